This is an optimization exercise on Yosys and OpenROAD, whose aim is small area and a short achievable clock period, not a production implementation.
RTL that was checked went through simulation tests only; none was proved equivalent to the original.
The runs stand in the order in which they began. Some may have run side by side, so a run need not build on the results above it, and the first need not be the original design.
Some runs may be left out. An edit can pass the tests and still lose a function that they never use.
Only the layout flow was run in runs 2 to 5, 10, 12, 15, 17, 19 and 20; the RTL was not checked for function there.
Power figures rest on the tool's default switching activity, not on a simulated workload.

==> design.v <==
`timescale 1ns / 1ps
module matrix_convol#(parameter m=9,f=3)(clk,rst,a,b,stride,out,done);
input clk,rst;
input [7:0]a,b;
input [3:0]stride;
output reg [15:0]out;
output reg done;
reg [1:0]state,next_state;
reg [7:0]x[m*m-1:0];
reg [7:0]h[f*f-1:0];
reg [15:0]sum;
reg [m:0]index;
reg [f:0]row,col;
reg [m:0]count_row,count_col;
always@(posedge clk)
begin
if(rst)
    state<=0;
else
    state<=next_state;
end
always@(posedge clk)
begin
case(state)
    0:  begin
        index<=0;
        row<=0;
        col<=0;
        count_row<=0;
        count_col<=0;
        done<=0;
        out<=0;
        end
    1:  begin
        x[index]<=a;
        if(index<f*f)
            h[index]<=b;
        if(index<m*m)
            index<=index+1;
        else
            index<=0;
        end
    2:  begin
        done=0;
        if(row==0 && col==0)
            begin
            sum = x[m*(count_row+row)+count_col]*h[f*row+col];
            end
        else
            begin
            sum = sum + x[m*(count_row+row)+count_col+col]*h[f*row+col];
            end
        if(row==f-1 && col==f-1)
            begin
            out = sum;
            done = 1;
            end
        end
    3:  begin
        if(col<f-1)
            begin
            col<=col+1;
            end
        else
            begin
            col<=0;
            if(row<f-1)
                begin
                row<=row+1;
                end
            else
                begin
                row<=0;
                if(count_col+f<m)
                    begin
                    count_col<=count_col+stride;
                    end
                else
                    begin
                    count_col<=0;
                    if(count_row+f<m)
                        begin
                        count_row<=count_row+stride;
                        end
                    else
                        begin
                        count_row<=0;
                        end
                    end
                end
            end
        end
endcase
end
always@(*)
begin
case(state)
    0:  begin
        next_state=1;
        end
    1:  begin
        if(index==m*m)
            begin
            next_state=2;
            end
        else
            begin
            next_state=1;
            end
        end
    2:  begin
        next_state=3;
        end
    3:  begin
        next_state=2;
        if((count_col+f>m || count_row+f>m)||(count_col+f==m && count_row+f==m && col>=f-1 && row>=f-1))
            begin
            next_state=0;
            end
        end
endcase
end
endmodule
==> run.sh <==
#!/bin/bash
# synth_recipe.tcl (not shown) runs the flow's synth.tcl, then flattens the netlist and writes it again
# the make line also repeats each setting of config.mk as NAME=value (left out here)
make -C /OpenROAD-flow-scripts/flow DESIGN_CONFIG=/design/flow/config.mk WORK_HOME=/design/flow/orfs CLKGATE_MAP_FILE= SYNTH_SCRIPT=/design/flow/synth_recipe.tcl finish
==> config.mk <==
export PLATFORM = sky130hd
export DESIGN_NAME = matrix_convol
export DESIGN_NICKNAME = matrix_convol
export VERILOG_FILES = /design/flow/design.v
export SDC_FILE = /design/flow/constraint.sdc
export NUM_CORES = 4
export LEC_CHECK = 0
export CAP_MARGIN = 20
export CORE_MARGIN = 2
export CORE_UTILIZATION = 40
export SLEW_MARGIN = 20
==> constraint.sdc <==
create_clock -name core_clock -period 11.0 [get_ports {clk}]
set_input_delay 2.2000 -clock core_clock [delete_from_list [all_inputs] [get_ports {clk}]]
set_output_delay 2.2000 -clock core_clock [all_outputs]
set_load 0.01 [all_outputs]
==> impl_metrics.env, run 1 <==
export IMPL_status="finished clean"
export IMPL_finalSetupViolCount=0
export IMPL_skew_pair_late_insertion_delay_ns=0.66
export IMPL_yosys_top_cells_count="791 x sky130_fd_sc_hd__edfxtp_1, 394 x sky130_fd_sc_hd__mux4_2, 194 x sky130_fd_sc_hd__inv_1"
export IMPL_floorplan_initialDensity=0.403
export IMPL_highest_clock_rate_ghz=0.0969
export IMPL_grt_usage=0.215
export IMPL_yosys_area_top_type_share=0.560
export IMPL_cp_num_buf_inv=4
export IMPL_cts_path_max_buffers=3
export IMPL_cts_tree="yes"
export IMPL_max_slew_margin=0.206
export IMPL_via_per_inst=6.07
export IMPL_finalHoldViolations=0
export IMPL_final_max_slew_viol_count=0
export IMPL_cp_arrival_ns=10.70
export IMPL_design_core_area_um2=105000
export IMPL_crit_path_top_delay_cell="sky130_fd_sc_hd__nor2_2"
export IMPL_ctsResizeCount=0
export IMPL_timing_critical_path_max_delay_family="adder cells"
export IMPL_drive_above_1_share=0.240
export IMPL_number_of_global_route_vias_before_repair=24800
export IMPL_synth_ff_latch_count=793
export IMPL_synth_lib_cells_used_distinct=68
export IMPL_totalWireLength_um=116000
export IMPL_critical_path_most_common_cell="sky130_fd_sc_hd__ha_1"
export IMPL_grt_pass1_wl_um=170000
export IMPL_cts_htree_levels=3
export IMPL_min_path_type="reg -> reg"
export IMPL_final_setup_skew_ns=0.0309
export IMPL_port_buffers=38
export IMPL_io_pin_count=39
export IMPL_synthTopCellsByArea="sky130_fd_sc_hd__edfxtp_1 56%, sky130_fd_sc_hd__mux4_2 21%, sky130_fd_sc_hd__fa_1 4.5%, sky130_fd_sc_hd__ha_1 3.5%, sky130_fd_sc_hd__inv_1 1.7%"
export IMPL_die_width_um=330
export IMPL_nFillCells=8903
export IMPL_drc_errors=0
export IMPL_synthFlopType="sky130_fd_sc_hd__edfxtp_1"
export IMPL_layout_nets=2825
export IMPL_tritoncts_num_sinks=793
export IMPL_worst_slew_pin_slew_ns=1.19
export IMPL_multi_input_combinational_cell_area_um2=17400
export IMPL_placed_cell_area_um2=44500
export IMPL_grt_max_degree=100
export IMPL_cts_reportedPaths_clkPinSlew_ns=0.06
export IMPL_slack_of_the_worst_reg_to_reg_path_ns=0.68
export IMPL_netlist_area_um2=42400
export IMPL_avgSynthCellArea_um2=16.8
export IMPL_grt_ovfl_total=0
export IMPL_worstSetupEndpointType="register"
export IMPL_critical_path_max_fanout=17
export IMPL_dp_hpwl_um=78600
export IMPL_period_needed_ns=10.32
export IMPL_post_cts_setup_buffers=0
export IMPL_finalCritPeriodShare=0.938
export IMPL_numCtsBuffers=85
export IMPL_setup_tns_ns=0
export IMPL_die_area_um2=109000
export IMPL_syn_to_final_growth_pct=11.5
export IMPL_post_synth_top_count_cell="sky130_fd_sc_hd__edfxtp_1"
export IMPL_number_of_drc_violations_after_detailed_routing_iteration_0=2668
export IMPL_row_count=119
export IMPL_netlist_top_cell_by_area="sky130_fd_sc_hd__edfxtp_1"
export IMPL_globalplace_congestion=0.932
export IMPL_number_of_antenna_violations_at_the_first_check_in_global_routing=0
export IMPL_layout_cell_area_non_filler_um2=47300
export IMPL_post_synth_arst_share=0
export IMPL_via_count=24500
export IMPL_yosysWarnings=1
export IMPL_antenna_violating_nets_post_route=0
export IMPL_timing_worst_setup_path_type="reg -> reg"
export IMPL_timing_critical_path_required_ns=11.39
export IMPL_seq_area_frac_synth=0.561
export IMPL_crit_path_start_kind="register"
export IMPL_rsz0062_at_grt="false"
export IMPL_root_buffer="sky130_fd_sc_hd__clkbuf_16"
export IMPL_firstDrtPassIters=7
export IMPL_max_cap_violations=0
export IMPL_ctsHoldBuffers=0
export IMPL_syn_inst=2519
export IMPL_die_height_um=330
export IMPL_critical_path_max_stage_delay_ns=0.78
export IMPL_drt_wirelength_per_cell_um=28.6
export IMPL_synth_enable_flop_cells=791
export IMPL_final_seq_area_um2=23800
kinds of logic (layout without fill, tap and decap cells):
kind of cell               after synthesis  after routing  share of synthesized area
DFF                                    793            793                      0.561
muxes                                  468            468                      0.229
and+or+nand+nor                        461            461                     0.0521
buffers and inverters                  322            441                     0.0326
adders and majority gates              215            215                     0.0804
AOI/OAI and AO/OA                      209            209                     0.0339
xor gates and xnor gates                50             50                     0.0112
other                                    1             16                  0.0000884
cell type report:
| class | count | share of cell area |
|---|---|---|
| Sequential cell | 793 | 0.503 |
| Multi-Input combinational cell | 1417 | 0.368 |
| Clock buffer | 100 | 0.0480 |
| Tap cell | 1391 | 0.0368 |
| Timing Repair Buffer | 95 | 0.0180 |
| Inverter | 196 | 0.0156 |
| Clock inverter | 50 | 0.0104 |
| Antenna cell | 2 | 0.000106 |
through the flow:
step | std cells | hold WS (ns) | worst slack (ns) | utilization
floorplan | 2532 | 0.487 | 1.53 | -
finish | 4044 | 0.541 | 0.684 | 0.449
global route | 4042 | 0.569 | 0.103 | 0.449
CTS | 4042 | 0.542 | 0.676 | 0.449
detailed placement | 3892 | 0.530 | 0.737 | 0.423
global placement | 3891 | 0.505 | 1.00 | 0.423
tightest hold or removal path, delay by kind of cell (launching register included):
kind | cells | cell delay [ns]
compound gates | 1 | 0.06
flops | 1 | 0.34
simple gates | 1 | 0.09
state kept, by name (all words and copies together), names as in the netlist:
signal / cells
h: 72
count_row: 10
sum: 16
count_col: 10
col: 4
done: 1
x: 648
row: 4
state: 2
index: 10
out: 16
per-layer routing:
layer | GRT usage | wire (um) | up-vias
met2 | 0.349 | 56000 | 1225
met3 | 0.0377 | 8700 | 208
li1 | - | - | 10200
met4 | 0.0729 | 3790 | 0
met5 | 0 | 0 | -
met1 | 0.294 | 47100 | 12900
worst paths after layout:
| check | depth (start not counted) | start | endpoint |
|---|---|---|---|
| worst max-delay path | 31 | row[2] | out[14] |
| worst min-delay path | 2 | state[0] | state[0] |
| worst max register to register | 31 | row[2] | out[14] |
| worst min register to register | 2 | state[0] | state[0] |
placed cells by master, fill, tap and decap left out, types with 25 or more instances in the layout:
cell,n
sky130_fd_sc_hd__fa_1,94
sky130_fd_sc_hd__a21oi_1,47
sky130_fd_sc_hd__mux2i_1,57
sky130_fd_sc_hd__nor3_1,58
sky130_fd_sc_hd__buf_4,50
sky130_fd_sc_hd__clkbuf_16,89
sky130_fd_sc_hd__o21ai_0,46
sky130_fd_sc_hd__xnor2_1,25
sky130_fd_sc_hd__mux4_2,394
sky130_fd_sc_hd__edfxtp_1,791
sky130_fd_sc_hd__nand2_1,86
sky130_fd_sc_hd__inv_1,194
sky130_fd_sc_hd__clkdlybuf4s50_1,30
sky130_fd_sc_hd__nor2_1,133
sky130_fd_sc_hd__ha_1,116
sky130_fd_sc_hd__nand3_1,63
Power of run 1 is not shown: default switching activity piles up to over one toggle a cycle in this logic, so the estimate is an artifact.
==> run 2, diff against run 1 <==
==> design.v (replaced) <==
`timescale 1ns / 1ps
module matrix_convol #(parameter m=9, f=3) (clk, rst, a, b, stride, out, done);
input clk, rst;
input [7:0] a, b;
input [3:0] stride;
output reg [15:0] out;
output reg done;
localparam [1:0] S_IDLE = 2'd0, S_LOAD = 2'd1, S_MAC = 2'd2, S_STEP = 2'd3;
reg [1:0] state;
reg [3:0] lr;       
reg [3:0] lc;       
reg [2:0] cc, cr;   
reg       ov;       
reg [647:0] xq;     
reg [71:0]  hq;     
reg [8:0]  rs;      
reg [1:0]  r, c;    
reg [8:0]  hs;      
reg [7:0]  xr, hr;  
reg [15:0] ps, pc;  
reg [15:0] acc;
wire ld_st   = (state == S_LOAD);
wire mac_st  = (state == S_MAC);
wire step_st = (state == S_STEP);
wire last_e  = (lc == 4'd8);
integer R, j;
always @(posedge clk) begin
    for (R = 0; R < 9; R = R + 1) begin
        for (j = 1; j < 9; j = j + 1)
            xq[(9*R+j)*8 +: 8] <= xq[(9*R+j-1)*8 +: 8];
        if (ld_st && lr == R)
            xq[(9*R)*8 +: 8] <= a;
        else
            xq[(9*R)*8 +: 8] <= xq[(9*R+8)*8 +: 8];
    end
    for (j = 1; j < 9; j = j + 1)
        hq[j*8 +: 8] <= hq[(j-1)*8 +: 8];
    if (ld_st && lr == 4'd0)
        hq[7:0] <= b;
    else
        hq[7:0] <= hq[71:64];
end
reg [7:0] xt, ht;
always @(*) begin
    xt = 8'd0;
    ht = 8'd0;
    for (R = 0; R < 9; R = R + 1) begin
        xt = xt | ({8{rs[R]}} & xq[(9*R + (3*R)%9)*8 +: 8]);
        ht = ht | ({8{hs[R]}} & hq[R*8 +: 8]);
    end
end
reg [8:0] hs_n, rs_n;
reg [1:0] r_n, c_n;
always @(*) begin
    hs_n = 9'd0;
    case ({cr, cc})
        6'd0: hs_n = 9'b000000001;
        6'd1: hs_n = 9'b000000010;
        6'd2: hs_n = 9'b000000100;
        6'd3: hs_n = 9'b000001000;
        6'd4: hs_n = 9'b000010000;
        6'd5: hs_n = 9'b000100000;
        6'd6: hs_n = 9'b001000000;
        6'd7: hs_n = 9'b010000000;
        6'd8: hs_n = 9'b000001000;
        6'd9: hs_n = 9'b000010000;
        6'd10: hs_n = 9'b000100000;
        6'd11: hs_n = 9'b001000000;
        6'd12: hs_n = 9'b010000000;
        6'd13: hs_n = 9'b100000000;
        6'd14: hs_n = 9'b000000001;
        6'd15: hs_n = 9'b000000010;
        6'd16: hs_n = 9'b001000000;
        6'd17: hs_n = 9'b010000000;
        6'd18: hs_n = 9'b100000000;
        6'd19: hs_n = 9'b000000001;
        6'd20: hs_n = 9'b000000010;
        6'd21: hs_n = 9'b000000100;
        6'd22: hs_n = 9'b000001000;
        6'd23: hs_n = 9'b000010000;
        6'd24: hs_n = 9'b000000001;
        6'd25: hs_n = 9'b000000010;
        6'd26: hs_n = 9'b000000100;
        6'd27: hs_n = 9'b000001000;
        6'd28: hs_n = 9'b000010000;
        6'd29: hs_n = 9'b000100000;
        6'd30: hs_n = 9'b001000000;
        6'd31: hs_n = 9'b010000000;
        6'd32: hs_n = 9'b000001000;
        6'd33: hs_n = 9'b000010000;
        6'd34: hs_n = 9'b000100000;
        6'd35: hs_n = 9'b001000000;
        6'd36: hs_n = 9'b010000000;
        6'd37: hs_n = 9'b100000000;
        6'd38: hs_n = 9'b000000001;
        6'd39: hs_n = 9'b000000010;
        6'd40: hs_n = 9'b001000000;
        6'd41: hs_n = 9'b010000000;
        6'd42: hs_n = 9'b100000000;
        6'd43: hs_n = 9'b000000001;
        6'd44: hs_n = 9'b000000010;
        6'd45: hs_n = 9'b000000100;
        6'd46: hs_n = 9'b000001000;
        6'd47: hs_n = 9'b000010000;
        6'd48: hs_n = 9'b000000001;
        6'd49: hs_n = 9'b000000010;
        6'd50: hs_n = 9'b000000100;
        6'd51: hs_n = 9'b000001000;
        6'd52: hs_n = 9'b000010000;
        6'd53: hs_n = 9'b000100000;
        6'd54: hs_n = 9'b001000000;
        6'd55: hs_n = 9'b010000000;
        6'd56: hs_n = 9'b000001000;
        6'd57: hs_n = 9'b000010000;
        6'd58: hs_n = 9'b000100000;
        6'd59: hs_n = 9'b001000000;
        6'd60: hs_n = 9'b010000000;
        6'd61: hs_n = 9'b100000000;
        6'd62: hs_n = 9'b000000001;
        6'd63: hs_n = 9'b000000010;
        default: hs_n = 9'd0;
    endcase
    rs_n = 9'd0; r_n = 2'd0; c_n = 2'd0;
    case ({cr, cc})
        6'd0: begin rs_n = 9'b000000001; r_n = 2'd0; c_n = 2'd1; end
        6'd1: begin rs_n = 9'b000000001; r_n = 2'd0; c_n = 2'd0; end
        6'd2: begin rs_n = 9'b000000100; r_n = 2'd2; c_n = 2'd2; end
        6'd3: begin rs_n = 9'b000000100; r_n = 2'd2; c_n = 2'd1; end
        6'd4: begin rs_n = 9'b000000100; r_n = 2'd2; c_n = 2'd0; end
        6'd5: begin rs_n = 9'b000000010; r_n = 2'd1; c_n = 2'd2; end
        6'd6: begin rs_n = 9'b000000010; r_n = 2'd1; c_n = 2'd1; end
        6'd7: begin rs_n = 9'b000000010; r_n = 2'd1; c_n = 2'd0; end
        6'd8: begin rs_n = 9'b000001000; r_n = 2'd2; c_n = 2'd1; end
        6'd9: begin rs_n = 9'b000001000; r_n = 2'd2; c_n = 2'd0; end
        6'd10: begin rs_n = 9'b000000100; r_n = 2'd1; c_n = 2'd2; end
        6'd11: begin rs_n = 9'b000000100; r_n = 2'd1; c_n = 2'd1; end
        6'd12: begin rs_n = 9'b000000100; r_n = 2'd1; c_n = 2'd0; end
        6'd13: begin rs_n = 9'b000000010; r_n = 2'd0; c_n = 2'd2; end
        6'd14: begin rs_n = 9'b000000010; r_n = 2'd0; c_n = 2'd1; end
        6'd15: begin rs_n = 9'b000000010; r_n = 2'd0; c_n = 2'd0; end
        6'd16: begin rs_n = 9'b000001000; r_n = 2'd1; c_n = 2'd1; end
        6'd17: begin rs_n = 9'b000001000; r_n = 2'd1; c_n = 2'd0; end
        6'd18: begin rs_n = 9'b000000100; r_n = 2'd0; c_n = 2'd2; end
        6'd19: begin rs_n = 9'b000000100; r_n = 2'd0; c_n = 2'd1; end
        6'd20: begin rs_n = 9'b000000100; r_n = 2'd0; c_n = 2'd0; end
        6'd21: begin rs_n = 9'b000010000; r_n = 2'd2; c_n = 2'd2; end
        6'd22: begin rs_n = 9'b000010000; r_n = 2'd2; c_n = 2'd1; end
        6'd23: begin rs_n = 9'b000010000; r_n = 2'd2; c_n = 2'd0; end
        6'd24: begin rs_n = 9'b000001000; r_n = 2'd0; c_n = 2'd1; end
        6'd25: begin rs_n = 9'b000001000; r_n = 2'd0; c_n = 2'd0; end
        6'd26: begin rs_n = 9'b000100000; r_n = 2'd2; c_n = 2'd2; end
        6'd27: begin rs_n = 9'b000100000; r_n = 2'd2; c_n = 2'd1; end
        6'd28: begin rs_n = 9'b000100000; r_n = 2'd2; c_n = 2'd0; end
        6'd29: begin rs_n = 9'b000010000; r_n = 2'd1; c_n = 2'd2; end
        6'd30: begin rs_n = 9'b000010000; r_n = 2'd1; c_n = 2'd1; end
        6'd31: begin rs_n = 9'b000010000; r_n = 2'd1; c_n = 2'd0; end
        6'd32: begin rs_n = 9'b001000000; r_n = 2'd2; c_n = 2'd1; end
        6'd33: begin rs_n = 9'b001000000; r_n = 2'd2; c_n = 2'd0; end
        6'd34: begin rs_n = 9'b000100000; r_n = 2'd1; c_n = 2'd2; end
        6'd35: begin rs_n = 9'b000100000; r_n = 2'd1; c_n = 2'd1; end
        6'd36: begin rs_n = 9'b000100000; r_n = 2'd1; c_n = 2'd0; end
        6'd37: begin rs_n = 9'b000010000; r_n = 2'd0; c_n = 2'd2; end
        6'd38: begin rs_n = 9'b000010000; r_n = 2'd0; c_n = 2'd1; end
        6'd39: begin rs_n = 9'b000010000; r_n = 2'd0; c_n = 2'd0; end
        6'd40: begin rs_n = 9'b001000000; r_n = 2'd1; c_n = 2'd1; end
        6'd41: begin rs_n = 9'b001000000; r_n = 2'd1; c_n = 2'd0; end
        6'd42: begin rs_n = 9'b000100000; r_n = 2'd0; c_n = 2'd2; end
        6'd43: begin rs_n = 9'b000100000; r_n = 2'd0; c_n = 2'd1; end
        6'd44: begin rs_n = 9'b000100000; r_n = 2'd0; c_n = 2'd0; end
        6'd45: begin rs_n = 9'b010000000; r_n = 2'd2; c_n = 2'd2; end
        6'd46: begin rs_n = 9'b010000000; r_n = 2'd2; c_n = 2'd1; end
        6'd47: begin rs_n = 9'b010000000; r_n = 2'd2; c_n = 2'd0; end
        6'd48: begin rs_n = 9'b001000000; r_n = 2'd0; c_n = 2'd1; end
        6'd49: begin rs_n = 9'b001000000; r_n = 2'd0; c_n = 2'd0; end
        6'd50: begin rs_n = 9'b100000000; r_n = 2'd2; c_n = 2'd2; end
        6'd51: begin rs_n = 9'b100000000; r_n = 2'd2; c_n = 2'd1; end
        6'd52: begin rs_n = 9'b100000000; r_n = 2'd2; c_n = 2'd0; end
        6'd53: begin rs_n = 9'b010000000; r_n = 2'd1; c_n = 2'd2; end
        6'd54: begin rs_n = 9'b010000000; r_n = 2'd1; c_n = 2'd1; end
        6'd55: begin rs_n = 9'b010000000; r_n = 2'd1; c_n = 2'd0; end
        6'd58: begin rs_n = 9'b100000000; r_n = 2'd1; c_n = 2'd2; end
        6'd59: begin rs_n = 9'b100000000; r_n = 2'd1; c_n = 2'd1; end
        6'd60: begin rs_n = 9'b100000000; r_n = 2'd1; c_n = 2'd0; end
        6'd61: begin rs_n = 9'b010000000; r_n = 2'd0; c_n = 2'd2; end
        6'd62: begin rs_n = 9'b010000000; r_n = 2'd0; c_n = 2'd1; end
        6'd63: begin rs_n = 9'b010000000; r_n = 2'd0; c_n = 2'd0; end
        default: begin rs_n = 9'd0; r_n = 2'd0; c_n = 2'd0; end
    endcase
end
wire first = mac_st && lc == 4'd0;            
wire clr   = mac_st && lc == 4'd1;            
wire stop  = step_st && lc == 4'd4;           
always @(posedge clk) begin
    hs <= hs_n;
    if (first) begin
        rs <= rs_n; r <= r_n; c <= c_n;
    end else if (stop) begin
        rs <= 9'd0;
    end else if (c == 2'd2) begin
        c <= 2'd0;
        if (r == 2'd2) begin r <= 2'd0; rs <= rs >> 2; end
        else begin r <= r + 2'd1; rs <= rs << 1; end
    end else
        c <= c + 2'd1;
end
wire m_pp0_0 = xr[0] & hr[0];
wire m_pp0_1 = xr[1] & hr[0];
wire m_pp0_2 = xr[2] & hr[0];
wire m_pp0_3 = xr[3] & hr[0];
wire m_pp0_4 = xr[4] & hr[0];
wire m_pp0_5 = xr[5] & hr[0];
wire m_pp0_6 = xr[6] & hr[0];
wire m_pp0_7 = xr[7] & hr[0];
wire m_pp1_0 = xr[0] & hr[1];
wire m_pp1_1 = xr[1] & hr[1];
wire m_pp1_2 = xr[2] & hr[1];
wire m_pp1_3 = xr[3] & hr[1];
wire m_pp1_4 = xr[4] & hr[1];
wire m_pp1_5 = xr[5] & hr[1];
wire m_pp1_6 = xr[6] & hr[1];
wire m_pp1_7 = xr[7] & hr[1];
wire m_pp2_0 = xr[0] & hr[2];
wire m_pp2_1 = xr[1] & hr[2];
wire m_pp2_2 = xr[2] & hr[2];
wire m_pp2_3 = xr[3] & hr[2];
wire m_pp2_4 = xr[4] & hr[2];
wire m_pp2_5 = xr[5] & hr[2];
wire m_pp2_6 = xr[6] & hr[2];
wire m_pp2_7 = xr[7] & hr[2];
wire m_pp3_0 = xr[0] & hr[3];
wire m_pp3_1 = xr[1] & hr[3];
wire m_pp3_2 = xr[2] & hr[3];
wire m_pp3_3 = xr[3] & hr[3];
wire m_pp3_4 = xr[4] & hr[3];
wire m_pp3_5 = xr[5] & hr[3];
wire m_pp3_6 = xr[6] & hr[3];
wire m_pp3_7 = xr[7] & hr[3];
wire m_pp4_0 = xr[0] & hr[4];
wire m_pp4_1 = xr[1] & hr[4];
wire m_pp4_2 = xr[2] & hr[4];
wire m_pp4_3 = xr[3] & hr[4];
wire m_pp4_4 = xr[4] & hr[4];
wire m_pp4_5 = xr[5] & hr[4];
wire m_pp4_6 = xr[6] & hr[4];
wire m_pp4_7 = xr[7] & hr[4];
wire m_pp5_0 = xr[0] & hr[5];
wire m_pp5_1 = xr[1] & hr[5];
wire m_pp5_2 = xr[2] & hr[5];
wire m_pp5_3 = xr[3] & hr[5];
wire m_pp5_4 = xr[4] & hr[5];
wire m_pp5_5 = xr[5] & hr[5];
wire m_pp5_6 = xr[6] & hr[5];
wire m_pp5_7 = xr[7] & hr[5];
wire m_pp6_0 = xr[0] & hr[6];
wire m_pp6_1 = xr[1] & hr[6];
wire m_pp6_2 = xr[2] & hr[6];
wire m_pp6_3 = xr[3] & hr[6];
wire m_pp6_4 = xr[4] & hr[6];
wire m_pp6_5 = xr[5] & hr[6];
wire m_pp6_6 = xr[6] & hr[6];
wire m_pp6_7 = xr[7] & hr[6];
wire m_pp7_0 = xr[0] & hr[7];
wire m_pp7_1 = xr[1] & hr[7];
wire m_pp7_2 = xr[2] & hr[7];
wire m_pp7_3 = xr[3] & hr[7];
wire m_pp7_4 = xr[4] & hr[7];
wire m_pp7_5 = xr[5] & hr[7];
wire m_pp7_6 = xr[6] & hr[7];
wire m_pp7_7 = xr[7] & hr[7];
wire m_s1 = m_pp0_6 ^ m_pp1_5;
wire m_c2 = m_pp0_6 & m_pp1_5;
wire m_s3 = m_pp0_7 ^ m_pp1_6 ^ m_pp2_5;
wire m_c4 = (m_pp0_7 & m_pp1_6) | (m_pp0_7 & m_pp2_5) | (m_pp1_6 & m_pp2_5);
wire m_s5 = m_pp3_4 ^ m_pp4_3;
wire m_c6 = m_pp3_4 & m_pp4_3;
wire m_s7 = m_pp1_7 ^ m_pp2_6 ^ m_pp3_5;
wire m_c8 = (m_pp1_7 & m_pp2_6) | (m_pp1_7 & m_pp3_5) | (m_pp2_6 & m_pp3_5);
wire m_s9 = m_pp4_4 ^ m_pp5_3;
wire m_c10 = m_pp4_4 & m_pp5_3;
wire m_s11 = m_pp2_7 ^ m_pp3_6 ^ m_pp4_5;
wire m_c12 = (m_pp2_7 & m_pp3_6) | (m_pp2_7 & m_pp4_5) | (m_pp3_6 & m_pp4_5);
wire m_s13 = m_pp0_4 ^ m_pp1_3;
wire m_c14 = m_pp0_4 & m_pp1_3;
wire m_s15 = m_pp0_5 ^ m_pp1_4 ^ m_pp2_3;
wire m_c16 = (m_pp0_5 & m_pp1_4) | (m_pp0_5 & m_pp2_3) | (m_pp1_4 & m_pp2_3);
wire m_s17 = m_pp3_2 ^ m_pp4_1;
wire m_c18 = m_pp3_2 & m_pp4_1;
wire m_s19 = m_s1 ^ m_pp2_4 ^ m_pp3_3;
wire m_c20 = (m_s1 & m_pp2_4) | (m_s1 & m_pp3_3) | (m_pp2_4 & m_pp3_3);
wire m_s21 = m_pp4_2 ^ m_pp5_1 ^ m_pp6_0;
wire m_c22 = (m_pp4_2 & m_pp5_1) | (m_pp4_2 & m_pp6_0) | (m_pp5_1 & m_pp6_0);
wire m_s23 = m_s3 ^ m_s5 ^ m_pp5_2;
wire m_c24 = (m_s3 & m_s5) | (m_s3 & m_pp5_2) | (m_s5 & m_pp5_2);
wire m_s25 = m_pp6_1 ^ m_pp7_0 ^ m_c2;
wire m_c26 = (m_pp6_1 & m_pp7_0) | (m_pp6_1 & m_c2) | (m_pp7_0 & m_c2);
wire m_s27 = m_s7 ^ m_s9 ^ m_pp6_2;
wire m_c28 = (m_s7 & m_s9) | (m_s7 & m_pp6_2) | (m_s9 & m_pp6_2);
wire m_s29 = m_pp7_1 ^ m_c4 ^ m_c6;
wire m_c30 = (m_pp7_1 & m_c4) | (m_pp7_1 & m_c6) | (m_c4 & m_c6);
wire m_s31 = m_s11 ^ m_pp5_4 ^ m_pp6_3;
wire m_c32 = (m_s11 & m_pp5_4) | (m_s11 & m_pp6_3) | (m_pp5_4 & m_pp6_3);
wire m_s33 = m_pp7_2 ^ m_c8 ^ m_c10;
wire m_c34 = (m_pp7_2 & m_c8) | (m_pp7_2 & m_c10) | (m_c8 & m_c10);
wire m_s35 = m_pp3_7 ^ m_pp4_6 ^ m_pp5_5;
wire m_c36 = (m_pp3_7 & m_pp4_6) | (m_pp3_7 & m_pp5_5) | (m_pp4_6 & m_pp5_5);
wire m_s37 = m_pp6_4 ^ m_pp7_3 ^ m_c12;
wire m_c38 = (m_pp6_4 & m_pp7_3) | (m_pp6_4 & m_c12) | (m_pp7_3 & m_c12);
wire m_s39 = m_pp4_7 ^ m_pp5_6 ^ m_pp6_5;
wire m_c40 = (m_pp4_7 & m_pp5_6) | (m_pp4_7 & m_pp6_5) | (m_pp5_6 & m_pp6_5);
wire m_s41 = m_pp0_3 ^ m_pp1_2;
wire m_c42 = m_pp0_3 & m_pp1_2;
wire m_s43 = m_s13 ^ m_pp2_2 ^ m_pp3_1;
wire m_c44 = (m_s13 & m_pp2_2) | (m_s13 & m_pp3_1) | (m_pp2_2 & m_pp3_1);
wire m_s45 = m_s15 ^ m_s17 ^ m_pp5_0;
wire m_c46 = (m_s15 & m_s17) | (m_s15 & m_pp5_0) | (m_s17 & m_pp5_0);
wire m_s47 = m_s19 ^ m_s21 ^ m_c16;
wire m_c48 = (m_s19 & m_s21) | (m_s19 & m_c16) | (m_s21 & m_c16);
wire m_s49 = m_s23 ^ m_s25 ^ m_c20;
wire m_c50 = (m_s23 & m_s25) | (m_s23 & m_c20) | (m_s25 & m_c20);
wire m_s51 = m_s27 ^ m_s29 ^ m_c24;
wire m_c52 = (m_s27 & m_s29) | (m_s27 & m_c24) | (m_s29 & m_c24);
wire m_s53 = m_s31 ^ m_s33 ^ m_c28;
wire m_c54 = (m_s31 & m_s33) | (m_s31 & m_c28) | (m_s33 & m_c28);
wire m_s55 = m_s35 ^ m_s37 ^ m_c32;
wire m_c56 = (m_s35 & m_s37) | (m_s35 & m_c32) | (m_s37 & m_c32);
wire m_s57 = m_s39 ^ m_pp7_4 ^ m_c36;
wire m_c58 = (m_s39 & m_pp7_4) | (m_s39 & m_c36) | (m_pp7_4 & m_c36);
wire m_s59 = m_pp5_7 ^ m_pp6_6 ^ m_pp7_5;
wire m_c60 = (m_pp5_7 & m_pp6_6) | (m_pp5_7 & m_pp7_5) | (m_pp6_6 & m_pp7_5);
wire m_s61 = m_pp0_2 ^ m_pp1_1;
wire m_c62 = m_pp0_2 & m_pp1_1;
wire m_s63 = m_s41 ^ m_pp2_1 ^ m_pp3_0;
wire m_c64 = (m_s41 & m_pp2_1) | (m_s41 & m_pp3_0) | (m_pp2_1 & m_pp3_0);
wire m_s65 = m_s43 ^ m_pp4_0 ^ m_c42;
wire m_c66 = (m_s43 & m_pp4_0) | (m_s43 & m_c42) | (m_pp4_0 & m_c42);
wire m_s67 = m_s45 ^ m_c14 ^ m_c44;
wire m_c68 = (m_s45 & m_c14) | (m_s45 & m_c44) | (m_c14 & m_c44);
wire m_s69 = m_s47 ^ m_c18 ^ m_c46;
wire m_c70 = (m_s47 & m_c18) | (m_s47 & m_c46) | (m_c18 & m_c46);
wire m_s71 = m_s49 ^ m_c22 ^ m_c48;
wire m_c72 = (m_s49 & m_c22) | (m_s49 & m_c48) | (m_c22 & m_c48);
wire m_s73 = m_s51 ^ m_c26 ^ m_c50;
wire m_c74 = (m_s51 & m_c26) | (m_s51 & m_c50) | (m_c26 & m_c50);
wire m_s75 = m_s53 ^ m_c30 ^ m_c52;
wire m_c76 = (m_s53 & m_c30) | (m_s53 & m_c52) | (m_c30 & m_c52);
wire m_s77 = m_s55 ^ m_c34 ^ m_c54;
wire m_c78 = (m_s55 & m_c34) | (m_s55 & m_c54) | (m_c34 & m_c54);
wire m_s79 = m_s57 ^ m_c38 ^ m_c56;
wire m_c80 = (m_s57 & m_c38) | (m_s57 & m_c56) | (m_c38 & m_c56);
wire m_s81 = m_s59 ^ m_c40 ^ m_c58;
wire m_c82 = (m_s59 & m_c40) | (m_s59 & m_c58) | (m_c40 & m_c58);
wire m_s83 = m_pp6_7 ^ m_pp7_6 ^ m_c60;
wire m_c84 = (m_pp6_7 & m_pp7_6) | (m_pp6_7 & m_c60) | (m_pp7_6 & m_c60);
always @(posedge clk) begin
    xr  <= xt;
    hr  <= ht;
    ps  <= {1'b0, m_pp7_7, m_s83, m_s81, m_s79, m_s77, m_s75, m_s73, m_s71, m_s69, m_s67, m_s65, m_s63, m_s61, m_pp0_1, m_pp0_0};
    pc  <= {1'b0, m_c84, m_c82, m_c80, m_c78, m_c76, m_c74, m_c72, m_c70, m_c68, m_c66, m_c64, m_c62, m_pp2_0, m_pp1_0, 1'b0};
    acc <= clr ? 16'd0 : acc + ps + pc;
end
always @(posedge clk) begin
    if (rst)
        state <= S_IDLE;
    else case (state)
        S_IDLE: state <= S_LOAD;
        S_LOAD: state <= (lr == 4'd9) ? S_MAC : S_LOAD;
        S_MAC:  state <= S_STEP;
        default: state <= (ov || (cc == 3'd6 && cr == 3'd6 && last_e)) ? S_IDLE : S_MAC;
    endcase
end
wire [4:0] ccs = cc + stride;
wire [4:0] crs = cr + stride;
always @(posedge clk) begin
    case (state)
        S_IDLE: begin
            lr <= 4'd0; lc <= 4'd0;
            cc <= 3'd0; cr <= 3'd0; ov <= 1'b0;
            done <= 1'b0; out <= 16'd0;
        end
        S_LOAD: begin
            if (lr == 4'd9) lc <= 4'd0;
            else if (last_e) begin lc <= 4'd0; lr <= lr + 4'd1; end
            else lc <= lc + 4'd1;
        end
        S_MAC: begin
            done <= last_e;
            if (last_e) out <= acc;
        end
        default: begin
            lc <= last_e ? 4'd0 : lc + 4'd1;
            if (last_e) begin
                if (cc != 3'd6) begin
                    cc <= ccs[2:0];
                    ov <= ccs > 5'd6;
                end else begin
                    cc <= 3'd0;
                    if (cr != 3'd6) begin
                        cr <= crs[2:0];
                        ov <= crs > 5'd6;
                    end else
                        cr <= 3'd0;
                end
            end
        end
    endcase
end
endmodule
--- a/config.mk
+++ b/config.mk
@@ -10,2 +10,3 @@
 export CORE_UTILIZATION = 40
+export CTS_BUF_LIST = sky130_fd_sc_hd__clkbuf_8 sky130_fd_sc_hd__clkbuf_4
 export SLEW_MARGIN = 20
==> run 2 against run 1 <==
Compared with the run above:
- still clean
- first-iteration DRC count shrank 80%
- clock-buffer cell count up 85
- worst hold slack worse by 0.23 ns
- register-to-register slack improved by 7.3 ns
- global-route usage is 7.7 points lower
- via count is 54% lower
- clock skew is 0.0025 ns higher
- sequential share of layout area is 14 points higher
- die area is 45% lower
- cell count is 38% lower
- synthesized area shrank 46%
- fmax rose to 2.7 times the previous value
- critical path type is now reg -> out
==> impl_metrics.env, run 2 <==
export IMPL_status="finished clean"
export IMPL_avgSynthCellArea_um2=14.8
export IMPL_hold_end="xq[91]"
export IMPL_number_of_instances_in_the_placed_design=2316
export IMPL_floorplan_initialDensity=0.402
export IMPL_hold_path_depth=0
export IMPL_synth_ff_latch_count=837
export IMPL_via_count=11300
export IMPL_worst_slew_pin_slew_ns=1.03
export IMPL_power_per_cell_area_nw_per_um2=284
export IMPL_max_flop_register="xq"
export IMPL_yosys_top_cells_count="792 x sky130_fd_sc_hd__dfxtp_1, 72 x sky130_fd_sc_hd__mux2_2, 64 x sky130_fd_sc_hd__and2_1"
export IMPL_io_pin_count=39
export IMPL_largest_reg_flops=648
export IMPL_slack_of_the_worst_reg_to_reg_path_ns=8.00
export IMPL_clockPowerShare=0.331
export IMPL_root_buffer="sky130_fd_sc_hd__clkbuf_8"
export IMPL_skew_pair_late_insertion_delay_ns=0.71
export IMPL_cell_internal_pwr_uw=5580
export IMPL_tritoncts_num_sinks=837
export IMPL_largestRegisters="xq (648), hq (72)"
export IMPL_setup_tns_ns=0
export IMPL_post_synth_top_count_cell="sky130_fd_sc_hd__dfxtp_1"
export IMPL_p_sw_frac=0.268
export IMPL_antenna_violating_nets_post_route=0
export IMPL_timing_critical_path_max_delay_family="buffers and inverters"
export IMPL_final_setup_skew_ns=0.0335
export IMPL_globalplace_congestion=0.808
export IMPL_most_common_layout_cells="792 x sky130_fd_sc_hd__dfxtp_1, 144 x sky130_fd_sc_hd__clkbuf_8, 72 x sky130_fd_sc_hd__mux2_2"
export IMPL_synth_enable_flop_cells=45
export IMPL_highest_clock_rate_ghz=0.266
export IMPL_worstSetupEndpointType="output port"
export IMPL_numCtsBuffers=119
export IMPL_crit_path_top_delay_cell="sky130_fd_sc_hd__clkdlybuf4s50_1"
export IMPL_die_area_um2=59600
export IMPL_ctsHoldBuffers=0
export IMPL_rr_endpoint="ps[7]"
export IMPL_yosys_area_top_type_share=0.687
export IMPL_combinationalPowerShare=0.145
export IMPL_rsz0062_at_grt="false"
export IMPL_post_layout_nonfiller_instances=2525
export IMPL_synthTopCellsByArea="sky130_fd_sc_hd__dfxtp_1 69%, sky130_fd_sc_hd__edfxtp_1 5.9%, sky130_fd_sc_hd__fa_1 4.5%, sky130_fd_sc_hd__mux2_2 3.5%, sky130_fd_sc_hd__ha_1 2.4%"
export IMPL_min_path_type="reg -> reg"
export IMPL_port_buffers=38
export IMPL_cts_htree_levels=3
export IMPL_syn_inst=1555
export IMPL_drt_wirelength_per_cell_um=15.9
export IMPL_timing_worst_setup_path_type="reg -> out"
export IMPL_timing_critical_path_required_ns=8.80
export IMPL_final_common_cell="sky130_fd_sc_hd__dfxtp_1"
export IMPL_number_of_global_route_vias_before_repair=11800
export IMPL_reg2reg_from="xr[7]"
export IMPL_crit_path_start_kind="register"
export IMPL_post_synth_arst_share=0
export IMPL_netlist_top_cell_by_area="sky130_fd_sc_hd__dfxtp_1"
export IMPL_grt_ovfl_total=0
export IMPL_finalHoldViolations=0
export IMPL_synth_lib_cells_used_distinct=64
export IMPL_critical_path_max_stage_delay_ns=0.55
export IMPL_max_cap_violations=0
export IMPL_ir_worst_vdd_v=0.000119
export IMPL_period_needed_ns=3.76
export IMPL_cp_num_buf_inv=1
export IMPL_finalSetupViolCount=0
export IMPL_layout_nets=1791
export IMPL_via_per_inst=4.47
export IMPL_drc_errors=0
export IMPL_cts_path_max_buffers=3
export IMPL_power_uw=7620
export IMPL_synthFlopType="sky130_fd_sc_hd__dfxtp_1"
export IMPL_yosysWarnings=1
export IMPL_grt_max_degree=35
export IMPL_number_of_antenna_violations_at_the_first_check_in_global_routing=3
export IMPL_max_slew_margin=0.311
export IMPL_number_of_drc_violations_after_detailed_routing_iteration_0=524
export IMPL_p_leak_uw=0.0111
export IMPL_totalWireLength_um=40200
export IMPL_row_count=88
export IMPL_grt_pass1_wl_um=64300
export IMPL_cts_reportedPaths_clkPinSlew_ns=0.06
export IMPL_cts_tree="yes"
export IMPL_critical_path_max_fanout=1
export IMPL_netlist_area_um2=23100
export IMPL_grt_usage=0.138
export IMPL_syn_to_final_growth_pct=16.2
export IMPL_seq_area_frac_synth=0.746
export IMPL_cp_arrival_ns=1.56
export IMPL_firstDrtPassIters=5
export IMPL_seq_power_share=0.525
export IMPL_num_antenna_cells=0
export IMPL_power_net_switching_uw=2040
export IMPL_ctsResizeCount=0
export IMPL_dp_hpwl_um=25200
export IMPL_timing_reg2reg_worst_path_depth=8
export IMPL_timing_critical_path_cells="clkdlybuf4s50_1"
export IMPL_post_cts_setup_buffers=0
export IMPL_die_width_um=244
export IMPL_final_max_slew_viol_count=0
export IMPL_die_height_um=244
export IMPL_finalCritPeriodShare=0.342
export IMPL_holdCritStartpoint="xq[83]"
export IMPL_drive_above_1_share=0.173
export IMPL_design_core_area_um2=57400
[run 2: logic make-up after synthesis]
group | count (synthesis) | share of synthesized area
flops | 837 | 0.746
simple gates | 240 | 0.0566
compound gates | 169 | 0.0553
mux | 102 | 0.0503
buf+inv | 96 | 0.0171
fa+ha+maj | 96 | 0.0690
xor+xnor | 15 | 0.00570
[run 2: power by group through the flow]
stage          logic (uW)  clock network [uW]  registers (uW)
3_3_place_gp         1070                   0            4060
6_report             1100                2520            4000
2_1_floorplan         927                   0            3840
4_1_cts              1110                2600            4010
3_5_place_dp         1110                   0            4070
5_1_grt              1280                2740            4060
[run 2: metal layers]
layer	share of wire	wire [um]	vias to the layer above	GRT usage
met1	0.47	18900	5488	0.178
met2	0.47	18800	210	0.224
met5	0	0	-	0
li1	-	-	5513	-
met4	0.022	874	0	0.0522
met3	0.042	1680	65	0.0344
[run 2: worst max-delay path by stage]
stage / from / cells past startpoint / endpoint / slack [ns]
6_report: done / 1 / done / 7.24
5_1_grt: done / 1 / done / 7.15
4_1_cts: done / 1 / done / 7.16
3_5_place_dp: stride[0] / 7 / ov / 6.66
3_3_place_gp: stride[0] / 7 / ov / 6.72
2_1_floorplan: stride[0] / 6 / ov / 7.27
[run 2: area by class of cell]
type,count,area (um2)
sequential,837,17200
fill,4966,30600
clock inverter,23,283
inverter,52,195
multi-input combinational,622,5470
tap,765,957
clock buffer,185,2290
timing repair buffer,41,410
[run 2: metrics by stage]
step	utilization	hold slack, ns	setup slack, ns	cell area (um2)
final	0.467	0.311	7.24	26800
after CTS	0.467	0.306	7.16	26800
after global routing	0.467	0.315	7.15	26800
after global placement	0.422	0.310	6.72	24200
after floorplan	-	0.310	7.27	23100
after detailed placement	0.422	0.312	6.66	24200
==> run 3, diff against run 2 <==
--- a/config.mk
+++ b/config.mk
@@ -10,3 +10,2 @@
 export CORE_UTILIZATION = 40
-export CTS_BUF_LIST = sky130_fd_sc_hd__clkbuf_8 sky130_fd_sc_hd__clkbuf_4
 export SLEW_MARGIN = 20
==> run 3 against run 2 <==
Compared with the run above:
- still clean
- clock power is 12% higher
- register-to-register slack hardly changed
- die area stayed put
- sequential cell count stayed put
- final area is 0.73% higher
- power is 3.9% higher
- critical path depth is 6 higher
- clock skew is 0.016 ns lower
- non-clock buffer count stayed put
- global-route usage is 0.060 points lower
- sequential power hardly changed
- critical path type is now in -> reg
==> impl_metrics.env, run 3 <==
export IMPL_cts_htree_levels=3
export IMPL_synth_top_family_by_area="adder cells"
export IMPL_root_buffer="sky130_fd_sc_hd__clkbuf_16"
export IMPL_number_of_drc_violations_after_detailed_routing_iteration_0=590
export IMPL_floorplan_initialDensity=0.402
export IMPL_ctsHoldBuffers=0
export IMPL_timing_critical_path_cells="clkdlybuf4s50_1 -> ha_1 -> fa_1 -> xnor2_1 -> nor2_1 -> o41a_1 -> o21a_1"
export IMPL_dp_hpwl_um=25200
export IMPL_min_path_type="reg -> reg"
export IMPL_highest_clock_rate_ghz=0.269
export IMPL_grt_usage=0.137
export IMPL_power_per_cell_area_nw_per_um2=293
export IMPL_number_of_global_route_vias_before_repair=11600
export IMPL_die_height_um=244
export IMPL_synth_ff_latch_count=837
export IMPL_cts_reportedPaths_clkPinSlew_ns=0.06
export IMPL_drt_wirelength_per_cell_um=16.2
export IMPL_largest_reg_flops=648
export IMPL_num_antenna_cells=0
export IMPL_critical_path_max_stage_delay_ns=0.45
export IMPL_final_seq_area_um2=17200
export IMPL_yosysWarnings=1
export IMPL_cts_path_max_buffers=3
export IMPL_cp_arrival_ns=4.08
export IMPL_finalSetupViolCount=0
export IMPL_syn_to_final_growth_pct=17.1
export IMPL_nFillCells=4905
export IMPL_crit_path_start_kind="input port"
export IMPL_synth_lib_cells_used_distinct=64
export IMPL_timing_worst_setup_path_type="in -> reg"
export IMPL_cp_num_buf_inv=1
export IMPL_adder_and_majority_gate_portion_of_the_synthesized_area=0.0690
export IMPL_seq_power_share=0.505
export IMPL_finalHoldViolations=0
export IMPL_crit_path_top_delay_cell="sky130_fd_sc_hd__clkdlybuf4s50_1"
export IMPL_netlist_area_um2=23100
export IMPL_met2_wl_um=18600
export IMPL_status="finished clean"
export IMPL_most_common_layout_cells="792 x sky130_fd_sc_hd__dfxtp_1, 82 x sky130_fd_sc_hd__clkbuf_16, 72 x sky130_fd_sc_hd__mux2_2"
export IMPL_post_layout_nonfiller_instances=2462
export IMPL_ir_worst_vdd_v=0.000147
export IMPL_period_needed_ns=3.72
export IMPL_met3RoutedLength_um=1640
export IMPL_critical_path_max_fanout=2
export IMPL_rsz0062_at_grt="false"
export IMPL_post_synth_mux_area_share=0.0503
export IMPL_yosys_area_top_type_share=0.687
export IMPL_antenna_violating_nets_post_route=0
export IMPL_p_leak_uw=0.0111
export IMPL_finalCritPeriodShare=0.338
export IMPL_max_cap_violations=0
export IMPL_final_setup_skew_ns=0.0179
export IMPL_worstSetupEndpointType="register"
export IMPL_totalWireLength_um=39800
export IMPL_synthFlopType="sky130_fd_sc_hd__dfxtp_1"
export IMPL_yosys_top_cells_count="792 x sky130_fd_sc_hd__dfxtp_1, 72 x sky130_fd_sc_hd__mux2_2, 64 x sky130_fd_sc_hd__and2_1"
export IMPL_numCtsBuffers=80
export IMPL_synth_compound_gate_area_share=0.0553
export IMPL_grt_pass1_wl_um=63700
export IMPL_max_slew_margin=0.312
export IMPL_number_of_instances_in_the_placed_design=2316
export IMPL_design_core_area_um2=57400
export IMPL_drive_above_1_share=0.134
export IMPL_layout_nets=1752
export IMPL_synth_simple_area_share=0.0566
export IMPL_wirelength_met1_um=18800
export IMPL_worst_slew_pin_slew_ns=1.03
export IMPL_dr_max_layer_used="met4"
export IMPL_post_synth_top_count_cell="sky130_fd_sc_hd__dfxtp_1"
export IMPL_syn_inst=1555
export IMPL_netlist_top_cell_by_area="sky130_fd_sc_hd__dfxtp_1"
export IMPL_grt_max_degree=35
export IMPL_timing_critical_path_max_delay_family="adder cells"
export IMPL_post_synth_arst_share=0
export IMPL_grt_ovfl_total=0
export IMPL_avgSynthCellArea_um2=14.8
export IMPL_port_buffers=38
export IMPL_timing_critical_path_required_ns=11.36
export IMPL_die_width_um=244
export IMPL_via_count=11100
export IMPL_cell_internal_pwr_uw=5850
export IMPL_die_area_um2=59600
export IMPL_clockPowerShare=0.356
export IMPL_power_net_switching_uw=2080
export IMPL_final_max_slew_viol_count=0
export IMPL_seq_area_frac_synth=0.746
export IMPL_drc_errors=0
export IMPL_number_of_antenna_violations_at_the_first_check_in_global_routing=2
export IMPL_post_cts_setup_buffers=0
export IMPL_skew_pair_late_insertion_delay_ns=0.61
export IMPL_io_pin_count=39
export IMPL_ctsResizeCount=0
export IMPL_firstDrtPassIters=7
export IMPL_p_sw_frac=0.262
export IMPL_row_count=88
export IMPL_combinationalPowerShare=0.139
export IMPL_largestRegisters="xq (648), hq (72)"
export IMPL_via_per_inst=4.52
export IMPL_synthTopCellsByArea="sky130_fd_sc_hd__dfxtp_1 69%, sky130_fd_sc_hd__edfxtp_1 5.9%, sky130_fd_sc_hd__fa_1 4.5%, sky130_fd_sc_hd__mux2_2 3.5%, sky130_fd_sc_hd__ha_1 2.4%"
export IMPL_final_common_cell="sky130_fd_sc_hd__dfxtp_1"
export IMPL_multi_input_combinational_cell_area_um2=5470
export IMPL_setup_tns_ns=0
export IMPL_synth_enable_flop_cells=45
export IMPL_max_flop_register="xq"
export IMPL_globalplace_congestion=0.808
export IMPL_cts_tree="yes"
export IMPL_tritoncts_num_sinks=837
export IMPL_xor_xnor_share_of_the_synthesized_area=0.00570
==> run 3: kinds of logic after synthesis <==
family                   after synthesis
buffers and inverters                 96
XOR/XNOR                              15
multiplexers                         102
AO/OA/AOI/OAI                        169
flip-flops                           837
AND/OR/NAND/NOR                      240
adder cells (fa/ha/maj)               96
==> run 3: area by class of cell <==
class	instances	area share
Sequential cell	837	0.637
Clock inverter	38	0.0193
Clock buffer	107	0.0832
Timing Repair Buffer	41	0.0152
Multi-Input combinational cell	622	0.202
Tap cell	765	0.0354
Inverter	52	0.00723
==> run 3: final timing paths <==
| kind | slack, ns | endpoint | startpoint | cells after the start |
|---|---|---|---|---|
| hold / removal | 0.32 | xq[279] | xq[271] | 0 |
| setup reg to reg | 8.00 | ps[7] | xr[7] | 8 |
| hold reg to reg | 0.32 | xq[279] | xq[271] | 0 |
| setup / recovery | 7.28 | ov | stride[0] | 7 |
==> run 3: through the flow <==
step                instance area [um2]   util  power (uW)  hold slack, ns  setup WS (ns)
finish                            27000  0.471        7920           0.316           7.28
global route                      27000  0.471        8360           0.325           7.23
CTS                               27000  0.470        8020           0.312           7.25
detailed placement                24200  0.422        5170           0.312           6.66
global placement                  24200  0.422        5130           0.310           6.72
floorplan                         23100      -        4770           0.310           7.27
==> run 3: per-layer routing <==
layer  track usage  up-vias
li1              -     5427
met1         0.181     5441
met2         0.225      196
met3        0.0272       63
met4        0.0502        0
met5             0        -
==> run 3: power by group through the flow <==
stage               clock, uW  combinational, uW  sequential [uW]
finish                   2820               1100             4000
global route             3020               1280             4060
CTS                      2890               1110             4010
detailed placement          0               1110             4070
floorplan                   0                927             3840
global placement            0               1070             4060
==> run 4, diff against run 3 <==
--- a/design.v
+++ b/design.v
@@ -13,2 +13,4 @@
 reg       ov;       
+reg [3:0] strd;     
+reg       upd;      
 reg [647:0] xq;     
@@ -124,64 +126,63 @@
     case ({cr, cc})
-        6'd0: begin rs_n = 9'b000000001; r_n = 2'd0; c_n = 2'd1; end
-        6'd1: begin rs_n = 9'b000000001; r_n = 2'd0; c_n = 2'd0; end
-        6'd2: begin rs_n = 9'b000000100; r_n = 2'd2; c_n = 2'd2; end
-        6'd3: begin rs_n = 9'b000000100; r_n = 2'd2; c_n = 2'd1; end
-        6'd4: begin rs_n = 9'b000000100; r_n = 2'd2; c_n = 2'd0; end
-        6'd5: begin rs_n = 9'b000000010; r_n = 2'd1; c_n = 2'd2; end
-        6'd6: begin rs_n = 9'b000000010; r_n = 2'd1; c_n = 2'd1; end
-        6'd7: begin rs_n = 9'b000000010; r_n = 2'd1; c_n = 2'd0; end
-        6'd8: begin rs_n = 9'b000001000; r_n = 2'd2; c_n = 2'd1; end
-        6'd9: begin rs_n = 9'b000001000; r_n = 2'd2; c_n = 2'd0; end
-        6'd10: begin rs_n = 9'b000000100; r_n = 2'd1; c_n = 2'd2; end
-        6'd11: begin rs_n = 9'b000000100; r_n = 2'd1; c_n = 2'd1; end
-        6'd12: begin rs_n = 9'b000000100; r_n = 2'd1; c_n = 2'd0; end
-        6'd13: begin rs_n = 9'b000000010; r_n = 2'd0; c_n = 2'd2; end
-        6'd14: begin rs_n = 9'b000000010; r_n = 2'd0; c_n = 2'd1; end
-        6'd15: begin rs_n = 9'b000000010; r_n = 2'd0; c_n = 2'd0; end
-        6'd16: begin rs_n = 9'b000001000; r_n = 2'd1; c_n = 2'd1; end
-        6'd17: begin rs_n = 9'b000001000; r_n = 2'd1; c_n = 2'd0; end
-        6'd18: begin rs_n = 9'b000000100; r_n = 2'd0; c_n = 2'd2; end
-        6'd19: begin rs_n = 9'b000000100; r_n = 2'd0; c_n = 2'd1; end
-        6'd20: begin rs_n = 9'b000000100; r_n = 2'd0; c_n = 2'd0; end
-        6'd21: begin rs_n = 9'b000010000; r_n = 2'd2; c_n = 2'd2; end
-        6'd22: begin rs_n = 9'b000010000; r_n = 2'd2; c_n = 2'd1; end
-        6'd23: begin rs_n = 9'b000010000; r_n = 2'd2; c_n = 2'd0; end
-        6'd24: begin rs_n = 9'b000001000; r_n = 2'd0; c_n = 2'd1; end
-        6'd25: begin rs_n = 9'b000001000; r_n = 2'd0; c_n = 2'd0; end
-        6'd26: begin rs_n = 9'b000100000; r_n = 2'd2; c_n = 2'd2; end
-        6'd27: begin rs_n = 9'b000100000; r_n = 2'd2; c_n = 2'd1; end
-        6'd28: begin rs_n = 9'b000100000; r_n = 2'd2; c_n = 2'd0; end
-        6'd29: begin rs_n = 9'b000010000; r_n = 2'd1; c_n = 2'd2; end
-        6'd30: begin rs_n = 9'b000010000; r_n = 2'd1; c_n = 2'd1; end
-        6'd31: begin rs_n = 9'b000010000; r_n = 2'd1; c_n = 2'd0; end
-        6'd32: begin rs_n = 9'b001000000; r_n = 2'd2; c_n = 2'd1; end
-        6'd33: begin rs_n = 9'b001000000; r_n = 2'd2; c_n = 2'd0; end
-        6'd34: begin rs_n = 9'b000100000; r_n = 2'd1; c_n = 2'd2; end
-        6'd35: begin rs_n = 9'b000100000; r_n = 2'd1; c_n = 2'd1; end
-        6'd36: begin rs_n = 9'b000100000; r_n = 2'd1; c_n = 2'd0; end
-        6'd37: begin rs_n = 9'b000010000; r_n = 2'd0; c_n = 2'd2; end
-        6'd38: begin rs_n = 9'b000010000; r_n = 2'd0; c_n = 2'd1; end
-        6'd39: begin rs_n = 9'b000010000; r_n = 2'd0; c_n = 2'd0; end
-        6'd40: begin rs_n = 9'b001000000; r_n = 2'd1; c_n = 2'd1; end
-        6'd41: begin rs_n = 9'b001000000; r_n = 2'd1; c_n = 2'd0; end
-        6'd42: begin rs_n = 9'b000100000; r_n = 2'd0; c_n = 2'd2; end
-        6'd43: begin rs_n = 9'b000100000; r_n = 2'd0; c_n = 2'd1; end
-        6'd44: begin rs_n = 9'b000100000; r_n = 2'd0; c_n = 2'd0; end
-        6'd45: begin rs_n = 9'b010000000; r_n = 2'd2; c_n = 2'd2; end
-        6'd46: begin rs_n = 9'b010000000; r_n = 2'd2; c_n = 2'd1; end
-        6'd47: begin rs_n = 9'b010000000; r_n = 2'd2; c_n = 2'd0; end
-        6'd48: begin rs_n = 9'b001000000; r_n = 2'd0; c_n = 2'd1; end
-        6'd49: begin rs_n = 9'b001000000; r_n = 2'd0; c_n = 2'd0; end
-        6'd50: begin rs_n = 9'b100000000; r_n = 2'd2; c_n = 2'd2; end
-        6'd51: begin rs_n = 9'b100000000; r_n = 2'd2; c_n = 2'd1; end
-        6'd52: begin rs_n = 9'b100000000; r_n = 2'd2; c_n = 2'd0; end
-        6'd53: begin rs_n = 9'b010000000; r_n = 2'd1; c_n = 2'd2; end
-        6'd54: begin rs_n = 9'b010000000; r_n = 2'd1; c_n = 2'd1; end
-        6'd55: begin rs_n = 9'b010000000; r_n = 2'd1; c_n = 2'd0; end
-        6'd58: begin rs_n = 9'b100000000; r_n = 2'd1; c_n = 2'd2; end
-        6'd59: begin rs_n = 9'b100000000; r_n = 2'd1; c_n = 2'd1; end
-        6'd60: begin rs_n = 9'b100000000; r_n = 2'd1; c_n = 2'd0; end
-        6'd61: begin rs_n = 9'b010000000; r_n = 2'd0; c_n = 2'd2; end
-        6'd62: begin rs_n = 9'b010000000; r_n = 2'd0; c_n = 2'd1; end
-        6'd63: begin rs_n = 9'b010000000; r_n = 2'd0; c_n = 2'd0; end
+        6'd0: begin rs_n = 9'b000000001; r_n = 2'd0; c_n = 2'd2; end
+        6'd1: begin rs_n = 9'b000000001; r_n = 2'd0; c_n = 2'd1; end
+        6'd2: begin rs_n = 9'b000000001; r_n = 2'd0; c_n = 2'd0; end
+        6'd3: begin rs_n = 9'b000000100; r_n = 2'd2; c_n = 2'd2; end
+        6'd4: begin rs_n = 9'b000000100; r_n = 2'd2; c_n = 2'd1; end
+        6'd5: begin rs_n = 9'b000000100; r_n = 2'd2; c_n = 2'd0; end
+        6'd6: begin rs_n = 9'b000000010; r_n = 2'd1; c_n = 2'd2; end
+        6'd7: begin rs_n = 9'b000000010; r_n = 2'd1; c_n = 2'd1; end
+        6'd8: begin rs_n = 9'b000001000; r_n = 2'd2; c_n = 2'd2; end
+        6'd9: begin rs_n = 9'b000001000; r_n = 2'd2; c_n = 2'd1; end
+        6'd10: begin rs_n = 9'b000001000; r_n = 2'd2; c_n = 2'd0; end
+        6'd11: begin rs_n = 9'b000000100; r_n = 2'd1; c_n = 2'd2; end
+        6'd12: begin rs_n = 9'b000000100; r_n = 2'd1; c_n = 2'd1; end
+        6'd13: begin rs_n = 9'b000000100; r_n = 2'd1; c_n = 2'd0; end
+        6'd14: begin rs_n = 9'b000000010; r_n = 2'd0; c_n = 2'd2; end
+        6'd15: begin rs_n = 9'b000000010; r_n = 2'd0; c_n = 2'd1; end
+        6'd16: begin rs_n = 9'b000001000; r_n = 2'd1; c_n = 2'd2; end
+        6'd17: begin rs_n = 9'b000001000; r_n = 2'd1; c_n = 2'd1; end
+        6'd18: begin rs_n = 9'b000001000; r_n = 2'd1; c_n = 2'd0; end
+        6'd19: begin rs_n = 9'b000000100; r_n = 2'd0; c_n = 2'd2; end
+        6'd20: begin rs_n = 9'b000000100; r_n = 2'd0; c_n = 2'd1; end
+        6'd21: begin rs_n = 9'b000000100; r_n = 2'd0; c_n = 2'd0; end
+        6'd22: begin rs_n = 9'b000010000; r_n = 2'd2; c_n = 2'd2; end
+        6'd23: begin rs_n = 9'b000010000; r_n = 2'd2; c_n = 2'd1; end
+        6'd24: begin rs_n = 9'b000001000; r_n = 2'd0; c_n = 2'd2; end
+        6'd25: begin rs_n = 9'b000001000; r_n = 2'd0; c_n = 2'd1; end
+        6'd26: begin rs_n = 9'b000001000; r_n = 2'd0; c_n = 2'd0; end
+        6'd27: begin rs_n = 9'b000100000; r_n = 2'd2; c_n = 2'd2; end
+        6'd28: begin rs_n = 9'b000100000; r_n = 2'd2; c_n = 2'd1; end
+        6'd29: begin rs_n = 9'b000100000; r_n = 2'd2; c_n = 2'd0; end
+        6'd30: begin rs_n = 9'b000010000; r_n = 2'd1; c_n = 2'd2; end
+        6'd31: begin rs_n = 9'b000010000; r_n = 2'd1; c_n = 2'd1; end
+        6'd32: begin rs_n = 9'b001000000; r_n = 2'd2; c_n = 2'd2; end
+        6'd33: begin rs_n = 9'b001000000; r_n = 2'd2; c_n = 2'd1; end
+        6'd34: begin rs_n = 9'b001000000; r_n = 2'd2; c_n = 2'd0; end
+        6'd35: begin rs_n = 9'b000100000; r_n = 2'd1; c_n = 2'd2; end
+        6'd36: begin rs_n = 9'b000100000; r_n = 2'd1; c_n = 2'd1; end
+        6'd37: begin rs_n = 9'b000100000; r_n = 2'd1; c_n = 2'd0; end
+        6'd38: begin rs_n = 9'b000010000; r_n = 2'd0; c_n = 2'd2; end
+        6'd39: begin rs_n = 9'b000010000; r_n = 2'd0; c_n = 2'd1; end
+        6'd40: begin rs_n = 9'b001000000; r_n = 2'd1; c_n = 2'd2; end
+        6'd41: begin rs_n = 9'b001000000; r_n = 2'd1; c_n = 2'd1; end
+        6'd42: begin rs_n = 9'b001000000; r_n = 2'd1; c_n = 2'd0; end
+        6'd43: begin rs_n = 9'b000100000; r_n = 2'd0; c_n = 2'd2; end
+        6'd44: begin rs_n = 9'b000100000; r_n = 2'd0; c_n = 2'd1; end
+        6'd45: begin rs_n = 9'b000100000; r_n = 2'd0; c_n = 2'd0; end
+        6'd46: begin rs_n = 9'b010000000; r_n = 2'd2; c_n = 2'd2; end
+        6'd47: begin rs_n = 9'b010000000; r_n = 2'd2; c_n = 2'd1; end
+        6'd48: begin rs_n = 9'b001000000; r_n = 2'd0; c_n = 2'd2; end
+        6'd49: begin rs_n = 9'b001000000; r_n = 2'd0; c_n = 2'd1; end
+        6'd50: begin rs_n = 9'b001000000; r_n = 2'd0; c_n = 2'd0; end
+        6'd51: begin rs_n = 9'b100000000; r_n = 2'd2; c_n = 2'd2; end
+        6'd52: begin rs_n = 9'b100000000; r_n = 2'd2; c_n = 2'd1; end
+        6'd53: begin rs_n = 9'b100000000; r_n = 2'd2; c_n = 2'd0; end
+        6'd54: begin rs_n = 9'b010000000; r_n = 2'd1; c_n = 2'd2; end
+        6'd55: begin rs_n = 9'b010000000; r_n = 2'd1; c_n = 2'd1; end
+        6'd59: begin rs_n = 9'b100000000; r_n = 2'd1; c_n = 2'd2; end
+        6'd60: begin rs_n = 9'b100000000; r_n = 2'd1; c_n = 2'd1; end
+        6'd61: begin rs_n = 9'b100000000; r_n = 2'd1; c_n = 2'd0; end
+        6'd62: begin rs_n = 9'b010000000; r_n = 2'd0; c_n = 2'd2; end
+        6'd63: begin rs_n = 9'b010000000; r_n = 2'd0; c_n = 2'd1; end
         default: begin rs_n = 9'd0; r_n = 2'd0; c_n = 2'd0; end
@@ -189,5 +190,5 @@
 end
-wire first = mac_st && lc == 4'd0;            
-wire clr   = mac_st && lc == 4'd1;            
-wire stop  = step_st && lc == 4'd4;           
+wire first = step_st && lc == 4'd0;           
+wire clr   = step_st && lc == 4'd1;           
+wire stop  = mac_st && lc == 4'd5;            
 always @(posedge clk) begin
@@ -370,4 +371,8 @@
 end
-wire [4:0] ccs = cc + stride;
-wire [4:0] crs = cr + stride;
+wire [4:0] ccs = cc + strd;
+wire [4:0] crs = cr + strd;
+always @(posedge clk) begin
+    strd <= stride;
+    upd  <= step_st && last_e;
+end
 always @(posedge clk) begin
@@ -387,6 +392,3 @@
             if (last_e) out <= acc;
-        end
-        default: begin
-            lc <= last_e ? 4'd0 : lc + 4'd1;
-            if (last_e) begin
+            if (upd) begin
                 if (cc != 3'd6) begin
@@ -404,2 +406,5 @@
         end
+        default: begin
+            lc <= last_e ? 4'd0 : lc + 4'd1;
+        end
     endcase
--- a/config.mk
+++ b/config.mk
@@ -10,2 +10,5 @@
 export CORE_UTILIZATION = 40
+export CTS_BUF_LIST = sky130_fd_sc_hd__clkbuf_8
+export CTS_CLUSTER_DIAMETER = 50
+export CTS_CLUSTER_SIZE = 16
 export SLEW_MARGIN = 20
==> run 4 against run 3 <==
Compared with the run above:
- first-iteration DRC count down 13%
- register-to-register slack about the same
- power down 13%
- sequential power down 2%
- clock power down 39%
- setup slack better by 0.0011 ns
- via count down 1.6%
- clock-buffer cell count down 31
- critical path type is now reg -> out
- largest cell class unchanged
- highest routed layer unchanged
==> impl_metrics.env, run 4 <==
export IMPL_status="finished clean"
export IMPL_grt_ovfl_total=0
export IMPL_grt_max_degree=38
export IMPL_post_synth_top_count_cell="sky130_fd_sc_hd__dfxtp_1"
export IMPL_most_common_layout_cells="797 x sky130_fd_sc_hd__dfxtp_1, 82 x sky130_fd_sc_hd__mux2_2, 76 x sky130_fd_sc_hd__clkbuf_8"
export IMPL_seq_area_frac_synth=0.751
export IMPL_die_width_um=244
export IMPL_critical_path_max_fanout=1
export IMPL_die_area_um2=59500
export IMPL_launching_element_of_the_worst_setup_path="out[14]"
export IMPL_die_height_um=244
export IMPL_via_per_inst=4.53
export IMPL_finalSetupViolCount=0
export IMPL_grt_usage=0.135
export IMPL_max_flop_register="xq"
export IMPL_timing_worst_setup_path_type="reg -> out"
export IMPL_ctsResizeCount=0
export IMPL_place_ws_ns=7.69
export IMPL_setup_tns_ns=0
export IMPL_cts_tree="yes"
export IMPL_skew_pair_late_insertion_delay_ns=0.68
export IMPL_synthTopCellsByArea="sky130_fd_sc_hd__dfxtp_1 69%, sky130_fd_sc_hd__edfxtp_1 5.9%, sky130_fd_sc_hd__fa_1 4.5%, sky130_fd_sc_hd__mux2_2 4.0%, sky130_fd_sc_hd__ha_1 2.1%"
export IMPL_rsz0062_at_grt="false"
export IMPL_highest_clock_rate_ghz=0.269
export IMPL_period_needed_ns=3.72
export IMPL_port_buffers=38
export IMPL_netlist_area_um2=23000
export IMPL_crit_path_start_kind="register"
export IMPL_number_of_drc_violations_after_detailed_routing_iteration_0=515
export IMPL_timing_final_ws_setup_ns=7.28
export IMPL_largest_reg_flops=648
export IMPL_max_cap_violations=0
export IMPL_final_setup_skew_ns=0.0300
export IMPL_reg2reg_from="xr[7]"
export IMPL_cts_htree_levels=3
export IMPL_p_leak_uw=0.0104
export IMPL_netlist_top_cell_by_area="sky130_fd_sc_hd__dfxtp_1"
export IMPL_row_count=87
export IMPL_design_core_area_um2=56700
export IMPL_final_max_slew_viol_count=0
export IMPL_ctsHoldBuffers=0
export IMPL_layout_nets=1742
export IMPL_finalCritPeriodShare=0.338
export IMPL_worst_slew_pin_slew_ns=1.07
export IMPL_cts_path_max_buffers=3
export IMPL_synthFlopType="sky130_fd_sc_hd__dfxtp_1"
export IMPL_numCtsBuffers=72
export IMPL_timing_critical_path_cells="clkdlybuf4s50_1"
export IMPL_worstSetupEndpointType="output port"
export IMPL_grt_pass1_wl_um=61800
export IMPL_holdCritStartpoint="xq[172]"
export IMPL_antenna_violating_nets_post_route=0
export IMPL_via_count=11000
export IMPL_io_pin_count=39
export IMPL_dp_hpwl_um=25200
export IMPL_tritoncts_num_sinks=842
export IMPL_final_common_cell="sky130_fd_sc_hd__dfxtp_1"
export IMPL_avgSynthCellArea_um2=14.8
export IMPL_totalWireLength_um=39500
export IMPL_critical_path_max_stage_delay_ns=0.52
export IMPL_yosys_top_cells_count="797 x sky130_fd_sc_hd__dfxtp_1, 82 x sky130_fd_sc_hd__mux2_2, 63 x sky130_fd_sc_hd__and2_1"
export IMPL_timing_critical_path_max_delay_family="buffers and inverters"
export IMPL_drive_above_1_share=0.126
export IMPL_timing_critical_path_required_ns=8.80
export IMPL_max_slew_margin=0.289
export IMPL_yosys_area_top_type_share=0.693
export IMPL_min_path_type="reg -> reg"
export IMPL_number_of_antenna_violations_at_the_first_check_in_global_routing=1
export IMPL_post_synth_arst_share=0
export IMPL_drc_errors=0
export IMPL_globalplace_congestion=0.787
export IMPL_syn_to_final_growth_pct=11.0
export IMPL_root_buffer="sky130_fd_sc_hd__clkbuf_8"
export IMPL_power_per_cell_area_nw_per_um2=271
export IMPL_cp_num_buf_inv=1
export IMPL_largestRegisters="xq (648), hq (72)"
export IMPL_syn_inst=1559
export IMPL_firstDrtPassIters=5
export IMPL_finalHoldViolations=0
export IMPL_synth_lib_cells_used_distinct=70
export IMPL_crit_path_top_delay_cell="sky130_fd_sc_hd__clkdlybuf4s50_1"
export IMPL_synth_enable_flop_cells=45
export IMPL_floorplan_initialDensity=0.406
export IMPL_post_cts_setup_buffers=0
export IMPL_cts_reportedPaths_clkPinSlew_ns=0.10
export IMPL_cp_arrival_ns=1.52
export IMPL_number_of_global_route_vias_before_repair=11200
export IMPL_yosysWarnings=1
export IMPL_finalCoreUtilization=0.451
export IMPL_drt_wirelength_per_cell_um=16.3
export IMPL_ir_worst_vdd_v=0.000110
export IMPL_synth_ff_latch_count=842
[run 4: power by group]
group / switching, uW / leakage, uW / internal (uW)
Combinational: 694 / 0.00267 / 579
Sequential: 314 / 0.00703 / 3620
Clock: 1000 / 0.000703 / 718
[run 4: cell type report]
class                   count  area (um2)
flip-flops and latches    842       17300
diodes                      1        2.50
clock buffers              76        1050
well taps                 756         946
repair buffers             41         403
inverters                  52         195
fillers                  4966       31100
clock inverters            30         315
multi-input cells         620        5350
[run 4: cell families (layout without fill, tap and decap cells)]
kind of cell,after synthesis,after routing,synth area share
flip-flops,842,842,0.751
AND/OR/NAND/NOR,251,251,0.0591
AO/OA/AOI/OAI,163,163,0.0524
multiplexers,99,99,0.0481
buffers and inverters,97,199,0.0168
adder cells (fa/ha/maj),91,91,0.0664
XOR/XNOR,16,16,0.00608
other,0,1,0
[run 4: final timing paths]
check | slack [ns] | end | cells after the start
worst max-delay path | 7.28 | out[14] | 1
worst min-delay path | 0.31 | xq[180] | 0
worst max register to register | 8.01 | ps[7] | 8
worst min register to register | 0.31 | xq[180] | 0
[run 4: through the flow]
step / cells / area, um2 / hold WS [ns] / power (uW)
after floorplan: 1559 / 23000 / 0.310 / 4870
after global placement: 2311 / 24200 / 0.310 / 5250
after detailed placement: 2311 / 24200 / 0.312 / 5300
after CTS: 2417 / 25600 / 0.310 / 7020
after global routing: 2417 / 25600 / 0.316 / 7390
final: 2418 / 25600 / 0.313 / 6930
[run 4: routing by layer]
layer  wire length, um  part of all wire  track usage  vias up
met1             18000              0.45        0.169     5309
met4              1550             0.039       0.0717        0
met2             18500              0.47        0.222      202
li1                  -                 -            -     5368
met5                 0                 0            0        -
met3              1520             0.038       0.0259       73
==> run 5, diff against run 4 <==
--- a/config.mk
+++ b/config.mk
@@ -11,4 +11,4 @@
 export CTS_BUF_LIST = sky130_fd_sc_hd__clkbuf_8
-export CTS_CLUSTER_DIAMETER = 50
-export CTS_CLUSTER_SIZE = 16
+export CTS_CLUSTER_DIAMETER = 60
+export CTS_CLUSTER_SIZE = 20
 export SLEW_MARGIN = 20
==> run 5 against run 4 <==
Compared with the run above:
- sequential power about the same
- fmax shrank 0.18%
- combinational power hardly changed
- clock power decreased by 14%
- sequential share of layout area rose by 0.90 points
==> impl_metrics.env, run 5 <==
export IMPL_status="finished clean"
export IMPL_ctsHoldBuffers=0
export IMPL_via_count=10800
export IMPL_grt_pass1_wl_um=61500
export IMPL_ir_worst_vdd_v=0.000143
export IMPL_crit_path_start_kind="register"
export IMPL_largestRegisters="xq (648), hq (72)"
export IMPL_cp_arrival_ns=1.53
export IMPL_p_leak_uw=0.0102
export IMPL_finalHoldViolations=0
export IMPL_placed_cell_area_um2=24200
export IMPL_number_of_drc_violations_after_detailed_routing_iteration_0=524
export IMPL_timing_critical_path_max_delay_family="buffers and inverters"
export IMPL_number_of_instances_in_the_placed_design=2311
export IMPL_place_ws_ns=7.69
export IMPL_avgSynthCellArea_um2=14.8
export IMPL_synth_enable_flop_cells=45
export IMPL_grt_ovfl_total=0
export IMPL_port_buffers=38
export IMPL_post_synth_arst_share=0
export IMPL_power_per_cell_area_nw_per_um2=265
export IMPL_yosys_top_cells_count="797 x sky130_fd_sc_hd__dfxtp_1, 82 x sky130_fd_sc_hd__mux2_2, 63 x sky130_fd_sc_hd__and2_1"
export IMPL_worstSetupEndpointType="output port"
export IMPL_drive_above_1_share=0.110
export IMPL_number_of_antenna_violations_at_the_first_check_in_global_routing=2
export IMPL_rsz0062_at_grt="false"
export IMPL_critical_path_max_stage_delay_ns=0.52
export IMPL_post_cts_setup_buffers=0
export IMPL_timing_critical_path_required_ns=8.80
export IMPL_layout_cell_area_non_filler_um2=25200
export IMPL_final_setup_skew_ns=0.0336
export IMPL_grt_usage=0.134
export IMPL_die_area_um2=59500
export IMPL_max_slew_margin=0.291
export IMPL_die_height_um=244
export IMPL_yosysWarnings=1
export IMPL_max_cap_violations=0
export IMPL_cts_path_max_buffers=3
export IMPL_most_common_layout_cells="797 x sky130_fd_sc_hd__dfxtp_1, 82 x sky130_fd_sc_hd__mux2_2, 63 x sky130_fd_sc_hd__and2_1"
export IMPL_root_buffer="sky130_fd_sc_hd__clkbuf_8"
export IMPL_syn_to_final_growth_pct=9.51
export IMPL_setup_tns_ns=0
export IMPL_synth_ff_latch_count=842
export IMPL_synthTopCellsByArea="sky130_fd_sc_hd__dfxtp_1 69%, sky130_fd_sc_hd__edfxtp_1 5.9%, sky130_fd_sc_hd__fa_1 4.5%, sky130_fd_sc_hd__mux2_2 4.0%, sky130_fd_sc_hd__ha_1 2.1%"
export IMPL_synth_lib_cells_used_distinct=70
export IMPL_io_pin_count=39
export IMPL_number_of_global_route_vias_before_repair=11000
export IMPL_floorplan_initialDensity=0.406
export IMPL_num_antenna_cells=0
export IMPL_tritoncts_num_sinks=842
export IMPL_timing_final_ws_setup_ns=7.27
export IMPL_timing_worst_setup_path_type="reg -> out"
export IMPL_final_max_slew_viol_count=0
export IMPL_ctsResizeCount=0
export IMPL_max_flop_register="xq"
export IMPL_post_synth_top_count_cell="sky130_fd_sc_hd__dfxtp_1"
export IMPL_firstDrtPassIters=5
export IMPL_wirelength_met1_um=17900
export IMPL_antenna_violating_nets_post_route=0
export IMPL_finalHoldWorstSlack_ns=0.330
export IMPL_finalSetupViolCount=0
export IMPL_min_path_type="reg -> reg"
export IMPL_drt_wirelength_per_cell_um=16.4
export IMPL_final_seq_area_um2=17300
export IMPL_skew_pair_late_insertion_delay_ns=0.69
export IMPL_seq_area_frac_synth=0.751
export IMPL_totalWireLength_um=39200
export IMPL_largest_reg_flops=648
export IMPL_final_common_cell="sky130_fd_sc_hd__dfxtp_1"
export IMPL_grt_max_degree=38
export IMPL_netlist_top_cell_by_area="sky130_fd_sc_hd__dfxtp_1"
export IMPL_globalplace_congestion=0.787
export IMPL_multi_input_combinational_cell_area_um2=5350
export IMPL_cp_num_buf_inv=1
export IMPL_critical_path_max_fanout=1
export IMPL_met2_wl_um=18300
export IMPL_worst_slew_pin_slew_ns=1.06
export IMPL_via_per_inst=4.53
export IMPL_yosys_area_top_type_share=0.693
export IMPL_crit_path_top_delay_cell="sky130_fd_sc_hd__clkdlybuf4s50_1"
export IMPL_row_count=87
export IMPL_cts_tree="yes"
export IMPL_dr_max_layer_used="met4"
export IMPL_netlist_area_um2=23000
export IMPL_drc_errors=0
export IMPL_die_width_um=244
export IMPL_design_core_area_um2=56700
export IMPL_slack_of_the_worst_reg_to_reg_path_ns=7.98
export IMPL_numCtsBuffers=54
export IMPL_highest_clock_rate_ghz=0.268
export IMPL_layout_nets=1724
export IMPL_cts_reportedPaths_clkPinSlew_ns=0.11
export IMPL_period_needed_ns=3.73
export IMPL_met3RoutedLength_um=1480
export IMPL_synthFlopType="sky130_fd_sc_hd__dfxtp_1"
export IMPL_nFillCells=4983
export IMPL_timing_critical_path_cells="clkdlybuf4s50_1"
export IMPL_dp_hpwl_um=25200
export IMPL_finalCritPeriodShare=0.339
export IMPL_syn_inst=1559
export IMPL_post_layout_nonfiller_instances=2387
export IMPL_cts_htree_levels=2
-- run 5: path summary, 6_finish.rpt --
check,startpoint,to,cells past startpoint
hold / removal,xq[132],xq[140],0
setup / recovery,done,done,1
hold reg to reg,xq[132],xq[140],0
setup reg to reg,ps[1],acc[15],9
-- run 5: report_power, final --
group	internal [uW]	leakage (uW)	total (uW)	switching, uW
registers	3620	0.00703	3940	314
logic	578	0.00267	1270	693
clock network	538	0.000532	1480	943
total	4740	0.0102	6690	1950
-- run 5: per-stage QoR --
stage / util / power, uW
global placement: 0.427 / 5250
global route: 0.445 / 7150
finish: 0.445 / 6690
detailed placement: 0.427 / 5300
CTS: 0.445 / 6780
floorplan: - / 4870
-- run 5: area by class of cell --
cell class                 instances  share of cell area
sequential                       842               0.686
multi-input combinational        620               0.212
tap                              756              0.0375
clock buffer                      58              0.0316
timing repair buffer              41              0.0160
clock inverter                    18             0.00917
inverter                          52             0.00774
-- run 5: routing by layer --
| layer | vias up | GRT usage |
|---|---|---|
| met5 | - | 0 |
| met4 | 0 | 0.0576 |
| met3 | 81 | 0.0239 |
| met2 | 190 | 0.221 |
| met1 | 5222 | 0.172 |
| li1 | 5321 | - |
-- run 5: cell families (layout without fill, tap and decap cells) --
group	count (synthesis)	count (layout)	share of synthesized area
flops	842	842	0.751
simple gates	251	251	0.0591
compound gates	163	163	0.0524
mux	99	99	0.0481
buf+inv	97	169	0.0168
fa+ha+maj	91	91	0.0664
xor+xnor	16	16	0.00608
==> run 6, diff against run 5 <==
--- a/design.v
+++ b/design.v
@@ -19,3 +19,2 @@
 reg [1:0]  r, c;    
-reg [8:0]  hs;      
 reg [7:0]  xr, hr;  
@@ -53,72 +52,72 @@
 end
-reg [8:0] hs_n, rs_n;
+reg [8:0] hs, rs_n;   
 reg [1:0] r_n, c_n;
 always @(*) begin
-    hs_n = 9'd0;
+    hs = 9'd0;
     case ({cr, cc})
-        6'd0: hs_n = 9'b000000001;
-        6'd1: hs_n = 9'b000000010;
-        6'd2: hs_n = 9'b000000100;
-        6'd3: hs_n = 9'b000001000;
-        6'd4: hs_n = 9'b000010000;
-        6'd5: hs_n = 9'b000100000;
-        6'd6: hs_n = 9'b001000000;
-        6'd7: hs_n = 9'b010000000;
-        6'd8: hs_n = 9'b000001000;
-        6'd9: hs_n = 9'b000010000;
-        6'd10: hs_n = 9'b000100000;
-        6'd11: hs_n = 9'b001000000;
-        6'd12: hs_n = 9'b010000000;
-        6'd13: hs_n = 9'b100000000;
-        6'd14: hs_n = 9'b000000001;
-        6'd15: hs_n = 9'b000000010;
-        6'd16: hs_n = 9'b001000000;
-        6'd17: hs_n = 9'b010000000;
-        6'd18: hs_n = 9'b100000000;
-        6'd19: hs_n = 9'b000000001;
-        6'd20: hs_n = 9'b000000010;
-        6'd21: hs_n = 9'b000000100;
-        6'd22: hs_n = 9'b000001000;
-        6'd23: hs_n = 9'b000010000;
-        6'd24: hs_n = 9'b000000001;
-        6'd25: hs_n = 9'b000000010;
-        6'd26: hs_n = 9'b000000100;
-        6'd27: hs_n = 9'b000001000;
-        6'd28: hs_n = 9'b000010000;
-        6'd29: hs_n = 9'b000100000;
-        6'd30: hs_n = 9'b001000000;
-        6'd31: hs_n = 9'b010000000;
-        6'd32: hs_n = 9'b000001000;
-        6'd33: hs_n = 9'b000010000;
-        6'd34: hs_n = 9'b000100000;
-        6'd35: hs_n = 9'b001000000;
-        6'd36: hs_n = 9'b010000000;
-        6'd37: hs_n = 9'b100000000;
-        6'd38: hs_n = 9'b000000001;
-        6'd39: hs_n = 9'b000000010;
-        6'd40: hs_n = 9'b001000000;
-        6'd41: hs_n = 9'b010000000;
-        6'd42: hs_n = 9'b100000000;
-        6'd43: hs_n = 9'b000000001;
-        6'd44: hs_n = 9'b000000010;
-        6'd45: hs_n = 9'b000000100;
-        6'd46: hs_n = 9'b000001000;
-        6'd47: hs_n = 9'b000010000;
-        6'd48: hs_n = 9'b000000001;
-        6'd49: hs_n = 9'b000000010;
-        6'd50: hs_n = 9'b000000100;
-        6'd51: hs_n = 9'b000001000;
-        6'd52: hs_n = 9'b000010000;
-        6'd53: hs_n = 9'b000100000;
-        6'd54: hs_n = 9'b001000000;
-        6'd55: hs_n = 9'b010000000;
-        6'd56: hs_n = 9'b000001000;
-        6'd57: hs_n = 9'b000010000;
-        6'd58: hs_n = 9'b000100000;
-        6'd59: hs_n = 9'b001000000;
-        6'd60: hs_n = 9'b010000000;
-        6'd61: hs_n = 9'b100000000;
-        6'd62: hs_n = 9'b000000001;
-        6'd63: hs_n = 9'b000000010;
-        default: hs_n = 9'd0;
+        6'd0: hs = 9'b000000001;
+        6'd1: hs = 9'b000000010;
+        6'd2: hs = 9'b000000100;
+        6'd3: hs = 9'b000001000;
+        6'd4: hs = 9'b000010000;
+        6'd5: hs = 9'b000100000;
+        6'd6: hs = 9'b001000000;
+        6'd7: hs = 9'b010000000;
+        6'd8: hs = 9'b000001000;
+        6'd9: hs = 9'b000010000;
+        6'd10: hs = 9'b000100000;
+        6'd11: hs = 9'b001000000;
+        6'd12: hs = 9'b010000000;
+        6'd13: hs = 9'b100000000;
+        6'd14: hs = 9'b000000001;
+        6'd15: hs = 9'b000000010;
+        6'd16: hs = 9'b001000000;
+        6'd17: hs = 9'b010000000;
+        6'd18: hs = 9'b100000000;
+        6'd19: hs = 9'b000000001;
+        6'd20: hs = 9'b000000010;
+        6'd21: hs = 9'b000000100;
+        6'd22: hs = 9'b000001000;
+        6'd23: hs = 9'b000010000;
+        6'd24: hs = 9'b000000001;
+        6'd25: hs = 9'b000000010;
+        6'd26: hs = 9'b000000100;
+        6'd27: hs = 9'b000001000;
+        6'd28: hs = 9'b000010000;
+        6'd29: hs = 9'b000100000;
+        6'd30: hs = 9'b001000000;
+        6'd31: hs = 9'b010000000;
+        6'd32: hs = 9'b000001000;
+        6'd33: hs = 9'b000010000;
+        6'd34: hs = 9'b000100000;
+        6'd35: hs = 9'b001000000;
+        6'd36: hs = 9'b010000000;
+        6'd37: hs = 9'b100000000;
+        6'd38: hs = 9'b000000001;
+        6'd39: hs = 9'b000000010;
+        6'd40: hs = 9'b001000000;
+        6'd41: hs = 9'b010000000;
+        6'd42: hs = 9'b100000000;
+        6'd43: hs = 9'b000000001;
+        6'd44: hs = 9'b000000010;
+        6'd45: hs = 9'b000000100;
+        6'd46: hs = 9'b000001000;
+        6'd47: hs = 9'b000010000;
+        6'd48: hs = 9'b000000001;
+        6'd49: hs = 9'b000000010;
+        6'd50: hs = 9'b000000100;
+        6'd51: hs = 9'b000001000;
+        6'd52: hs = 9'b000010000;
+        6'd53: hs = 9'b000100000;
+        6'd54: hs = 9'b001000000;
+        6'd55: hs = 9'b010000000;
+        6'd56: hs = 9'b000001000;
+        6'd57: hs = 9'b000010000;
+        6'd58: hs = 9'b000100000;
+        6'd59: hs = 9'b001000000;
+        6'd60: hs = 9'b010000000;
+        6'd61: hs = 9'b100000000;
+        6'd62: hs = 9'b000000001;
+        6'd63: hs = 9'b000000010;
+        default: hs = 9'd0;
     endcase
@@ -194,3 +193,2 @@
 always @(posedge clk) begin
-    hs <= hs_n;
     if (first) begin
==> run 6 against run 5 <==
Compared with the run above:
- largest cell class unchanged
- global-route usage grew 0.44 points
- critical path depth is the same
- die area shrank 1.2%
- clock-buffer cell count shrank 3
- clock skew grew 0.014 ns
- synthesized cell count shrank 1.1%
- highest routed layer unchanged
- clock power is essentially flat
==> impl_metrics.env, run 6 <==
export IMPL_syn_inst=1542
export IMPL_root_buffer="sky130_fd_sc_hd__clkbuf_8"
export IMPL_highest_clock_rate_ghz=0.266
export IMPL_ctsResizeCount=0
export IMPL_numCtsBuffers=54
export IMPL_io_pin_count=39
export IMPL_dp_hpwl_um=25600
export IMPL_power_uw=6760
export IMPL_totalWireLength_um=40100
export IMPL_timing_critical_path_required_ns=8.80
export IMPL_num_antenna_cells=0
export IMPL_finalHoldWorstSlack_ns=0.310
export IMPL_number_of_antenna_violations_at_the_first_check_in_global_routing=0
export IMPL_tritoncts_num_sinks=833
export IMPL_drive_above_1_share=0.105
export IMPL_post_synth_top_count_cell="sky130_fd_sc_hd__dfxtp_1"
export IMPL_combinationalPowerShare=0.203
export IMPL_cell_internal_pwr_uw=4790
export IMPL_largest_reg_flops=648
export IMPL_synth_lib_cells_used_distinct=59
export IMPL_largestRegisters="xq (648), hq (72)"
export IMPL_layout_nets=1726
export IMPL_finalCoreUtilization=0.445
export IMPL_seq_area_frac_synth=0.753
export IMPL_finalSetupViolCount=0
export IMPL_rsz0062_at_grt="false"
export IMPL_number_of_drc_violations_after_detailed_routing_iteration_0=722
export IMPL_synth_ff_latch_count=833
export IMPL_globalplace_congestion=0.801
export IMPL_netlist_area_um2=22800
export IMPL_grt_ovfl_total=0
export IMPL_wirelength_met1_um=19700
export IMPL_timing_critical_path_cells="clkdlybuf4s50_1"
export IMPL_drc_errors=0
export IMPL_post_cts_setup_buffers=0
export IMPL_number_of_global_route_vias_before_repair=11000
export IMPL_finalCritPeriodShare=0.341
export IMPL_yosys_top_cells_count="788 x sky130_fd_sc_hd__dfxtp_1, 84 x sky130_fd_sc_hd__mux2_2, 77 x sky130_fd_sc_hd__nand2_1"
export IMPL_skew_pair_late_insertion_delay_ns=0.69
export IMPL_worst_slew_pin_slew_ns=1.04
export IMPL_p_leak_uw=0.0101
export IMPL_clockPowerShare=0.221
export IMPL_die_height_um=243
export IMPL_drt_wirelength_per_cell_um=16.8
export IMPL_max_slew_margin=0.302
export IMPL_ctsHoldBuffers=0
export IMPL_crit_path_top_delay_cell="sky130_fd_sc_hd__clkdlybuf4s50_1"
export IMPL_yosysWarnings=1
export IMPL_floorplan_initialDensity=0.404
export IMPL_finalHoldViolations=0
export IMPL_synthFlopType="sky130_fd_sc_hd__dfxtp_1"
export IMPL_min_path_type="reg -> reg"
export IMPL_die_area_um2=58800
export IMPL_timing_critical_path_max_delay_family="buffers and inverters"
export IMPL_max_flop_register="xq"
export IMPL_nFillCells=5050
export IMPL_met3RoutedLength_um=1960
export IMPL_via_per_inst=4.61
export IMPL_cts_htree_levels=2
export IMPL_status="finished clean"
export IMPL_firstDrtPassIters=7
export IMPL_cts_reportedPaths_clkPinSlew_ns=0.11
export IMPL_netlist_top_cell_by_area="sky130_fd_sc_hd__dfxtp_1"
export IMPL_syn_to_final_growth_pct=10.0
export IMPL_critical_path_max_fanout=1
export IMPL_synthTopCellsByArea="sky130_fd_sc_hd__dfxtp_1 69%, sky130_fd_sc_hd__edfxtp_1 5.9%, sky130_fd_sc_hd__fa_1 4.6%, sky130_fd_sc_hd__mux2_2 4.2%, sky130_fd_sc_hd__ha_1 2.2%"
export IMPL_p_sw_frac=0.291
export IMPL_final_max_slew_viol_count=0
export IMPL_port_buffers=38
export IMPL_power_net_switching_uw=1970
export IMPL_timing_worst_setup_path_type="reg -> out"
export IMPL_seq_power_share=0.576
export IMPL_cts_path_max_buffers=3
export IMPL_period_needed_ns=3.76
export IMPL_worstSetupEndpointType="output port"
export IMPL_cts_tree="yes"
export IMPL_cp_arrival_ns=1.56
export IMPL_critical_path_max_stage_delay_ns=0.54
export IMPL_row_count=87
export IMPL_power_per_cell_area_nw_per_um2=270
export IMPL_final_setup_skew_ns=0.0473
export IMPL_most_common_layout_cells="788 x sky130_fd_sc_hd__dfxtp_1, 84 x sky130_fd_sc_hd__mux2_2, 77 x sky130_fd_sc_hd__nand2_1"
export IMPL_setup_tns_ns=0
export IMPL_design_core_area_um2=56300
export IMPL_post_synth_arst_share=0
export IMPL_grt_pass1_wl_um=63000
export IMPL_met2_wl_um=17500
export IMPL_max_cap_violations=0
export IMPL_crit_path_start_kind="register"
export IMPL_timing_final_ws_setup_ns=7.24
export IMPL_antenna_violating_nets_post_route=0
export IMPL_via_count=11000
export IMPL_grt_usage=0.138
export IMPL_die_width_um=243
export IMPL_dr_max_layer_used="met4"
export IMPL_grt_max_degree=25
export IMPL_ir_worst_vdd_v=0.000114
export IMPL_yosys_area_top_type_share=0.693
export IMPL_cp_num_buf_inv=1
export IMPL_final_common_cell="sky130_fd_sc_hd__dfxtp_1"
export IMPL_place_ws_ns=7.69
export IMPL_avgSynthCellArea_um2=14.8
export IMPL_synth_enable_flop_cells=45
==> run 6: metal layers <==
| layer | global-route usage | vias up |
|---|---|---|
| met2 | 0.212 | 234 |
| met1 | 0.196 | 5372 |
| met5 | 0 | - |
| li1 | - | 5343 |
| met3 | 0.0274 | 72 |
| met4 | 0.0428 | 0 |
==> run 6: power by group through the flow <==
stage,logic (uW),registers [uW],clock network (uW)
6_report,1370,3890,1500
4_1_cts,1390,3900,1560
3_3_place_gp,1350,3950,0
5_1_grt,1620,3950,1670
2_1_floorplan,1090,3790,0
3_5_place_dp,1380,3970,0
==> run 6: final cells by class <==
cell class                 count  area [um2]  area share
clock buffer                  55         757      0.0302
clock inverter                22         283      0.0113
inverter                      56         210     0.00840
multi-input combinational    625        5300       0.212
sequential                   833       17100       0.684
tap                          756         946      0.0378
timing repair buffer          42         410      0.0164
==> run 6: worst register-to-register path, delay by kind of cell, from the launching register on <==
| kind | cells | cell delay, ns |
|---|---|---|
| simple gates | 1 | 0.24 |
| flops | 1 | 0.59 |
| buf+inv | 2 | 0.11 |
| fa+ha+maj | 4 | 2.00 |
==> run 6: final timing paths <==
check	startpoint	endpoint	slack [ns]	cells after the start
max	done	done	7.24	1
min	xq[445]	xq[453]	0.31	0
max reg2reg	hr[3]	ps[9]	7.90	7
min reg2reg	xq[445]	xq[453]	0.31	0
==> run 6: stage by stage <==
stage,cell area (um2),std cells
after detailed placement,24000,2312
after floorplan,22800,1542
final,25000,2389
after global placement,24000,2312
after global routing,25000,2389
after CTS,25000,2389
==> run 6: logic make-up (layout without fill, tap and decap cells) <==
group / after synthesis / count (layout) / share of synthesized area
simple gates: 265 / 265 / 0.0597
fa+ha+maj: 92 / 92 / 0.0677
xor+xnor: 15 / 15 / 0.00577
compound gates: 158 / 158 / 0.0525
mux: 95 / 95 / 0.0470
flops: 833 / 833 / 0.753
buf+inv: 84 / 175 / 0.0148
==> run 7, diff against run 6 <==
==> flow/run.sh (new file) <==
#!/bin/bash
# The standard layout (standard.sh, every step unchanged), with the
# ports buffered by a plain buffer (buf_4) instead of the default choice.
set -euo pipefail
export BUFFER_PORTS_ARGS="-buffer_cell sky130_fd_sc_hd__buf_4"
bash standard.sh > standard.log 2>&1
==> standard.sh (new file) <==
#!/bin/bash
# synth_recipe.tcl (not shown) runs the flow's synth.tcl, then flattens the netlist and writes it again
# the make line also repeats each setting of config.mk as NAME=value (left out here)
make -C /OpenROAD-flow-scripts/flow DESIGN_CONFIG=/design/flow/config.mk WORK_HOME=/design/flow/orfs CLKGATE_MAP_FILE= SYNTH_SCRIPT=/design/flow/synth_recipe.tcl "${@:-finish}"
removed: run.sh
==> run 7 against run 6 <==
Compared with the run above:
- still clean on timing, DRC and antenna
- register-to-register slack better by 0.09 ns
- fmax grew 8.4%
- via count fell by 1.4%
- synthesized cell count unchanged
- first-iteration DRC count shrank 6.9%
- critical path type unchanged
- highest routed layer unchanged
==> impl_metrics.env, run 7 <==
export IMPL_yosys_top_cells_count="788 x sky130_fd_sc_hd__dfxtp_1, 84 x sky130_fd_sc_hd__mux2_2, 77 x sky130_fd_sc_hd__nand2_1"
export IMPL_antenna_violating_nets_post_route=0
export IMPL_max_cap_violations=0
export IMPL_floorplan_initialDensity=0.404
export IMPL_yosys_area_top_type_share=0.693
export IMPL_setup_tns_ns=0
export IMPL_cp_arrival_ns=1.27
export IMPL_die_height_um=243
export IMPL_skew_pair_late_insertion_delay_ns=0.69
export IMPL_ctsHoldBuffers=0
export IMPL_crit_path_start_kind="register"
export IMPL_grt_ovfl_total=0
export IMPL_synthTopCellsByArea="sky130_fd_sc_hd__dfxtp_1 69%, sky130_fd_sc_hd__edfxtp_1 5.9%, sky130_fd_sc_hd__fa_1 4.6%, sky130_fd_sc_hd__mux2_2 4.2%, sky130_fd_sc_hd__ha_1 2.2%"
export IMPL_drt_wirelength_per_cell_um=16.7
export IMPL_final_common_cell="sky130_fd_sc_hd__dfxtp_1"
export IMPL_row_count=87
export IMPL_most_common_layout_cells="788 x sky130_fd_sc_hd__dfxtp_1, 84 x sky130_fd_sc_hd__mux2_2, 77 x sky130_fd_sc_hd__nand2_1"
export IMPL_via_count=10900
export IMPL_clockPowerShare=0.209
export IMPL_p_sw_frac=0.290
export IMPL_seq_area_frac_synth=0.753
export IMPL_avgSynthCellArea_um2=14.8
export IMPL_worstSetupEndpointType="output port"
export IMPL_die_width_um=243
export IMPL_critical_path_max_fanout=1
export IMPL_drive_above_1_share=0.124
export IMPL_cts_path_max_buffers=3
export IMPL_combinationalPowerShare=0.205
export IMPL_cts_tree="yes"
export IMPL_layout_cell_area_non_filler_um2=24800
export IMPL_layout_nets=1723
export IMPL_globalplace_congestion=0.829
export IMPL_number_of_drc_violations_after_detailed_routing_iteration_0=672
export IMPL_p_leak_uw=0.0101
export IMPL_max_flop_register="xq"
export IMPL_tritoncts_num_sinks=833
export IMPL_final_max_slew_viol_count=0
export IMPL_totalWireLength_um=39700
export IMPL_die_area_um2=58800
export IMPL_critical_path_max_stage_delay_ns=0.43
export IMPL_min_path_type="reg -> reg"
export IMPL_max_slew_margin=0.304
export IMPL_cts_reportedPaths_clkPinSlew_ns=0.11
export IMPL_highest_clock_rate_ghz=0.289
export IMPL_number_of_antenna_violations_at_the_first_check_in_global_routing=0
export IMPL_synth_lib_cells_used_distinct=59
export IMPL_ir_worst_vdd_v=0.000134
export IMPL_synthFlopType="sky130_fd_sc_hd__dfxtp_1"
export IMPL_via_per_inst=4.57
export IMPL_largest_reg_flops=648
export IMPL_crit_path_top_delay_cell="sky130_fd_sc_hd__edfxtp_1"
export IMPL_timing_critical_path_required_ns=8.80
export IMPL_timing_critical_path_max_delay_family="flip-flops"
export IMPL_largestRegisters="xq (648), hq (72)"
export IMPL_synth_enable_flop_cells=45
export IMPL_power_per_cell_area_nw_per_um2=267
export IMPL_period_needed_ns=3.47
export IMPL_design_core_area_um2=56300
export IMPL_placed_cell_area_um2=23900
export IMPL_port_buffers=38
export IMPL_firstDrtPassIters=7
export IMPL_ctsResizeCount=0
export IMPL_finalHoldWorstSlack_ns=0.303
export IMPL_worst_slew_pin_slew_ns=1.04
export IMPL_syn_to_final_growth_pct=8.95
export IMPL_final_setup_skew_ns=0.0382
export IMPL_finalHoldViolations=0
export IMPL_numCtsBuffers=51
export IMPL_cp_num_buf_inv=1
export IMPL_timing_worst_setup_path_type="reg -> out"
export IMPL_post_synth_arst_share=0
export IMPL_cts_htree_levels=2
export IMPL_grt_usage=0.136
export IMPL_netlist_area_um2=22800
export IMPL_post_synth_top_count_cell="sky130_fd_sc_hd__dfxtp_1"
export IMPL_status="finished clean"
export IMPL_syn_inst=1542
export IMPL_io_pin_count=39
export IMPL_cell_internal_pwr_uw=4700
export IMPL_finalCritPeriodShare=0.315
export IMPL_post_cts_setup_buffers=0
export IMPL_num_antenna_cells=0
export IMPL_seq_power_share=0.586
export IMPL_root_buffer="sky130_fd_sc_hd__clkbuf_8"
export IMPL_power_net_switching_uw=1920
export IMPL_dp_hpwl_um=25500
export IMPL_number_of_global_route_vias_before_repair=10900
export IMPL_yosysWarnings=1
export IMPL_grt_pass1_wl_um=62500
export IMPL_timing_critical_path_cells="buf_4"
export IMPL_synth_ff_latch_count=833
export IMPL_finalSetupViolCount=0
export IMPL_grt_max_degree=25
export IMPL_drc_errors=0
export IMPL_rsz0062_at_grt="false"
export IMPL_netlist_top_cell_by_area="sky130_fd_sc_hd__dfxtp_1"
[run 7: cell counts after synthesis]
No cell type changed its count.
[run 7: metrics by stage]
stage,instances,worst slack [ns],power (uW),util
after CTS,2378,7.47,6710,0.441
after floorplan,1542,8.26,4880,-
final,2378,7.53,6630,0.441
after global routing,2378,7.46,7090,0.441
after detailed placement,2312,7.97,5330,0.425
after global placement,2312,7.99,5290,0.425
[run 7: cells by family (layout without fill, tap and decap cells)]
logic type	count (synthesis)	after routing	share of synthesized area
xor gates and xnor gates	15	15	0.00577
muxes	95	95	0.0470
DFF	833	833	0.753
AOI/OAI and AO/OA	158	158	0.0525
buffers and inverters	84	164	0.0148
adders and majority gates	92	92	0.0677
and+or+nand+nor	265	265	0.0597
[run 7: area by class of cell]
cell class,count,area [um2]
Clock buffer,53,729
Inverter,56,210
Timing Repair Buffer,42,315
Fill cell,5035,31500
Tap cell,756,946
Sequential cell,833,17100
Clock inverter,13,170
Multi-Input combinational cell,625,5300
[run 7: path summary, 6_finish.rpt]
kind | start | endpoint | slack [ns] | depth (start not counted)
worst min-delay path | xq[257] | xq[265] | 0.30 | 0
worst max-delay path | done | done | 7.53 | 1
worst max register to register | ps[1] | acc[15] | 7.99 | 11
worst min register to register | xq[257] | xq[265] | 0.30 | 0
[run 7: per-layer routing]
layer | part of all wire | track usage | up-vias
li1 | - | - | 5307
met1 | 0.49 | 0.194 | 5275
met2 | 0.43 | 0.205 | 218
met3 | 0.046 | 0.0260 | 70
met4 | 0.032 | 0.0516 | 0
met5 | 0 | 0 | -
[run 7: power groups by stage]
stage / Clock [uW] / Combinational, uW / Sequential, uW
after floorplan: 0 / 1090 / 3790
after global placement: 0 / 1340 / 3950
after detailed placement: 0 / 1370 / 3960
after CTS: 1440 / 1380 / 3900
after global routing: 1550 / 1590 / 3950
final: 1390 / 1360 / 3890
[run 7: worst reg2reg max path, cell delays in order (launching register included)]
cell                       delay, ns
sky130_fd_sc_hd__dfxtp_1        0.33
sky130_fd_sc_hd__fa_1           0.54
sky130_fd_sc_hd__ha_1           0.16
sky130_fd_sc_hd__inv_1          0.06
sky130_fd_sc_hd__fa_1           0.44
sky130_fd_sc_hd__nor2b_1        0.15
sky130_fd_sc_hd__o21ai_0        0.12
sky130_fd_sc_hd__a21boi_0       0.27
sky130_fd_sc_hd__o21ai_0        0.28
sky130_fd_sc_hd__a211o_1        0.34
sky130_fd_sc_hd__a21o_1         0.16
sky130_fd_sc_hd__a21oi_1        0.12
==> run 8, diff against run 7 <==
==> flow/run.sh (replaced) <==
#!/bin/bash
# The standard layout (standard.sh, every step unchanged), with the
# ports buffered by a plain buffer (buf_4) and no dummy clock loads.
set -euo pipefail
export BUFFER_PORTS_ARGS="-buffer_cell sky130_fd_sc_hd__buf_4"
export CTS_ARGS="-sink_clustering_enable -repair_clock_nets -sink_clustering_size 20 -sink_clustering_max_diameter 60 -buf_list sky130_fd_sc_hd__clkbuf_8 -dont_use_dummy_load"
bash standard.sh > standard.log 2>&1
==> run 8 against run 7 <==
Compared with the run above:
- still clean
- worst hold slack worse by 0.051 ns
- combinational power is essentially flat
- via count is 0.23% lower
- first-iteration DRC count shrank 2.7%
- sequential cell count stayed put
- synthesized cell count did not move
- critical path type unchanged
- critical endpoint unchanged
==> impl_metrics.env, run 8 <==
export IMPL_holdCritStartpoint="xq[257]"
export IMPL_cts_path_max_buffers=3
export IMPL_wirelength_met1_um=19500
export IMPL_combinationalPowerShare=0.209
export IMPL_seq_area_frac_synth=0.753
export IMPL_grt_pass1_wl_um=62500
export IMPL_number_of_antenna_violations_at_the_first_check_in_global_routing=0
export IMPL_finalCritPeriodShare=0.307
export IMPL_met2_wl_um=17000
export IMPL_slack_of_the_worst_reg_to_reg_path_ns=7.99
export IMPL_timing_critical_path_required_ns=8.80
export IMPL_dp_hpwl_um=25500
export IMPL_layout_nets=1723
export IMPL_worstSetupEndpointType="output port"
export IMPL_max_cap_violations=0
export IMPL_crit_path_top_delay_cell="sky130_fd_sc_hd__edfxtp_1"
export IMPL_drive_above_1_share=0.116
export IMPL_p_sw_frac=0.286
export IMPL_timing_worst_setup_path_type="reg -> out"
export IMPL_tritoncts_num_sinks=833
export IMPL_avgSynthCellArea_um2=14.8
export IMPL_status="finished clean"
export IMPL_synth_enable_flop_cells=45
export IMPL_hold_path_depth=0
export IMPL_drc_errors=0
export IMPL_timing_critical_path_max_delay_family="flip-flops"
export IMPL_place_ws_ns=7.97
export IMPL_dr_max_layer_used="met4"
export IMPL_synth_lib_cells_used_distinct=59
export IMPL_clockPowerShare=0.192
export IMPL_timing_critical_path_cells="buf_4"
export IMPL_seq_power_share=0.599
export IMPL_period_needed_ns=3.38
export IMPL_skew_pair_late_insertion_delay_ns=0.69
export IMPL_totalWireLength_um=39700
export IMPL_design_core_area_um2=56300
export IMPL_met3RoutedLength_um=1830
export IMPL_synthFlopType="sky130_fd_sc_hd__dfxtp_1"
export IMPL_max_flop_register="xq"
export IMPL_max_slew_margin=0.325
export IMPL_antenna_violating_nets_post_route=0
export IMPL_netlist_area_um2=22800
export IMPL_power_net_switching_uw=1850
export IMPL_floorplan_initialDensity=0.404
export IMPL_setup_tns_ns=0
export IMPL_yosysWarnings=1
export IMPL_die_area_um2=58800
export IMPL_root_buffer="sky130_fd_sc_hd__clkbuf_8"
export IMPL_firstDrtPassIters=6
export IMPL_globalplace_congestion=0.829
export IMPL_worstSetupPathDepth=1
export IMPL_cts_htree_levels=2
export IMPL_worst_slew_pin_slew_ns=1.01
export IMPL_syn_inst=1542
export IMPL_critical_path_max_stage_delay_ns=0.42
export IMPL_power_uw=6490
export IMPL_power_per_cell_area_nw_per_um2=264
export IMPL_final_max_slew_viol_count=0
export IMPL_cts_reportedPaths_clkPinSlew_ns=0.11
export IMPL_finalHoldViolations=0
export IMPL_yosys_area_top_type_share=0.693
export IMPL_yosys_top_cells_count="788 x sky130_fd_sc_hd__dfxtp_1, 84 x sky130_fd_sc_hd__mux2_2, 77 x sky130_fd_sc_hd__nand2_1"
export IMPL_ctsHoldBuffers=0
export IMPL_grt_ovfl_total=0
export IMPL_most_common_layout_cells="788 x sky130_fd_sc_hd__dfxtp_1, 84 x sky130_fd_sc_hd__mux2_2, 77 x sky130_fd_sc_hd__nand2_1"
export IMPL_hold_end="xq[265]"
export IMPL_timing_reg2reg_worst_path_depth=11
export IMPL_syn_to_final_growth_pct=8.08
export IMPL_synthTopCellsByArea="sky130_fd_sc_hd__dfxtp_1 69%, sky130_fd_sc_hd__edfxtp_1 5.9%, sky130_fd_sc_hd__fa_1 4.6%, sky130_fd_sc_hd__mux2_2 4.2%, sky130_fd_sc_hd__ha_1 2.2%"
export IMPL_rsz0062_at_grt="false"
export IMPL_post_synth_arst_share=0
export IMPL_largest_reg_flops=648
export IMPL_timing_final_ws_setup_ns=7.62
export IMPL_die_height_um=243
export IMPL_rr_endpoint="acc[15]"
export IMPL_finalSetupViolCount=0
export IMPL_via_count=10800
export IMPL_cp_num_buf_inv=1
export IMPL_cp_arrival_ns=1.18
export IMPL_numCtsBuffers=51
export IMPL_grt_usage=0.136
export IMPL_port_buffers=38
export IMPL_post_cts_setup_buffers=0
export IMPL_cts_tree="yes"
export IMPL_ctsResizeCount=0
export IMPL_number_of_drc_violations_after_detailed_routing_iteration_0=654
export IMPL_synth_ff_latch_count=833
export IMPL_ir_worst_vdd_v=0.000130
export IMPL_min_path_type="reg -> reg"
export IMPL_io_pin_count=39
export IMPL_final_common_cell="sky130_fd_sc_hd__dfxtp_1"
export IMPL_num_antenna_cells=0
export IMPL_grt_max_degree=25
export IMPL_die_width_um=243
export IMPL_row_count=87
export IMPL_final_setup_skew_ns=0.0945
export IMPL_highest_clock_rate_ghz=0.296
export IMPL_p_leak_uw=0.0100
export IMPL_post_synth_top_count_cell="sky130_fd_sc_hd__dfxtp_1"
export IMPL_netlist_top_cell_by_area="sky130_fd_sc_hd__dfxtp_1"
export IMPL_critical_path_max_fanout=1
export IMPL_crit_path_start_kind="register"
export IMPL_cell_internal_pwr_uw=4640
export IMPL_via_per_inst=4.59
export IMPL_drt_wirelength_per_cell_um=16.8
export IMPL_number_of_global_route_vias_before_repair=10900
export IMPL_largestRegisters="xq (648), hq (72)"
export IMPL_reg2reg_from="ps[1]"
[run 8: worst max path at each step]
stage / from / to / slack [ns]
final: done / done / 7.62
after global routing: out[2] / out[2] / 7.53
after CTS: out[1] / out[1] / 7.53
after detailed placement: ps[1] / acc[15] / 7.97
after global placement: ps[1] / acc[15] / 7.99
after floorplan: xr[7] / ps[9] / 8.26
[run 8: cells by family after synthesis]
kind of cell,synth area share
AO/OA/AOI/OAI,0.0525
XOR/XNOR,0.00577
adder cells (fa/ha/maj),0.0677
buffers and inverters,0.0148
flip-flops,0.753
multiplexers,0.0470
AND/OR/NAND/NOR,0.0597
[run 8: cell type report]
type | count | area, um2
fill | 5047 | 31700
multi-input combinational | 625 | 5300
timing repair buffer | 42 | 315
tap | 756 | 946
sequential | 833 | 17100
clock buffer | 51 | 702
inverter | 56 | 210
[run 8: routing by layer]
metal,global-route usage,vias up
met5,0,-
met4,0.0541,0
met3,0.0261,76
met2,0.204,227
met1,0.194,5256
li1,-,5286
[run 8: per-stage QoR]
step / cells / utilization / cell area (um2) / hold WS (ns)
finish: 2363 / 0.437 / 24600 / 0.252
floorplan: 1542 / - / 22800 / 0.310
global placement: 2312 / 0.425 / 23900 / 0.310
global route: 2363 / 0.437 / 24600 / 0.255
detailed placement: 2312 / 0.425 / 23900 / 0.312
CTS: 2363 / 0.437 / 24600 / 0.257
[run 8: power groups by stage]
stage / Combinational [uW] / Clock, uW / Sequential [uW]
6_report: 1360 / 1250 / 3890
3_3_place_gp: 1340 / 0 / 3950
2_1_floorplan: 1090 / 0 / 3790
5_1_grt: 1590 / 1410 / 3950
4_1_cts: 1380 / 1300 / 3900
3_5_place_dp: 1370 / 0 / 3960
==> run 9, diff against run 8 <==
==> flow/run.sh (replaced) <==
#!/bin/bash
# The standard layout (standard.sh, every step unchanged), with the
# ports buffered by a plain buffer (buf_4) no dummy clock loads, and timing repair aimed at a 3.1 ns period.
set -euo pipefail
export BUFFER_PORTS_ARGS="-buffer_cell sky130_fd_sc_hd__buf_4"
export CTS_ARGS="-sink_clustering_enable -repair_clock_nets -sink_clustering_size 20 -sink_clustering_max_diameter 60 -buf_list sky130_fd_sc_hd__clkbuf_8 -dont_use_dummy_load"
export SETUP_SLACK_MARGIN=7.9
bash standard.sh > standard.log 2>&1
==> run 9 against run 8 <==
Compared with the run above:
- setup slack better by 0.0011 ns
- sequential cell count did not move
- critical endpoint is now out[1]
- global-route usage is essentially flat
- clock-buffer cell count stayed put
- first-iteration DRC count increased by 1.4%
- clock skew barely moved
- synthesized cell count is the same
- worst hold slack did not move
- still clean
- critical path type unchanged
- largest power group unchanged
- die area did not move
- final area is 0.18% higher
- clock power hardly changed
- core utilization is 0.080 points higher
==> impl_metrics.env, run 9 <==
export IMPL_numCtsBuffers=51
export IMPL_finalHoldViolations=0
export IMPL_cp_num_buf_inv=1
export IMPL_rsz0062_at_grt="true"
export IMPL_cts_reportedPaths_clkPinSlew_ns=0.11
export IMPL_largest_reg_flops=648
export IMPL_grt_ovfl_total=0
export IMPL_dp_hpwl_um=25500
export IMPL_post_cts_setup_buffers=0
export IMPL_num_antenna_cells=0
export IMPL_finalCritPeriodShare=0.307
export IMPL_critical_path_max_stage_delay_ns=0.42
export IMPL_design_core_area_um2=56300
export IMPL_finalCoreUtilization=0.438
export IMPL_seq_area_frac_synth=0.753
export IMPL_syn_inst=1542
export IMPL_via_count=10800
export IMPL_highest_clock_rate_ghz=0.296
export IMPL_post_synth_arst_share=0
export IMPL_synth_enable_flop_cells=45
export IMPL_worstSetupEndpointType="output port"
export IMPL_ir_worst_vdd_v=0.000130
export IMPL_die_area_um2=58800
export IMPL_place_ws_ns=7.97
export IMPL_placed_cell_area_um2=23900
export IMPL_die_height_um=243
export IMPL_ctsHoldBuffers=0
export IMPL_status="finished clean"
export IMPL_power_uw=6500
export IMPL_final_setup_skew_ns=0.0947
export IMPL_critical_path_max_fanout=1
export IMPL_p_leak_uw=0.0100
export IMPL_timing_worst_setup_path_type="reg -> out"
export IMPL_totalWireLength_um=39700
export IMPL_ctsResizeCount=11
export IMPL_cp_arrival_ns=1.18
export IMPL_via_per_inst=4.57
export IMPL_yosys_top_cells_count="788 x sky130_fd_sc_hd__dfxtp_1, 84 x sky130_fd_sc_hd__mux2_2, 77 x sky130_fd_sc_hd__nand2_1"
export IMPL_netlist_top_cell_by_area="sky130_fd_sc_hd__dfxtp_1"
export IMPL_final_common_cell="sky130_fd_sc_hd__dfxtp_1"
export IMPL_finalSetupViolCount=0
export IMPL_tritoncts_num_sinks=833
export IMPL_layout_nets=1723
export IMPL_max_slew_margin=0.328
export IMPL_worst_slew_pin_slew_ns=1.00
export IMPL_root_buffer="sky130_fd_sc_hd__clkbuf_8"
export IMPL_period_needed_ns=3.38
export IMPL_io_pin_count=39
export IMPL_crit_path_start_kind="register"
export IMPL_grt_usage=0.136
export IMPL_netlist_area_um2=22800
export IMPL_final_max_slew_viol_count=0
export IMPL_max_flop_register="xq"
export IMPL_firstDrtPassIters=7
export IMPL_globalplace_congestion=0.829
export IMPL_min_path_type="reg -> reg"
export IMPL_yosysWarnings=1
export IMPL_number_of_global_route_vias_before_repair=10900
export IMPL_synthFlopType="sky130_fd_sc_hd__dfxtp_1"
export IMPL_port_buffers=38
export IMPL_yosys_area_top_type_share=0.693
export IMPL_largestRegisters="xq (648), hq (72)"
export IMPL_drive_above_1_share=0.116
export IMPL_synth_ff_latch_count=833
export IMPL_cts_tree="yes"
export IMPL_number_of_antenna_violations_at_the_first_check_in_global_routing=0
export IMPL_layout_cell_area_non_filler_um2=24600
export IMPL_timing_final_ws_setup_ns=7.62
export IMPL_syn_to_final_growth_pct=8.28
export IMPL_cts_htree_levels=2
export IMPL_die_width_um=243
export IMPL_power_per_cell_area_nw_per_um2=264
export IMPL_avgSynthCellArea_um2=14.8
export IMPL_grt_pass1_wl_um=62500
export IMPL_crit_path_top_delay_cell="sky130_fd_sc_hd__edfxtp_1"
export IMPL_synth_lib_cells_used_distinct=59
export IMPL_number_of_drc_violations_after_detailed_routing_iteration_0=663
export IMPL_antenna_violating_nets_post_route=0
export IMPL_floorplan_initialDensity=0.404
export IMPL_row_count=87
export IMPL_cts_path_max_buffers=3
export IMPL_timing_critical_path_max_delay_family="flip-flops"
export IMPL_grt_max_degree=25
export IMPL_drt_wirelength_per_cell_um=16.8
export IMPL_most_common_layout_cells="788 x sky130_fd_sc_hd__dfxtp_1, 84 x sky130_fd_sc_hd__mux2_2, 77 x sky130_fd_sc_hd__nand2_1"
export IMPL_skew_pair_late_insertion_delay_ns=0.69
export IMPL_max_cap_violations=0
export IMPL_timing_critical_path_cells="buf_6"
export IMPL_post_synth_top_count_cell="sky130_fd_sc_hd__dfxtp_1"
export IMPL_synthTopCellsByArea="sky130_fd_sc_hd__dfxtp_1 69%, sky130_fd_sc_hd__edfxtp_1 5.9%, sky130_fd_sc_hd__fa_1 4.6%, sky130_fd_sc_hd__mux2_2 4.2%, sky130_fd_sc_hd__ha_1 2.2%"
export IMPL_timing_critical_path_required_ns=8.80
export IMPL_drc_errors=0
export IMPL_setup_tns_ns=0
==> run 9: path summary, 6_finish.rpt <==
check,to,cells after the start,from,slack (ns)
max,out[1],1,out[1],7.62
min,xq[265],0,xq[257],0.25
max reg2reg,ps[7],6,hr[0],8.00
min reg2reg,xq[265],0,xq[257],0.25
==> run 9: cell type report <==
cell class / instances / area [um2]
inverter: 56 / 210
tap: 756 / 946
sequential: 833 / 17100
timing repair buffer: 42 / 360
multi-input combinational: 625 / 5300
fill: 5049 / 31600
clock buffer: 51 / 702
==> run 9: kinds of logic (layout without fill, tap and decap cells) <==
| group | after synthesis | count (layout) | share of synthesized area |
|---|---|---|---|
| adder cells (fa/ha/maj) | 92 | 92 | 0.0677 |
| buffers and inverters | 84 | 149 | 0.0148 |
| AO/OA/AOI/OAI | 158 | 158 | 0.0525 |
| flip-flops | 833 | 833 | 0.753 |
| multiplexers | 95 | 95 | 0.0470 |
| AND/OR/NAND/NOR | 265 | 265 | 0.0597 |
| XOR/XNOR | 15 | 15 | 0.00577 |
==> run 9: per-stage QoR <==
stage               hold WS (ns)  std cells
floorplan                  0.310       1542
global placement           0.310       2312
detailed placement         0.312       2312
CTS                        0.257       2363
global route               0.255       2363
finish                     0.252       2363
==> run 9: report_power, final <==
group | switching [uW] | internal, uW
registers | 302 | 3590
clock network | 832 | 417
logic | 724 | 635
total | 1860 | 4640
==> run 9: metal layers <==
metal  GRT usage  vias up  routed length (um)
met5           0        -                   0
li1            -     5289                   -
met3      0.0261       74                1690
met2       0.204      202               17000
met4      0.0541        0                1320
met1       0.194     5236               19600
==> run 10, diff against run 9 <==
--- a/design.v
+++ b/design.v
@@ -17,4 +17,4 @@
 reg [71:0]  hq;     
-reg [8:0]  rs;      
-reg [1:0]  r, c;    
+reg [3:0]  e;       
+reg        rd;      
 reg [7:0]  xr, hr;  
@@ -32,3 +32,3 @@
         if (ld_st && lr == R)
-            xq[(9*R)*8 +: 8] <= a;
+            xq[(9*R)*8 +: 8] <= ~a;
         else
@@ -39,3 +39,3 @@
     if (ld_st && lr == 4'd0)
-        hq[7:0] <= b;
+        hq[7:0] <= ~b;
     else
@@ -45,3 +45,3 @@
 always @(*) begin
-    xt = 8'd0;
+    xt = {8{~rd}};
     ht = 8'd0;
@@ -52,4 +52,4 @@
 end
-reg [8:0] hs, rs_n;   
-reg [1:0] r_n, c_n;
+reg [8:0] hs;         
+reg [3:0] e_n;        
 always @(*) begin
@@ -123,68 +123,77 @@
     endcase
-    rs_n = 9'd0; r_n = 2'd0; c_n = 2'd0;
+    e_n = 4'd0;
     case ({cr, cc})
-        6'd0: begin rs_n = 9'b000000001; r_n = 2'd0; c_n = 2'd2; end
-        6'd1: begin rs_n = 9'b000000001; r_n = 2'd0; c_n = 2'd1; end
-        6'd2: begin rs_n = 9'b000000001; r_n = 2'd0; c_n = 2'd0; end
-        6'd3: begin rs_n = 9'b000000100; r_n = 2'd2; c_n = 2'd2; end
-        6'd4: begin rs_n = 9'b000000100; r_n = 2'd2; c_n = 2'd1; end
-        6'd5: begin rs_n = 9'b000000100; r_n = 2'd2; c_n = 2'd0; end
-        6'd6: begin rs_n = 9'b000000010; r_n = 2'd1; c_n = 2'd2; end
-        6'd7: begin rs_n = 9'b000000010; r_n = 2'd1; c_n = 2'd1; end
-        6'd8: begin rs_n = 9'b000001000; r_n = 2'd2; c_n = 2'd2; end
-        6'd9: begin rs_n = 9'b000001000; r_n = 2'd2; c_n = 2'd1; end
-        6'd10: begin rs_n = 9'b000001000; r_n = 2'd2; c_n = 2'd0; end
-        6'd11: begin rs_n = 9'b000000100; r_n = 2'd1; c_n = 2'd2; end
-        6'd12: begin rs_n = 9'b000000100; r_n = 2'd1; c_n = 2'd1; end
-        6'd13: begin rs_n = 9'b000000100; r_n = 2'd1; c_n = 2'd0; end
-        6'd14: begin rs_n = 9'b000000010; r_n = 2'd0; c_n = 2'd2; end
-        6'd15: begin rs_n = 9'b000000010; r_n = 2'd0; c_n = 2'd1; end
-        6'd16: begin rs_n = 9'b000001000; r_n = 2'd1; c_n = 2'd2; end
-        6'd17: begin rs_n = 9'b000001000; r_n = 2'd1; c_n = 2'd1; end
-        6'd18: begin rs_n = 9'b000001000; r_n = 2'd1; c_n = 2'd0; end
-        6'd19: begin rs_n = 9'b000000100; r_n = 2'd0; c_n = 2'd2; end
-        6'd20: begin rs_n = 9'b000000100; r_n = 2'd0; c_n = 2'd1; end
-        6'd21: begin rs_n = 9'b000000100; r_n = 2'd0; c_n = 2'd0; end
-        6'd22: begin rs_n = 9'b000010000; r_n = 2'd2; c_n = 2'd2; end
-        6'd23: begin rs_n = 9'b000010000; r_n = 2'd2; c_n = 2'd1; end
-        6'd24: begin rs_n = 9'b000001000; r_n = 2'd0; c_n = 2'd2; end
-        6'd25: begin rs_n = 9'b000001000; r_n = 2'd0; c_n = 2'd1; end
-        6'd26: begin rs_n = 9'b000001000; r_n = 2'd0; c_n = 2'd0; end
-        6'd27: begin rs_n = 9'b000100000; r_n = 2'd2; c_n = 2'd2; end
-        6'd28: begin rs_n = 9'b000100000; r_n = 2'd2; c_n = 2'd1; end
-        6'd29: begin rs_n = 9'b000100000; r_n = 2'd2; c_n = 2'd0; end
-        6'd30: begin rs_n = 9'b000010000; r_n = 2'd1; c_n = 2'd2; end
-        6'd31: begin rs_n = 9'b000010000; r_n = 2'd1; c_n = 2'd1; end
-        6'd32: begin rs_n = 9'b001000000; r_n = 2'd2; c_n = 2'd2; end
-        6'd33: begin rs_n = 9'b001000000; r_n = 2'd2; c_n = 2'd1; end
-        6'd34: begin rs_n = 9'b001000000; r_n = 2'd2; c_n = 2'd0; end
-        6'd35: begin rs_n = 9'b000100000; r_n = 2'd1; c_n = 2'd2; end
-        6'd36: begin rs_n = 9'b000100000; r_n = 2'd1; c_n = 2'd1; end
-        6'd37: begin rs_n = 9'b000100000; r_n = 2'd1; c_n = 2'd0; end
-        6'd38: begin rs_n = 9'b000010000; r_n = 2'd0; c_n = 2'd2; end
-        6'd39: begin rs_n = 9'b000010000; r_n = 2'd0; c_n = 2'd1; end
-        6'd40: begin rs_n = 9'b001000000; r_n = 2'd1; c_n = 2'd2; end
-        6'd41: begin rs_n = 9'b001000000; r_n = 2'd1; c_n = 2'd1; end
-        6'd42: begin rs_n = 9'b001000000; r_n = 2'd1; c_n = 2'd0; end
-        6'd43: begin rs_n = 9'b000100000; r_n = 2'd0; c_n = 2'd2; end
-        6'd44: begin rs_n = 9'b000100000; r_n = 2'd0; c_n = 2'd1; end
-        6'd45: begin rs_n = 9'b000100000; r_n = 2'd0; c_n = 2'd0; end
-        6'd46: begin rs_n = 9'b010000000; r_n = 2'd2; c_n = 2'd2; end
-        6'd47: begin rs_n = 9'b010000000; r_n = 2'd2; c_n = 2'd1; end
-        6'd48: begin rs_n = 9'b001000000; r_n = 2'd0; c_n = 2'd2; end
-        6'd49: begin rs_n = 9'b001000000; r_n = 2'd0; c_n = 2'd1; end
-        6'd50: begin rs_n = 9'b001000000; r_n = 2'd0; c_n = 2'd0; end
-        6'd51: begin rs_n = 9'b100000000; r_n = 2'd2; c_n = 2'd2; end
-        6'd52: begin rs_n = 9'b100000000; r_n = 2'd2; c_n = 2'd1; end
-        6'd53: begin rs_n = 9'b100000000; r_n = 2'd2; c_n = 2'd0; end
-        6'd54: begin rs_n = 9'b010000000; r_n = 2'd1; c_n = 2'd2; end
-        6'd55: begin rs_n = 9'b010000000; r_n = 2'd1; c_n = 2'd1; end
-        6'd59: begin rs_n = 9'b100000000; r_n = 2'd1; c_n = 2'd2; end
-        6'd60: begin rs_n = 9'b100000000; r_n = 2'd1; c_n = 2'd1; end
-        6'd61: begin rs_n = 9'b100000000; r_n = 2'd1; c_n = 2'd0; end
-        6'd62: begin rs_n = 9'b010000000; r_n = 2'd0; c_n = 2'd2; end
-        6'd63: begin rs_n = 9'b010000000; r_n = 2'd0; c_n = 2'd1; end
-        default: begin rs_n = 9'd0; r_n = 2'd0; c_n = 2'd0; end
+        6'd0: e_n = 4'd2;
+        6'd1: e_n = 4'd1;
+        6'd2: e_n = 4'd0;
+        6'd3: e_n = 4'd8;
+        6'd4: e_n = 4'd7;
+        6'd5: e_n = 4'd6;
+        6'd6: e_n = 4'd5;
+        6'd7: e_n = 4'd4;
+        6'd8: e_n = 4'd8;
+        6'd9: e_n = 4'd7;
+        6'd10: e_n = 4'd6;
+        6'd11: e_n = 4'd5;
+        6'd12: e_n = 4'd4;
+        6'd13: e_n = 4'd3;
+        6'd14: e_n = 4'd2;
+        6'd15: e_n = 4'd1;
+        6'd16: e_n = 4'd5;
+        6'd17: e_n = 4'd4;
+        6'd18: e_n = 4'd3;
+        6'd19: e_n = 4'd2;
+        6'd20: e_n = 4'd1;
+        6'd21: e_n = 4'd0;
+        6'd22: e_n = 4'd8;
+        6'd23: e_n = 4'd7;
+        6'd24: e_n = 4'd2;
+        6'd25: e_n = 4'd1;
+        6'd26: e_n = 4'd0;
+        6'd27: e_n = 4'd8;
+        6'd28: e_n = 4'd7;
+        6'd29: e_n = 4'd6;
+        6'd30: e_n = 4'd5;
+        6'd31: e_n = 4'd4;
+        6'd32: e_n = 4'd8;
+        6'd33: e_n = 4'd7;
+        6'd34: e_n = 4'd6;
+        6'd35: e_n = 4'd5;
+        6'd36: e_n = 4'd4;
+        6'd37: e_n = 4'd3;
+        6'd38: e_n = 4'd2;
+        6'd39: e_n = 4'd1;
+        6'd40: e_n = 4'd5;
+        6'd41: e_n = 4'd4;
+        6'd42: e_n = 4'd3;
+        6'd43: e_n = 4'd2;
+        6'd44: e_n = 4'd1;
+        6'd45: e_n = 4'd0;
+        6'd46: e_n = 4'd8;
+        6'd47: e_n = 4'd7;
+        6'd48: e_n = 4'd2;
+        6'd49: e_n = 4'd1;
+        6'd50: e_n = 4'd0;
+        6'd51: e_n = 4'd8;
+        6'd52: e_n = 4'd7;
+        6'd53: e_n = 4'd6;
+        6'd54: e_n = 4'd5;
+        6'd55: e_n = 4'd4;
+        6'd56: e_n = 4'd8;
+        6'd57: e_n = 4'd7;
+        6'd58: e_n = 4'd6;
+        6'd59: e_n = 4'd5;
+        6'd60: e_n = 4'd4;
+        6'd61: e_n = 4'd3;
+        6'd62: e_n = 4'd2;
+        6'd63: e_n = 4'd1;
+        default: e_n = 4'd0;
     endcase
 end
+wire [3:0] row = cr + ((e >= 4'd6) ? 4'd2 : (e >= 4'd3) ? 4'd1 : 4'd0);
+reg  [8:0] rs;
+always @(*) begin
+    for (R = 0; R < 9; R = R + 1)
+        rs[R] = rd && row == R;
+end
 wire first = step_st && lc == 4'd0;           
@@ -193,77 +202,69 @@
 always @(posedge clk) begin
-    if (first) begin
-        rs <= rs_n; r <= r_n; c <= c_n;
-    end else if (stop) begin
-        rs <= 9'd0;
-    end else if (c == 2'd2) begin
-        c <= 2'd0;
-        if (r == 2'd2) begin r <= 2'd0; rs <= rs >> 2; end
-        else begin r <= r + 2'd1; rs <= rs << 1; end
-    end else
-        c <= c + 2'd1;
+    e  <= first ? e_n : (e == 4'd8 ? 4'd0 : e + 4'd1);
+    rd <= first | (rd & ~stop);
 end
-wire m_pp0_0 = xr[0] & hr[0];
-wire m_pp0_1 = xr[1] & hr[0];
-wire m_pp0_2 = xr[2] & hr[0];
-wire m_pp0_3 = xr[3] & hr[0];
-wire m_pp0_4 = xr[4] & hr[0];
-wire m_pp0_5 = xr[5] & hr[0];
-wire m_pp0_6 = xr[6] & hr[0];
-wire m_pp0_7 = xr[7] & hr[0];
-wire m_pp1_0 = xr[0] & hr[1];
-wire m_pp1_1 = xr[1] & hr[1];
-wire m_pp1_2 = xr[2] & hr[1];
-wire m_pp1_3 = xr[3] & hr[1];
-wire m_pp1_4 = xr[4] & hr[1];
-wire m_pp1_5 = xr[5] & hr[1];
-wire m_pp1_6 = xr[6] & hr[1];
-wire m_pp1_7 = xr[7] & hr[1];
-wire m_pp2_0 = xr[0] & hr[2];
-wire m_pp2_1 = xr[1] & hr[2];
-wire m_pp2_2 = xr[2] & hr[2];
-wire m_pp2_3 = xr[3] & hr[2];
-wire m_pp2_4 = xr[4] & hr[2];
-wire m_pp2_5 = xr[5] & hr[2];
-wire m_pp2_6 = xr[6] & hr[2];
-wire m_pp2_7 = xr[7] & hr[2];
-wire m_pp3_0 = xr[0] & hr[3];
-wire m_pp3_1 = xr[1] & hr[3];
-wire m_pp3_2 = xr[2] & hr[3];
-wire m_pp3_3 = xr[3] & hr[3];
-wire m_pp3_4 = xr[4] & hr[3];
-wire m_pp3_5 = xr[5] & hr[3];
-wire m_pp3_6 = xr[6] & hr[3];
-wire m_pp3_7 = xr[7] & hr[3];
-wire m_pp4_0 = xr[0] & hr[4];
-wire m_pp4_1 = xr[1] & hr[4];
-wire m_pp4_2 = xr[2] & hr[4];
-wire m_pp4_3 = xr[3] & hr[4];
-wire m_pp4_4 = xr[4] & hr[4];
-wire m_pp4_5 = xr[5] & hr[4];
-wire m_pp4_6 = xr[6] & hr[4];
-wire m_pp4_7 = xr[7] & hr[4];
-wire m_pp5_0 = xr[0] & hr[5];
-wire m_pp5_1 = xr[1] & hr[5];
-wire m_pp5_2 = xr[2] & hr[5];
-wire m_pp5_3 = xr[3] & hr[5];
-wire m_pp5_4 = xr[4] & hr[5];
-wire m_pp5_5 = xr[5] & hr[5];
-wire m_pp5_6 = xr[6] & hr[5];
-wire m_pp5_7 = xr[7] & hr[5];
-wire m_pp6_0 = xr[0] & hr[6];
-wire m_pp6_1 = xr[1] & hr[6];
-wire m_pp6_2 = xr[2] & hr[6];
-wire m_pp6_3 = xr[3] & hr[6];
-wire m_pp6_4 = xr[4] & hr[6];
-wire m_pp6_5 = xr[5] & hr[6];
-wire m_pp6_6 = xr[6] & hr[6];
-wire m_pp6_7 = xr[7] & hr[6];
-wire m_pp7_0 = xr[0] & hr[7];
-wire m_pp7_1 = xr[1] & hr[7];
-wire m_pp7_2 = xr[2] & hr[7];
-wire m_pp7_3 = xr[3] & hr[7];
-wire m_pp7_4 = xr[4] & hr[7];
-wire m_pp7_5 = xr[5] & hr[7];
-wire m_pp7_6 = xr[6] & hr[7];
-wire m_pp7_7 = xr[7] & hr[7];
+wire m_pp0_0 = ~(xr[0] | hr[0]);
+wire m_pp0_1 = ~(xr[1] | hr[0]);
+wire m_pp0_2 = ~(xr[2] | hr[0]);
+wire m_pp0_3 = ~(xr[3] | hr[0]);
+wire m_pp0_4 = ~(xr[4] | hr[0]);
+wire m_pp0_5 = ~(xr[5] | hr[0]);
+wire m_pp0_6 = ~(xr[6] | hr[0]);
+wire m_pp0_7 = ~(xr[7] | hr[0]);
+wire m_pp1_0 = ~(xr[0] | hr[1]);
+wire m_pp1_1 = ~(xr[1] | hr[1]);
+wire m_pp1_2 = ~(xr[2] | hr[1]);
+wire m_pp1_3 = ~(xr[3] | hr[1]);
+wire m_pp1_4 = ~(xr[4] | hr[1]);
+wire m_pp1_5 = ~(xr[5] | hr[1]);
+wire m_pp1_6 = ~(xr[6] | hr[1]);
+wire m_pp1_7 = ~(xr[7] | hr[1]);
+wire m_pp2_0 = ~(xr[0] | hr[2]);
+wire m_pp2_1 = ~(xr[1] | hr[2]);
+wire m_pp2_2 = ~(xr[2] | hr[2]);
+wire m_pp2_3 = ~(xr[3] | hr[2]);
+wire m_pp2_4 = ~(xr[4] | hr[2]);
+wire m_pp2_5 = ~(xr[5] | hr[2]);
+wire m_pp2_6 = ~(xr[6] | hr[2]);
+wire m_pp2_7 = ~(xr[7] | hr[2]);
+wire m_pp3_0 = ~(xr[0] | hr[3]);
+wire m_pp3_1 = ~(xr[1] | hr[3]);
+wire m_pp3_2 = ~(xr[2] | hr[3]);
+wire m_pp3_3 = ~(xr[3] | hr[3]);
+wire m_pp3_4 = ~(xr[4] | hr[3]);
+wire m_pp3_5 = ~(xr[5] | hr[3]);
+wire m_pp3_6 = ~(xr[6] | hr[3]);
+wire m_pp3_7 = ~(xr[7] | hr[3]);
+wire m_pp4_0 = ~(xr[0] | hr[4]);
+wire m_pp4_1 = ~(xr[1] | hr[4]);
+wire m_pp4_2 = ~(xr[2] | hr[4]);
+wire m_pp4_3 = ~(xr[3] | hr[4]);
+wire m_pp4_4 = ~(xr[4] | hr[4]);
+wire m_pp4_5 = ~(xr[5] | hr[4]);
+wire m_pp4_6 = ~(xr[6] | hr[4]);
+wire m_pp4_7 = ~(xr[7] | hr[4]);
+wire m_pp5_0 = ~(xr[0] | hr[5]);
+wire m_pp5_1 = ~(xr[1] | hr[5]);
+wire m_pp5_2 = ~(xr[2] | hr[5]);
+wire m_pp5_3 = ~(xr[3] | hr[5]);
+wire m_pp5_4 = ~(xr[4] | hr[5]);
+wire m_pp5_5 = ~(xr[5] | hr[5]);
+wire m_pp5_6 = ~(xr[6] | hr[5]);
+wire m_pp5_7 = ~(xr[7] | hr[5]);
+wire m_pp6_0 = ~(xr[0] | hr[6]);
+wire m_pp6_1 = ~(xr[1] | hr[6]);
+wire m_pp6_2 = ~(xr[2] | hr[6]);
+wire m_pp6_3 = ~(xr[3] | hr[6]);
+wire m_pp6_4 = ~(xr[4] | hr[6]);
+wire m_pp6_5 = ~(xr[5] | hr[6]);
+wire m_pp6_6 = ~(xr[6] | hr[6]);
+wire m_pp6_7 = ~(xr[7] | hr[6]);
+wire m_pp7_0 = ~(xr[0] | hr[7]);
+wire m_pp7_1 = ~(xr[1] | hr[7]);
+wire m_pp7_2 = ~(xr[2] | hr[7]);
+wire m_pp7_3 = ~(xr[3] | hr[7]);
+wire m_pp7_4 = ~(xr[4] | hr[7]);
+wire m_pp7_5 = ~(xr[5] | hr[7]);
+wire m_pp7_6 = ~(xr[6] | hr[7]);
+wire m_pp7_7 = ~(xr[7] | hr[7]);
 wire m_s1 = m_pp0_6 ^ m_pp1_5;
==> flow/run.sh (replaced) <==
#!/bin/bash
# The standard layout (standard.sh, every step unchanged), with the
# ports buffered by a plain buffer (buf_4) and no dummy clock loads.
set -euo pipefail
export BUFFER_PORTS_ARGS="-buffer_cell sky130_fd_sc_hd__buf_4"
export CTS_ARGS="-sink_clustering_enable -repair_clock_nets -sink_clustering_size 20 -sink_clustering_max_diameter 60 -buf_list sky130_fd_sc_hd__clkbuf_8 -dont_use_dummy_load"
bash standard.sh > standard.log 2>&1
==> run 10 against run 9 <==
Compared with the run above:
- sequential power shrank 2%
- core utilization is 0.26 points lower
- still clean
- highest routed layer unchanged
- sequential share of layout area fell by 0.90 points
- global-route usage rose by 0.39 points
- fmax is 11% lower
==> impl_metrics.env, run 10 <==
export IMPL_avgSynthCellArea_um2=13.4
export IMPL_io_pin_count=39
export IMPL_netlist_top_cell_by_area="sky130_fd_sc_hd__dfxtp_1"
export IMPL_crit_path_start_kind="register"
export IMPL_min_path_type="reg -> reg"
export IMPL_adder_and_majority_gate_portion_of_the_synthesized_area=0.0713
export IMPL_post_synth_arst_share=0
export IMPL_syn_inst=1696
export IMPL_synthFlopType="sky130_fd_sc_hd__dfxtp_1"
export IMPL_highest_clock_rate_ghz=0.262
export IMPL_finalHoldViolations=0
export IMPL_hold_end="xq[547]"
export IMPL_floorplan_initialDensity=0.404
export IMPL_cp_arrival_ns=4.42
export IMPL_holdCritStartpoint="xq[539]"
export IMPL_row_count=87
export IMPL_rsz0062_at_grt="false"
export IMPL_grt_max_degree=34
export IMPL_dp_hpwl_um=27700
export IMPL_hold_path_depth=0
export IMPL_skew_pair_late_insertion_delay_ns=0.68
export IMPL_status="finished clean"
export IMPL_grt_usage=0.140
export IMPL_ir_worst_vdd_v=0.000110
export IMPL_tritoncts_num_sinks=825
export IMPL_via_per_inst=4.67
export IMPL_number_of_antenna_violations_at_the_first_check_in_global_routing=0
export IMPL_finalCoreUtilization=0.435
export IMPL_crit_path_top_delay_cell="sky130_fd_sc_hd__nor4_2"
export IMPL_p_leak_uw=0.00986
export IMPL_max_slew_margin=0.347
export IMPL_worstSetupEndpointType="register"
export IMPL_via_count=11700
export IMPL_number_of_drc_violations_after_detailed_routing_iteration_0=720
export IMPL_synthTopCellsByArea="sky130_fd_sc_hd__dfxtp_1 70%, sky130_fd_sc_hd__fa_1 4.7%, sky130_fd_sc_hd__edfxtp_1 4.2%, sky130_fd_sc_hd__ha_1 2.5%, sky130_fd_sc_hd__nand2_1 2.4%"
export IMPL_placed_cell_area_um2=23800
export IMPL_post_cts_setup_buffers=0
export IMPL_synth_compound_gate_area_share=0.0755
export IMPL_finalSetupViolCount=0
export IMPL_cts_path_max_buffers=3
export IMPL_timing_critical_path_max_delay_family="simple AND/OR/NAND/NOR gates"
export IMPL_grt_pass1_wl_um=65400
export IMPL_grt_ovfl_total=0
export IMPL_yosysWarnings=1
export IMPL_firstDrtPassIters=6
export IMPL_ctsHoldBuffers=0
export IMPL_rr_endpoint="xr[7]"
export IMPL_timing_reg2reg_worst_path_depth=17
export IMPL_xor_xnor_share_of_the_synthesized_area=0.00533
export IMPL_synth_enable_flop_cells=32
export IMPL_seq_area_frac_synth=0.739
export IMPL_post_synth_mux_area_share=0.0121
export IMPL_critical_path_max_fanout=33
export IMPL_globalplace_congestion=0.850
export IMPL_synth_top_family_by_area="simple AND/OR/NAND/NOR gates"
export IMPL_cts_reportedPaths_clkPinSlew_ns=0.12
export IMPL_synth_ff_latch_count=825
export IMPL_numCtsBuffers=51
export IMPL_drc_errors=0
export IMPL_max_flop_register="xq"
export IMPL_launching_element_of_the_worst_setup_path="e[0]"
export IMPL_reg2reg_from="e[0]"
export IMPL_critical_path_max_stage_delay_ns=0.63
export IMPL_cts_htree_levels=2
export IMPL_max_cap_violations=0
export IMPL_layout_cell_area_non_filler_um2=24500
export IMPL_die_height_um=243
export IMPL_worst_slew_pin_slew_ns=0.979
export IMPL_largest_reg_flops=648
export IMPL_timing_worst_setup_path_type="reg -> reg"
export IMPL_timing_critical_path_cells="inv_1 -> ha_1 -> nor2_1 -> nor2_1 -> nor2_1 -> inv_1 -> nor2_1 -> ha_1 -> inv_1 -> fa_1 -> buf_4 -> nand3b_1 -> nor4_2 -> nand2_1 -> o311ai_0 -> a211oi_1 -> o21ai_0"
export IMPL_root_buffer="sky130_fd_sc_hd__clkbuf_8"
export IMPL_yosys_area_top_type_share=0.697
export IMPL_antenna_violating_nets_post_route=0
export IMPL_syn_to_final_growth_pct=7.74
export IMPL_yosys_top_cells_count="793 x sky130_fd_sc_hd__dfxtp_1, 147 x sky130_fd_sc_hd__nand2_1, 104 x sky130_fd_sc_hd__o21ai_0"
export IMPL_period_needed_ns=3.81
export IMPL_finalCritPeriodShare=0.346
export IMPL_largestRegisters="xq (648), hq (72)"
export IMPL_totalWireLength_um=40800
export IMPL_power_per_cell_area_nw_per_um2=267
export IMPL_most_common_layout_cells="793 x sky130_fd_sc_hd__dfxtp_1, 147 x sky130_fd_sc_hd__nand2_1, 104 x sky130_fd_sc_hd__o21ai_0"
export IMPL_drive_above_1_share=0.0770
export IMPL_timing_critical_path_required_ns=11.61
export IMPL_die_width_um=243
export IMPL_final_setup_skew_ns=0.0825
export IMPL_synth_lib_cells_used_distinct=72
export IMPL_setup_tns_ns=0
export IMPL_critical_path_most_common_cell="sky130_fd_sc_hd__nor2_1"
export IMPL_drt_wirelength_per_cell_um=16.3
export IMPL_slack_of_the_worst_reg_to_reg_path_ns=7.19
export IMPL_cp_num_buf_inv=4
export IMPL_design_core_area_um2=56400
export IMPL_layout_nets=1863
export IMPL_number_of_global_route_vias_before_repair=11800
export IMPL_ctsResizeCount=0
export IMPL_port_buffers=38
export IMPL_die_area_um2=58900
export IMPL_final_max_slew_viol_count=0
export IMPL_cts_tree="yes"
export IMPL_netlist_area_um2=22800
export IMPL_synth_simple_area_share=0.0779
export IMPL_final_common_cell="sky130_fd_sc_hd__dfxtp_1"
export IMPL_num_antenna_cells=0
export IMPL_post_synth_top_count_cell="sky130_fd_sc_hd__dfxtp_1"
run 10: cell families (layout without fill, tap and decap cells):
| logic type | count (synthesis) | in the layout |
|---|---|---|
| simple gates | 371 | 371 |
| flops | 825 | 825 |
| mux | 24 | 24 |
| compound gates | 258 | 258 |
| fa+ha+maj | 98 | 98 |
| buf+inv | 107 | 152 |
| xor+xnor | 13 | 13 |
run 10: worst register-to-register path: cells and delay by family, from the launching register on:
| kind | cells | cell delay (ns) |
|---|---|---|
| simple gates | 7 | 1.56 |
| fa+ha+maj | 3 | 0.90 |
| buf+inv | 4 | 0.59 |
| flops | 1 | 0.41 |
| compound gates | 3 | 0.32 |
run 10: how the worst max path moves through the flow:
stage | endpoint | slack (ns) | cells after the start
3_3_place_gp | xr[0] | 7.42 | 17
4_1_cts | xr[3] | 7.22 | 17
3_5_place_dp | xr[3] | 7.23 | 17
6_report | xr[7] | 7.19 | 17
5_1_grt | xr[1] | 6.81 | 17
2_1_floorplan | xr[0] | 7.89 | 16
run 10: per-layer routing:
metal	track usage	share of wire
met1	0.190	0.48
met2	0.230	0.46
met3	0.0236	0.040
met4	0.0433	0.022
met5	0	0
run 10: final cells by class:
type / instances / area (um2)
timing repair buffer: 42 / 315
sequential: 825 / 16800
tap: 756 / 946
inverter: 59 / 221
fill: 5205 / 31800
clock buffer: 51 / 702
multi-input combinational: 764 / 5520
run 10: power breakdown:
part	total, uW	switching, uW	internal [uW]
clock	1250	834	418
combinational	1480	838	638
sequential	3820	283	3540
run 10: stage by stage:
step                      worst slack (ns)  hold WS [ns]  total power, uW  instances
after global routing                  6.81         0.267             7000       2497
final                                 7.19         0.273             6550       2497
after detailed placement              7.23         0.312             5370       2446
after floorplan                       7.89         0.310             4950       1696
after CTS                             7.22         0.271             6620       2497
after global placement                7.42         0.310             5300       2446
==> run 11, diff against run 10 <==
--- a/design.v
+++ b/design.v
@@ -17,4 +17,4 @@
 reg [71:0]  hq;     
-reg [3:0]  e;       
-reg        rd;      
+reg [8:0]  rs;      
+reg [1:0]  r, c;    
 reg [7:0]  xr, hr;  
@@ -45,3 +45,3 @@
 always @(*) begin
-    xt = {8{~rd}};
+    xt = {8{~|rs}};
     ht = 8'd0;
@@ -52,4 +52,4 @@
 end
-reg [8:0] hs;         
-reg [3:0] e_n;        
+reg [8:0] hs, rs_n;   
+reg [1:0] r_n, c_n;
 always @(*) begin
@@ -123,77 +123,68 @@
     endcase
-    e_n = 4'd0;
+    rs_n = 9'd0; r_n = 2'd0; c_n = 2'd0;
     case ({cr, cc})
-        6'd0: e_n = 4'd2;
-        6'd1: e_n = 4'd1;
-        6'd2: e_n = 4'd0;
-        6'd3: e_n = 4'd8;
-        6'd4: e_n = 4'd7;
-        6'd5: e_n = 4'd6;
-        6'd6: e_n = 4'd5;
-        6'd7: e_n = 4'd4;
-        6'd8: e_n = 4'd8;
-        6'd9: e_n = 4'd7;
-        6'd10: e_n = 4'd6;
-        6'd11: e_n = 4'd5;
-        6'd12: e_n = 4'd4;
-        6'd13: e_n = 4'd3;
-        6'd14: e_n = 4'd2;
-        6'd15: e_n = 4'd1;
-        6'd16: e_n = 4'd5;
-        6'd17: e_n = 4'd4;
-        6'd18: e_n = 4'd3;
-        6'd19: e_n = 4'd2;
-        6'd20: e_n = 4'd1;
-        6'd21: e_n = 4'd0;
-        6'd22: e_n = 4'd8;
-        6'd23: e_n = 4'd7;
-        6'd24: e_n = 4'd2;
-        6'd25: e_n = 4'd1;
-        6'd26: e_n = 4'd0;
-        6'd27: e_n = 4'd8;
-        6'd28: e_n = 4'd7;
-        6'd29: e_n = 4'd6;
-        6'd30: e_n = 4'd5;
-        6'd31: e_n = 4'd4;
-        6'd32: e_n = 4'd8;
-        6'd33: e_n = 4'd7;
-        6'd34: e_n = 4'd6;
-        6'd35: e_n = 4'd5;
-        6'd36: e_n = 4'd4;
-        6'd37: e_n = 4'd3;
-        6'd38: e_n = 4'd2;
-        6'd39: e_n = 4'd1;
-        6'd40: e_n = 4'd5;
-        6'd41: e_n = 4'd4;
-        6'd42: e_n = 4'd3;
-        6'd43: e_n = 4'd2;
-        6'd44: e_n = 4'd1;
-        6'd45: e_n = 4'd0;
-        6'd46: e_n = 4'd8;
-        6'd47: e_n = 4'd7;
-        6'd48: e_n = 4'd2;
-        6'd49: e_n = 4'd1;
-        6'd50: e_n = 4'd0;
-        6'd51: e_n = 4'd8;
-        6'd52: e_n = 4'd7;
-        6'd53: e_n = 4'd6;
-        6'd54: e_n = 4'd5;
-        6'd55: e_n = 4'd4;
-        6'd56: e_n = 4'd8;
-        6'd57: e_n = 4'd7;
-        6'd58: e_n = 4'd6;
-        6'd59: e_n = 4'd5;
-        6'd60: e_n = 4'd4;
-        6'd61: e_n = 4'd3;
-        6'd62: e_n = 4'd2;
-        6'd63: e_n = 4'd1;
-        default: e_n = 4'd0;
+        6'd0: begin rs_n = 9'b000000001; r_n = 2'd0; c_n = 2'd2; end
+        6'd1: begin rs_n = 9'b000000001; r_n = 2'd0; c_n = 2'd1; end
+        6'd2: begin rs_n = 9'b000000001; r_n = 2'd0; c_n = 2'd0; end
+        6'd3: begin rs_n = 9'b000000100; r_n = 2'd2; c_n = 2'd2; end
+        6'd4: begin rs_n = 9'b000000100; r_n = 2'd2; c_n = 2'd1; end
+        6'd5: begin rs_n = 9'b000000100; r_n = 2'd2; c_n = 2'd0; end
+        6'd6: begin rs_n = 9'b000000010; r_n = 2'd1; c_n = 2'd2; end
+        6'd7: begin rs_n = 9'b000000010; r_n = 2'd1; c_n = 2'd1; end
+        6'd8: begin rs_n = 9'b000001000; r_n = 2'd2; c_n = 2'd2; end
+        6'd9: begin rs_n = 9'b000001000; r_n = 2'd2; c_n = 2'd1; end
+        6'd10: begin rs_n = 9'b000001000; r_n = 2'd2; c_n = 2'd0; end
+        6'd11: begin rs_n = 9'b000000100; r_n = 2'd1; c_n = 2'd2; end
+        6'd12: begin rs_n = 9'b000000100; r_n = 2'd1; c_n = 2'd1; end
+        6'd13: begin rs_n = 9'b000000100; r_n = 2'd1; c_n = 2'd0; end
+        6'd14: begin rs_n = 9'b000000010; r_n = 2'd0; c_n = 2'd2; end
+        6'd15: begin rs_n = 9'b000000010; r_n = 2'd0; c_n = 2'd1; end
+        6'd16: begin rs_n = 9'b000001000; r_n = 2'd1; c_n = 2'd2; end
+        6'd17: begin rs_n = 9'b000001000; r_n = 2'd1; c_n = 2'd1; end
+        6'd18: begin rs_n = 9'b000001000; r_n = 2'd1; c_n = 2'd0; end
+        6'd19: begin rs_n = 9'b000000100; r_n = 2'd0; c_n = 2'd2; end
+        6'd20: begin rs_n = 9'b000000100; r_n = 2'd0; c_n = 2'd1; end
+        6'd21: begin rs_n = 9'b000000100; r_n = 2'd0; c_n = 2'd0; end
+        6'd22: begin rs_n = 9'b000010000; r_n = 2'd2; c_n = 2'd2; end
+        6'd23: begin rs_n = 9'b000010000; r_n = 2'd2; c_n = 2'd1; end
+        6'd24: begin rs_n = 9'b000001000; r_n = 2'd0; c_n = 2'd2; end
+        6'd25: begin rs_n = 9'b000001000; r_n = 2'd0; c_n = 2'd1; end
+        6'd26: begin rs_n = 9'b000001000; r_n = 2'd0; c_n = 2'd0; end
+        6'd27: begin rs_n = 9'b000100000; r_n = 2'd2; c_n = 2'd2; end
+        6'd28: begin rs_n = 9'b000100000; r_n = 2'd2; c_n = 2'd1; end
+        6'd29: begin rs_n = 9'b000100000; r_n = 2'd2; c_n = 2'd0; end
+        6'd30: begin rs_n = 9'b000010000; r_n = 2'd1; c_n = 2'd2; end
+        6'd31: begin rs_n = 9'b000010000; r_n = 2'd1; c_n = 2'd1; end
+        6'd32: begin rs_n = 9'b001000000; r_n = 2'd2; c_n = 2'd2; end
+        6'd33: begin rs_n = 9'b001000000; r_n = 2'd2; c_n = 2'd1; end
+        6'd34: begin rs_n = 9'b001000000; r_n = 2'd2; c_n = 2'd0; end
+        6'd35: begin rs_n = 9'b000100000; r_n = 2'd1; c_n = 2'd2; end
+        6'd36: begin rs_n = 9'b000100000; r_n = 2'd1; c_n = 2'd1; end
+        6'd37: begin rs_n = 9'b000100000; r_n = 2'd1; c_n = 2'd0; end
+        6'd38: begin rs_n = 9'b000010000; r_n = 2'd0; c_n = 2'd2; end
+        6'd39: begin rs_n = 9'b000010000; r_n = 2'd0; c_n = 2'd1; end
+        6'd40: begin rs_n = 9'b001000000; r_n = 2'd1; c_n = 2'd2; end
+        6'd41: begin rs_n = 9'b001000000; r_n = 2'd1; c_n = 2'd1; end
+        6'd42: begin rs_n = 9'b001000000; r_n = 2'd1; c_n = 2'd0; end
+        6'd43: begin rs_n = 9'b000100000; r_n = 2'd0; c_n = 2'd2; end
+        6'd44: begin rs_n = 9'b000100000; r_n = 2'd0; c_n = 2'd1; end
+        6'd45: begin rs_n = 9'b000100000; r_n = 2'd0; c_n = 2'd0; end
+        6'd46: begin rs_n = 9'b010000000; r_n = 2'd2; c_n = 2'd2; end
+        6'd47: begin rs_n = 9'b010000000; r_n = 2'd2; c_n = 2'd1; end
+        6'd48: begin rs_n = 9'b001000000; r_n = 2'd0; c_n = 2'd2; end
+        6'd49: begin rs_n = 9'b001000000; r_n = 2'd0; c_n = 2'd1; end
+        6'd50: begin rs_n = 9'b001000000; r_n = 2'd0; c_n = 2'd0; end
+        6'd51: begin rs_n = 9'b100000000; r_n = 2'd2; c_n = 2'd2; end
+        6'd52: begin rs_n = 9'b100000000; r_n = 2'd2; c_n = 2'd1; end
+        6'd53: begin rs_n = 9'b100000000; r_n = 2'd2; c_n = 2'd0; end
+        6'd54: begin rs_n = 9'b010000000; r_n = 2'd1; c_n = 2'd2; end
+        6'd55: begin rs_n = 9'b010000000; r_n = 2'd1; c_n = 2'd1; end
+        6'd59: begin rs_n = 9'b100000000; r_n = 2'd1; c_n = 2'd2; end
+        6'd60: begin rs_n = 9'b100000000; r_n = 2'd1; c_n = 2'd1; end
+        6'd61: begin rs_n = 9'b100000000; r_n = 2'd1; c_n = 2'd0; end
+        6'd62: begin rs_n = 9'b010000000; r_n = 2'd0; c_n = 2'd2; end
+        6'd63: begin rs_n = 9'b010000000; r_n = 2'd0; c_n = 2'd1; end
+        default: begin rs_n = 9'd0; r_n = 2'd0; c_n = 2'd0; end
     endcase
 end
-wire [3:0] row = cr + ((e >= 4'd6) ? 4'd2 : (e >= 4'd3) ? 4'd1 : 4'd0);
-reg  [8:0] rs;
-always @(*) begin
-    for (R = 0; R < 9; R = R + 1)
-        rs[R] = rd && row == R;
-end
 wire first = step_st && lc == 4'd0;           
@@ -202,4 +193,12 @@
 always @(posedge clk) begin
-    e  <= first ? e_n : (e == 4'd8 ? 4'd0 : e + 4'd1);
-    rd <= first | (rd & ~stop);
+    if (first) begin
+        rs <= rs_n; r <= r_n; c <= c_n;
+    end else if (stop) begin
+        rs <= 9'd0;
+    end else if (c == 2'd2) begin
+        c <= 2'd0;
+        if (r == 2'd2) begin r <= 2'd0; rs <= rs >> 2; end
+        else begin r <= r + 2'd1; rs <= rs << 1; end
+    end else
+        c <= c + 2'd1;
 end
@@ -370,2 +369,8 @@
 end
+wire take = mac_st && last_e;
+wire keep = ld_st || (state[1] && !take);
+always @(posedge clk) begin
+    out  <= (acc & {16{take}}) | (out & {16{keep}});
+    done <= state[1] && last_e;
+end
 wire [4:0] ccs = cc + strd;
@@ -381,3 +386,2 @@
             cc <= 3'd0; cr <= 3'd0; ov <= 1'b0;
-            done <= 1'b0; out <= 16'd0;
         end
@@ -389,4 +393,2 @@
         S_MAC: begin
-            done <= last_e;
-            if (last_e) out <= acc;
             if (upd) begin
==> flow/run.sh (replaced) <==
#!/bin/bash
# The standard layout (standard.sh, every step unchanged), with the
# ports buffered by a plain buffer (buf_4) and a clock tree without dummy
# loads, with clkbuf_16 at its root and upper level and clkbuf_8 at its leaves.
set -euo pipefail
export BUFFER_PORTS_ARGS="-buffer_cell sky130_fd_sc_hd__buf_4"
export CTS_ARGS="-sink_clustering_enable -repair_clock_nets -sink_clustering_size 20 -sink_clustering_max_diameter 60 -buf_list sky130_fd_sc_hd__clkbuf_8 -root_buf sky130_fd_sc_hd__clkbuf_16 -dont_use_dummy_load"
bash standard.sh > standard.log 2>&1
--- a/config.mk
+++ b/config.mk
@@ -9,3 +9,3 @@
 export CORE_MARGIN = 2
-export CORE_UTILIZATION = 40
+export CORE_UTILIZATION = 60
 export CTS_BUF_LIST = sky130_fd_sc_hd__clkbuf_8
==> run 11 against run 10 <==
Compared with the run above:
- clock-buffer cell count unchanged
- synthesized area fell by 0.66%
- routed wire length decreased by 5.3%
- first-iteration DRC count rose by 3.3%
==> impl_metrics.env, run 11 <==
export IMPL_status="finished clean"
export IMPL_worstSetupEndpointType="output port"
export IMPL_setup_tns_ns=0
export IMPL_layout_nets=1810
export IMPL_final_common_cell="sky130_fd_sc_hd__dfxtp_1"
export IMPL_die_height_um=198
export IMPL_yosys_area_top_type_share=0.712
export IMPL_number_of_drc_violations_after_detailed_routing_iteration_0=744
export IMPL_ir_worst_vdd_v=0.000177
export IMPL_num_antenna_cells=0
export IMPL_cp_arrival_ns=1.07
export IMPL_synthFlopType="sky130_fd_sc_hd__dfxtp_1"
export IMPL_cp_num_buf_inv=1
export IMPL_timing_critical_path_max_delay_family="flip-flops"
export IMPL_antenna_violating_nets_post_route=0
export IMPL_grt_usage=0.202
export IMPL_port_buffers=38
export IMPL_xor_xnor_share_of_the_synthesized_area=0.00542
export IMPL_design_core_area_um2=37400
export IMPL_numCtsBuffers=51
export IMPL_max_cap_violations=0
export IMPL_netlist_area_um2=22600
export IMPL_floorplan_initialDensity=0.605
export IMPL_totalWireLength_um=38600
export IMPL_post_synth_mux_area_share=0.00813
export IMPL_yosys_top_cells_count="805 x sky130_fd_sc_hd__dfxtp_1, 111 x sky130_fd_sc_hd__nand2_1, 89 x sky130_fd_sc_hd__nor2_1, 89 x sky130_fd_sc_hd__o21ai_0, 52 x sky130_fd_sc_hd__fa_1"
export IMPL_io_pin_count=39
export IMPL_drt_wirelength_per_cell_um=17.5
export IMPL_timing_critical_path_cells="buf_4"
export IMPL_highest_clock_rate_ghz=0.306
export IMPL_syn_inst=1649
export IMPL_root_buffer="sky130_fd_sc_hd__clkbuf_16"
export IMPL_adder_and_majority_gate_portion_of_the_synthesized_area=0.0681
export IMPL_cts_reportedPaths_clkPinSlew_ns=0.11
export IMPL_post_synth_top_count_cell="sky130_fd_sc_hd__dfxtp_1"
export IMPL_ctsHoldBuffers=0
export IMPL_rsz0062_at_grt="false"
export IMPL_max_flop_register="xq"
export IMPL_crit_path_top_delay_cell="sky130_fd_sc_hd__dfxtp_1"
export IMPL_most_common_layout_cells="805 x sky130_fd_sc_hd__dfxtp_1, 111 x sky130_fd_sc_hd__nand2_1, 89 x sky130_fd_sc_hd__o21ai_0, 89 x sky130_fd_sc_hd__nor2_1, 52 x sky130_fd_sc_hd__fa_1"
export IMPL_cts_path_max_buffers=3
export IMPL_critical_path_max_stage_delay_ns=0.37
export IMPL_period_needed_ns=3.27
export IMPL_synth_simple_area_share=0.0699
export IMPL_post_cts_setup_buffers=0
export IMPL_min_path_type="reg -> reg"
export IMPL_firstDrtPassIters=8
export IMPL_drive_above_1_share=0.0797
export IMPL_finalCritPeriodShare=0.297
export IMPL_avgSynthCellArea_um2=13.7
export IMPL_cts_tree="yes"
export IMPL_synth_enable_flop_cells=28
export IMPL_power_per_cell_area_nw_per_um2=276
export IMPL_synth_top_family_by_area="compound AO/OA/AOI/OAI gates"
export IMPL_dp_hpwl_um=25800
export IMPL_critical_path_max_fanout=2
export IMPL_cts_htree_levels=2
export IMPL_worst_slew_pin_slew_ns=1.02
export IMPL_synthTopCellsByArea="sky130_fd_sc_hd__dfxtp_1 71%, sky130_fd_sc_hd__fa_1 4.6%, sky130_fd_sc_hd__edfxtp_1 3.7%, sky130_fd_sc_hd__ha_1 2.2%, sky130_fd_sc_hd__o21ai_0 2.0%"
export IMPL_finalHoldViolations=0
export IMPL_die_width_um=198
export IMPL_netlist_top_cell_by_area="sky130_fd_sc_hd__dfxtp_1"
export IMPL_nFillCells=2860
export IMPL_tritoncts_num_sinks=833
export IMPL_skew_pair_late_insertion_delay_ns=0.57
export IMPL_ctsResizeCount=0
export IMPL_finalSetupViolCount=0
export IMPL_largest_reg_flops=648
export IMPL_yosysWarnings=1
export IMPL_synth_compound_gate_area_share=0.0821
export IMPL_die_area_um2=39300
export IMPL_row_count=71
export IMPL_timing_final_ws_setup_ns=7.73
export IMPL_synth_ff_latch_count=833
export IMPL_syn_to_final_growth_pct=6.72
export IMPL_p_leak_uw=0.00978
export IMPL_timing_worst_setup_path_type="reg -> out"
export IMPL_timing_critical_path_required_ns=8.80
export IMPL_synth_lib_cells_used_distinct=69
export IMPL_place_ws_ns=7.95
export IMPL_number_of_global_route_vias_before_repair=11300
export IMPL_final_max_slew_viol_count=0
export IMPL_post_synth_arst_share=0
export IMPL_largestRegisters="xq (648), hq (72)"
export IMPL_seq_area_frac_synth=0.749
export IMPL_grt_ovfl_total=0
export IMPL_grt_max_degree=33
export IMPL_grt_pass1_wl_um=60700
export IMPL_crit_path_start_kind="register"
export IMPL_via_per_inst=5.14
export IMPL_globalplace_congestion=0.867
export IMPL_final_setup_skew_ns=0.0600
export IMPL_via_count=11300
export IMPL_max_slew_margin=0.321
export IMPL_drc_errors=0
export IMPL_number_of_antenna_violations_at_the_first_check_in_global_routing=1
-- run 11: path summary, 6_finish.rpt --
path	slack (ns)	from	depth (start not counted)	to
worst max-delay path	7.73	out[1]	1	out[1]
worst min-delay path	0.28	xq[505]	0	xq[513]
worst max register to register	7.95	ps[1]	10	acc[15]
worst min register to register	0.28	xq[505]	0	xq[513]
-- run 11: logic make-up after synthesis --
| group | after synthesis |
|---|---|
| adders and majority gates | 92 |
| and+or+nand+nor | 330 |
| muxes | 16 |
| xor gates and xnor gates | 14 |
| buffers and inverters | 94 |
| DFF | 833 |
| AOI/OAI and AO/OA | 270 |
-- run 11: layout make-up --
cell class	instances	area, um2	share of cell area
clock buffer	51	758	0.0314
inverter	47	176	0.00731
multi-input combinational	722	5310	0.220
sequential	833	17000	0.702
tap	511	639	0.0265
timing repair buffer	41	308	0.0127
-- run 11: through the flow --
| stage | instance area (um2) | std cells | hold WS (ns) | total power, uW | util |
|---|---|---|---|---|---|
| final | 24100 | 2205 | 0.285 | 6660 | 0.646 |
| after global routing | 24100 | 2205 | 0.288 | 7090 | 0.646 |
| after CTS | 24100 | 2205 | 0.289 | 6730 | 0.645 |
| after detailed placement | 23400 | 2154 | 0.312 | 5450 | 0.625 |
| after global placement | 23400 | 2154 | 0.310 | 5400 | 0.625 |
| after floorplan | 22600 | 1649 | 0.310 | 5030 | - |
-- run 11: power breakdown --
group,switching (uW),internal [uW]
logic,771,654
registers,322,3620
clock network,827,462
total,1920,4740
-- run 11: metal layers --
metal	up-vias	GRT usage	wire [um]
met4	2	0.0649	800
li1	5618	-	-
met5	-	0	8
met3	65	0.0324	1630
met2	198	0.310	16800
met1	5445	0.296	19400
==> run 12, diff against run 11 <==
--- a/design.v
+++ b/design.v
@@ -19,3 +19,2 @@
 reg [1:0]  r, c;    
-reg [7:0]  xr, hr;  
 reg [15:0] ps, pc;  
@@ -48,3 +47,3 @@
     for (R = 0; R < 9; R = R + 1) begin
-        xt = xt | ({8{rs[R]}} & xq[(9*R + (3*R)%9)*8 +: 8]);
+        xt = xt | ({8{rs[R]}} & xq[(9*R + (3*R+1)%9)*8 +: 8]);
         ht = ht | ({8{hs[R]}} & hq[R*8 +: 8]);
@@ -52,72 +51,73 @@
 end
-reg [8:0] hs, rs_n;   
+reg [8:0] hs_n, rs_n;
+reg [8:0] hs;         
 reg [1:0] r_n, c_n;
 always @(*) begin
-    hs = 9'd0;
+    hs_n = 9'd0;
     case ({cr, cc})
-        6'd0: hs = 9'b000000001;
-        6'd1: hs = 9'b000000010;
-        6'd2: hs = 9'b000000100;
-        6'd3: hs = 9'b000001000;
-        6'd4: hs = 9'b000010000;
-        6'd5: hs = 9'b000100000;
-        6'd6: hs = 9'b001000000;
-        6'd7: hs = 9'b010000000;
-        6'd8: hs = 9'b000001000;
-        6'd9: hs = 9'b000010000;
-        6'd10: hs = 9'b000100000;
-        6'd11: hs = 9'b001000000;
-        6'd12: hs = 9'b010000000;
-        6'd13: hs = 9'b100000000;
-        6'd14: hs = 9'b000000001;
-        6'd15: hs = 9'b000000010;
-        6'd16: hs = 9'b001000000;
-        6'd17: hs = 9'b010000000;
-        6'd18: hs = 9'b100000000;
-        6'd19: hs = 9'b000000001;
-        6'd20: hs = 9'b000000010;
-        6'd21: hs = 9'b000000100;
-        6'd22: hs = 9'b000001000;
-        6'd23: hs = 9'b000010000;
-        6'd24: hs = 9'b000000001;
-        6'd25: hs = 9'b000000010;
-        6'd26: hs = 9'b000000100;
-        6'd27: hs = 9'b000001000;
-        6'd28: hs = 9'b000010000;
-        6'd29: hs = 9'b000100000;
-        6'd30: hs = 9'b001000000;
-        6'd31: hs = 9'b010000000;
-        6'd32: hs = 9'b000001000;
-        6'd33: hs = 9'b000010000;
-        6'd34: hs = 9'b000100000;
-        6'd35: hs = 9'b001000000;
-        6'd36: hs = 9'b010000000;
-        6'd37: hs = 9'b100000000;
-        6'd38: hs = 9'b000000001;
-        6'd39: hs = 9'b000000010;
-        6'd40: hs = 9'b001000000;
-        6'd41: hs = 9'b010000000;
-        6'd42: hs = 9'b100000000;
-        6'd43: hs = 9'b000000001;
-        6'd44: hs = 9'b000000010;
-        6'd45: hs = 9'b000000100;
-        6'd46: hs = 9'b000001000;
-        6'd47: hs = 9'b000010000;
-        6'd48: hs = 9'b000000001;
-        6'd49: hs = 9'b000000010;
-        6'd50: hs = 9'b000000100;
-        6'd51: hs = 9'b000001000;
-        6'd52: hs = 9'b000010000;
-        6'd53: hs = 9'b000100000;
-        6'd54: hs = 9'b001000000;
-        6'd55: hs = 9'b010000000;
-        6'd56: hs = 9'b000001000;
-        6'd57: hs = 9'b000010000;
-        6'd58: hs = 9'b000100000;
-        6'd59: hs = 9'b001000000;
-        6'd60: hs = 9'b010000000;
-        6'd61: hs = 9'b100000000;
-        6'd62: hs = 9'b000000001;
-        6'd63: hs = 9'b000000010;
-        default: hs = 9'd0;
+        6'd0: hs_n = 9'b000000010;
+        6'd1: hs_n = 9'b000000100;
+        6'd2: hs_n = 9'b000001000;
+        6'd3: hs_n = 9'b000010000;
+        6'd4: hs_n = 9'b000100000;
+        6'd5: hs_n = 9'b001000000;
+        6'd6: hs_n = 9'b010000000;
+        6'd7: hs_n = 9'b100000000;
+        6'd8: hs_n = 9'b000010000;
+        6'd9: hs_n = 9'b000100000;
+        6'd10: hs_n = 9'b001000000;
+        6'd11: hs_n = 9'b010000000;
+        6'd12: hs_n = 9'b100000000;
+        6'd13: hs_n = 9'b000000001;
+        6'd14: hs_n = 9'b000000010;
+        6'd15: hs_n = 9'b000000100;
+        6'd16: hs_n = 9'b010000000;
+        6'd17: hs_n = 9'b100000000;
+        6'd18: hs_n = 9'b000000001;
+        6'd19: hs_n = 9'b000000010;
+        6'd20: hs_n = 9'b000000100;
+        6'd21: hs_n = 9'b000001000;
+        6'd22: hs_n = 9'b000010000;
+        6'd23: hs_n = 9'b000100000;
+        6'd24: hs_n = 9'b000000010;
+        6'd25: hs_n = 9'b000000100;
+        6'd26: hs_n = 9'b000001000;
+        6'd27: hs_n = 9'b000010000;
+        6'd28: hs_n = 9'b000100000;
+        6'd29: hs_n = 9'b001000000;
+        6'd30: hs_n = 9'b010000000;
+        6'd31: hs_n = 9'b100000000;
+        6'd32: hs_n = 9'b000010000;
+        6'd33: hs_n = 9'b000100000;
+        6'd34: hs_n = 9'b001000000;
+        6'd35: hs_n = 9'b010000000;
+        6'd36: hs_n = 9'b100000000;
+        6'd37: hs_n = 9'b000000001;
+        6'd38: hs_n = 9'b000000010;
+        6'd39: hs_n = 9'b000000100;
+        6'd40: hs_n = 9'b010000000;
+        6'd41: hs_n = 9'b100000000;
+        6'd42: hs_n = 9'b000000001;
+        6'd43: hs_n = 9'b000000010;
+        6'd44: hs_n = 9'b000000100;
+        6'd45: hs_n = 9'b000001000;
+        6'd46: hs_n = 9'b000010000;
+        6'd47: hs_n = 9'b000100000;
+        6'd48: hs_n = 9'b000000010;
+        6'd49: hs_n = 9'b000000100;
+        6'd50: hs_n = 9'b000001000;
+        6'd51: hs_n = 9'b000010000;
+        6'd52: hs_n = 9'b000100000;
+        6'd53: hs_n = 9'b001000000;
+        6'd54: hs_n = 9'b010000000;
+        6'd55: hs_n = 9'b100000000;
+        6'd56: hs_n = 9'b000010000;
+        6'd57: hs_n = 9'b000100000;
+        6'd58: hs_n = 9'b001000000;
+        6'd59: hs_n = 9'b010000000;
+        6'd60: hs_n = 9'b100000000;
+        6'd61: hs_n = 9'b000000001;
+        6'd62: hs_n = 9'b000000010;
+        6'd63: hs_n = 9'b000000100;
+        default: hs_n = 9'd0;
     endcase
@@ -189,6 +189,7 @@
 end
-wire first = step_st && lc == 4'd0;           
+wire first = mac_st && lc == 4'd1;            
 wire clr   = step_st && lc == 4'd1;           
-wire stop  = mac_st && lc == 4'd5;            
+wire stop  = step_st && lc == 4'd5;           
 always @(posedge clk) begin
+    hs <= hs_n;
     if (first) begin
@@ -204,66 +205,66 @@
 end
-wire m_pp0_0 = ~(xr[0] | hr[0]);
-wire m_pp0_1 = ~(xr[1] | hr[0]);
-wire m_pp0_2 = ~(xr[2] | hr[0]);
-wire m_pp0_3 = ~(xr[3] | hr[0]);
-wire m_pp0_4 = ~(xr[4] | hr[0]);
-wire m_pp0_5 = ~(xr[5] | hr[0]);
-wire m_pp0_6 = ~(xr[6] | hr[0]);
-wire m_pp0_7 = ~(xr[7] | hr[0]);
-wire m_pp1_0 = ~(xr[0] | hr[1]);
-wire m_pp1_1 = ~(xr[1] | hr[1]);
-wire m_pp1_2 = ~(xr[2] | hr[1]);
-wire m_pp1_3 = ~(xr[3] | hr[1]);
-wire m_pp1_4 = ~(xr[4] | hr[1]);
-wire m_pp1_5 = ~(xr[5] | hr[1]);
-wire m_pp1_6 = ~(xr[6] | hr[1]);
-wire m_pp1_7 = ~(xr[7] | hr[1]);
-wire m_pp2_0 = ~(xr[0] | hr[2]);
-wire m_pp2_1 = ~(xr[1] | hr[2]);
-wire m_pp2_2 = ~(xr[2] | hr[2]);
-wire m_pp2_3 = ~(xr[3] | hr[2]);
-wire m_pp2_4 = ~(xr[4] | hr[2]);
-wire m_pp2_5 = ~(xr[5] | hr[2]);
-wire m_pp2_6 = ~(xr[6] | hr[2]);
-wire m_pp2_7 = ~(xr[7] | hr[2]);
-wire m_pp3_0 = ~(xr[0] | hr[3]);
-wire m_pp3_1 = ~(xr[1] | hr[3]);
-wire m_pp3_2 = ~(xr[2] | hr[3]);
-wire m_pp3_3 = ~(xr[3] | hr[3]);
-wire m_pp3_4 = ~(xr[4] | hr[3]);
-wire m_pp3_5 = ~(xr[5] | hr[3]);
-wire m_pp3_6 = ~(xr[6] | hr[3]);
-wire m_pp3_7 = ~(xr[7] | hr[3]);
-wire m_pp4_0 = ~(xr[0] | hr[4]);
-wire m_pp4_1 = ~(xr[1] | hr[4]);
-wire m_pp4_2 = ~(xr[2] | hr[4]);
-wire m_pp4_3 = ~(xr[3] | hr[4]);
-wire m_pp4_4 = ~(xr[4] | hr[4]);
-wire m_pp4_5 = ~(xr[5] | hr[4]);
-wire m_pp4_6 = ~(xr[6] | hr[4]);
-wire m_pp4_7 = ~(xr[7] | hr[4]);
-wire m_pp5_0 = ~(xr[0] | hr[5]);
-wire m_pp5_1 = ~(xr[1] | hr[5]);
-wire m_pp5_2 = ~(xr[2] | hr[5]);
-wire m_pp5_3 = ~(xr[3] | hr[5]);
-wire m_pp5_4 = ~(xr[4] | hr[5]);
-wire m_pp5_5 = ~(xr[5] | hr[5]);
-wire m_pp5_6 = ~(xr[6] | hr[5]);
-wire m_pp5_7 = ~(xr[7] | hr[5]);
-wire m_pp6_0 = ~(xr[0] | hr[6]);
-wire m_pp6_1 = ~(xr[1] | hr[6]);
-wire m_pp6_2 = ~(xr[2] | hr[6]);
-wire m_pp6_3 = ~(xr[3] | hr[6]);
-wire m_pp6_4 = ~(xr[4] | hr[6]);
-wire m_pp6_5 = ~(xr[5] | hr[6]);
-wire m_pp6_6 = ~(xr[6] | hr[6]);
-wire m_pp6_7 = ~(xr[7] | hr[6]);
-wire m_pp7_0 = ~(xr[0] | hr[7]);
-wire m_pp7_1 = ~(xr[1] | hr[7]);
-wire m_pp7_2 = ~(xr[2] | hr[7]);
-wire m_pp7_3 = ~(xr[3] | hr[7]);
-wire m_pp7_4 = ~(xr[4] | hr[7]);
-wire m_pp7_5 = ~(xr[5] | hr[7]);
-wire m_pp7_6 = ~(xr[6] | hr[7]);
-wire m_pp7_7 = ~(xr[7] | hr[7]);
+wire m_pp0_0 = ~(xt[0] | ht[0]);
+wire m_pp0_1 = ~(xt[1] | ht[0]);
+wire m_pp0_2 = ~(xt[2] | ht[0]);
+wire m_pp0_3 = ~(xt[3] | ht[0]);
+wire m_pp0_4 = ~(xt[4] | ht[0]);
+wire m_pp0_5 = ~(xt[5] | ht[0]);
+wire m_pp0_6 = ~(xt[6] | ht[0]);
+wire m_pp0_7 = ~(xt[7] | ht[0]);
+wire m_pp1_0 = ~(xt[0] | ht[1]);
+wire m_pp1_1 = ~(xt[1] | ht[1]);
+wire m_pp1_2 = ~(xt[2] | ht[1]);
+wire m_pp1_3 = ~(xt[3] | ht[1]);
+wire m_pp1_4 = ~(xt[4] | ht[1]);
+wire m_pp1_5 = ~(xt[5] | ht[1]);
+wire m_pp1_6 = ~(xt[6] | ht[1]);
+wire m_pp1_7 = ~(xt[7] | ht[1]);
+wire m_pp2_0 = ~(xt[0] | ht[2]);
+wire m_pp2_1 = ~(xt[1] | ht[2]);
+wire m_pp2_2 = ~(xt[2] | ht[2]);
+wire m_pp2_3 = ~(xt[3] | ht[2]);
+wire m_pp2_4 = ~(xt[4] | ht[2]);
+wire m_pp2_5 = ~(xt[5] | ht[2]);
+wire m_pp2_6 = ~(xt[6] | ht[2]);
+wire m_pp2_7 = ~(xt[7] | ht[2]);
+wire m_pp3_0 = ~(xt[0] | ht[3]);
+wire m_pp3_1 = ~(xt[1] | ht[3]);
+wire m_pp3_2 = ~(xt[2] | ht[3]);
+wire m_pp3_3 = ~(xt[3] | ht[3]);
+wire m_pp3_4 = ~(xt[4] | ht[3]);
+wire m_pp3_5 = ~(xt[5] | ht[3]);
+wire m_pp3_6 = ~(xt[6] | ht[3]);
+wire m_pp3_7 = ~(xt[7] | ht[3]);
+wire m_pp4_0 = ~(xt[0] | ht[4]);
+wire m_pp4_1 = ~(xt[1] | ht[4]);
+wire m_pp4_2 = ~(xt[2] | ht[4]);
+wire m_pp4_3 = ~(xt[3] | ht[4]);
+wire m_pp4_4 = ~(xt[4] | ht[4]);
+wire m_pp4_5 = ~(xt[5] | ht[4]);
+wire m_pp4_6 = ~(xt[6] | ht[4]);
+wire m_pp4_7 = ~(xt[7] | ht[4]);
+wire m_pp5_0 = ~(xt[0] | ht[5]);
+wire m_pp5_1 = ~(xt[1] | ht[5]);
+wire m_pp5_2 = ~(xt[2] | ht[5]);
+wire m_pp5_3 = ~(xt[3] | ht[5]);
+wire m_pp5_4 = ~(xt[4] | ht[5]);
+wire m_pp5_5 = ~(xt[5] | ht[5]);
+wire m_pp5_6 = ~(xt[6] | ht[5]);
+wire m_pp5_7 = ~(xt[7] | ht[5]);
+wire m_pp6_0 = ~(xt[0] | ht[6]);
+wire m_pp6_1 = ~(xt[1] | ht[6]);
+wire m_pp6_2 = ~(xt[2] | ht[6]);
+wire m_pp6_3 = ~(xt[3] | ht[6]);
+wire m_pp6_4 = ~(xt[4] | ht[6]);
+wire m_pp6_5 = ~(xt[5] | ht[6]);
+wire m_pp6_6 = ~(xt[6] | ht[6]);
+wire m_pp6_7 = ~(xt[7] | ht[6]);
+wire m_pp7_0 = ~(xt[0] | ht[7]);
+wire m_pp7_1 = ~(xt[1] | ht[7]);
+wire m_pp7_2 = ~(xt[2] | ht[7]);
+wire m_pp7_3 = ~(xt[3] | ht[7]);
+wire m_pp7_4 = ~(xt[4] | ht[7]);
+wire m_pp7_5 = ~(xt[5] | ht[7]);
+wire m_pp7_6 = ~(xt[6] | ht[7]);
+wire m_pp7_7 = ~(xt[7] | ht[7]);
 wire m_s1 = m_pp0_6 ^ m_pp1_5;
@@ -353,4 +354,2 @@
 always @(posedge clk) begin
-    xr  <= xt;
-    hr  <= ht;
     ps  <= {1'b0, m_pp7_7, m_s83, m_s81, m_s79, m_s77, m_s75, m_s73, m_s71, m_s69, m_s67, m_s65, m_s63, m_s61, m_pp0_1, m_pp0_0};
==> flow/run.sh (replaced) <==
#!/bin/bash
# The standard layout (standard.sh, every step unchanged), with the
# ports buffered by a plain buffer (buf_4) and a clock tree without dummy
# loads, with clkbuf_16 at its root and upper level and clkbuf_8 at its
# leaves; timing repair aims at a 3.05 ns period.
set -euo pipefail
export BUFFER_PORTS_ARGS="-buffer_cell sky130_fd_sc_hd__buf_4"
export CTS_ARGS="-sink_clustering_enable -repair_clock_nets -sink_clustering_size 20 -sink_clustering_max_diameter 60 -buf_list sky130_fd_sc_hd__clkbuf_8 -root_buf sky130_fd_sc_hd__clkbuf_16 -dont_use_dummy_load"
export SETUP_SLACK_MARGIN=7.95
bash standard.sh > standard.log 2>&1
--- a/config.mk
+++ b/config.mk
@@ -9,3 +9,3 @@
 export CORE_MARGIN = 2
-export CORE_UTILIZATION = 60
+export CORE_UTILIZATION = 40
 export CTS_BUF_LIST = sky130_fd_sc_hd__clkbuf_8
==> run 12 against run 11 <==
Compared with the run above:
- largest power group unchanged
- die area grew 46%
- clock-buffer cell count is the same
- cell count grew 12%
- synthesized area shrank 1.6%
- core utilization shrank 19 points
- critical path type is now reg -> reg
- register-to-register slack lost 0.60 ns
==> impl_metrics.env, run 12 <==
export IMPL_status="finished clean"
export IMPL_yosys_top_cells_count="798 x sky130_fd_sc_hd__dfxtp_1, 114 x sky130_fd_sc_hd__nand2_1, 100 x sky130_fd_sc_hd__o21ai_0"
export IMPL_num_antenna_cells=0
export IMPL_synth_ff_latch_count=826
export IMPL_ir_worst_vdd_v=0.000143
export IMPL_cts_htree_levels=2
export IMPL_dp_hpwl_um=26900
export IMPL_launching_element_of_the_worst_setup_path="rs[1]"
export IMPL_min_path_type="reg -> reg"
export IMPL_cts_tree="yes"
export IMPL_io_pin_count=39
export IMPL_seq_area_frac_synth=0.756
export IMPL_die_area_um2=57500
export IMPL_grt_max_degree=29
export IMPL_power_uw=6850
export IMPL_floorplan_initialDensity=0.404
export IMPL_yosysWarnings=1
export IMPL_synthTopCellsByArea="sky130_fd_sc_hd__dfxtp_1 72%, sky130_fd_sc_hd__fa_1 4.7%, sky130_fd_sc_hd__edfxtp_1 3.8%, sky130_fd_sc_hd__o21ai_0 2.2%, sky130_fd_sc_hd__ha_1 2.2%"
export IMPL_finalHoldViolations=0
export IMPL_numCtsBuffers=51
export IMPL_worst_slew_pin_slew_ns=0.972
export IMPL_yosys_area_top_type_share=0.718
export IMPL_grt_ovfl_total=0
export IMPL_drt_wirelength_per_cell_um=16.2
export IMPL_final_seq_area_um2=16800
export IMPL_firstDrtPassIters=6
export IMPL_syn_to_final_growth_pct=11.8
export IMPL_most_common_layout_cells="781 x sky130_fd_sc_hd__dfxtp_1, 114 x sky130_fd_sc_hd__nand2_1, 100 x sky130_fd_sc_hd__o21ai_0"
export IMPL_crit_path_start_kind="register"
export IMPL_final_setup_skew_ns=0.0799
export IMPL_grt_usage=0.141
export IMPL_max_cap_violations=0
export IMPL_final_common_cell="sky130_fd_sc_hd__dfxtp_1"
export IMPL_final_max_slew_viol_count=0
export IMPL_via_count=11500
export IMPL_holdCritStartpoint="xq[76]"
export IMPL_placed_cell_area_um2=23300
export IMPL_ctsHoldBuffers=0
export IMPL_max_slew_margin=0.352
export IMPL_period_needed_ns=3.65
export IMPL_cts_reportedPaths_clkPinSlew_ns=0.11
export IMPL_reg2reg_from="rs[1]"
export IMPL_highest_clock_rate_ghz=0.274
export IMPL_setup_tns_ns=0
export IMPL_multi_input_combinational_cell_area_um2=5240
export IMPL_die_width_um=240
export IMPL_post_synth_top_count_cell="sky130_fd_sc_hd__dfxtp_1"
export IMPL_cts_path_max_buffers=3
export IMPL_via_per_inst=4.64
export IMPL_drive_above_1_share=0.135
export IMPL_post_synth_arst_share=0
export IMPL_totalWireLength_um=40100
export IMPL_layout_cell_area_non_filler_um2=24900
export IMPL_rsz0062_at_grt="true"
export IMPL_globalplace_congestion=0.792
export IMPL_die_height_um=240
export IMPL_netlist_top_cell_by_area="sky130_fd_sc_hd__dfxtp_1"
export IMPL_port_buffers=38
export IMPL_cp_arrival_ns=4.12
export IMPL_layout_nets=1843
export IMPL_avgSynthCellArea_um2=13.7
export IMPL_skew_pair_late_insertion_delay_ns=0.59
export IMPL_antenna_violating_nets_post_route=0
export IMPL_number_of_drc_violations_after_detailed_routing_iteration_0=606
export IMPL_number_of_antenna_violations_at_the_first_check_in_global_routing=2
export IMPL_drc_errors=0
export IMPL_grt_pass1_wl_um=62900
export IMPL_synth_enable_flop_cells=28
export IMPL_max_flop_register="xq"
export IMPL_tritoncts_num_sinks=826
export IMPL_finalCritPeriodShare=0.332
export IMPL_nFillCells=4944
export IMPL_p_leak_uw=0.0101
export IMPL_syn_inst=1619
export IMPL_root_buffer="sky130_fd_sc_hd__clkbuf_16"
export IMPL_synthFlopType="sky130_fd_sc_hd__dfxtp_1"
export IMPL_design_core_area_um2=55100
export IMPL_synth_lib_cells_used_distinct=68
export IMPL_largest_reg_flops=648
export IMPL_finalSetupViolCount=0
export IMPL_largestRegisters="xq (648), hq (72)"
export IMPL_power_per_cell_area_nw_per_um2=275
export IMPL_row_count=86
export IMPL_timing_worst_setup_path_type="reg -> reg"
export IMPL_netlist_area_um2=22300
export IMPL_critical_path_max_fanout=4
export IMPL_timing_critical_path_required_ns=11.47
export IMPL_worstSetupEndpointType="register"
export IMPL_number_of_global_route_vias_before_repair=11500
run 12: changes by cell type after synthesis, sizes merged, moves of 8 or more:
cell | before | now
a22oi | 26 | 18
or2 | 27 | 17
nor2 | 89 | 97
o21ai | 91 | 102
nand3 | 11 | 20
nor3 | 17 | 7
run 12: kinds of logic after synthesis:
| group | after synthesis | share of synthesized area |
|---|---|---|
| buf+inv | 94 | 0.0175 |
| flops | 826 | 0.756 |
| fa+ha+maj | 91 | 0.0687 |
| mux | 14 | 0.00630 |
| simple gates | 310 | 0.0641 |
| compound gates | 260 | 0.0783 |
| xor+xnor | 24 | 0.00945 |
run 12: routing by layer:
layer,share of wire,global-route usage,vias up,wire (um)
met5,0,0,-,0
met4,0.035,0.0614,0,1420
met3,0.043,0.0272,89,1740
met2,0.43,0.214,239,17300
met1,0.49,0.197,5544,19700
li1,-,-,5609,-
run 12: power breakdown:
| part | internal [uW] | switching [uW] |
|---|---|---|
| Clock | 462 | 829 |
| Sequential | 3550 | 257 |
| Combinational | 803 | 947 |
| Total | 4820 | 2030 |
run 12: worst paths after layout:
check	endpoint	slack (ns)	depth (start not counted)
max	ps[8]	7.35	11
min	xq[84]	0.30	0
max reg2reg	ps[8]	7.35	11
min reg2reg	xq[84]	0.30	0
run 12: final cells by class:
class,count,area share
timing repair buffer,108,0.0382
multi-input combinational,699,0.211
sequential,826,0.677
clock buffer,51,0.0305
tap,748,0.0376
inverter,44,0.00664
run 12: timing repair:
item,in CTS,in global routing
buffers inserted,59,7
gates cloned,0,0
gates resized for setup,61,33
setup endpoints to repair,34,36
pin swaps,25,26
run 12: critical path, stage by stage (launching register included):
cell and delay [ns]:
sky130_fd_sc_hd__edfxtp_1 0.44, sky130_fd_sc_hd__buf_4 0.17, sky130_fd_sc_hd__buf_6 0.12, sky130_fd_sc_hd__a222oi_1 0.33
sky130_fd_sc_hd__nand4_1 0.15, sky130_fd_sc_hd__buf_6 0.17, sky130_fd_sc_hd__buf_6 0.13, sky130_fd_sc_hd__nor2_4 0.08
sky130_fd_sc_hd__fa_1 0.45, sky130_fd_sc_hd__fa_2 0.59, sky130_fd_sc_hd__fa_1 0.43, sky130_fd_sc_hd__fa_2 0.52
run 12: through the flow:
step,util,cells,setup WS [ns],hold WS (ns)
global route,0.452,2476,7.23,0.296
detailed placement,0.424,2359,7.19,0.312
CTS,0.449,2469,7.41,0.303
floorplan,-,1619,7.64,0.310
finish,0.452,2476,7.35,0.297
global placement,0.423,2358,7.30,0.310
==> run 13, diff against run 12 <==
==> design.v: back to that of run 11 <==
==> run 13 against run 12 <==
Compared with the run above:
- still clean on timing, DRC and antenna
- routed wire length is 1.6% lower
- combinational power is 17% lower
- worst hold slack worse by 0.028 ns
- fmax is 14% higher
- core utilization is 1.2 points lower
- largest power group unchanged
==> impl_metrics.env, run 13 <==
export IMPL_grt_usage=0.136
export IMPL_largest_reg_flops=648
export IMPL_syn_to_final_growth_pct=9.05
export IMPL_yosysWarnings=1
export IMPL_ctsHoldBuffers=0
export IMPL_cts_tree="yes"
export IMPL_die_width_um=242
export IMPL_final_setup_skew_ns=0.0982
export IMPL_synth_ff_latch_count=833
export IMPL_cts_htree_levels=2
export IMPL_adder_and_majority_gate_portion_of_the_synthesized_area=0.0681
export IMPL_finalHoldWorstSlack_ns=0.268
export IMPL_root_buffer="sky130_fd_sc_hd__clkbuf_16"
export IMPL_placed_cell_area_um2=23700
export IMPL_critical_path_max_stage_delay_ns=0.33
export IMPL_grt_ovfl_total=0
export IMPL_firstDrtPassIters=5
export IMPL_cts_reportedPaths_clkPinSlew_ns=0.11
export IMPL_post_synth_mux_area_share=0.00813
export IMPL_dp_hpwl_um=26100
export IMPL_timing_critical_path_required_ns=8.80
export IMPL_cts_path_max_buffers=3
export IMPL_timing_worst_setup_path_type="reg -> out"
export IMPL_most_common_layout_cells="788 x sky130_fd_sc_hd__dfxtp_1, 111 x sky130_fd_sc_hd__nand2_1, 89 x sky130_fd_sc_hd__o21ai_0, 89 x sky130_fd_sc_hd__nor2_1, 52 x sky130_fd_sc_hd__fa_1"
export IMPL_cp_arrival_ns=0.99
export IMPL_setup_tns_ns=0
export IMPL_seq_area_frac_synth=0.749
export IMPL_via_per_inst=4.62
export IMPL_timing_critical_path_cells="buf_6"
export IMPL_finalHoldViolations=0
export IMPL_grt_max_degree=45
export IMPL_drc_errors=0
export IMPL_number_of_antenna_violations_at_the_first_check_in_global_routing=1
export IMPL_cp_num_buf_inv=1
export IMPL_min_path_type="reg -> reg"
export IMPL_synth_top_family_by_area="compound AO/OA/AOI/OAI gates"
export IMPL_row_count=87
export IMPL_highest_clock_rate_ghz=0.313
export IMPL_power_per_cell_area_nw_per_um2=272
export IMPL_rsz0062_at_grt="true"
export IMPL_synthTopCellsByArea="sky130_fd_sc_hd__dfxtp_1 71%, sky130_fd_sc_hd__fa_1 4.6%, sky130_fd_sc_hd__edfxtp_1 3.7%, sky130_fd_sc_hd__ha_1 2.2%, sky130_fd_sc_hd__o21ai_0 2.0%"
export IMPL_crit_path_start_kind="register"
export IMPL_max_cap_violations=0
export IMPL_final_max_slew_viol_count=0
export IMPL_layout_nets=1826
export IMPL_number_of_drc_violations_after_detailed_routing_iteration_0=740
export IMPL_post_synth_arst_share=0
export IMPL_finalSetupViolCount=0
export IMPL_worst_slew_pin_slew_ns=0.984
export IMPL_power_uw=6720
export IMPL_numCtsBuffers=55
export IMPL_yosys_top_cells_count="805 x sky130_fd_sc_hd__dfxtp_1, 111 x sky130_fd_sc_hd__nand2_1, 89 x sky130_fd_sc_hd__nor2_1, 89 x sky130_fd_sc_hd__o21ai_0, 52 x sky130_fd_sc_hd__fa_1"
export IMPL_timing_critical_path_max_delay_family="flip-flops"
export IMPL_tritoncts_num_sinks=833
export IMPL_die_height_um=242
export IMPL_xor_xnor_share_of_the_synthesized_area=0.00542
export IMPL_netlist_top_cell_by_area="sky130_fd_sc_hd__dfxtp_1"
export IMPL_totalWireLength_um=39500
export IMPL_p_leak_uw=0.00989
export IMPL_max_flop_register="xq"
export IMPL_synth_compound_gate_area_share=0.0821
export IMPL_status="finished clean"
export IMPL_number_of_global_route_vias_before_repair=11300
export IMPL_syn_inst=1649
export IMPL_worstSetupEndpointType="output port"
export IMPL_post_synth_top_count_cell="sky130_fd_sc_hd__dfxtp_1"
export IMPL_final_common_cell="sky130_fd_sc_hd__dfxtp_1"
export IMPL_synth_simple_area_share=0.0699
export IMPL_globalplace_congestion=0.857
export IMPL_largestRegisters="xq (648), hq (72)"
export IMPL_antenna_violating_nets_post_route=0
export IMPL_critical_path_max_fanout=2
export IMPL_period_needed_ns=3.19
export IMPL_netlist_area_um2=22600
export IMPL_avgSynthCellArea_um2=13.7
export IMPL_layout_cell_area_non_filler_um2=24700
export IMPL_crit_path_top_delay_cell="sky130_fd_sc_hd__dfxtp_2"
export IMPL_synth_lib_cells_used_distinct=69
export IMPL_port_buffers=38
export IMPL_floorplan_initialDensity=0.403
export IMPL_design_core_area_um2=56200
export IMPL_grt_pass1_wl_um=63100
export IMPL_synth_enable_flop_cells=28
export IMPL_max_slew_margin=0.344
export IMPL_drive_above_1_share=0.0988
export IMPL_finalCritPeriodShare=0.290
export IMPL_ir_worst_vdd_v=0.000143
export IMPL_via_count=11400
export IMPL_skew_pair_late_insertion_delay_ns=0.58
export IMPL_die_area_um2=58500
export IMPL_io_pin_count=39
export IMPL_synthFlopType="sky130_fd_sc_hd__dfxtp_1"
export IMPL_drt_wirelength_per_cell_um=16.0
export IMPL_yosys_area_top_type_share=0.712
## run 13: cell count changes after synthesis, sizes merged, moves of 8 or more
cell   change
a22oi      +8
nand3      -9
nor2       -8
nor3      +10
o21ai     -11
or2       +10
## run 13: metrics by stage
step                cells  worst slack [ns]  utilization
floorplan            1649              8.08            -
global placement     2401              8.07        0.422
detailed placement   2401              7.98        0.422
CTS                  2463              7.75        0.439
global route         2467              7.75        0.439
finish               2467              7.81        0.439
## run 13: logic make-up after synthesis
| kind of cell | Yosys count |
|---|---|
| compound gates | 270 |
| buf+inv | 94 |
| fa+ha+maj | 92 |
| xor+xnor | 14 |
| mux | 16 |
| simple gates | 330 |
| flops | 833 |
## run 13: power breakdown
part	switching (uW)	total (uW)	internal, uW
clock network	840	1330	493
logic	790	1450	662
registers	311	3930	3620
total	1940	6720	4780
## run 13: worst paths after layout
kind           start      end  slack (ns)  depth (start not counted)
max          out[14]  out[14]        7.81                          1
max reg2reg    hr[3]    ps[8]        8.06                          6
min reg2reg  xq[180]  xq[188]        0.27                          0
min          xq[180]  xq[188]        0.27                          0
## run 13: final cells by class
type | instances | area [um2]
Clock buffer | 55 | 813
Timing Repair Buffer | 53 | 462
Sequential cell | 833 | 17000
Inverter | 47 | 176
Multi-Input combinational cell | 722 | 5300
Tap cell | 756 | 946
Fill cell | 5097 | 31500
Antenna cell | 1 | 2.50
## run 13: metal layers
layer | part of all wire | global-route usage
met5 | 0 | 0
met4 | 0.024 | 0.0470
met3 | 0.038 | 0.0236
met2 | 0.45 | 0.215
met1 | 0.49 | 0.189
## run 13: timing repair
action,CTS,global route
gates cloned,0,0
buffers inserted,7,3
gates resized for setup,33,2
pin swaps,0,1
endpoints found under the setup margin,17,19
## run 13: worst reg2reg max path: cells and delay by family, from the launching register on
family	cells	cell delay (ns)
adders and majority gates	4	2.00
buffers and inverters	1	0.06
and+or+nand+nor	1	0.34
DFF	1	0.41
==> run 14, diff against run 13 <==
==> flow/run.sh (replaced) <==
#!/bin/bash
# The standard layout (standard.sh, every step unchanged), with the
# ports buffered by a plain buffer (buf_4) and a clock tree without dummy
# loads, with clkbuf_16 at its root and upper level and clkbuf_8 at its leaves.
set -euo pipefail
export BUFFER_PORTS_ARGS="-buffer_cell sky130_fd_sc_hd__buf_4"
export CTS_ARGS="-sink_clustering_enable -repair_clock_nets -sink_clustering_size 20 -sink_clustering_max_diameter 60 -buf_list sky130_fd_sc_hd__clkbuf_8 -root_buf sky130_fd_sc_hd__clkbuf_16 -dont_use_dummy_load"
bash standard.sh > standard.log 2>&1
==> run 14 against run 13 <==
Compared with the run above:
- fmax is 0.66% lower
- critical endpoint unchanged
- core utilization decreased by 0.29 points
- sequential power about the same
- clock power barely moved
- setup slack worse by 0.021 ns
- synthesized area did not move
- synthesized cell count is the same
- clock-buffer cell count is the same
- die area did not move
- still clean on timing, DRC and antenna
==> impl_metrics.env, run 14 <==
export IMPL_largestRegisters="xq (648), hq (72)"
export IMPL_timing_reg2reg_worst_path_depth=6
export IMPL_critical_path_max_stage_delay_ns=0.34
export IMPL_placed_cell_area_um2=23700
export IMPL_grt_ovfl_total=0
export IMPL_synth_enable_flop_cells=28
export IMPL_synthFlopType="sky130_fd_sc_hd__dfxtp_1"
export IMPL_antenna_violating_nets_post_route=0
export IMPL_power_uw=6710
export IMPL_seq_area_frac_synth=0.749
export IMPL_timing_critical_path_to="out[14]"
export IMPL_root_buffer="sky130_fd_sc_hd__clkbuf_16"
export IMPL_xor_xnor_share_of_the_synthesized_area=0.00542
export IMPL_skew_pair_late_insertion_delay_ns=0.58
export IMPL_tritoncts_num_sinks=833
export IMPL_period_needed_ns=3.22
export IMPL_io_pin_count=39
export IMPL_totalWireLength_um=39400
export IMPL_timing_critical_path_max_delay_family="flip-flops"
export IMPL_yosys_top_cells_count="805 x sky130_fd_sc_hd__dfxtp_1, 111 x sky130_fd_sc_hd__nand2_1, 89 x sky130_fd_sc_hd__nor2_1, 89 x sky130_fd_sc_hd__o21ai_0, 52 x sky130_fd_sc_hd__fa_1"
export IMPL_worstSetupEndpointType="output port"
export IMPL_worst_slew_pin_slew_ns=0.969
export IMPL_drive_above_1_share=0.0829
export IMPL_finalSetupViolCount=0
export IMPL_ctsResizeCount=0
export IMPL_power_per_cell_area_nw_per_um2=274
export IMPL_row_count=87
export IMPL_crit_path_start_kind="register"
export IMPL_yosys_area_top_type_share=0.712
export IMPL_cts_htree_levels=2
export IMPL_netlist_top_cell_by_area="sky130_fd_sc_hd__dfxtp_1"
export IMPL_power_net_switching_uw=1940
export IMPL_timing_worst_setup_path_type="reg -> out"
export IMPL_grt_usage=0.136
export IMPL_final_common_cell="sky130_fd_sc_hd__dfxtp_1"
export IMPL_cp_num_buf_inv=1
export IMPL_die_height_um=242
export IMPL_syn_to_final_growth_pct=8.32
export IMPL_die_width_um=242
export IMPL_cts_tree="yes"
export IMPL_drt_wirelength_per_cell_um=16.0
export IMPL_adder_and_majority_gate_portion_of_the_synthesized_area=0.0681
export IMPL_via_count=11400
export IMPL_combinationalPowerShare=0.215
export IMPL_ctsHoldBuffers=0
export IMPL_synth_top_family_by_area="compound AO/OA/AOI/OAI gates"
export IMPL_final_max_slew_viol_count=0
export IMPL_worstSetupPathDepth=1
export IMPL_floorplan_initialDensity=0.403
export IMPL_p_sw_frac=0.289
export IMPL_cp_arrival_ns=1.02
export IMPL_firstDrtPassIters=6
export IMPL_nFillCells=5125
export IMPL_reg2reg_from="hr[3]"
export IMPL_layout_cell_area_non_filler_um2=24500
export IMPL_rsz0062_at_grt="false"
export IMPL_post_synth_mux_area_share=0.00813
export IMPL_highest_clock_rate_ghz=0.311
export IMPL_finalCoreUtilization=0.436
export IMPL_timing_critical_path_required_ns=8.80
export IMPL_rr_endpoint="ps[8]"
export IMPL_crit_path_top_delay_cell="sky130_fd_sc_hd__dfxtp_1"
export IMPL_finalCritPeriodShare=0.292
export IMPL_launching_element_of_the_worst_setup_path="out[14]"
export IMPL_synthTopCellsByArea="sky130_fd_sc_hd__dfxtp_1 71%, sky130_fd_sc_hd__fa_1 4.6%, sky130_fd_sc_hd__edfxtp_1 3.7%, sky130_fd_sc_hd__ha_1 2.2%, sky130_fd_sc_hd__o21ai_0 2.0%"
export IMPL_slack_of_the_worst_reg_to_reg_path_ns=8.05
export IMPL_via_per_inst=4.64
export IMPL_avgSynthCellArea_um2=13.7
export IMPL_synth_lib_cells_used_distinct=69
export IMPL_number_of_drc_violations_after_detailed_routing_iteration_0=666
export IMPL_timing_critical_path_cells="buf_4"
export IMPL_post_synth_top_count_cell="sky130_fd_sc_hd__dfxtp_1"
export IMPL_cell_internal_pwr_uw=4770
export IMPL_dp_hpwl_um=26100
export IMPL_final_setup_skew_ns=0.0982
export IMPL_synth_ff_latch_count=833
export IMPL_syn_inst=1649
export IMPL_p_leak_uw=0.00981
export IMPL_number_of_global_route_vias_before_repair=11200
export IMPL_max_cap_violations=0
export IMPL_status="finished clean"
export IMPL_largest_reg_flops=648
export IMPL_globalplace_congestion=0.857
export IMPL_cts_path_max_buffers=3
export IMPL_netlist_area_um2=22600
export IMPL_max_slew_margin=0.354
export IMPL_port_buffers=38
export IMPL_number_of_antenna_violations_at_the_first_check_in_global_routing=1
export IMPL_most_common_layout_cells="805 x sky130_fd_sc_hd__dfxtp_1, 111 x sky130_fd_sc_hd__nand2_1, 89 x sky130_fd_sc_hd__o21ai_0, 89 x sky130_fd_sc_hd__nor2_1, 52 x sky130_fd_sc_hd__fa_1"
export IMPL_layout_nets=1816
export IMPL_number_of_instances_in_the_placed_design=2401
export IMPL_clockPowerShare=0.199
export IMPL_die_area_um2=58500
export IMPL_drc_errors=0
export IMPL_seq_power_share=0.586
export IMPL_finalHoldViolations=0
export IMPL_synth_compound_gate_area_share=0.0821
export IMPL_grt_pass1_wl_um=63000
export IMPL_min_path_type="reg -> reg"
export IMPL_ir_worst_vdd_v=0.000143
export IMPL_post_cts_setup_buffers=0
export IMPL_critical_path_max_fanout=2
export IMPL_design_core_area_um2=56200
export IMPL_cts_reportedPaths_clkPinSlew_ns=0.10
export IMPL_setup_tns_ns=0
export IMPL_grt_max_degree=45
export IMPL_max_flop_register="xq"
export IMPL_post_layout_nonfiller_instances=2457
export IMPL_post_synth_arst_share=0
export IMPL_yosysWarnings=1
export IMPL_numCtsBuffers=55
export IMPL_synth_simple_area_share=0.0699
==> run 14: cell counts after synthesis <==
No cell type changed its count.
==> run 14: cell type report <==
class                   instances  area [um2]  area share
well taps                     756         946      0.0386
diodes                          1        2.50    0.000102
repair buffers                 43         323      0.0132
clock buffers                  55         813      0.0332
inverters                      47         176     0.00720
flip-flops and latches        833       17000       0.692
multi-input cells             722        5290       0.216
==> run 14: kinds of logic (layout without fill, tap and decap cells) <==
logic type	Yosys count	in the layout
multiplexers	16	16
AND/OR/NAND/NOR	330	330
buffers and inverters	94	145
AO/OA/AOI/OAI	270	270
flip-flops	833	833
adder cells (fa/ha/maj)	92	92
XOR/XNOR	14	14
other	0	1
==> run 14: how the worst min path moves through the flow <==
stage / cells past startpoint / end / start
global route: 0 / xq[172] / xq[164]
global placement: 0 / xq[18] / xq[10]
CTS: 0 / xq[252] / xq[244]
floorplan: 0 / xq[100] / xq[92]
finish: 0 / xq[188] / xq[180]
detailed placement: 0 / xq[311] / xq[303]
==> run 14: stage by stage <==
step	setup WS, ns	hold slack, ns
5_1_grt	7.71	0.269
3_3_place_gp	8.07	0.310
4_1_cts	7.73	0.269
3_5_place_dp	7.98	0.312
6_report	7.78	0.269
2_1_floorplan	8.08	0.310
==> run 14: power groups by stage <==
stage,Sequential (uW),Combinational (uW),Clock (uW)
2_1_floorplan,3840,1190,0
3_3_place_gp,3990,1420,0
3_5_place_dp,4010,1450,0
4_1_cts,3940,1460,1390
5_1_grt,4000,1660,1500
6_report,3930,1440,1330
==> run 14: routing by layer <==
layer	track usage	up-vias	part of all wire
met2	0.214	191	0.44
met1	0.189	5513	0.49
li1	-	5629	-
met5	0	-	0
met3	0.0240	67	0.040
met4	0.0470	0	0.024
==> run 14: worst reg2reg max path: cells and delay by family (launching register included) <==
| family | cells | cell delay [ns] |
|---|---|---|
| adders and majority gates | 4 | 2.00 |
| buffers and inverters | 1 | 0.06 |
| and+or+nand+nor | 1 | 0.34 |
| DFF | 1 | 0.41 |
==> run 15, diff against run 14 <==
--- a/design.v
+++ b/design.v
@@ -13,4 +13,2 @@
 reg       ov;       
-reg [3:0] strd;     
-reg       upd;      
 reg [647:0] xq;     
@@ -375,8 +373,4 @@
 end
-wire [4:0] ccs = cc + strd;
-wire [4:0] crs = cr + strd;
-always @(posedge clk) begin
-    strd <= stride;
-    upd  <= step_st && last_e;
-end
+wire [4:0] ccs = cc + stride;
+wire [4:0] crs = cr + stride;
 always @(posedge clk) begin
@@ -393,3 +387,6 @@
         S_MAC: begin
-            if (upd) begin
+        end
+        default: begin
+            lc <= last_e ? 4'd0 : lc + 4'd1;
+            if (last_e) begin
                 if (cc != 3'd6) begin
@@ -407,5 +404,2 @@
         end
-        default: begin
-            lc <= last_e ? 4'd0 : lc + 4'd1;
-        end
     endcase
==> run 15 against run 14 <==
Compared with the run above:
- clock-buffer cell count decreased by 5
- worst hold slack improved by 0.011 ns
- synthesized cell count is 1.7% lower
- routed wire length about the same
- non-clock buffer count unchanged
- sequential cell count shrank 5
- largest power group unchanged
- core utilization up 0.21 points
==> impl_metrics.env, run 15 <==
export IMPL_root_buffer="sky130_fd_sc_hd__clkbuf_16"
export IMPL_ir_worst_vdd_v=0.000160
export IMPL_drt_wirelength_per_cell_um=16.3
export IMPL_max_slew_margin=0.302
export IMPL_floorplan_initialDensity=0.405
export IMPL_yosys_area_top_type_share=0.716
export IMPL_io_pin_count=39
export IMPL_netlist_top_cell_by_area="sky130_fd_sc_hd__dfxtp_1"
export IMPL_port_buffers=38
export IMPL_syn_to_final_growth_pct=8.16
export IMPL_power_net_switching_uw=2120
export IMPL_drive_above_1_share=0.0719
export IMPL_clockPowerShare=0.185
export IMPL_number_of_global_route_vias_before_repair=11500
export IMPL_seq_power_share=0.571
export IMPL_synthFlopType="sky130_fd_sc_hd__dfxtp_1"
export IMPL_critical_path_max_fanout=2
export IMPL_timing_reg2reg_worst_path_depth=8
export IMPL_finalSetupViolCount=0
export IMPL_max_flop_register="xq"
export IMPL_period_needed_ns=3.46
export IMPL_rr_endpoint="hr[2]"
export IMPL_skew_pair_late_insertion_delay_ns=0.58
export IMPL_reg2reg_from="cc[1]"
export IMPL_layout_nets=1790
export IMPL_most_common_layout_cells="800 x sky130_fd_sc_hd__dfxtp_1, 108 x sky130_fd_sc_hd__nand2_1, 84 x sky130_fd_sc_hd__o21ai_0"
export IMPL_drc_errors=0
export IMPL_worst_slew_pin_slew_ns=1.04
export IMPL_setup_tns_ns=0
export IMPL_syn_inst=1621
export IMPL_combinationalPowerShare=0.244
export IMPL_cts_path_max_buffers=3
export IMPL_slack_of_the_worst_reg_to_reg_path_ns=7.90
export IMPL_status="finished clean"
export IMPL_totalWireLength_um=39400
export IMPL_final_max_slew_viol_count=0
export IMPL_cp_arrival_ns=3.79
export IMPL_row_count=86
export IMPL_post_synth_arst_share=0
export IMPL_hold_end="xq[491]"
export IMPL_grt_pass1_wl_um=63200
export IMPL_rsz0062_at_grt="false"
export IMPL_cts_tree="yes"
export IMPL_avgSynthCellArea_um2=13.8
export IMPL_synth_simple_area_share=0.0679
export IMPL_post_layout_nonfiller_instances=2418
export IMPL_synth_lib_cells_used_distinct=64
export IMPL_finalCoreUtilization=0.438
export IMPL_cell_internal_pwr_uw=4840
export IMPL_post_synth_mux_area_share=0.0101
export IMPL_antenna_violating_nets_post_route=0
export IMPL_cts_reportedPaths_clkPinSlew_ns=0.11
export IMPL_p_leak_uw=0.00971
export IMPL_design_core_area_um2=55200
export IMPL_hold_path_depth=0
export IMPL_seq_area_frac_synth=0.753
export IMPL_post_cts_setup_buffers=0
export IMPL_finalHoldViolations=0
export IMPL_synth_ff_latch_count=828
export IMPL_timing_worst_setup_path_type="in -> reg"
export IMPL_die_area_um2=57800
export IMPL_synth_top_family_by_area="compound AO/OA/AOI/OAI gates"
export IMPL_synthTopCellsByArea="sky130_fd_sc_hd__dfxtp_1 72%, sky130_fd_sc_hd__fa_1 4.7%, sky130_fd_sc_hd__edfxtp_1 3.8%, sky130_fd_sc_hd__ha_1 2.5%, sky130_fd_sc_hd__o21ai_0 1.9%"
export IMPL_timing_critical_path_required_ns=11.34
export IMPL_synth_enable_flop_cells=28
export IMPL_yosysWarnings=1
export IMPL_number_of_antenna_violations_at_the_first_check_in_global_routing=0
export IMPL_tritoncts_num_sinks=828
export IMPL_via_count=11200
export IMPL_number_of_drc_violations_after_detailed_routing_iteration_0=689
export IMPL_die_height_um=241
export IMPL_globalplace_congestion=0.821
export IMPL_post_synth_top_count_cell="sky130_fd_sc_hd__dfxtp_1"
export IMPL_power_uw=6970
export IMPL_cts_htree_levels=2
export IMPL_adder_and_majority_gate_portion_of_the_synthesized_area=0.0711
export IMPL_grt_ovfl_total=0
export IMPL_yosys_top_cells_count="800 x sky130_fd_sc_hd__dfxtp_1, 108 x sky130_fd_sc_hd__nand2_1, 84 x sky130_fd_sc_hd__o21ai_0"
export IMPL_dp_hpwl_um=25600
export IMPL_grt_usage=0.140
export IMPL_number_of_instances_in_the_placed_design=2368
export IMPL_grt_max_degree=28
export IMPL_final_common_cell="sky130_fd_sc_hd__dfxtp_1"
export IMPL_firstDrtPassIters=5
export IMPL_ctsResizeCount=0
export IMPL_via_per_inst=4.63
export IMPL_final_setup_skew_ns=0.0504
export IMPL_min_path_type="reg -> reg"
export IMPL_holdCritStartpoint="xq[483]"
export IMPL_num_antenna_cells=0
export IMPL_netlist_area_um2=22400
export IMPL_p_sw_frac=0.305
export IMPL_die_width_um=241
export IMPL_finalCritPeriodShare=0.314
export IMPL_crit_path_start_kind="input port"
export IMPL_highest_clock_rate_ghz=0.289
export IMPL_ctsHoldBuffers=0
export IMPL_worstSetupEndpointType="register"
export IMPL_power_per_cell_area_nw_per_um2=288
export IMPL_xor_xnor_share_of_the_synthesized_area=0.00587
export IMPL_synth_compound_gate_area_share=0.0756
export IMPL_largestRegisters="xq (648), hq (72)"
export IMPL_numCtsBuffers=50
export IMPL_max_cap_violations=0
export IMPL_largest_reg_flops=648
run 15: cell count changes in the layout (fill, tap and decap cells not counted), moves of 5 or more:
cell                        before  now
sky130_fd_sc_hd__a21oi_1        39   24
sky130_fd_sc_hd__mux2i_1         8   15
sky130_fd_sc_hd__dfxtp_1       805  800
sky130_fd_sc_hd__and3_1          7    1
sky130_fd_sc_hd__o21ai_1         2   11
sky130_fd_sc_hd__o2bb2ai_1       0    5
sky130_fd_sc_hd__nand3_1        11   20
sky130_fd_sc_hd__or2_2          26   21
sky130_fd_sc_hd__a22oi_1        26   31
sky130_fd_sc_hd__nand4_1        12   18
sky130_fd_sc_hd__clkbuf_8       50   45
sky130_fd_sc_hd__o21ai_0        89   84
sky130_fd_sc_hd__nor2_1         89   79
sky130_fd_sc_hd__a22o_1         31   24
run 15: cells by family (layout without fill, tap and decap cells):
group | after synthesis | count (layout)
xor+xnor | 15 | 15
simple gates | 319 | 319
buf+inv | 93 | 142
compound gates | 251 | 251
flops | 828 | 828
mux | 19 | 19
fa+ha+maj | 96 | 96
run 15: final cells by class:
type,instances,area [um2]
well taps,748,936
repair buffers,43,323
flip-flops and latches,828,16900
clock buffers,50,744
multi-input cells,700,5160
fillers,4976,31000
inverters,49,184
run 15: critical path, stage by stage:
cell	delay [ns]
sky130_fd_sc_hd__buf_4	0.09
sky130_fd_sc_hd__ha_1	0.17
sky130_fd_sc_hd__inv_1	0.07
sky130_fd_sc_hd__fa_1	0.41
sky130_fd_sc_hd__xor2_1	0.19
sky130_fd_sc_hd__nor3b_1	0.24
sky130_fd_sc_hd__nor3_1	0.08
sky130_fd_sc_hd__a221oi_1	0.33
run 15: metal layers:
metal | GRT usage | wire (um) | up-vias
met2 | 0.223 | 17200 | 204
met3 | 0.0224 | 1510 | 64
met1 | 0.194 | 19500 | 5417
li1 | - | - | 5520
met5 | 0 | 0 | -
met4 | 0.0508 | 1150 | 0
run 15: worst max path at each step:
stage	from	end	slack [ns]	cells after the start
2_1_floorplan	stride[0]	ov	7.40	7
3_3_place_gp	stride[0]	ov	7.16	8
3_5_place_dp	stride[0]	ov	7.04	8
4_1_cts	stride[0]	ov	7.61	8
5_1_grt	stride[0]	ov	7.45	8
6_report	stride[0]	ov	7.54	8
run 15: power groups by stage:
stage / Sequential, uW / Combinational (uW) / Clock (uW)
final: 3980 / 1700 / 1290
after global routing: 4050 / 1980 / 1450
after CTS: 3990 / 1730 / 1350
after detailed placement: 4050 / 1710 / 0
after global placement: 4030 / 1640 / 0
after floorplan: 3870 / 1370 / 0
run 15: metrics by stage:
step | hold WS, ns | area, um2 | setup slack [ns]
after floorplan | 0.310 | 22400 | 7.40
after global placement | 0.310 | 23500 | 7.16
after detailed placement | 0.312 | 23500 | 7.04
after CTS | 0.291 | 24200 | 7.61
after global routing | 0.295 | 24200 | 7.45
final | 0.280 | 24200 | 7.54
==> run 16, diff against run 15 <==
--- a/design.v
+++ b/design.v
@@ -13,2 +13,4 @@
 reg       ov;       
+reg [3:0] strd;     
+reg       upd;      
 reg [647:0] xq;     
@@ -373,4 +375,8 @@
 end
-wire [4:0] ccs = cc + stride;
-wire [4:0] crs = cr + stride;
+wire [4:0] ccs = cc + strd;
+wire [4:0] crs = cr + strd;
+always @(posedge clk) begin
+    strd <= stride;
+    upd  <= step_st && last_e;
+end
 always @(posedge clk) begin
@@ -387,6 +393,3 @@
         S_MAC: begin
-        end
-        default: begin
-            lc <= last_e ? 4'd0 : lc + 4'd1;
-            if (last_e) begin
+            if (upd) begin
                 if (cc != 3'd6) begin
@@ -404,2 +407,5 @@
         end
+        default: begin
+            lc <= last_e ? 4'd0 : lc + 4'd1;
+        end
     endcase
--- a/config.mk
+++ b/config.mk
@@ -7,2 +7,3 @@
 export LEC_CHECK = 0
+export ABC_AREA = 1
 export CAP_MARGIN = 20
==> run 16 against run 15 <==
Compared with the run above:
- still clean
- global-route usage is 0.56 points higher
- sequential share of layout area is 1.4 points lower
- via count is 9.2% higher
- clock skew is 0.079 ns higher
- first-iteration DRC count is 4.1% lower
- critical path type is now reg -> out
==> impl_metrics.env, run 16 <==
export IMPL_status="finished clean"
export IMPL_max_slew_margin=0.284
export IMPL_synth_simple_area_share=0.113
export IMPL_grt_pass1_wl_um=68000
export IMPL_post_cts_setup_buffers=0
export IMPL_yosys_top_cells_count="805 x sky130_fd_sc_hd__dfxtp_1, 215 x sky130_fd_sc_hd__nand2_1, 168 x sky130_fd_sc_hd__nor2_1"
export IMPL_die_width_um=244
export IMPL_globalplace_congestion=0.844
export IMPL_final_max_slew_viol_count=0
export IMPL_antenna_violating_nets_post_route=0
export IMPL_number_of_antenna_violations_at_the_first_check_in_global_routing=0
export IMPL_layout_cell_area_non_filler_um2=24800
export IMPL_multi_input_combinational_cell_area_um2=5340
export IMPL_via_count=12200
export IMPL_highest_clock_rate_ghz=0.310
export IMPL_crit_path_top_delay_cell="sky130_fd_sc_hd__dfxtp_1"
export IMPL_finalHoldViolations=0
export IMPL_die_area_um2=59500
export IMPL_finalCritPeriodShare=0.293
export IMPL_finalSetupViolCount=0
export IMPL_cts_reportedPaths_clkPinSlew_ns=0.10
export IMPL_min_path_type="reg -> reg"
export IMPL_largestRegisters="xq (648), hq (72)"
export IMPL_max_cap_violations=0
export IMPL_port_buffers=38
export IMPL_largest_reg_flops=648
export IMPL_final_seq_area_um2=17000
export IMPL_timing_critical_path_cells="buf_4"
export IMPL_netlist_top_cell_by_area="sky130_fd_sc_hd__dfxtp_1"
export IMPL_post_synth_top_count_cell="sky130_fd_sc_hd__dfxtp_1"
export IMPL_holdCritStartpoint="hq[4]"
export IMPL_ir_worst_vdd_v=0.000145
export IMPL_timing_worst_setup_path_type="reg -> out"
export IMPL_synth_lib_cells_used_distinct=49
export IMPL_row_count=87
export IMPL_reg2reg_from="state[1]"
export IMPL_xor_xnor_share_of_the_synthesized_area=0.00190
export IMPL_cts_path_max_buffers=3
export IMPL_setup_tns_ns=0
export IMPL_synth_enable_flop_cells=28
export IMPL_finalHoldWorstSlack_ns=0.268
export IMPL_cp_arrival_ns=1.02
export IMPL_layout_nets=2056
export IMPL_firstDrtPassIters=5
export IMPL_finalCoreUtilization=0.438
export IMPL_cp_num_buf_inv=1
export IMPL_dp_hpwl_um=29300
export IMPL_rsz0062_at_grt="false"
export IMPL_worstSetupEndpointType="output port"
export IMPL_ctsHoldBuffers=0
export IMPL_synthTopCellsByArea="sky130_fd_sc_hd__dfxtp_1 70%, sky130_fd_sc_hd__fa_1 4.5%, sky130_fd_sc_hd__edfxtp_1 3.6%, sky130_fd_sc_hd__nand2_1 3.5%, sky130_fd_sc_hd__nand3_1 3.1%"
export IMPL_avgSynthCellArea_um2=12.2
export IMPL_via_per_inst=4.54
export IMPL_synth_ff_latch_count=833
export IMPL_die_height_um=244
export IMPL_syn_to_final_growth_pct=7.84
export IMPL_yosys_area_top_type_share=0.699
export IMPL_synth_top_family_by_area="simple AND/OR/NAND/NOR gates"
export IMPL_netlist_area_um2=23000
export IMPL_seq_area_frac_synth=0.736
export IMPL_worst_slew_pin_slew_ns=1.07
export IMPL_drt_wirelength_per_cell_um=15.9
export IMPL_placed_cell_area_um2=24000
export IMPL_yosysWarnings=1
export IMPL_number_of_drc_violations_after_detailed_routing_iteration_0=661
export IMPL_root_buffer="sky130_fd_sc_hd__clkbuf_16"
export IMPL_timing_critical_path_required_ns=8.80
export IMPL_syn_inst=1893
export IMPL_synth_compound_gate_area_share=0.0490
export IMPL_numCtsBuffers=54
export IMPL_drive_above_1_share=0.0701
export IMPL_max_flop_register="xq"
export IMPL_floorplan_initialDensity=0.406
export IMPL_most_common_layout_cells="805 x sky130_fd_sc_hd__dfxtp_1, 215 x sky130_fd_sc_hd__nand2_1, 168 x sky130_fd_sc_hd__nor2_1"
export IMPL_power_uw=6850
export IMPL_num_antenna_cells=0
export IMPL_period_needed_ns=3.22
export IMPL_ctsResizeCount=0
export IMPL_crit_path_start_kind="register"
export IMPL_adder_and_majority_gate_portion_of_the_synthesized_area=0.0669
export IMPL_slack_of_the_worst_reg_to_reg_path_ns=8.08
export IMPL_power_per_cell_area_nw_per_um2=276
export IMPL_critical_path_max_fanout=2
export IMPL_nFillCells=5194
export IMPL_launching_element_of_the_worst_setup_path="out[15]"
export IMPL_design_core_area_um2=56700
export IMPL_tritoncts_num_sinks=833
export IMPL_number_of_global_route_vias_before_repair=12500
export IMPL_cts_htree_levels=2
export IMPL_grt_usage=0.146
export IMPL_synthFlopType="sky130_fd_sc_hd__dfxtp_1"
export IMPL_final_setup_skew_ns=0.129
export IMPL_post_synth_mux_area_share=0.00130
export IMPL_grt_max_degree=21
export IMPL_final_common_cell="sky130_fd_sc_hd__dfxtp_1"
export IMPL_timing_critical_path_max_delay_family="flip-flops"
export IMPL_skew_pair_late_insertion_delay_ns=0.60
export IMPL_p_leak_uw=0.0106
export IMPL_drc_errors=0
export IMPL_totalWireLength_um=42900
export IMPL_critical_path_max_stage_delay_ns=0.34
export IMPL_io_pin_count=39
export IMPL_post_synth_arst_share=0
export IMPL_cts_tree="yes"
export IMPL_grt_ovfl_total=0
run 16: cell types whose count changed in the layout (fill, tap and decap cells not counted), sizes merged, moves of 19 or more:
cell / change
a22oi: -31
nor2: +94
nand2: +111
inv: +84
a21oi: +57
nand3: +145
or2: -19
run 16: path summary, 6_finish.rpt:
| check | depth (start not counted) | end |
|---|---|---|
| worst max-delay path | 1 | out[15] |
| worst min-delay path | 0 | hq[12] |
| worst max register to register | 6 | rs[7] |
| worst min register to register | 0 | hq[12] |
run 16: area by class of cell:
class                   count  share of cell area
flip-flops and latches    833               0.682
clock buffers              54              0.0322
multi-input cells         879               0.215
well taps                 756              0.0381
inverters                 134              0.0202
repair buffers             40              0.0121
run 16: stage by stage:
step                      instances  worst slack, ns
final                          2696             7.78
after global routing           2696             7.70
after global placement         2642             8.06
after floorplan                1893             8.08
after detailed placement       2642             8.06
after CTS                      2696             7.72
run 16: per-layer routing:
| layer | GRT usage | up-vias | routed length (um) |
|---|---|---|---|
| met5 | 0 | - | 0 |
| met4 | 0.0407 | 0 | 950 |
| met3 | 0.0283 | 72 | 2020 |
| met2 | 0.233 | 208 | 18700 |
| met1 | 0.202 | 5832 | 21200 |
| li1 | - | 6129 | - |
run 16: logic make-up after synthesis:
group / count (synthesis)
xor+xnor: 5
fa+ha+maj: 92
flops: 833
simple gates: 579
buf+inv: 181
mux: 3
compound gates: 200
run 16: power by group:
part | internal (uW) | switching, uW | leakage [uW] | total (uW)
combinational | 545 | 913 | 0.00317 | 1460
clock | 485 | 852 | 0.000414 | 1340
sequential | 3710 | 347 | 0.00697 | 4060
==> run 17, diff against run 16 <==
--- a/design.v
+++ b/design.v
@@ -12,5 +12,4 @@
 reg [2:0] cc, cr;   
+reg       ov1;      
 reg       ov;       
-reg [3:0] strd;     
-reg       upd;      
 reg [647:0] xq;     
@@ -375,7 +374,7 @@
 end
-wire [4:0] ccs = cc + strd;
-wire [4:0] crs = cr + strd;
+wire [2:0] lim = (cc != 3'd6) ? 3'd6 - cc : 3'd6 - cr;
+wire       over = stride[3] || (stride[2:0] > lim);
 always @(posedge clk) begin
-    strd <= stride;
-    upd  <= step_st && last_e;
+    ov1 <= step_st && last_e && over;
+    ov  <= ov1;
 end
@@ -385,3 +384,3 @@
             lr <= 4'd0; lc <= 4'd0;
-            cc <= 3'd0; cr <= 3'd0; ov <= 1'b0;
+            cc <= 3'd0; cr <= 3'd0;
         end
@@ -393,12 +392,13 @@
         S_MAC: begin
-            if (upd) begin
+        end
+        default: begin
+            lc <= last_e ? 4'd0 : lc + 4'd1;
+            if (last_e) begin
                 if (cc != 3'd6) begin
-                    cc <= ccs[2:0];
-                    ov <= ccs > 5'd6;
+                    cc <= cc + stride[2:0];
                 end else begin
                     cc <= 3'd0;
-                    if (cr != 3'd6) begin
-                        cr <= crs[2:0];
-                        ov <= crs > 5'd6;
-                    end else
+                    if (cr != 3'd6)
+                        cr <= cr + stride[2:0];
+                    else
                         cr <= 3'd0;
@@ -407,5 +407,2 @@
         end
-        default: begin
-            lc <= last_e ? 4'd0 : lc + 4'd1;
-        end
     endcase
--- a/config.mk
+++ b/config.mk
@@ -7,3 +7,2 @@
 export LEC_CHECK = 0
-export ABC_AREA = 1
 export CAP_MARGIN = 20
==> run 17 against run 16 <==
Compared with the run above:
- critical path type unchanged
- sequential power hardly changed
- sequential cell count shrank 4
- still clean on timing, DRC and antenna
- die area shrank 1.5%
- clock skew decreased by 0.059 ns
- largest cell class unchanged
==> impl_metrics.env, run 17 <==
export IMPL_grt_pass1_wl_um=64500
export IMPL_p_leak_uw=0.00983
export IMPL_tritoncts_num_sinks=829
export IMPL_min_path_type="reg -> reg"
export IMPL_timing_critical_path_cells="buf_4"
export IMPL_rsz0062_at_grt="false"
export IMPL_layout_nets=1830
export IMPL_synth_ff_latch_count=829
export IMPL_critical_path_max_stage_delay_ns=0.38
export IMPL_die_height_um=242
export IMPL_globalplace_congestion=0.875
export IMPL_max_slew_margin=0.356
export IMPL_antenna_violating_nets_post_route=0
export IMPL_ctsHoldBuffers=0
export IMPL_number_of_drc_violations_after_detailed_routing_iteration_0=841
export IMPL_numCtsBuffers=51
export IMPL_worstSetupEndpointType="output port"
export IMPL_cts_htree_levels=2
export IMPL_finalSetupViolCount=0
export IMPL_worst_slew_pin_slew_ns=0.963
export IMPL_post_cts_setup_buffers=0
export IMPL_yosysWarnings=1
export IMPL_num_antenna_cells=0
export IMPL_avgSynthCellArea_um2=13.6
export IMPL_number_of_instances_in_the_placed_design=2413
export IMPL_floorplan_initialDensity=0.403
export IMPL_power_per_cell_area_nw_per_um2=283
export IMPL_synth_enable_flop_cells=27
export IMPL_largestRegisters="xq (648), hq (72)"
export IMPL_timing_critical_path_max_delay_family="flip-flops"
export IMPL_number_of_global_route_vias_before_repair=11700
export IMPL_dp_hpwl_um=26200
export IMPL_post_layout_nonfiller_instances=2464
export IMPL_cts_tree="yes"
export IMPL_syn_inst=1665
export IMPL_timing_final_ws_setup_ns=7.74
export IMPL_grt_ovfl_total=0
export IMPL_via_per_inst=4.72
export IMPL_die_area_um2=58700
export IMPL_synthTopCellsByArea="sky130_fd_sc_hd__dfxtp_1 71%, sky130_fd_sc_hd__fa_1 4.6%, sky130_fd_sc_hd__edfxtp_1 3.6%, sky130_fd_sc_hd__ha_1 2.5%, sky130_fd_sc_hd__o21ai_0 2.1%"
export IMPL_skew_pair_late_insertion_delay_ns=0.58
export IMPL_totalWireLength_um=40500
export IMPL_final_common_cell="sky130_fd_sc_hd__dfxtp_1"
export IMPL_syn_to_final_growth_pct=7.97
export IMPL_number_of_antenna_violations_at_the_first_check_in_global_routing=0
export IMPL_grt_max_degree=55
export IMPL_final_max_slew_viol_count=0
export IMPL_power_uw=6940
export IMPL_ir_worst_vdd_v=0.000130
export IMPL_row_count=87
export IMPL_design_core_area_um2=56300
export IMPL_via_count=11600
export IMPL_drive_above_1_share=0.0785
export IMPL_critical_path_max_fanout=2
export IMPL_post_synth_arst_share=0
export IMPL_highest_clock_rate_ghz=0.306
export IMPL_finalCoreUtilization=0.435
export IMPL_cp_arrival_ns=1.06
export IMPL_yosys_top_cells_count="802 x sky130_fd_sc_hd__dfxtp_1, 114 x sky130_fd_sc_hd__nand2_1, 93 x sky130_fd_sc_hd__o21ai_0"
export IMPL_cp_num_buf_inv=1
export IMPL_finalCritPeriodShare=0.297
export IMPL_max_flop_register="xq"
export IMPL_seq_area_frac_synth=0.743
export IMPL_cts_reportedPaths_clkPinSlew_ns=0.10
export IMPL_synthFlopType="sky130_fd_sc_hd__dfxtp_1"
export IMPL_period_needed_ns=3.26
export IMPL_place_ws_ns=7.43
export IMPL_drc_errors=0
export IMPL_post_synth_top_count_cell="sky130_fd_sc_hd__dfxtp_1"
export IMPL_crit_path_top_delay_cell="sky130_fd_sc_hd__dfxtp_1"
export IMPL_final_setup_skew_ns=0.0702
export IMPL_most_common_layout_cells="802 x sky130_fd_sc_hd__dfxtp_1, 114 x sky130_fd_sc_hd__nand2_1, 93 x sky130_fd_sc_hd__o21ai_0"
export IMPL_root_buffer="sky130_fd_sc_hd__clkbuf_16"
export IMPL_status="finished clean"
export IMPL_io_pin_count=39
export IMPL_largest_reg_flops=648
export IMPL_drt_wirelength_per_cell_um=16.4
export IMPL_cts_path_max_buffers=3
export IMPL_yosys_area_top_type_share=0.708
export IMPL_setup_tns_ns=0
export IMPL_timing_worst_setup_path_type="reg -> out"
export IMPL_netlist_area_um2=22700
export IMPL_die_width_um=242
export IMPL_netlist_top_cell_by_area="sky130_fd_sc_hd__dfxtp_1"
export IMPL_crit_path_start_kind="register"
export IMPL_firstDrtPassIters=8
export IMPL_grt_usage=0.138
export IMPL_max_cap_violations=0
export IMPL_timing_critical_path_required_ns=8.80
export IMPL_finalHoldViolations=0
export IMPL_ctsResizeCount=0
export IMPL_synth_lib_cells_used_distinct=64
export IMPL_port_buffers=38
[run 17: cell families after synthesis]
family,Yosys count,share of synthesized area
buf+inv,113,0.0204
compound gates,275,0.0841
mux,17,0.00799
xor+xnor,19,0.00766
fa+ha+maj,98,0.0712
flops,829,0.743
simple gates,314,0.0654
[run 17: layer usage]
metal  vias up  GRT usage  routed length [um]
li1       5659          -                   -
met5         -          0                   0
met3        76     0.0220                1610
met2       235      0.214               17700
met1      5663      0.196               20100
met4         0     0.0501                1110
[run 17: worst paths after layout]
kind                 from       to  slack [ns]  cells past startpoint
setup / recovery  out[15]  out[15]        7.74                      1
hold / removal    xq[149]  xq[157]        0.28                      0
setup reg to reg    xr[7]    ps[8]        8.04                      6
hold reg to reg   xq[149]  xq[157]        0.28                      0
[run 17: report_power, final]
| part | internal (uW) | switching (uW) | total [uW] |
|---|---|---|---|
| Sequential | 3670 | 365 | 4040 |
| Combinational | 703 | 897 | 1600 |
| Clock | 462 | 843 | 1310 |
[run 17: worst register-to-register path, stage by stage (launching register included)]
cell	delay, ns
sky130_fd_sc_hd__dfxtp_1	0.41
sky130_fd_sc_hd__or2_2	0.33
sky130_fd_sc_hd__fa_1	0.51
sky130_fd_sc_hd__fa_1	0.52
sky130_fd_sc_hd__fa_1	0.54
sky130_fd_sc_hd__inv_1	0.05
sky130_fd_sc_hd__fa_1	0.52
[run 17: layout make-up]
type                       instances  area [um2]
fill                            5078       31800
sequential                       829       16900
multi-input combinational        723        5370
tap                              756         946
clock buffer                      51         758
timing repair buffer              44         330
inverter                          61         229
[run 17: per-stage QoR]
step / instance area [um2] / hold WS (ns)
floorplan: 22700 / 0.310
global placement: 23700 / 0.310
detailed placement: 23700 / 0.312
CTS: 24500 / 0.288
global route: 24500 / 0.283
finish: 24500 / 0.284
==> run 18, diff against run 17 <==
--- a/design.v
+++ b/design.v
@@ -12,4 +12,5 @@
 reg [2:0] cc, cr;   
-reg       ov1;      
 reg       ov;       
+reg [3:0] strd;     
+reg       upd;      
 reg [647:0] xq;     
@@ -374,7 +375,7 @@
 end
-wire [2:0] lim = (cc != 3'd6) ? 3'd6 - cc : 3'd6 - cr;
-wire       over = stride[3] || (stride[2:0] > lim);
+wire [4:0] ccs = cc + strd;
+wire [4:0] crs = cr + strd;
 always @(posedge clk) begin
-    ov1 <= step_st && last_e && over;
-    ov  <= ov1;
+    strd <= stride;
+    upd  <= step_st && last_e;
 end
@@ -384,3 +385,3 @@
             lr <= 4'd0; lc <= 4'd0;
-            cc <= 3'd0; cr <= 3'd0;
+            cc <= 3'd0; cr <= 3'd0; ov <= 1'b0;
         end
@@ -392,13 +393,12 @@
         S_MAC: begin
-        end
-        default: begin
-            lc <= last_e ? 4'd0 : lc + 4'd1;
-            if (last_e) begin
+            if (upd) begin
                 if (cc != 3'd6) begin
-                    cc <= cc + stride[2:0];
+                    cc <= ccs[2:0];
+                    ov <= ccs > 5'd6;
                 end else begin
                     cc <= 3'd0;
-                    if (cr != 3'd6)
-                        cr <= cr + stride[2:0];
-                    else
+                    if (cr != 3'd6) begin
+                        cr <= crs[2:0];
+                        ov <= crs > 5'd6;
+                    end else
                         cr <= 3'd0;
@@ -407,2 +407,5 @@
         end
+        default: begin
+            lc <= last_e ? 4'd0 : lc + 4'd1;
+        end
     endcase
==> flow/run.sh (replaced) <==
#!/bin/bash
# The standard layout (standard.sh, every step unchanged), with the
# ports buffered by a plain buffer (buf_2) and a clock tree without dummy
# loads, with clkbuf_16 at its root and upper level and clkbuf_8 at its leaves.
set -euo pipefail
export BUFFER_PORTS_ARGS="-buffer_cell sky130_fd_sc_hd__buf_2"
export CTS_ARGS="-sink_clustering_enable -repair_clock_nets -sink_clustering_size 20 -sink_clustering_max_diameter 60 -buf_list sky130_fd_sc_hd__clkbuf_8 -root_buf sky130_fd_sc_hd__clkbuf_16 -dont_use_dummy_load"
bash standard.sh > standard.log 2>&1
==> run 18 against run 17 <==
Compared with the run above:
- fmax up 0.70%
- die area down 0.29%
- clock-buffer cell count up 2
- largest cell class unchanged
- setup slack better by 0.023 ns
- cell count down 0.41%
- sequential share of layout area up 0.70 points
- combinational power down about 10%
- critical endpoint is now out[1]
- global-route usage down 0.26 points
- worst hold slack worse by 0.036 ns
==> impl_metrics.env, run 18 <==
export IMPL_cts_htree_levels=2
export IMPL_final_setup_skew_ns=0.109
export IMPL_grt_max_degree=45
export IMPL_number_of_drc_violations_after_detailed_routing_iteration_0=795
export IMPL_finalSetupViolCount=0
export IMPL_min_path_type="reg -> reg"
export IMPL_post_synth_arst_share=0
export IMPL_timing_reg2reg_worst_path_depth=10
export IMPL_number_of_antenna_violations_at_the_first_check_in_global_routing=1
export IMPL_via_per_inst=4.63
export IMPL_port_buffers=38
export IMPL_firstDrtPassIters=5
export IMPL_io_pin_count=39
export IMPL_hold_path_depth=0
export IMPL_ir_worst_vdd_v=0.000120
export IMPL_highest_clock_rate_ghz=0.308
export IMPL_numCtsBuffers=53
export IMPL_tritoncts_num_sinks=833
export IMPL_synthTopCellsByArea="sky130_fd_sc_hd__dfxtp_1 71%, sky130_fd_sc_hd__fa_1 4.6%, sky130_fd_sc_hd__edfxtp_1 3.7%, sky130_fd_sc_hd__ha_1 2.2%, sky130_fd_sc_hd__o21ai_0 2.0%"
export IMPL_yosys_area_top_type_share=0.712
export IMPL_skew_pair_late_insertion_delay_ns=0.58
export IMPL_yosysWarnings=1
export IMPL_synth_ff_latch_count=833
export IMPL_yosys_top_cells_count="805 x sky130_fd_sc_hd__dfxtp_1, 111 x sky130_fd_sc_hd__nand2_1, 89 x sky130_fd_sc_hd__nor2_1, 89 x sky130_fd_sc_hd__o21ai_0, 52 x sky130_fd_sc_hd__fa_1"
export IMPL_largest_reg_flops=648
export IMPL_seq_area_frac_synth=0.749
export IMPL_nFillCells=5177
export IMPL_crit_path_top_delay_cell="sky130_fd_sc_hd__dfxtp_1"
export IMPL_max_cap_violations=0
export IMPL_status="finished clean"
export IMPL_cts_path_max_buffers=3
export IMPL_xor_xnor_share_of_the_synthesized_area=0.00542
export IMPL_num_antenna_cells=0
export IMPL_critical_path_max_stage_delay_ns=0.35
export IMPL_globalplace_congestion=0.841
export IMPL_post_synth_mux_area_share=0.00813
export IMPL_syn_to_final_growth_pct=7.77
export IMPL_max_slew_margin=0.366
export IMPL_critical_path_max_fanout=2
export IMPL_die_height_um=242
export IMPL_post_synth_top_count_cell="sky130_fd_sc_hd__dfxtp_1"
export IMPL_root_buffer="sky130_fd_sc_hd__clkbuf_16"
export IMPL_drive_above_1_share=0.0819
export IMPL_cts_tree="yes"
export IMPL_die_width_um=242
export IMPL_timing_critical_path_max_delay_family="flip-flops"
export IMPL_synth_enable_flop_cells=28
export IMPL_period_needed_ns=3.24
export IMPL_cp_arrival_ns=1.04
export IMPL_grt_pass1_wl_um=62800
export IMPL_worstSetupPathDepth=1
export IMPL_synth_compound_gate_area_share=0.0821
export IMPL_final_common_cell="sky130_fd_sc_hd__dfxtp_1"
export IMPL_synthFlopType="sky130_fd_sc_hd__dfxtp_1"
export IMPL_worst_slew_pin_slew_ns=0.951
export IMPL_adder_and_majority_gate_portion_of_the_synthesized_area=0.0681
export IMPL_syn_inst=1649
export IMPL_timing_critical_path_required_ns=8.80
export IMPL_final_max_slew_viol_count=0
export IMPL_finalHoldViolations=0
export IMPL_cp_num_buf_inv=1
export IMPL_drt_wirelength_per_cell_um=16.1
export IMPL_grt_usage=0.135
export IMPL_largestRegisters="xq (648), hq (72)"
export IMPL_totalWireLength_um=39600
export IMPL_drc_errors=0
export IMPL_via_count=11400
export IMPL_row_count=87
export IMPL_synth_top_family_by_area="compound AO/OA/AOI/OAI gates"
export IMPL_number_of_instances_in_the_placed_design=2401
export IMPL_synth_lib_cells_used_distinct=69
export IMPL_dp_hpwl_um=26000
export IMPL_netlist_area_um2=22600
export IMPL_power_per_cell_area_nw_per_um2=275
export IMPL_ctsResizeCount=0
export IMPL_die_area_um2=58500
export IMPL_grt_ovfl_total=0
export IMPL_antenna_violating_nets_post_route=0
export IMPL_finalHoldWorstSlack_ns=0.248
export IMPL_max_flop_register="xq"
export IMPL_cts_reportedPaths_clkPinSlew_ns=0.11
export IMPL_floorplan_initialDensity=0.403
export IMPL_timing_critical_path_cells="buf_2"
export IMPL_design_core_area_um2=56200
export IMPL_avgSynthCellArea_um2=13.7
export IMPL_worstSetupEndpointType="output port"
export IMPL_synth_simple_area_share=0.0699
export IMPL_number_of_global_route_vias_before_repair=11400
export IMPL_timing_worst_setup_path_type="reg -> out"
export IMPL_post_layout_nonfiller_instances=2454
export IMPL_p_leak_uw=0.00978
export IMPL_rsz0062_at_grt="false"
export IMPL_most_common_layout_cells="805 x sky130_fd_sc_hd__dfxtp_1, 111 x sky130_fd_sc_hd__nand2_1, 89 x sky130_fd_sc_hd__o21ai_0, 89 x sky130_fd_sc_hd__nor2_1, 52 x sky130_fd_sc_hd__fa_1"
export IMPL_finalCritPeriodShare=0.295
export IMPL_ctsHoldBuffers=0
export IMPL_crit_path_start_kind="register"
export IMPL_setup_tns_ns=0
export IMPL_layout_nets=1814
export IMPL_netlist_top_cell_by_area="sky130_fd_sc_hd__dfxtp_1"
export IMPL_post_cts_setup_buffers=0
[run 18: routing by layer]
layer  share of wire  vias up  global-route usage
li1                -     5624                   -
met1            0.50     5475               0.191
met2            0.43      198               0.209
met3           0.043       72              0.0277
met4           0.025        0              0.0432
met5               0        -                   0
[run 18: logic make-up (layout without fill, tap and decap cells)]
group	after synthesis	in the layout
DFF	833	833
adders and majority gates	92	92
xor gates and xnor gates	14	14
muxes	16	16
AOI/OAI and AO/OA	270	270
buffers and inverters	94	143
and+or+nand+nor	330	330
[run 18: worst paths after layout]
| kind | from | end | slack [ns] |
|---|---|---|---|
| worst min-delay path | xq[164] | xq[172] | 0.25 |
| worst max register to register | ps[1] | acc[15] | 7.98 |
| worst max-delay path | out[1] | out[1] | 7.76 |
| worst min register to register | xq[164] | xq[172] | 0.25 |
[run 18: cell type report]
type	count	area, um2	area share
clock buffer	53	786	0.0322
inverter	47	176	0.00723
multi-input combinational	722	5290	0.217
sequential	833	17000	0.695
tap	756	946	0.0388
timing repair buffer	43	228	0.00934
[run 18: report_power, final]
group          switching, uW  total [uW]  internal (uW)
sequential               314        3940           3620
combinational            782        1440            654
clock                    846        1320            477
[run 18: metrics by stage]
step,total power [uW],util,setup WS (ns),instance area (um2)
floorplan,5030,-,8.08,22600
global placement,5400,0.420,8.08,23600
detailed placement,5460,0.420,8.02,23600
CTS,6780,0.434,7.69,24400
global route,7150,0.434,7.67,24400
finish,6700,0.434,7.76,24400
==> run 19, diff against run 18 <==
--- a/design.v
+++ b/design.v
@@ -9,3 +9,2 @@
 reg [1:0] state;
-reg [3:0] lr;       
 reg [3:0] lc;       
@@ -31,3 +30,3 @@
             xq[(9*R+j)*8 +: 8] <= xq[(9*R+j-1)*8 +: 8];
-        if (ld_st && lr == R)
+        if (ld_st && rs[R])
             xq[(9*R)*8 +: 8] <= ~a;
@@ -38,3 +37,3 @@
         hq[j*8 +: 8] <= hq[(j-1)*8 +: 8];
-    if (ld_st && lr == 4'd0)
+    if (ld_st && rs[0])
         hq[7:0] <= ~b;
@@ -193,3 +192,7 @@
 always @(posedge clk) begin
-    if (first) begin
+    if (state == S_IDLE)
+        rs <= 9'd1;
+    else if (ld_st) begin
+        if (last_e) rs <= rs << 1;
+    end else if (first) begin
         rs <= rs_n; r <= r_n; c <= c_n;
@@ -364,3 +367,3 @@
         S_IDLE: state <= S_LOAD;
-        S_LOAD: state <= (lr == 4'd9) ? S_MAC : S_LOAD;
+        S_LOAD: state <= (rs == 9'd0) ? S_MAC : S_LOAD;
         S_MAC:  state <= S_STEP;
@@ -384,3 +387,3 @@
         S_IDLE: begin
-            lr <= 4'd0; lc <= 4'd0;
+            lc <= 4'd0;
             cc <= 3'd0; cr <= 3'd0; ov <= 1'b0;
@@ -388,4 +391,4 @@
         S_LOAD: begin
-            if (lr == 4'd9) lc <= 4'd0;
-            else if (last_e) begin lc <= 4'd0; lr <= lr + 4'd1; end
+            if (rs == 9'd0) lc <= 4'd0;
+            else if (last_e) lc <= 4'd0;
             else lc <= lc + 4'd1;
==> flow/run.sh (replaced) <==
#!/bin/bash
# The standard layout (standard.sh, every step unchanged), with the
# ports buffered by a plain buffer (buf_4) and a clock tree without dummy
# loads, with clkbuf_16 at its root and upper level and clkbuf_8 at its leaves.
set -euo pipefail
export BUFFER_PORTS_ARGS="-buffer_cell sky130_fd_sc_hd__buf_4"
export CTS_ARGS="-sink_clustering_enable -repair_clock_nets -sink_clustering_size 18 -sink_clustering_max_diameter 60 -buf_list sky130_fd_sc_hd__clkbuf_8 -root_buf sky130_fd_sc_hd__clkbuf_16 -dont_use_dummy_load"
bash standard.sh > standard.log 2>&1
--- a/config.mk
+++ b/config.mk
@@ -12,3 +12,3 @@
 export CTS_CLUSTER_DIAMETER = 60
-export CTS_CLUSTER_SIZE = 20
+export CTS_CLUSTER_SIZE = 18
 export SLEW_MARGIN = 20
==> run 19 against run 18 <==
Compared with the run above:
- largest cell class unchanged
- sequential power is 7.9% lower
- routed wire length is 4.3% higher
- still clean on timing, DRC and antenna
- core utilization is 0.62 points higher
- die area is 0.71% lower
- global-route usage is 1.2 points higher
- clock skew is 0.022 ns lower
- highest routed layer unchanged
- register-to-register slack better by 0.04 ns
- synthesized cell count is 2.1% higher
- sequential share of layout area is 0.77 points lower
==> impl_metrics.env, run 19 <==
export IMPL_setup_tns_ns=0
export IMPL_yosys_area_top_type_share=0.725
export IMPL_most_common_layout_cells="814 x sky130_fd_sc_hd__dfxtp_1, 165 x sky130_fd_sc_hd__nand2_1, 120 x sky130_fd_sc_hd__o21ai_0"
export IMPL_syn_inst=1683
export IMPL_timing_critical_path_cells="buf_4"
export IMPL_final_setup_skew_ns=0.0865
export IMPL_highest_clock_rate_ghz=0.308
export IMPL_dp_hpwl_um=27000
export IMPL_cts_path_max_buffers=3
export IMPL_via_per_inst=4.70
export IMPL_drive_above_1_share=0.0814
export IMPL_die_area_um2=58100
export IMPL_via_count=11700
export IMPL_tritoncts_num_sinks=829
export IMPL_post_cts_setup_buffers=0
export IMPL_finalCoreUtilization=0.440
export IMPL_ir_worst_vdd_v=0.000164
export IMPL_holdCritStartpoint="xq[248]"
export IMPL_finalHoldWorstSlack_ns=0.265
export IMPL_totalWireLength_um=41300
export IMPL_number_of_instances_in_the_placed_design=2425
export IMPL_hold_path_depth=0
export IMPL_design_core_area_um2=55300
export IMPL_period_needed_ns=3.25
export IMPL_ctsResizeCount=0
export IMPL_port_buffers=38
export IMPL_finalHoldViolations=0
export IMPL_row_count=86
export IMPL_die_height_um=241
export IMPL_worst_slew_pin_slew_ns=0.955
export IMPL_synthTopCellsByArea="sky130_fd_sc_hd__dfxtp_1 73%, sky130_fd_sc_hd__fa_1 4.6%, sky130_fd_sc_hd__nand2_1 2.8%, sky130_fd_sc_hd__o21ai_0 2.7%, sky130_fd_sc_hd__edfxtp_1 2.0%"
export IMPL_number_of_global_route_vias_before_repair=12000
export IMPL_timing_reg2reg_worst_path_depth=6
export IMPL_post_synth_top_count_cell="sky130_fd_sc_hd__dfxtp_1"
export IMPL_max_flop_register="xq"
export IMPL_grt_pass1_wl_um=66800
export IMPL_worstSetupEndpointType="output port"
export IMPL_crit_path_top_delay_cell="sky130_fd_sc_hd__dfxtp_1"
export IMPL_floorplan_initialDensity=0.406
export IMPL_final_common_cell="sky130_fd_sc_hd__dfxtp_1"
export IMPL_timing_critical_path_max_delay_family="flip-flops"
export IMPL_hold_end="xq[256]"
export IMPL_netlist_top_cell_by_area="sky130_fd_sc_hd__dfxtp_1"
export IMPL_finalCritPeriodShare=0.295
export IMPL_post_synth_arst_share=0
export IMPL_cts_tree="yes"
export IMPL_largest_reg_flops=648
export IMPL_number_of_drc_violations_after_detailed_routing_iteration_0=992
export IMPL_layout_nets=1845
export IMPL_slack_of_the_worst_reg_to_reg_path_ns=8.02
export IMPL_post_layout_nonfiller_instances=2481
export IMPL_grt_usage=0.148
export IMPL_status="finished clean"
export IMPL_die_width_um=241
export IMPL_p_leak_uw=0.00978
export IMPL_finalSetupViolCount=0
export IMPL_numCtsBuffers=56
export IMPL_nFillCells=5083
export IMPL_cts_reportedPaths_clkPinSlew_ns=0.10
export IMPL_globalplace_congestion=0.829
export IMPL_number_of_antenna_violations_at_the_first_check_in_global_routing=0
export IMPL_netlist_area_um2=22500
export IMPL_skew_pair_late_insertion_delay_ns=0.59
export IMPL_launching_element_of_the_worst_setup_path="done"
export IMPL_antenna_violating_nets_post_route=0
export IMPL_rsz0062_at_grt="false"
export IMPL_min_path_type="reg -> reg"
export IMPL_synthFlopType="sky130_fd_sc_hd__dfxtp_1"
export IMPL_num_antenna_cells=0
export IMPL_root_buffer="sky130_fd_sc_hd__clkbuf_16"
export IMPL_crit_path_start_kind="register"
export IMPL_critical_path_max_fanout=1
export IMPL_drc_errors=0
export IMPL_critical_path_max_stage_delay_ns=0.34
export IMPL_cp_num_buf_inv=1
export IMPL_ctsHoldBuffers=0
export IMPL_yosys_top_cells_count="814 x sky130_fd_sc_hd__dfxtp_1, 165 x sky130_fd_sc_hd__nand2_1, 120 x sky130_fd_sc_hd__o21ai_0"
export IMPL_grt_max_degree=33
export IMPL_syn_to_final_growth_pct=8.41
export IMPL_synth_lib_cells_used_distinct=67
export IMPL_reg2reg_from="hr[0]"
export IMPL_synth_enable_flop_cells=15
export IMPL_io_pin_count=39
export IMPL_firstDrtPassIters=9
export IMPL_timing_critical_path_required_ns=8.80
export IMPL_drt_wirelength_per_cell_um=16.6
export IMPL_max_cap_violations=0
export IMPL_seq_area_frac_synth=0.746
export IMPL_synth_ff_latch_count=829
export IMPL_cts_htree_levels=2
export IMPL_grt_ovfl_total=0
export IMPL_yosysWarnings=1
export IMPL_timing_worst_setup_path_type="reg -> out"
export IMPL_largestRegisters="xq (648), hq (72)"
export IMPL_avgSynthCellArea_um2=13.3
export IMPL_max_slew_margin=0.363
export IMPL_rr_endpoint="ps[7]"
export IMPL_final_max_slew_viol_count=0
export IMPL_cp_arrival_ns=1.05
export IMPL_power_per_cell_area_nw_per_um2=247
-- run 19: final cells by class --
cell class	count	area [um2]	share of cell area
Sequential cell	829	16700	0.688
Multi-Input combinational cell	753	5310	0.218
Tap cell	748	936	0.0384
Clock buffer	56	827	0.0340
Timing Repair Buffer	48	360	0.0148
Inverter	47	176	0.00724
-- run 19: worst max path at each step --
stage / end / slack (ns) / cells after the start
floorplan: ps[7] / 8.08 / 7
global placement: ps[7] / 8.06 / 6
detailed placement: ps[7] / 8.05 / 6
CTS: done / 7.71 / 1
global route: done / 7.69 / 1
finish: done / 7.75 / 1
-- run 19: routing by layer --
layer	track usage	share of wire	up-vias
met3	0.0261	0.046	68
met2	0.237	0.45	288
met4	0.0492	0.023	0
li1	-	-	5724
met5	0	0	-
met1	0.202	0.48	5570
-- run 19: kinds of logic (layout without fill, tap and decap cells) --
group / after synthesis / count (layout) / synth area share
fa+ha+maj: 88 / 88 / 0.0664
xor+xnor: 15 / 15 / 0.00585
buf+inv: 101 / 151 / 0.0184
flops: 829 / 829 / 0.746
mux: 6 / 6 / 0.00301
simple gates: 363 / 363 / 0.0726
compound gates: 281 / 281 / 0.0883
-- run 19: power by group --
group | switching [uW] | leakage [uW] | internal [uW]
sequential | 191 | 0.00694 | 3440
combinational | 573 | 0.00241 | 471
clock | 850 | 0.000428 | 501
total | 1610 | 0.00978 | 4410
-- run 19: metrics by stage --
stage	instance area, um2	worst slack [ns]	total power (uW)
final	24400	7.75	6020
after global routing	24400	7.69	6430
after CTS	24400	7.71	6100
after detailed placement	23500	8.05	4750
after global placement	23500	8.06	4710
after floorplan	22500	8.08	4450
==> run 20, diff against run 19 <==
--- a/design.v
+++ b/design.v
@@ -20,3 +20,4 @@
 reg [15:0] ps, pc;  
-reg [15:0] acc;
+reg [15:0] acc;     
+reg [3:1]  ca, cb;  
 wire ld_st   = (state == S_LOAD);
@@ -360,4 +361,79 @@
     pc  <= {1'b0, m_c84, m_c82, m_c80, m_c78, m_c76, m_c74, m_c72, m_c70, m_c68, m_c66, m_c64, m_c62, m_pp2_0, m_pp1_0, 1'b0};
-    acc <= clr ? 16'd0 : acc + ps + pc;
+    acc <= clr ? 16'd0 : acc_n;
+    ca  <= clr ? 3'd0 : ca_n;
+    cb  <= clr ? 3'd0 : cb_n;
 end
+wire [15:0] cs_s, cs_k;    
+assign cs_s[0] = acc[0] ^ ps[0] ^ pc[0];
+assign cs_k[0] = (acc[0] & ps[0]) | (acc[0] & pc[0]) | (ps[0] & pc[0]);
+assign cs_s[1] = acc[1] ^ ps[1] ^ pc[1];
+assign cs_k[1] = (acc[1] & ps[1]) | (acc[1] & pc[1]) | (ps[1] & pc[1]);
+assign cs_s[2] = acc[2] ^ ps[2] ^ pc[2];
+assign cs_k[2] = (acc[2] & ps[2]) | (acc[2] & pc[2]) | (ps[2] & pc[2]);
+assign cs_s[3] = acc[3] ^ ps[3] ^ pc[3];
+assign cs_k[3] = (acc[3] & ps[3]) | (acc[3] & pc[3]) | (ps[3] & pc[3]);
+assign cs_s[4] = acc[4] ^ ps[4] ^ pc[4];
+assign cs_k[4] = (acc[4] & ps[4]) | (acc[4] & pc[4]) | (ps[4] & pc[4]);
+assign cs_s[5] = acc[5] ^ ps[5] ^ pc[5];
+assign cs_k[5] = (acc[5] & ps[5]) | (acc[5] & pc[5]) | (ps[5] & pc[5]);
+assign cs_s[6] = acc[6] ^ ps[6] ^ pc[6];
+assign cs_k[6] = (acc[6] & ps[6]) | (acc[6] & pc[6]) | (ps[6] & pc[6]);
+assign cs_s[7] = acc[7] ^ ps[7] ^ pc[7];
+assign cs_k[7] = (acc[7] & ps[7]) | (acc[7] & pc[7]) | (ps[7] & pc[7]);
+assign cs_s[8] = acc[8] ^ ps[8] ^ pc[8];
+assign cs_k[8] = (acc[8] & ps[8]) | (acc[8] & pc[8]) | (ps[8] & pc[8]);
+assign cs_s[9] = acc[9] ^ ps[9] ^ pc[9];
+assign cs_k[9] = (acc[9] & ps[9]) | (acc[9] & pc[9]) | (ps[9] & pc[9]);
+assign cs_s[10] = acc[10] ^ ps[10] ^ pc[10];
+assign cs_k[10] = (acc[10] & ps[10]) | (acc[10] & pc[10]) | (ps[10] & pc[10]);
+assign cs_s[11] = acc[11] ^ ps[11] ^ pc[11];
+assign cs_k[11] = (acc[11] & ps[11]) | (acc[11] & pc[11]) | (ps[11] & pc[11]);
+assign cs_s[12] = acc[12] ^ ps[12] ^ pc[12];
+assign cs_k[12] = (acc[12] & ps[12]) | (acc[12] & pc[12]) | (ps[12] & pc[12]);
+assign cs_s[13] = acc[13] ^ ps[13] ^ pc[13];
+assign cs_k[13] = (acc[13] & ps[13]) | (acc[13] & pc[13]) | (ps[13] & pc[13]);
+assign cs_s[14] = acc[14] ^ ps[14] ^ pc[14];
+assign cs_k[14] = (acc[14] & ps[14]) | (acc[14] & pc[14]) | (ps[14] & pc[14]);
+assign cs_s[15] = acc[15] ^ ps[15] ^ pc[15];
+assign cs_k[15] = (acc[15] & ps[15]) | (acc[15] & pc[15]) | (ps[15] & pc[15]);
+wire [15:0] acc_n;
+wire [3:1] ca_n, cb_n;
+assign acc_n[0] = cs_s[0] ^ 1'b0 ^ 1'b0;
+wire rc0 = (cs_s[0] & 1'b0) | (cs_s[0] & 1'b0) | (1'b0 & 1'b0);
+assign acc_n[1] = cs_s[1] ^ cs_k[0] ^ rc0;
+wire rc1 = (cs_s[1] & cs_k[0]) | (cs_s[1] & rc0) | (cs_k[0] & rc0);
+assign acc_n[2] = cs_s[2] ^ cs_k[1] ^ rc1;
+wire rc2 = (cs_s[2] & cs_k[1]) | (cs_s[2] & rc1) | (cs_k[1] & rc1);
+assign acc_n[3] = cs_s[3] ^ cs_k[2] ^ rc2;
+wire rc3 = (cs_s[3] & cs_k[2]) | (cs_s[3] & rc2) | (cs_k[2] & rc2);
+assign ca_n[1] = rc3;
+assign cb_n[1] = cs_k[3];
+assign acc_n[4] = cs_s[4] ^ cb[1] ^ ca[1];
+wire rc4 = (cs_s[4] & cb[1]) | (cs_s[4] & ca[1]) | (cb[1] & ca[1]);
+assign acc_n[5] = cs_s[5] ^ cs_k[4] ^ rc4;
+wire rc5 = (cs_s[5] & cs_k[4]) | (cs_s[5] & rc4) | (cs_k[4] & rc4);
+assign acc_n[6] = cs_s[6] ^ cs_k[5] ^ rc5;
+wire rc6 = (cs_s[6] & cs_k[5]) | (cs_s[6] & rc5) | (cs_k[5] & rc5);
+assign acc_n[7] = cs_s[7] ^ cs_k[6] ^ rc6;
+wire rc7 = (cs_s[7] & cs_k[6]) | (cs_s[7] & rc6) | (cs_k[6] & rc6);
+assign ca_n[2] = rc7;
+assign cb_n[2] = cs_k[7];
+assign acc_n[8] = cs_s[8] ^ cb[2] ^ ca[2];
+wire rc8 = (cs_s[8] & cb[2]) | (cs_s[8] & ca[2]) | (cb[2] & ca[2]);
+assign acc_n[9] = cs_s[9] ^ cs_k[8] ^ rc8;
+wire rc9 = (cs_s[9] & cs_k[8]) | (cs_s[9] & rc8) | (cs_k[8] & rc8);
+assign acc_n[10] = cs_s[10] ^ cs_k[9] ^ rc9;
+wire rc10 = (cs_s[10] & cs_k[9]) | (cs_s[10] & rc9) | (cs_k[9] & rc9);
+assign acc_n[11] = cs_s[11] ^ cs_k[10] ^ rc10;
+wire rc11 = (cs_s[11] & cs_k[10]) | (cs_s[11] & rc10) | (cs_k[10] & rc10);
+assign ca_n[3] = rc11;
+assign cb_n[3] = cs_k[11];
+assign acc_n[12] = cs_s[12] ^ cb[3] ^ ca[3];
+wire rc12 = (cs_s[12] & cb[3]) | (cs_s[12] & ca[3]) | (cb[3] & ca[3]);
+assign acc_n[13] = cs_s[13] ^ cs_k[12] ^ rc12;
+wire rc13 = (cs_s[13] & cs_k[12]) | (cs_s[13] & rc12) | (cs_k[12] & rc12);
+assign acc_n[14] = cs_s[14] ^ cs_k[13] ^ rc13;
+wire rc14 = (cs_s[14] & cs_k[13]) | (cs_s[14] & rc13) | (cs_k[13] & rc13);
+assign acc_n[15] = cs_s[15] ^ cs_k[14] ^ rc14;
+wire rc15 = (cs_s[15] & cs_k[14]) | (cs_s[15] & rc14) | (cs_k[14] & rc14);
 always @(posedge clk) begin
==> run 20 against run 19 <==
Compared with the run above:
- sequential cell count is 6 higher
- routed wire length is 3.7% lower
- core utilization is 0.32 points lower
- sequential share of layout area is 0.33 points lower
- still clean
- highest routed layer unchanged
- clock power hardly changed
- via count is 0.35% lower
- critical endpoint is now out[8]
==> impl_metrics.env, run 20 <==
export IMPL_most_common_layout_cells="820 x sky130_fd_sc_hd__dfxtp_1, 148 x sky130_fd_sc_hd__nand2_1, 126 x sky130_fd_sc_hd__o21ai_0"
export IMPL_ctsResizeCount=0
export IMPL_tritoncts_num_sinks=835
export IMPL_die_height_um=243
export IMPL_number_of_antenna_violations_at_the_first_check_in_global_routing=0
export IMPL_yosys_area_top_type_share=0.720
export IMPL_dr_max_layer_used="met4"
export IMPL_post_layout_nonfiller_instances=2502
export IMPL_cts_htree_levels=2
export IMPL_multi_input_combinational_cell_area_um2=5460
export IMPL_timing_worst_setup_path_type="reg -> out"
export IMPL_cts_path_max_buffers=3
export IMPL_crit_path_start_kind="register"
export IMPL_largest_reg_flops=648
export IMPL_met2_wl_um=17600
export IMPL_synthFlopType="sky130_fd_sc_hd__dfxtp_1"
export IMPL_row_count=87
export IMPL_netlist_area_um2=22800
export IMPL_largestRegisters="xq (648), hq (72)"
export IMPL_drive_above_1_share=0.0790
export IMPL_design_core_area_um2=56400
export IMPL_critical_path_max_fanout=2
export IMPL_avgSynthCellArea_um2=13.4
export IMPL_period_needed_ns=3.24
export IMPL_die_width_um=243
export IMPL_io_pin_count=39
export IMPL_port_buffers=38
export IMPL_synth_lib_cells_used_distinct=68
export IMPL_seq_area_frac_synth=0.739
export IMPL_antenna_violating_nets_post_route=0
export IMPL_yosysWarnings=1
export IMPL_launching_element_of_the_worst_setup_path="out[8]"
export IMPL_syn_to_final_growth_pct=8.04
export IMPL_drc_errors=0
export IMPL_num_antenna_cells=0
export IMPL_via_per_inst=4.64
export IMPL_skew_pair_late_insertion_delay_ns=0.59
export IMPL_final_common_cell="sky130_fd_sc_hd__dfxtp_1"
export IMPL_root_buffer="sky130_fd_sc_hd__clkbuf_16"
export IMPL_timing_critical_path_max_delay_family="flip-flops"
export IMPL_holdCritStartpoint="xq[206]"
export IMPL_finalHoldWorstSlack_ns=0.276
export IMPL_number_of_instances_in_the_placed_design=2447
export IMPL_finalCritPeriodShare=0.294
export IMPL_grt_usage=0.138
export IMPL_numCtsBuffers=55
export IMPL_max_slew_margin=0.348
export IMPL_post_cts_setup_buffers=0
export IMPL_finalSetupViolCount=0
export IMPL_synthTopCellsByArea="sky130_fd_sc_hd__dfxtp_1 72%, sky130_fd_sc_hd__fa_1 5.6%, sky130_fd_sc_hd__o21ai_0 2.8%, sky130_fd_sc_hd__nand2_1 2.4%, sky130_fd_sc_hd__edfxtp_1 2.0%"
export IMPL_grt_pass1_wl_um=64800
export IMPL_power_per_cell_area_nw_per_um2=229
export IMPL_layout_nets=1857
export IMPL_post_synth_mux_area_share=0.00439
export IMPL_power_uw=5650
export IMPL_netlist_top_cell_by_area="sky130_fd_sc_hd__dfxtp_1"
export IMPL_final_seq_area_um2=16900
export IMPL_grt_max_degree=33
export IMPL_critical_path_max_stage_delay_ns=0.36
export IMPL_synth_top_family_by_area="simple AND/OR/NAND/NOR gates"
export IMPL_met3RoutedLength_um=1400
export IMPL_final_max_slew_viol_count=0
export IMPL_cts_reportedPaths_clkPinSlew_ns=0.10
export IMPL_max_cap_violations=0
export IMPL_cp_num_buf_inv=1
export IMPL_crit_path_top_delay_cell="sky130_fd_sc_hd__dfxtp_1"
export IMPL_drt_wirelength_per_cell_um=15.9
export IMPL_firstDrtPassIters=5
export IMPL_die_area_um2=59000
export IMPL_reg2reg_from="cr[1]"
export IMPL_min_path_type="reg -> reg"
export IMPL_nFillCells=5230
export IMPL_p_leak_uw=0.00990
export IMPL_number_of_global_route_vias_before_repair=11800
export IMPL_ir_worst_vdd_v=0.000131
export IMPL_synth_simple_area_share=0.0825
export IMPL_number_of_drc_violations_after_detailed_routing_iteration_0=750
export IMPL_finalHoldViolations=0
export IMPL_ctsHoldBuffers=0
export IMPL_via_count=11600
export IMPL_synth_compound_gate_area_share=0.0795
export IMPL_dp_hpwl_um=26100
export IMPL_yosys_top_cells_count="820 x sky130_fd_sc_hd__dfxtp_1, 148 x sky130_fd_sc_hd__nand2_1, 126 x sky130_fd_sc_hd__o21ai_0"
export IMPL_setup_tns_ns=0
export IMPL_synth_ff_latch_count=835
export IMPL_wirelength_met1_um=19500
export IMPL_totalWireLength_um=39800
export IMPL_worstSetupEndpointType="output port"
export IMPL_floorplan_initialDensity=0.405
export IMPL_status="finished clean"
export IMPL_post_synth_top_count_cell="sky130_fd_sc_hd__dfxtp_1"
export IMPL_grt_ovfl_total=0
export IMPL_max_flop_register="xq"
export IMPL_worst_slew_pin_slew_ns=0.974
export IMPL_timing_critical_path_cells="buf_4"
export IMPL_rsz0062_at_grt="false"
export IMPL_cp_arrival_ns=1.04
export IMPL_adder_and_majority_gate_portion_of_the_synthesized_area=0.0688
export IMPL_post_synth_arst_share=0
export IMPL_cts_tree="yes"
export IMPL_highest_clock_rate_ghz=0.309
export IMPL_globalplace_congestion=0.824
export IMPL_xor_xnor_share_of_the_synthesized_area=0.00346
export IMPL_timing_critical_path_required_ns=8.80
export IMPL_final_setup_skew_ns=0.0866
export IMPL_syn_inst=1707
export IMPL_synth_enable_flop_cells=15
[run 20: cell count changes after synthesis, moves of 12 or more]
cell,before,now
sky130_fd_sc_hd__nor3b_1,1,18
sky130_fd_sc_hd__nand2_1,165,148
sky130_fd_sc_hd__fa_1,52,64
sky130_fd_sc_hd__nor2b_1,11,35
sky130_fd_sc_hd__a222oi_1,26,13
sky130_fd_sc_hd__ha_1,36,23
sky130_fd_sc_hd__a221o_1,16,0
sky130_fd_sc_hd__inv_1,47,64
sky130_fd_sc_hd__nor2_1,90,65
sky130_fd_sc_hd__nand3_1,20,5
[run 20: through the flow]
stage	setup WS (ns)	util	cell area, um2
after floorplan	8.11	-	22800
after global placement	7.98	0.423	23800
after detailed placement	7.85	0.423	23800
after CTS	7.70	0.437	24600
final	7.76	0.437	24600
after global routing	7.60	0.437	24600
[run 20: final timing paths]
check | endpoint | slack (ns) | cells past startpoint
worst max-delay path | out[8] | 7.76 | 1
worst min-delay path | xq[214] | 0.28 | 0
worst max register to register | hr[4] | 7.80 | 5
worst min register to register | xq[214] | 0.28 | 0
[run 20: per-layer routing]
metal | global-route usage | vias to the layer above
met1 | 0.191 | 5641
met5 | 0 | -
met3 | 0.0231 | 72
met4 | 0.0520 | 0
li1 | - | 5700
met2 | 0.216 | 196
[run 20: cell families after synthesis]
group / after synthesis
XOR/XNOR: 9
flip-flops: 835
buffers and inverters: 123
adder cells (fa/ha/maj): 87
multiplexers: 7
AND/OR/NAND/NOR: 376
AO/OA/AOI/OAI: 270
[run 20: layout make-up]
type / count / share of cell area
Tap cell: 756 / 0.0384
Clock buffer: 55 / 0.0330
Sequential cell: 835 / 0.684
Multi-Input combinational cell: 749 / 0.221
Timing Repair Buffer: 43 / 0.0131
Inverter: 64 / 0.00975
[run 20: where the power goes]
group          leakage, uW  internal (uW)  switching [uW]
Sequential         0.00698           3460             193
Clock             0.000421            494             846
Combinational      0.00250            322             329

[port drivers added, routing unchanged]
No port has a modelled driver above. Below, the same layouts with a new extraction and two added sets of constraints.
Step 1 assumes that a clkbuf_16 drives the clock port and a buf_2 every other input.
Step 2, shift: input delay + t, output delay - t, t = (earliest + latest rising clock arrival at the registers) / 2. This alone moves slack from input paths to output paths.
a / b / c = no drivers / after step 1 / after step 2; a / b = the first two.
run	t (ns)	setup WS [ns]	hold WS [ns]	clock arrival spread, ns	cell pins on the clock port's net
run 1	0.720	0.684 / 0.684 / 0.684	0.541 / 0.541 / 0.541	0.037 / 0.038	1
run 2	0.744	7.242 / 7.188 / 6.661	0.311 / 0.311 / 0.311	0.037 / 0.037	1
run 3	0.657	7.280 / 7.255 / 6.659	0.316 / 0.316 / 0.316	0.021 / 0.022	1
run 4	0.714	7.281 / 7.227 / 7.712	0.313 / 0.313 / 0.313	0.041 / 0.041	1
run 5	0.726	7.274 / 7.219 / 7.742	0.330 / 0.330 / 0.330	0.040 / 0.039	1
run 6	0.722	7.244 / 7.193 / 7.731	0.310 / 0.310 / 0.310	0.047 / 0.047	1
run 7	0.727	7.535 / 7.481 / 7.993	0.303 / 0.303 / 0.303	0.048 / 0.048	1
run 8	0.699	7.619 / 7.567 / 7.990	0.252 / 0.252 / 0.252	0.104 / 0.104	1
run 9	0.701	7.620 / 7.568 / 7.999	0.252 / 0.252 / 0.252	0.103 / 0.103	1
run 10	0.681	7.190 / 7.190 / 7.190	0.273 / 0.273 / 0.273	0.099 / 0.099	1
run 11	0.594	7.730 / 7.674 / 7.954	0.285 / 0.285 / 0.285	0.063 / 0.063	1
run 12	0.602	7.349 / 7.349 / 7.349	0.297 / 0.297 / 0.297	0.081 / 0.081	1
run 13	0.597	7.805 / 7.745 / 8.056	0.268 / 0.268 / 0.268	0.119 / 0.119	1
run 14	0.597	7.784 / 7.724 / 8.055	0.269 / 0.269 / 0.269	0.119 / 0.120	1
run 15	0.603	7.544 / 7.572 / 6.969	0.280 / 0.280 / 0.280	0.062 / 0.063	1
run 16	0.591	7.777 / 7.721 / 8.084	0.268 / 0.268 / 0.268	0.137 / 0.137	1
run 17	0.603	7.735 / 7.682 / 7.386	0.284 / 0.284 / 0.284	0.071 / 0.071	1
run 18	0.588	7.758 / 7.702 / 7.984	0.248 / 0.248 / 0.248	0.114 / 0.113	1
run 19	0.609	7.755 / 7.697 / 8.022	0.265 / 0.265 / 0.265	0.090 / 0.090	1
run 20	0.597	7.763 / 7.709 / 7.799	0.276 / 0.276 / 0.276	0.087 / 0.087	1
After both steps setup and hold are still met in every run listed. The setup slack of run 3, which loses most, moves by -0.025 ns with the drivers and by -0.621 ns with both steps.
